Source: an optimization exercise on an open RTL-to-GDS flow (aim: small area, a short achievable clock period and few clock cycles per item). Production flows keep margins and buffers that such runs may drop. At most, simulation tests tie the RTL to the original design; equivalence was not proved. The runs stand in the order in which they began. Some may have run side by side, so a run need not build on the results above it, and the first need not be the original design. The series may have gaps, and a smaller design here may also do less where the tests do not look. Only the layout flow was run in runs 2 and 3; the RTL was not checked for function there.

$ cat flow/run.sh
#!/bin/bash
# synth_recipe.tcl (not shown) runs the flow's synth.tcl, then flattens the netlist and writes it again
# the make line also repeats each setting of config.mk as NAME=value (left out here)
make -C /OpenROAD-flow-scripts/flow DESIGN_CONFIG=/design/flow/config.mk WORK_HOME=/design/flow/orfs CLKGATE_MAP_FILE= SYNTH_SCRIPT=/design/flow/synth_recipe.tcl finish
$ cat flow/config.mk
export PLATFORM = sky130hd
export DESIGN_NAME = shift_add_multiplier
export DESIGN_NICKNAME = shift_add_multiplier
export VERILOG_FILES = /design/flow/design.v
export SDC_FILE = /design/flow/constraint.sdc
export NUM_CORES = 4
export LEC_CHECK = 0
export CAP_MARGIN = 20
export CORE_MARGIN = 2
export CORE_UTILIZATION = 40
export SLEW_MARGIN = 20
$ cat flow/design.v
module shift_add_multiplier
#(
    parameter int OPERAND_WIDTH = 32
)
(
    input logic flush,
    input logic clk,
    input logic rst,
    input logic start,
    input logic [1:0] mul_type,
    input logic[OPERAND_WIDTH-1:0] a,
    input logic[OPERAND_WIDTH-1:0] b,
    output logic[2*OPERAND_WIDTH-1:0] p,
    output logic done,  
    output  logic   work
);
    enum int unsigned {IDLE, SHIFT, ADD, DONE} curr_state, next_state;
    localparam int OP_WIDTH_LOG = $clog2(OPERAND_WIDTH);
    logic [OP_WIDTH_LOG-1:0] counter;
    logic [OPERAND_WIDTH-1:0] b_reg;
    logic [2*OPERAND_WIDTH-1:0] accumulator, a_reg;  
    logic neg_result;
    always_comb
    begin : state_transition
        next_state = curr_state;
        unique case (curr_state)
            IDLE:    
            begin
                if (flush )next_state = IDLE;
                else next_state = start ? ADD : IDLE;
            end
            ADD:    
             begin
                if (flush )next_state = IDLE;
                else next_state = SHIFT;
            end
            SHIFT:   
            begin
                if (flush )next_state = IDLE;
                else next_state = (counter == unsigned'((OP_WIDTH_LOG)'(OPERAND_WIDTH-1))) ? DONE : ADD;
            end
            DONE:    
            begin
                if (flush )next_state = IDLE;
                else next_state = start ? DONE : IDLE;
            end
            default: next_state = curr_state;
        endcase
    end : state_transition
    always_comb
    begin : state_outputs
        done = '0;
        p = '0;
        unique case (curr_state)
            DONE:
            begin
                done = 1'b1;
                unique case (mul_type)
                    2'b00: p = accumulator[2*OPERAND_WIDTH-1:0];
                    2'b01,
                    2'b10: p = neg_result ? (~accumulator[2*OPERAND_WIDTH-1-1:0])+1'b1 : accumulator;
                    default: ;
                endcase
            end
            default: ;
        endcase
    end : state_outputs
    always_ff @ (posedge clk)
    begin
        if (rst || flush)
        begin
            curr_state <= IDLE;
            a_reg <= '0;
            b_reg <= '0;
            accumulator <= '0;
            counter <= '0;
            neg_result <= '0;
        end
        else
        begin
            curr_state <= next_state;
            unique case (curr_state)
                IDLE:
                begin
                    if (start)
                    begin
                        accumulator <= '0;
                        unique case (mul_type)
                            2'b00:
                            begin
                                neg_result <= '0;    
                                a_reg <= {{OPERAND_WIDTH{1'b0}}, a};
                                a_reg <= {{OPERAND_WIDTH{1'b0}}, a};
                                b_reg <= b;
                            end
                            2'b01:
                            begin
                                neg_result <= (a[OPERAND_WIDTH-1] ^ b[OPERAND_WIDTH-1]) && ((a != '0) && (b != '0));
                                a_reg <= (a[OPERAND_WIDTH-1]) ? {OPERAND_WIDTH*{1'b0}, (~a + 1'b1)} : a;
                                b_reg <= (b[OPERAND_WIDTH-1]) ? {(~b + 1'b1)} : b;
                                b_reg <= (b[OPERAND_WIDTH-1]) ? {(~b + 1'b1)} : b;
                            end
                            2'b10:
                            begin
                                neg_result <= a[OPERAND_WIDTH-1];
                                a_reg <= (a[OPERAND_WIDTH-1]) ? {OPERAND_WIDTH*{1'b0}, (~a + 1'b1)} : a;
                                b_reg <= b;
                            end
                            default:;
                        endcase
                    end
                end
                ADD: if (b_reg[0]) accumulator <= accumulator + a_reg;
                SHIFT:
                begin
                    a_reg <= a_reg<<1;
                    b_reg <= b_reg>>1;
                    counter <= counter + 1'b1;
                end
                DONE: counter <= '0;
                default: ;
            endcase
        end
    end
    always_ff @( posedge clk ) begin 
        if (rst || flush)       work <= 1'b0;
        else if(start) work <= 1'b1;
        else if (done) work <= 1'b0;
        else           work <= work;
    end
endmodule
$ cat flow/constraint.sdc
create_clock -name core_clock -period 5.5 [get_ports {clk}]
set_input_delay 1.1000 -clock core_clock [delete_from_list [all_inputs] [get_ports {clk}]]
set_output_delay 1.1000 -clock core_clock [all_outputs]
set_load 0.01 [all_outputs]
==> out/results.txt, run 1 <==
Slew @ Worst Pin -> 0.881 ns
Setup CP Type -> register to output pin
Clk slew on worst S/H paths -> 0.06 ns
DP Wirelength -> 33300 um
Most common cell in the netlist -> nor2_1
EDFF count, synth -> 0
Quantity of hold-fixing buffers added after cts -> 0
Syn_nets -> 1944
Final Skew -> 0.0123 ns
Final setup violation count -> 0
Drt wl/cell -> 18.9 um
Worst setup EP type -> output pin
Yosys top cell by area -> dfxtp_1
CTS H-tree lvls -> 4
Period minus WS final -> 5.24 ns
Reg2reg setup slack -> 1.60 ns
Setup Fix Bufs, Post-CTS -> 0
Post-synth top area share -> 0.251
TritonRoute pass-1 iters -> 8
Slew HR -> 0.409
First-pass GRT wire length -> 70000 um
Final Cycle Share -> 0.954
Final Max Tran Viols -> 0
Max Fclk -> 0.191 GHz
Critical path arrival -> 4.14 ns
Clock tree buffer depth -> 2
Hold Startpoint -> b_reg[31]$_SDFFE_PP0P_
Clock tree sinks -> 169
Seq cells post-synth -> 169
Area grow syn2layout -> 17.0%
Synth area leaders -> dfxtp_1 25%, ha_1 6.8%, a21oi_1 6.1%
Setup TNS -> 0 ns
Chip Height -> 187 um
Worst Slack Setup Final -> 0.256 ns
Die ar. -> 35100 um2
FP Rows -> 67
Vias in the first global route -> 12900
I/O Buffers -> 135
Synth unique cells -> 86
Die X -> 187 um
CTS buffer count -> 17
# IOs -> 136
Routability cong. -> 0.929
Critical R2R Capture -> accumulator[59]$_SDFFE_PP0P_
Maxcap violations -> 0
Critical path fanouts, max -> 6
Pre-CTS WS -> 0.625 ns
Total Routing Usage GR -> 0.244
Largest net degree at the start of global routing -> 62
Vias -> 14100
Hold Fails Final Rpt -> 0
Post-CTS resize count -> 0
Post-synth top cells -> 203 x nor2_1, 177 x nand2_1, 169 x dfxtp_1, 165 x a21oi_1, 112 x o21ai_0
Root Buffer -> clkbuf_16
CTS tree -> done
Antenna violations before repair -> 0
Syn Std Cell Area -> 13500 um2
Core area -> 33400 um2
Reg2reg path depth -> 11
FF-to-FF Start -> accumulator[32]$_SDFFE_PP0P_
Mapped Cells -> 1800
Number of antenna cells inserted -> 0
Hold worst-path end -> b_reg[31]$_SDFFE_PP0P_
RSZ-0062 raised after global routing -> no
Startpoint types -> register
Layout cells sized above 1 -> 0.0597
DR vias/cell -> 6.05
Sequential area share after synthesis -> 0.251
WL final -> 43800 um
DRC -> 0
Nets -> 2008
Post-Synthesis Mean Instance Area -> 7.48 um2
Synth Flop Type -> dfxtp_1
Status -> timing/DRC/antenna clean
GRT overflow -> 0
Clock Latency Late Sink -> 0.44 ns
Required @ worst endpoint -> 4.40 ns
Yosys warnings -> 1
Min-Delay Path Class -> register to register
Ys async rst share -> 0
Initial Util -> 0.403
Drt initial violations -> 1486
Worst hold stages -> 2
Antenna-violating nets left -> 0
==> final cells by class <==
class / instances / area (um2)
clock buffer: 22 / 464
clock inverter: 8 / 97.6
fill: 3452 / 17600
inverter: 38 / 143
multi-input combinational: 1470 / 9510
sequential: 169 / 3380
tap: 448 / 561
timing repair buffer: 168 / 1600
==> logic make-up after synthesis <==
kind of cell             synth area share
buffers and inverters              0.0457
XOR/XNOR                           0.0703
adder cells (fa/ha/maj)            0.0693
AO/OA/AOI/OAI                       0.323
multiplexers                      0.00158
AND/OR/NAND/NOR                     0.239
flip-flops                          0.251
==> how the worst max path moves through the flow <==
stage	startpoint	end	slack, ns	depth (start not counted)
floorplan	accumulator[1]$_SDFFE_PP0P_	p[62]	1.55	11
global placement	mul_type[0]	p[46]	0.61	8
detailed placement	mul_type[0]	p[46]	0.63	8
CTS	accumulator[1]$_SDFFE_PP0P_	p[60]	0.24	12
global route	accumulator[1]$_SDFFE_PP0P_	p[60]	0.01	12
finish	accumulator[1]$_SDFFE_PP0P_	p[62]	0.26	12
==> metal layers <==
metal / vias up / wire length [um] / global-route usage
met2: 546 / 18200 / 0.363
met5: - / 0 / 0
met3: 42 / 3320 / 0.0432
met1: 6582 / 21800 / 0.364
li1: 6884 / - / -
met4: 0 / 541 / 0.0524
==> cell usage in the layout (no fill, tap or decap), types with 55 or more instances in the layout <==
cell,n
ha_1,72
nor3_1,55
nor2_1,201
a222oi_1,61
a21oi_1,165
nand2_1,177
clkdlybuf4s50_1,135
xnor2_1,60
o21ai_0,112
dfxtp_1,168
==> per-stage QoR <==
step / cells / area, um2 / utilization / hold slack, ns
2_1_floorplan: 1800 / 13500 / - / 0.453
3_3_place_gp: 2293 / 15200 / 0.455 / 0.481
4_1_cts: 2323 / 15800 / 0.472 / 0.505
3_5_place_dp: 2293 / 15200 / 0.455 / 0.486
6_report: 2323 / 15800 / 0.472 / 0.502
5_1_grt: 2323 / 15800 / 0.472 / 0.525
==> worst max-delay path: stages, from the launching register on <==
cell             delay (ns)
dfxtp_1                0.37
inv_1                  0.13
ha_1                   0.22
or4b_4                 0.50
or3_4                  0.42
or3_4                  0.42
o41ai_4                0.46
and2_4                 0.24
nand2_2                0.06
nor2_2                 0.08
o21ai_1                0.07
a21oi_2                0.12
clkdlybuf4s50_1        0.61
Testbench counts, summed over its fixed seeds: cycles 51,456, items 768.
Power of run 1 is not shown: the default activity estimate is doubtful for this run.
==> run 2, diff against run 1 <==
==> flow/design.v (replaced) <==
module shift_add_multiplier
#(
    parameter int OPERAND_WIDTH = 32
)
(
    input  logic        flush,
    input  logic        clk,
    input  logic        rst,
    input  logic        start,
    input  logic [1:0]  mul_type,
    input  logic [31:0] a,
    input  logic [31:0] b,
    output logic [63:0] p,
    output logic        done,
    output logic        work
);
    logic [36:0] P_lo;
    logic [27:0] P_hi;
    logic [31:0] S;
    logic [31:0] C;
    logic [3:0] L_s, L_c;
    logic cy;
    logic [3:0] cnt;
    logic busy, last, fin, first;
    logic [1:0] e_one, e_two, e_neg;
    wire load   = start & ~busy & ~last & ~fin;
    wire nfirst = ~first;
    wire [32:0] A = {(mul_type[0] | mul_type[1]) & a[31], a};
    wire [36:0] bext = {{4{(mul_type == 2'b01) & b[31]}}, b, 1'b0};
    wire [31:0] sg = S & {32{nfirst}};
    wire [31:0] cg = C & {32{nfirst}};
    wire [33:0] pp0 = (({34{e_one[0]}} & {A[32], A}) | ({34{e_two[0]}} & {A, 1'b0})) ^ {34{e_neg[0]}};
    wire [33:0] pp1 = (({34{e_one[1]}} & {A[32], A}) | ({34{e_two[1]}} & {A, 1'b0})) ^ {34{e_neg[1]}};
    wire s1 = sg[0] ^ cg[0] ^ e_neg[0];
    wire c2 = (sg[0] & cg[0]) | (sg[0] & e_neg[0]) | (cg[0] & e_neg[0]);
    wire s3 = sg[1] ^ cg[1] ^ pp0[1];
    wire c4 = (sg[1] & cg[1]) | (sg[1] & pp0[1]) | (cg[1] & pp0[1]);
    wire s5 = sg[2] ^ cg[2] ^ e_neg[1];
    wire c6 = (sg[2] & cg[2]) | (sg[2] & e_neg[1]) | (cg[2] & e_neg[1]);
    wire s7 = pp0[2] ^ pp1[0] ^ s5;
    wire c8 = (pp0[2] & pp1[0]) | (pp0[2] & s5) | (pp1[0] & s5);
    wire s9 = sg[3] ^ cg[3] ^ pp0[3];
    wire c10 = (sg[3] & cg[3]) | (sg[3] & pp0[3]) | (cg[3] & pp0[3]);
    wire s11 = pp1[1] ^ c6 ^ s9;
    wire c12 = (pp1[1] & c6) | (pp1[1] & s9) | (c6 & s9);
    wire s13 = sg[4] ^ cg[4] ^ pp0[4];
    wire c14 = (sg[4] & cg[4]) | (sg[4] & pp0[4]) | (cg[4] & pp0[4]);
    wire s15 = pp1[2] ^ c10 ^ s13;
    wire c16 = (pp1[2] & c10) | (pp1[2] & s13) | (c10 & s13);
    wire s17 = sg[5] ^ cg[5] ^ pp0[5];
    wire c18 = (sg[5] & cg[5]) | (sg[5] & pp0[5]) | (cg[5] & pp0[5]);
    wire s19 = pp1[3] ^ c14 ^ s17;
    wire c20 = (pp1[3] & c14) | (pp1[3] & s17) | (c14 & s17);
    wire s21 = sg[6] ^ cg[6] ^ pp0[6];
    wire c22 = (sg[6] & cg[6]) | (sg[6] & pp0[6]) | (cg[6] & pp0[6]);
    wire s23 = pp1[4] ^ c18 ^ s21;
    wire c24 = (pp1[4] & c18) | (pp1[4] & s21) | (c18 & s21);
    wire s25 = sg[7] ^ cg[7] ^ pp0[7];
    wire c26 = (sg[7] & cg[7]) | (sg[7] & pp0[7]) | (cg[7] & pp0[7]);
    wire s27 = pp1[5] ^ c22 ^ s25;
    wire c28 = (pp1[5] & c22) | (pp1[5] & s25) | (c22 & s25);
    wire s29 = sg[8] ^ cg[8] ^ pp0[8];
    wire c30 = (sg[8] & cg[8]) | (sg[8] & pp0[8]) | (cg[8] & pp0[8]);
    wire s31 = pp1[6] ^ c26 ^ s29;
    wire c32 = (pp1[6] & c26) | (pp1[6] & s29) | (c26 & s29);
    wire s33 = sg[9] ^ cg[9] ^ pp0[9];
    wire c34 = (sg[9] & cg[9]) | (sg[9] & pp0[9]) | (cg[9] & pp0[9]);
    wire s35 = pp1[7] ^ c30 ^ s33;
    wire c36 = (pp1[7] & c30) | (pp1[7] & s33) | (c30 & s33);
    wire s37 = sg[10] ^ cg[10] ^ pp0[10];
    wire c38 = (sg[10] & cg[10]) | (sg[10] & pp0[10]) | (cg[10] & pp0[10]);
    wire s39 = pp1[8] ^ c34 ^ s37;
    wire c40 = (pp1[8] & c34) | (pp1[8] & s37) | (c34 & s37);
    wire s41 = sg[11] ^ cg[11] ^ pp0[11];
    wire c42 = (sg[11] & cg[11]) | (sg[11] & pp0[11]) | (cg[11] & pp0[11]);
    wire s43 = pp1[9] ^ c38 ^ s41;
    wire c44 = (pp1[9] & c38) | (pp1[9] & s41) | (c38 & s41);
    wire s45 = sg[12] ^ cg[12] ^ pp0[12];
    wire c46 = (sg[12] & cg[12]) | (sg[12] & pp0[12]) | (cg[12] & pp0[12]);
    wire s47 = pp1[10] ^ c42 ^ s45;
    wire c48 = (pp1[10] & c42) | (pp1[10] & s45) | (c42 & s45);
    wire s49 = sg[13] ^ cg[13] ^ pp0[13];
    wire c50 = (sg[13] & cg[13]) | (sg[13] & pp0[13]) | (cg[13] & pp0[13]);
    wire s51 = pp1[11] ^ c46 ^ s49;
    wire c52 = (pp1[11] & c46) | (pp1[11] & s49) | (c46 & s49);
    wire s53 = sg[14] ^ cg[14] ^ pp0[14];
    wire c54 = (sg[14] & cg[14]) | (sg[14] & pp0[14]) | (cg[14] & pp0[14]);
    wire s55 = pp1[12] ^ c50 ^ s53;
    wire c56 = (pp1[12] & c50) | (pp1[12] & s53) | (c50 & s53);
    wire s57 = sg[15] ^ cg[15] ^ pp0[15];
    wire c58 = (sg[15] & cg[15]) | (sg[15] & pp0[15]) | (cg[15] & pp0[15]);
    wire s59 = pp1[13] ^ c54 ^ s57;
    wire c60 = (pp1[13] & c54) | (pp1[13] & s57) | (c54 & s57);
    wire s61 = sg[16] ^ cg[16] ^ pp0[16];
    wire c62 = (sg[16] & cg[16]) | (sg[16] & pp0[16]) | (cg[16] & pp0[16]);
    wire s63 = pp1[14] ^ c58 ^ s61;
    wire c64 = (pp1[14] & c58) | (pp1[14] & s61) | (c58 & s61);
    wire s65 = sg[17] ^ cg[17] ^ pp0[17];
    wire c66 = (sg[17] & cg[17]) | (sg[17] & pp0[17]) | (cg[17] & pp0[17]);
    wire s67 = pp1[15] ^ c62 ^ s65;
    wire c68 = (pp1[15] & c62) | (pp1[15] & s65) | (c62 & s65);
    wire s69 = sg[18] ^ cg[18] ^ pp0[18];
    wire c70 = (sg[18] & cg[18]) | (sg[18] & pp0[18]) | (cg[18] & pp0[18]);
    wire s71 = pp1[16] ^ c66 ^ s69;
    wire c72 = (pp1[16] & c66) | (pp1[16] & s69) | (c66 & s69);
    wire s73 = sg[19] ^ cg[19] ^ pp0[19];
    wire c74 = (sg[19] & cg[19]) | (sg[19] & pp0[19]) | (cg[19] & pp0[19]);
    wire s75 = pp1[17] ^ c70 ^ s73;
    wire c76 = (pp1[17] & c70) | (pp1[17] & s73) | (c70 & s73);
    wire s77 = sg[20] ^ cg[20] ^ pp0[20];
    wire c78 = (sg[20] & cg[20]) | (sg[20] & pp0[20]) | (cg[20] & pp0[20]);
    wire s79 = pp1[18] ^ c74 ^ s77;
    wire c80 = (pp1[18] & c74) | (pp1[18] & s77) | (c74 & s77);
    wire s81 = sg[21] ^ cg[21] ^ pp0[21];
    wire c82 = (sg[21] & cg[21]) | (sg[21] & pp0[21]) | (cg[21] & pp0[21]);
    wire s83 = pp1[19] ^ c78 ^ s81;
    wire c84 = (pp1[19] & c78) | (pp1[19] & s81) | (c78 & s81);
    wire s85 = sg[22] ^ cg[22] ^ pp0[22];
    wire c86 = (sg[22] & cg[22]) | (sg[22] & pp0[22]) | (cg[22] & pp0[22]);
    wire s87 = pp1[20] ^ c82 ^ s85;
    wire c88 = (pp1[20] & c82) | (pp1[20] & s85) | (c82 & s85);
    wire s89 = sg[23] ^ cg[23] ^ pp0[23];
    wire c90 = (sg[23] & cg[23]) | (sg[23] & pp0[23]) | (cg[23] & pp0[23]);
    wire s91 = pp1[21] ^ c86 ^ s89;
    wire c92 = (pp1[21] & c86) | (pp1[21] & s89) | (c86 & s89);
    wire s93 = sg[24] ^ cg[24] ^ pp0[24];
    wire c94 = (sg[24] & cg[24]) | (sg[24] & pp0[24]) | (cg[24] & pp0[24]);
    wire s95 = pp1[22] ^ c90 ^ s93;
    wire c96 = (pp1[22] & c90) | (pp1[22] & s93) | (c90 & s93);
    wire s97 = sg[25] ^ cg[25] ^ pp0[25];
    wire c98 = (sg[25] & cg[25]) | (sg[25] & pp0[25]) | (cg[25] & pp0[25]);
    wire s99 = pp1[23] ^ c94 ^ s97;
    wire c100 = (pp1[23] & c94) | (pp1[23] & s97) | (c94 & s97);
    wire s101 = sg[26] ^ cg[26] ^ pp0[26];
    wire c102 = (sg[26] & cg[26]) | (sg[26] & pp0[26]) | (cg[26] & pp0[26]);
    wire s103 = pp1[24] ^ c98 ^ s101;
    wire c104 = (pp1[24] & c98) | (pp1[24] & s101) | (c98 & s101);
    wire s105 = sg[27] ^ cg[27] ^ pp0[27];
    wire c106 = (sg[27] & cg[27]) | (sg[27] & pp0[27]) | (cg[27] & pp0[27]);
    wire s107 = pp1[25] ^ c102 ^ s105;
    wire c108 = (pp1[25] & c102) | (pp1[25] & s105) | (c102 & s105);
    wire s109 = sg[28] ^ cg[28] ^ pp0[28];
    wire c110 = (sg[28] & cg[28]) | (sg[28] & pp0[28]) | (cg[28] & pp0[28]);
    wire s111 = pp1[26] ^ c106 ^ s109;
    wire c112 = (pp1[26] & c106) | (pp1[26] & s109) | (c106 & s109);
    wire s113 = sg[29] ^ cg[29] ^ pp0[29];
    wire c114 = (sg[29] & cg[29]) | (sg[29] & pp0[29]) | (cg[29] & pp0[29]);
    wire s115 = pp1[27] ^ c110 ^ s113;
    wire c116 = (pp1[27] & c110) | (pp1[27] & s113) | (c110 & s113);
    wire s117 = sg[30] ^ cg[30] ^ pp0[30];
    wire c118 = (sg[30] & cg[30]) | (sg[30] & pp0[30]) | (cg[30] & pp0[30]);
    wire s119 = pp1[28] ^ c114 ^ s117;
    wire c120 = (pp1[28] & c114) | (pp1[28] & s117) | (c114 & s117);
    wire s121 = sg[31] ^ cg[31] ^ pp0[31];
    wire c122 = (sg[31] & cg[31]) | (sg[31] & pp0[31]) | (cg[31] & pp0[31]);
    wire s123 = pp1[29] ^ c118 ^ s121;
    wire c124 = (pp1[29] & c118) | (pp1[29] & s121) | (c118 & s121);
    wire s125 = nfirst ^ pp0[32] ^ pp1[30];
    wire c126 = (nfirst & pp0[32]) | (nfirst & pp1[30]) | (pp0[32] & pp1[30]);
    wire s127 = c122 ^ s125;
    wire c128 = c122 & s125;
    wire s129 = first ^ ~pp0[33] ^ pp1[31];
    wire c130 = (first & ~pp0[33]) | (first & pp1[31]) | (~pp0[33] & pp1[31]);
    wire s131 = c126 ^ s129;
    wire c132 = c126 & s129;
    wire s133 = ~(pp1[32] ^ c130);
    wire c134 = pp1[32] | c130;
    wire [4:0] lsum = {L_s[3], L_s[2], L_s[1], L_s[0]} + {L_c[3], L_c[2], L_c[1], L_c[0]} + cy;
    wire [3:0] lo = lsum[3:0];
    wire [31:0] hsum = {{S[27], S[26], S[25], S[24], S[23], S[22], S[21], S[20], S[19], S[18], S[17], S[16], S[15], S[14], S[13], S[12], S[11], S[10], S[9], S[8], S[7], S[6], S[5], S[4], S[3], S[2], S[1], S[0]}, {L_s[3], L_s[2], L_s[1], L_s[0]}} + {{C[27], C[26], C[25], C[24], C[23], C[22], C[21], C[20], C[19], C[18], C[17], C[16], C[15], C[14], C[13], C[12], C[11], C[10], C[9], C[8], C[7], C[6], C[5], C[4], C[3], C[2], C[1], C[0]}, {L_c[3], L_c[2], L_c[1], L_c[0]}} + cy;
    wire [4:0] nwin = load ? bext[4:0] : P_lo[8:4];
    always_ff @(posedge clk) begin
        work  <= start & ~rst & ~flush;
        first <= load;
        e_one[0] <= nwin[1] ^ nwin[0];
        e_two[0] <= (nwin[2] & ~nwin[1] & ~nwin[0]) | (~nwin[2] & nwin[1] & nwin[0]);
        e_neg[0] <= nwin[2] & ~(nwin[1] & nwin[0]);
        e_one[1] <= nwin[3] ^ nwin[2];
        e_two[1] <= (nwin[4] & ~nwin[3] & ~nwin[2]) | (~nwin[4] & nwin[3] & nwin[2]);
        e_neg[1] <= nwin[4] & ~(nwin[3] & nwin[2]);
        L_s[0] <= pp0[0];
        L_c[0] <= s1;
        L_s[1] <= c2;
        L_c[1] <= s3;
        L_s[2] <= c4;
        L_c[2] <= s7;
        L_s[3] <= c8;
        L_c[3] <= s11;
        cy <= lsum[4] & nfirst;
        S[0] <= c12;
        S[1] <= c16;
        S[2] <= c20;
        S[3] <= c24;
        S[4] <= c28;
        S[5] <= c32;
        S[6] <= c36;
        S[7] <= c40;
        S[8] <= c44;
        S[9] <= c48;
        S[10] <= c52;
        S[11] <= c56;
        S[12] <= c60;
        S[13] <= c64;
        S[14] <= c68;
        S[15] <= c72;
        S[16] <= c76;
        S[17] <= c80;
        S[18] <= c84;
        S[19] <= c88;
        S[20] <= c92;
        S[21] <= c96;
        S[22] <= c100;
        S[23] <= c104;
        S[24] <= c108;
        S[25] <= c112;
        S[26] <= c116;
        S[27] <= c120;
        S[28] <= c124;
        S[29] <= c128;
        S[30] <= c132;
        S[31] <= ~pp1[33];
        C[0] <= s15;
        C[1] <= s19;
        C[2] <= s23;
        C[3] <= s27;
        C[4] <= s31;
        C[5] <= s35;
        C[6] <= s39;
        C[7] <= s43;
        C[8] <= s47;
        C[9] <= s51;
        C[10] <= s55;
        C[11] <= s59;
        C[12] <= s63;
        C[13] <= s67;
        C[14] <= s71;
        C[15] <= s75;
        C[16] <= s79;
        C[17] <= s83;
        C[18] <= s87;
        C[19] <= s91;
        C[20] <= s95;
        C[21] <= s99;
        C[22] <= s103;
        C[23] <= s107;
        C[24] <= s111;
        C[25] <= s115;
        C[26] <= s119;
        C[27] <= s123;
        C[28] <= s127;
        C[29] <= s131;
        C[30] <= s133;
        C[31] <= c134;
        if (rst || flush) begin
            busy <= 1'b0;
            last <= 1'b0;
            fin  <= 1'b0;
        end else begin
            busy <= load | (busy & (cnt != 4'(8)));
            last <= busy & (cnt == 4'(8));
            fin  <= last | (fin & start);
        end
        if (load) begin
            cnt  <= '0;
            P_lo <= bext;
        end else if (busy | last) begin
            cnt  <= cnt + 1'b1;
            P_lo <= {lo, P_lo[36:4]};
        end
        if (last)
            P_hi <= hsum[31:4];
    end
    assign done = fin;
    assign p    = {P_hi, P_lo[36:1]};
endmodule
==> out/results.txt, run 2 <==
Setup TNS -> 0 ns (unchanged)
Synth Area in XOR/XNOR -> 0.0912 (+0.0209)
Syn_nets -> 1034 (-47%)
Area share of fa/ha/maj cells after synthesis -> 0.191 (+0.122)
Seq cells post-synth -> 152 (-10%)
DRC -> 0 (unchanged)
First-pass GRT wire length -> 36100 um (-48%)
Critical Path Max Stage Delay -> 0.60 ns (about the same)
Post-synth top cells -> 88 x dfxtp_1, 79 x xnor2_1, 74 x inv_1, 66 x fa_1, 64 x edfxtp_1
Startpoint types -> input pin
Clk slew on worst S/H paths -> 0.07 ns (about the same)
Post-CTS resize count -> 0 (unchanged)
I/O Buffers -> 135 (unchanged)
Die X -> 157 um (-16%)
Met2 WL post-DR -> 10200 um (-44%)
# IOs -> 136 (unchanged)
Synth area leaders -> edfxtp_1 21%, dfxtp_1 19%, fa_1 14%
Clock tree buffer depth -> 2 (unchanged)
Critical-path cell list -> clkdlybuf4s50_1 -> nand2b_1 -> nor2_2 -> mux2i_1 -> inv_1 -> or3_1 -> o21ai_0
Chip Height -> 157 um (-16%)
M1 WL -> 10500 um (-52%)
Max Fclk -> 0.344 GHz (+81%)
Min Hold Slack -> 0.510 ns (+0.00761 ns)
Syn Std Cell Area -> 9320 um2 (-31%)
Critical path fanouts, max -> 18 (+12)
Critical path arrival -> 3.26 ns (-0.88 ns)
Antenna violations before repair -> 0 (unchanged)
Routability cong. -> 0.805 (-13%)
Final setup violation count -> 0 (unchanged)
Layout cells sized above 1 -> 0.0655 (+0.00579)
Commonest non-fill, non-tap cell in the layout -> clkdlybuf4s50_1
Drt wl/cell -> 16.8 um (-11%)
Mux share of post-synthesis cell area -> 0.00443 (+0.00285)
Post-Synthesis Mean Instance Area -> 10.8 um2 (+45%)
Nets -> 1152 (-43%)
WP buf/inv -> 2 (unchanged)
Hold Fails Final Rpt -> 0 (unchanged)
Final Cycle Share -> 0.528 (-0.426)
CP top delay family -> simple AND/OR/NAND/NOR gates
Synth Flop Type -> dfxtp_1
Most common cell in the netlist -> dfxtp_1
Most flop-heavy register -> P_lo
Clock Latency Late Sink -> 0.44 ns (about the same)
Min-Delay Path Class -> register to register
Drt initial violations -> 367 (-75%)
Sequential area share after synthesis -> 0.395 (+0.144)
Antenna-violating nets left -> 0 (unchanged)
Slew HR -> 0.331 (-0.0771)
CTS tree -> done
Die ar. -> 24500 um2 (-30%)
Worst setup EP type -> register
Vias -> 6608 (-53%)
TritonRoute pass-1 iters -> 5 (-3)
Number of flip-flops in the largest register -> 36
Final core utilization -> 0.506 (+0.0334)
Yosys top cell by area -> edfxtp_1
WL final -> 22000 um (-50%)
Setup Fix Bufs, Post-CTS -> 0 (unchanged)
Slowest-stage cell, CP -> nor2_2
Core area -> 22800 um2 (-32%)
Final Skew -> 0.0156 ns (+0.00335 ns)
Number of antenna cells inserted -> 0 (unchanged)
DR vias/cell -> 5.06 (-16%)
DP Wirelength -> 15900 um (-52%)
Yosys warnings -> 1 (unchanged)
Largest net degree at the start of global routing -> 68 (+9.7%)
Most frequent cells in the layout -> 135 x clkdlybuf4s50_1, 87 x dfxtp_1, 79 x xnor2_1, 74 x inv_1, 66 x fa_1
Quantity of hold-fixing buffers added after cts -> 0 (unchanged)
Simple-Gate Fraction of Synth Area -> 0.108 (-0.131)
Vias in the first global route -> 6810 (-47%)
Synth unique cells -> 69 (-20%)
Final Max Tran Viols -> 0 (unchanged)
Total Routing Usage GR -> 0.189 (-0.0542)
DR top layer -> met4
Area grow syn2layout -> 23.6%
GRT overflow -> 0 (unchanged)
Ys async rst share -> 0 (unchanged)
CTS H-tree lvls -> 4 (unchanged)
RSZ-0062 raised after global routing -> no
EDFF count, synth -> 64 (+64)
Complex-gate fraction of the synthesized area -> 0.158 (-0.165)
Mapped Cells -> 861 (-52%)
CTS buffer count -> 17 (unchanged)
Setup CP Type -> input pin to register
Status -> timing/DRC/antenna clean
Initial Util -> 0.409 (+0.00570)
Required @ worst endpoint -> 5.86 ns (+1.46 ns)
Largest family of logic cells by synthesized area -> adder cells
Slew @ Worst Pin -> 1.00 ns (+0.122 ns)
Maxcap violations -> 0 (unchanged)
Period minus WS final -> 2.90 ns (-2.34 ns)
Filler Cell Count -> 2062 (-40%)
Metal3 WL -> 915 um (-72%)
FP Rows -> 55 (-18%)
Clock tree sinks -> 152 (-10%)
Post-synth top area share -> 0.206 (-0.0451)
Root Buffer -> clkbuf_16
run 2: changes by cell type in the layout (fill, tap and decap cells not counted), sizes merged, moves of 64 or more:
cell | previous run | this run
fa | 1 | 66
nand2 | 179 | 40
edfxtp | 0 | 64
nor2 | 204 | 30
dfxtp | 169 | 88
o21ai | 116 | 26
a21oi | 166 | 36
run 2: layout make-up:
cell class,instances,area [um2],area share
clock buffer,17,425,0.0369
clock inverter,15,165,0.0143
inverter,75,282,0.0244
multi-input combinational,589,5150,0.447
sequential,152,3680,0.320
tap,313,392,0.0340
timing repair buffer,144,1420,0.123
run 2: path summary, 6_finish.rpt:
path	start	to	slack, ns	cells after the start
setup / recovery	start	e_two[1]$_DFF_P_	2.60	7
hold / removal	cnt[0]$_SDFFE_PP0N_	cnt[0]$_SDFFE_PP0N_	0.51	1
setup reg to reg	L_s[0]$_DFF_P_	P_hi[26]$_DFFE_PP_	2.60	9
hold reg to reg	cnt[0]$_SDFFE_PP0N_	cnt[0]$_SDFFE_PP0N_	0.51	1
run 2: metrics by stage:
step,instance area [um2],instances,setup slack (ns)
2_1_floorplan,9320,861,2.89
3_3_place_gp,10900,1273,2.23
3_5_place_dp,10900,1273,2.17
4_1_cts,11500,1305,2.59
5_1_grt,11500,1305,2.37
6_report,11500,1305,2.60
run 2: logic make-up (layout without fill, tap and decap cells):
family | Yosys count | after routing
adder cells (fa/ha/maj) | 103 | 103
multiplexers | 4 | 4
AND/OR/NAND/NOR | 186 | 186
flip-flops | 152 | 152
buffers and inverters | 120 | 251
XOR/XNOR | 97 | 97
AO/OA/AOI/OAI | 199 | 199
run 2: routing by layer:
metal | vias to the layer above | global-route usage
li1 | 3211 | -
met1 | 3217 | 0.259
met2 | 154 | 0.303
met3 | 26 | 0.0396
met4 | 0 | 0.0555
met5 | - | 0
Power of run 2 is not shown: the default activity estimate is doubtful for this run.
==> run 3, diff against run 2 <==
--- a/flow/config.mk
+++ b/flow/config.mk
@@ -6,6 +6,8 @@
 export NUM_CORES = 4
 export LEC_CHECK = 0
+export ABC_CLOCK_PERIOD_IN_PS = 2500
 export CAP_MARGIN = 20
 export CORE_MARGIN = 2
 export CORE_UTILIZATION = 40
+export SETUP_SLACK_MARGIN = 3.0
 export SLEW_MARGIN = 20
==> out/results.txt, run 3 <==
Clk slew on worst S/H paths -> 0.07 ns (about the same)
Slew HR -> 0.465 (+0.134)
Clock tree sinks -> 152 (unchanged)
Clock tree buffer depth -> 2 (unchanged)
WL final -> 22500 um (+2.3%)
RSZ-0062 raised after global routing -> yes
Most used cell, CP -> fa_2
Seq cells post-synth -> 152 (unchanged)
Drt initial violations -> 397 (+8.2%)
Critical path arrival -> 2.77 ns (-0.49 ns)
Number of antenna cells inserted -> 0 (unchanged)
Die ar. -> 24500 um2 (unchanged)
Drt wl/cell -> 17.2 um (+1.9%)
Routability cong. -> 0.804 (about the same)
DR vias/cell -> 5.11 (+0.93%)
# IOs -> 136 (unchanged)
Die X -> 157 um (unchanged)
Setup CP Type -> register to register
Required @ worst endpoint -> 5.67 ns (-0.19 ns)
Antenna-violating nets left -> 0 (unchanged)
Min Hold Slack -> 0.511 ns (+0.00163 ns)
CTS H-tree lvls -> 4 (unchanged)
Status -> timing/DRC/antenna clean
Worst setup EP type -> register
Root Buffer -> clkbuf_16
Final Cycle Share -> 0.473 (-0.0547)
Most frequent cells in the layout -> 91 x clkdlybuf4s50_1, 85 x dfxtp_1, 79 x xnor2_1, 74 x inv_1
Maxcap violations -> 0 (unchanged)
Clock Latency Late Sink -> 0.44 ns (about the same)
CTS buffer count -> 17 (unchanged)
Footprint of the multi-input gates -> 5280 um2 (+2.5%)
Min-Delay Path Class -> register to register
Hold Fails Final Rpt -> 0 (unchanged)
Period minus WS final -> 2.60 ns (-0.301 ns)
FP Rows -> 55 (unchanged)
TritonRoute pass-1 iters -> 5 (unchanged)
Syn Std Cell Area -> 9320 um2 (unchanged)
Antenna violations before repair -> 0 (unchanged)
Max Fclk -> 0.384 GHz (+12%)
DRC -> 0 (unchanged)
Setup TNS -> 0 ns (unchanged)
Final Max Tran Viols -> 0 (unchanged)
Slowest-stage cell, CP -> fa_2
DP Wirelength -> 16300 um (+2.7%)
Layout cells sized above 1 -> 0.0913 (+0.0257)
Reg2reg setup slack -> 2.90 ns (+0.30 ns)
Synth area leaders -> edfxtp_1 21%, dfxtp_1 19%, fa_1 14%
I/O Buffers -> 135 (unchanged)
Final setup violation count -> 0 (unchanged)
Commonest non-fill, non-tap cell in the layout -> clkdlybuf4s50_1
Synth Flop Type -> dfxtp_1
Number of flip-flops in the largest register -> 36 (unchanged)
CP top delay family -> compound AO/OA/AOI/OAI gates
Vias -> 6695 (+1.3%)
Critical path fanouts, max -> 3 (-15)
Syn_nets -> 1034 (unchanged)
Register Area -> 3690 um2 (+0.14%)
Startpoint types -> register
Yosys warnings -> 1 (unchanged)
Chip Height -> 157 um (unchanged)
Critical-path cell list -> fa_2 -> fa_2 -> a21oi_4 -> o211ai_4 -> and3_4 -> a221o_2 -> nor2_4 -> a211o_2 -> o311ai_2
Final Skew -> 0.0133 ns (-0.00229 ns)
Synth unique cells -> 69 (unchanged)
First-pass GRT wire length -> 36400 um (+0.72%)
Core area -> 22800 um2 (unchanged)
Largest net degree at the start of global routing -> 44 (-35%)
Yosys top cell by area -> edfxtp_1
Sequential area share after synthesis -> 0.395 (unchanged)
Initial Util -> 0.409 (unchanged)
Quantity of hold-fixing buffers added after cts -> 0 (unchanged)
Filler Cell Count -> 2069 (+0.34%)
Mapped Cells -> 861 (unchanged)
Post-Synthesis Mean Instance Area -> 10.8 um2 (unchanged)
Vias in the first global route -> 6815 (+0.073%)
Post-synth top area share -> 0.206 (unchanged)
WP buf/inv -> 0 (-2)
Most common cell in the netlist -> dfxtp_1
Slew @ Worst Pin -> 0.803 ns (-0.200 ns)
Most flop-heavy register -> P_lo
Area grow syn2layout -> 25.3%
Total Routing Usage GR -> 0.191 (+0.00162)
Critical Path Max Stage Delay -> 0.40 ns (-0.20 ns)
Post-synth top cells -> 88 x dfxtp_1, 79 x xnor2_1, 74 x inv_1, 66 x fa_1, 64 x edfxtp_1
CTS tree -> done
Nets -> 1157 (+0.43%)
Ys async rst share -> 0 (unchanged)
GRT overflow -> 0 (unchanged)
EDFF count, synth -> 64 (unchanged)
-- run 3: area by class of cell --
type                            count  share of cell area
Multi-Input combinational cell    589               0.452
Sequential cell                   152               0.316
Timing Repair Buffer              149               0.124
Clock buffer                       17              0.0364
Tap cell                          313              0.0335
Inverter                           75              0.0243
Clock inverter                     15              0.0141
-- run 3: kinds of logic after synthesis --
family                   after synthesis  share of synthesized area
AND/OR/NAND/NOR                      186                      0.108
XOR/XNOR                              97                     0.0912
multiplexers                           4                    0.00443
buffers and inverters                120                     0.0522
flip-flops                           152                      0.395
adder cells (fa/ha/maj)              103                      0.191
AO/OA/AOI/OAI                        199                      0.158
-- run 3: repair_timing --
| item | 4_1_cts | 5_1_grt |
|---|---|---|
| endpoints found under the hold margin | 0 | 0 |
| setup buffers | 2 | 3 |
| endpoints found under the setup margin | 79 | 22 |
| resized for setup | 53 | 22 |
| pin swaps | 7 | 6 |
-- run 3: through the flow --
step                 util  setup WS (ns)  instances  area [um2]
floorplan               -           3.01        861        9330
global placement    0.480           2.39       1273       10900
detailed placement  0.480           2.37       1273       10900
CTS                 0.508           2.92       1307       11600
global route        0.513           2.84       1310       11700
finish              0.513           2.90       1310       11700
-- run 3: path summary, 6_finish.rpt --
check	cells past startpoint	startpoint	to
worst max-delay path	9	cy$_DFF_P_	P_hi[26]$_DFFE_PP_
worst min-delay path	1	busy$_SDFF_PP0_	last$_SDFF_PP0_
worst max register to register	9	cy$_DFF_P_	P_hi[26]$_DFFE_PP_
worst min register to register	1	busy$_SDFF_PP0_	last$_SDFF_PP0_
-- run 3: routing by layer --
layer,GRT usage,routed length [um]
met4,0.0564,374
met5,0,0
met2,0.313,10800
met3,0.0332,811
met1,0.259,10500
Power of run 3 is not shown: the default activity estimate is doubtful for this run.
==> run 4, diff against run 3 <==
--- a/flow/design.v
+++ b/flow/design.v
@@ -166,7 +166,9 @@
     wire s133 = ~(pp1[32] ^ c130);
     wire c134 = pp1[32] | c130;
-    wire [4:0] lsum = {L_s[3], L_s[2], L_s[1], L_s[0]} + {L_c[3], L_c[2], L_c[1], L_c[0]} + cy;
+    wire [5:0] lsum1 = {1'b0, {L_s[3], L_s[2], L_s[1], L_s[0]}, 1'b1} + {1'b0, {L_c[3], L_c[2], L_c[1], L_c[0]}, cy};
+    wire [4:0] lsum = lsum1[5:1];
     wire [3:0] lo = lsum[3:0];
-    wire [31:0] hsum = {{S[27], S[26], S[25], S[24], S[23], S[22], S[21], S[20], S[19], S[18], S[17], S[16], S[15], S[14], S[13], S[12], S[11], S[10], S[9], S[8], S[7], S[6], S[5], S[4], S[3], S[2], S[1], S[0]}, {L_s[3], L_s[2], L_s[1], L_s[0]}} + {{C[27], C[26], C[25], C[24], C[23], C[22], C[21], C[20], C[19], C[18], C[17], C[16], C[15], C[14], C[13], C[12], C[11], C[10], C[9], C[8], C[7], C[6], C[5], C[4], C[3], C[2], C[1], C[0]}, {L_c[3], L_c[2], L_c[1], L_c[0]}} + cy;
+    wire [32:0] hsum1 = {{S[27], S[26], S[25], S[24], S[23], S[22], S[21], S[20], S[19], S[18], S[17], S[16], S[15], S[14], S[13], S[12], S[11], S[10], S[9], S[8], S[7], S[6], S[5], S[4], S[3], S[2], S[1], S[0]}, {L_s[3], L_s[2], L_s[1], L_s[0]}, 1'b1} + {{C[27], C[26], C[25], C[24], C[23], C[22], C[21], C[20], C[19], C[18], C[17], C[16], C[15], C[14], C[13], C[12], C[11], C[10], C[9], C[8], C[7], C[6], C[5], C[4], C[3], C[2], C[1], C[0]}, {L_c[3], L_c[2], L_c[1], L_c[0]}, cy};
+    wire [31:0] hsum = hsum1[32:1];
     wire [4:0] nwin = load ? bext[4:0] : P_lo[8:4];
     always_ff @(posedge clk) begin
--- a/flow/config.mk
+++ b/flow/config.mk
@@ -6,8 +6,8 @@
 export NUM_CORES = 4
 export LEC_CHECK = 0
-export ABC_CLOCK_PERIOD_IN_PS = 2500
+export ABC_CLOCK_PERIOD_IN_PS = 2200
 export CAP_MARGIN = 20
 export CORE_MARGIN = 2
 export CORE_UTILIZATION = 40
-export SETUP_SLACK_MARGIN = 3.0
+export SETUP_SLACK_MARGIN = 3.4
 export SLEW_MARGIN = 20
==> out/results.txt, run 4 <==
Status -> timing/DRC/antenna clean
Sequential area share after synthesis -> 0.388 (-0.00719)
Final Cycle Share -> 0.413 (-0.0598)
Min Hold Slack -> 0.507 ns (-0.00468 ns)
CP Depth -> 7 (-2)
Yosys warnings -> 1 (unchanged)
Reg2reg setup slack -> 3.29 ns (+0.39 ns)
Most common cell in the netlist -> dfxtp_1
CP top delay family -> adder cells
Worst setup EP type -> register
Area grow syn2layout -> 36.9%
GRT overflow -> 0 (unchanged)
FF-to-FF Start -> cy$_DFF_P_
Antenna-violating nets left -> 0 (unchanged)
Initial Util -> 0.406 (-0.00354)
Slowest-stage cell, CP -> fa_1
Number of flip-flops in the largest register -> 36 (unchanged)
DR vias/cell -> 5.16 (+0.88%)
CTS buffer count -> 17 (unchanged)
# IOs -> 136 (unchanged)
Drt initial violations -> 372 (-6.3%)
Die ar. -> 25000 um2 (+1.8%)
Min-Delay Path Class -> register to register
Largest net degree at the start of global routing -> 68 (+55%)
Vias -> 7223 (+7.9%)
Register Area -> 3720 um2 (+0.92%)
Final Skew -> 0.0147 ns (+0.00135 ns)
Setup TNS -> 0 ns (unchanged)
Total Routing Usage GR -> 0.204 (+0.0129)
Hold Fails Final Rpt -> 0 (unchanged)
Most flop-heavy register -> P_lo
First-pass GRT wire length -> 38700 um (+6.2%)
Quantity of hold-fixing buffers added after cts -> 0 (unchanged)
Footprint of the multi-input gates -> 6160 um2 (+17%)
Mapped Cells -> 900 (+4.5%)
Startpoint types -> input pin
Period minus WS final -> 2.27 ns (-0.329 ns)
WP buf/inv -> 3 (+3)
Clock tree sinks -> 152 (unchanged)
Most frequent cells in the layout -> 70 x inv_1, 69 x xnor2_1, 66 x dfxtp_1, 64 x edfxtp_1, 63 x nand2b_1
Critical path fanouts, max -> 2 (-1)
Yosys top cell by area -> edfxtp_1
Slew HR -> 0.572 (+0.107)
DRC -> 0 (unchanged)
Setup CP Type -> input pin to register
Required @ worst endpoint -> 5.87 ns (+0.20 ns)
Post-synth top cells -> 88 x dfxtp_1, 86 x inv_1, 85 x xnor2_1, 65 x fa_1, 65 x nand2b_1
Routability cong. -> 0.850 (+5.7%)
Chip Height -> 158 um (+0.90%)
Hold worst-path end -> cnt[0]$_SDFFE_PP0N_
TritonRoute pass-1 iters -> 5 (unchanged)
Clock Latency Late Sink -> 0.42 ns (-0.02 ns)
Hold Startpoint -> cnt[0]$_SDFFE_PP0N_
Maxcap violations -> 0 (unchanged)
I/O Buffers -> 135 (unchanged)
Slew @ Worst Pin -> 0.641 ns (-0.161 ns)
Synth area leaders -> edfxtp_1 20%, dfxtp_1 19%, fa_1 14%
Post-synth top area share -> 0.202 (-0.00375)
Seq cells post-synth -> 152 (unchanged)
Reg2reg path depth -> 9 (unchanged)
Commonest non-fill, non-tap cell in the layout -> inv_1
WL final -> 25200 um (+12%)
CTS H-tree lvls -> 4 (unchanged)
Number of antenna cells inserted -> 0 (unchanged)
Clk slew on worst S/H paths -> 0.07 ns (about the same)
Nets -> 1242 (+7.3%)
Antenna violations before repair -> 0 (unchanged)
Filler Cell Count -> 2036 (-1.6%)
Vias in the first global route -> 7123 (+4.5%)
EDFF count, synth -> 64 (unchanged)
Critical path arrival -> 2.64 ns (-0.13 ns)
Layout cells sized above 1 -> 0.357 (+0.265)
CTS tree -> done
Ys async rst share -> 0 (unchanged)
Critical Path Max Stage Delay -> 0.51 ns (+0.11 ns)
Synth unique cells -> 61 (-12%)
Critical R2R Capture -> P_hi[17]$_DFFE_PP_
Final Max Tran Viols -> 0 (unchanged)
Syn_nets -> 1073 (+3.8%)
DP Wirelength -> 17600 um (+7.9%)
Worst hold stages -> 1 (unchanged)
Final setup violation count -> 0 (unchanged)
Core area -> 23400 um2 (+2.7%)
Root Buffer -> clkbuf_16
Post-Synthesis Mean Instance Area -> 10.5 um2 (-2.6%)
Syn Std Cell Area -> 9490 um2 (+1.9%)
Critical-path cell list -> buf_8 -> buf_6 -> a22oi_2 -> xnor2_2 -> fa_1 -> inv_2 -> fa_2
Die X -> 158 um (+0.90%)
Drt wl/cell -> 18.0 um (+4.8%)
Synth Flop Type -> dfxtp_1
Clock tree buffer depth -> 2 (unchanged)
RSZ-0062 raised after global routing -> yes
Max Fclk -> 0.440 GHz (+14%)
FP Rows -> 56 (+1.8%)
[run 4: how the worst max path moves through the flow]
stage                from          endpoint  slack [ns]
floorplan            a[6]      C[3]$_DFF_P_        3.06
finish               a[9]      C[5]$_DFF_P_        3.23
global placement    start  e_two[1]$_DFF_P_        2.21
global route         a[7]      C[4]$_DFF_P_        3.20
CTS                  a[9]      C[6]$_DFF_P_        3.24
detailed placement  start  e_two[1]$_DFF_P_        2.20
[run 4: area by class of cell]
class | count | area share
tap | 319 | 0.0307
inverter | 87 | 0.0255
clock buffer | 17 | 0.0327
multi-input combinational | 608 | 0.474
clock inverter | 15 | 0.0134
sequential | 152 | 0.287
timing repair buffer | 203 | 0.137
[run 4: per-layer routing]
metal  routed length (um)  track usage  vias to the layer above
met4                  246       0.0433                        0
met2                11400        0.305                      194
met5                    0            0                        -
met1                11800        0.298                     3541
met3                 1710       0.0523                       14
li1                     -            -                     3474
[run 4: stage by stage]
step           setup WS (ns)  instances  utilization  area, um2
6_report                3.23       1401        0.555      13000
3_3_place_gp            2.21       1306        0.481      11300
4_1_cts                 3.24       1385        0.536      12500
3_5_place_dp            2.20       1306        0.481      11300
2_1_floorplan           3.06        900            -       9690
5_1_grt                 3.20       1401        0.555      13000
[run 4: kinds of logic after synthesis]
| group | synth area share |
|---|---|
| mux | 0.00540 |
| xor+xnor | 0.0923 |
| fa+ha+maj | 0.187 |
| buf+inv | 0.0571 |
| flops | 0.388 |
| compound gates | 0.168 |
| simple gates | 0.102 |
[run 4: timing repair]
item                       CTS  global route
setup endpoints to repair  223           150
cloned                       1             0
pin swaps                  115            70
buffers inserted            46            16
resized for setup          573            86
Testbench counts for the RTL of run 4, summed over its fixed seeds: cycles 9,984, items 768.
Power of run 4 is not shown: the default activity estimate is doubtful for this run.
==> run 5, diff against run 4 <==
--- a/flow/config.mk
+++ b/flow/config.mk
@@ -10,4 +10,4 @@
 export CORE_MARGIN = 2
 export CORE_UTILIZATION = 40
-export SETUP_SLACK_MARGIN = 3.4
+export SETUP_SLACK_MARGIN = 3.0
 export SLEW_MARGIN = 20
==> out/results.txt, run 5 <==
Filler Cell Count -> 2189 (+7.5%)
Drt wl/cell -> 17.3 um (-3.7%)
Critical Path Max Stage Delay -> 0.54 ns (+0.03 ns)
Status -> timing/DRC/antenna clean
EDFF count, synth -> 64 (unchanged)
WP buf/inv -> 2 (-1)
Period minus WS final -> 2.47 ns (+0.195 ns)
Slew @ Worst Pin -> 0.800 ns (+0.159 ns)
Antenna-violating nets left -> 0 (unchanged)
Sequential area share after synthesis -> 0.388 (unchanged)
Setup TNS -> 0 ns (unchanged)
CP top delay family -> adder cells
Final Cycle Share -> 0.449 (+0.0354)
Synth area leaders -> edfxtp_1 20%, dfxtp_1 19%, fa_1 14%
Number of flip-flops in the largest register -> 36 (unchanged)
Ys async rst share -> 0 (unchanged)
Final setup violation count -> 0 (unchanged)
Die X -> 158 um (unchanged)
Core area -> 23400 um2 (unchanged)
CTS tree -> done
Initial Util -> 0.406 (unchanged)
Synth Flop Type -> dfxtp_1
CTS buffer count -> 17 (unchanged)
GRT overflow -> 0 (unchanged)
Commonest non-fill, non-tap cell in the layout -> clkdlybuf4s50_1
Drt initial violations -> 395 (+6.2%)
Yosys top cell by area -> edfxtp_1
WL final -> 23500 um (-6.9%)
# IOs -> 136 (unchanged)
Post-synth top area share -> 0.202 (unchanged)
Clock tree buffer depth -> 2 (unchanged)
Worst setup EP type -> register
Grt met1 use -> 0.296 (-0.00229)
Mapped Cells -> 900 (unchanged)
Clock tree sinks -> 152 (unchanged)
Post-Synthesis Mean Instance Area -> 10.5 um2 (unchanged)
TritonRoute pass-1 iters -> 5 (unchanged)
Total Routing Usage GR -> 0.196 (-0.00760)
DR vias/cell -> 5.17 (+0.30%)
Post-synth top cells -> 88 x dfxtp_1, 86 x inv_1, 85 x xnor2_1, 65 x fa_1, 65 x nand2b_1
Most used cell, CP -> fa_1
Critical-path cell list -> dlygate4sd2_1 -> a22oi_2 -> xnor2_2 -> fa_1 -> inv_1 -> fa_1
Seq cells post-synth -> 152 (unchanged)
Synth unique cells -> 61 (unchanged)
Slowest-stage cell, CP -> fa_1
Final Skew -> 0.0129 ns (-0.00175 ns)
Vias in the first global route -> 6675 (-6.3%)
Clk slew on worst S/H paths -> 0.06 ns (about the same)
Most common cell in the netlist -> dfxtp_1
Final Max Tran Viols -> 0 (unchanged)
CTS H-tree lvls -> 4 (unchanged)
Clock Latency Late Sink -> 0.44 ns (+0.02 ns)
Vias -> 7007 (-3.0%)
RSZ-0062 raised after global routing -> no
Antenna violations before repair -> 0 (unchanged)
FP Rows -> 56 (unchanged)
Syn Std Cell Area -> 9490 um2 (unchanged)
Reg2reg setup slack -> 3.10 ns (-0.19 ns)
DRC -> 0 (unchanged)
Number of antenna cells inserted -> 0 (unchanged)
Min-Delay Path Class -> register to register
Critical path arrival -> 2.78 ns (+0.14 ns)
Root Buffer -> clkbuf_16
Largest net degree at the start of global routing -> 68 (unchanged)
Layout cells sized above 1 -> 0.0849 (-0.272)
Maxcap violations -> 0 (unchanged)
Critical path fanouts, max -> 4 (+2)
DP Wirelength -> 17500 um (-0.75%)
Nets -> 1196 (-3.7%)
Dpl cell area -> 11100 um2 (-1.4%)
Max Fclk -> 0.405 GHz (-7.9%)
Most flop-heavy register -> P_lo
Busiest grt layer -> met1
Met3 usage -> 0.0408 (-0.0115)
Final core utilization -> 0.508 (-0.0475)
Slew HR -> 0.466 (-0.106)
Area grow syn2layout -> 25.1%
Routability cong. -> 0.851 (+0.12%)
Required @ worst endpoint -> 5.81 ns (-0.06 ns)
Chip Height -> 158 um (unchanged)
First-pass GRT wire length -> 37100 um (-4.1%)
Syn_nets -> 1073 (unchanged)
Grt met2 use -> 0.283 (-0.0219)
I/O Buffers -> 135 (unchanged)
Final instance area -> 11900 um2 (-8.6%)
Hold Fails Final Rpt -> 0 (unchanged)
Yosys warnings -> 1 (unchanged)
Most frequent cells in the layout -> 98 x clkdlybuf4s50_1, 87 x dfxtp_1, 86 x inv_1, 84 x xnor2_1
Setup CP Type -> input pin to register
Die ar. -> 25000 um2 (unchanged)
Startpoint types -> input pin
run 5: routing by layer:
| metal | share of wire | up-vias |
|---|---|---|
| met2 | 0.43 | 177 |
| met3 | 0.050 | 25 |
| met1 | 0.51 | 3439 |
| li1 | - | 3366 |
| met5 | 0 | - |
| met4 | 0.015 | 0 |
run 5: worst paths after layout:
kind                  startpoint             endpoint  cells past startpoint
min          cnt[0]$_SDFFE_PP0N_  cnt[0]$_SDFFE_PP0N_                      1
max reg2reg       L_s[0]$_DFF_P_   P_hi[17]$_DFFE_PP_                      8
max                         a[3]         C[0]$_DFF_P_                      6
min reg2reg  cnt[0]$_SDFFE_PP0N_  cnt[0]$_SDFFE_PP0N_                      1
run 5: cell families (layout without fill, tap and decap cells):
family          after synthesis  in the layout  synth area share
simple gates                180            180             0.102
fa+ha+maj                   103            103             0.187
mux                           5              5           0.00540
xor+xnor                    100            100            0.0923
compound gates              220            220             0.168
buf+inv                     140            276            0.0571
flops                       152            152             0.388
run 5: cell type report:
cell class | instances | area (um2) | share of cell area
multi-input combinational | 608 | 5380 | 0.453
sequential | 152 | 3680 | 0.310
timing repair buffer | 157 | 1520 | 0.128
clock buffer | 22 | 475 | 0.0400
tap | 319 | 399 | 0.0336
inverter | 87 | 329 | 0.0277
clock inverter | 10 | 93.8 | 0.00790
run 5: stage by stage:
stage | std cells | worst slack, ns | hold slack, ns
2_1_floorplan | 900 | 3.04 | 0.462
4_1_cts | 1352 | 3.00 | 0.504
3_5_place_dp | 1311 | 2.29 | 0.489
3_3_place_gp | 1311 | 2.32 | 0.480
6_report | 1355 | 3.03 | 0.500
5_1_grt | 1355 | 2.99 | 0.534
run 5: timing repair:
| action | CTS | global route |
|---|---|---|
| pin swaps | 8 | 7 |
| gates resized for setup | 53 | 10 |
| hold buffers | 0 | 0 |
| setup endpoints to repair | 95 | 15 |
| gates cloned | 1 | 0 |
| setup buffers | 8 | 3 |
Power of run 5 is not shown: the default activity estimate is doubtful for this run.
==> run 6, diff against run 5 <==
--- a/flow/config.mk
+++ b/flow/config.mk
@@ -10,4 +10,5 @@
 export CORE_MARGIN = 2
 export CORE_UTILIZATION = 40
+export CTS_BUF_LIST = sky130_fd_sc_hd__clkbuf_4 sky130_fd_sc_hd__clkbuf_8
 export SETUP_SLACK_MARGIN = 3.0
 export SLEW_MARGIN = 20
==> out/results.txt, run 6 <==
Final setup violation count -> 0 (unchanged)
Register Area -> 3680 um2 (unchanged)
Required @ worst endpoint -> 5.85 ns (+0.04 ns)
Most used cell, CP -> fa_1
Number of flip-flops in the largest register -> 36 (unchanged)
Most frequent cells in the layout -> 87 x dfxtp_1, 86 x inv_1, 85 x xnor2_1, 65 x fa_1
Setup crit start -> a[2]
RSZ-0062 raised after global routing -> yes
Antenna-violating nets left -> 0 (unchanged)
Critical R2R Capture -> P_hi[17]$_DFFE_PP_
Startpoint types -> input pin
Core area -> 23400 um2 (unchanged)
Clock tree sinks -> 152 (unchanged)
Slew @ Worst Pin -> 0.780 ns (-0.0206 ns)
Most flop-heavy register -> P_lo
Die X -> 158 um (unchanged)
Drt initial violations -> 426 (+7.8%)
Synth area leaders -> edfxtp_1 20%, dfxtp_1 19%, fa_1 14%
TritonRoute pass-1 iters -> 5 (unchanged)
Nets -> 1197 (+0.084%)
Syn Std Cell Area -> 9490 um2 (unchanged)
Reg2reg path depth -> 8 (unchanged)
Ys async rst share -> 0 (unchanged)
Maxcap violations -> 0 (unchanged)
Setup TNS -> 0 ns (unchanged)
Final Max Tran Viols -> 0 (unchanged)
Critical Path Max Stage Delay -> 0.54 ns (about the same)
Footprint of the multi-input gates -> 5360 um2 (-0.49%)
WL final -> 23400 um (-0.25%)
I/O Buffers -> 135 (unchanged)
Syn_nets -> 1073 (unchanged)
Status -> timing/DRC/antenna clean
Vias -> 7054 (+0.67%)
Worst setup EP type -> register
CTS H-tree lvls -> 4 (unchanged)
Root Buffer -> clkbuf_8
Yosys warnings -> 1 (unchanged)
Sequential area share after synthesis -> 0.388 (unchanged)
Hold Fails Final Rpt -> 0 (unchanged)
Critical path fanouts, max -> 4 (unchanged)
Clock tree buffer depth -> 2 (unchanged)
Mapped Cells -> 900 (unchanged)
Final Skew -> 0.0124 ns (-0.000544 ns)
First-pass GRT wire length -> 36900 um (-0.43%)
FP Rows -> 56 (unchanged)
Setup CP Type -> input pin to register
Layout cells sized above 1 -> 0.0878 (+0.00281)
Vias in the first global route -> 6717 (+0.63%)
Die ar. -> 25000 um2 (unchanged)
Total Routing Usage GR -> 0.195 (-0.00148)
Post-synth top cells -> 88 x dfxtp_1, 86 x inv_1, 85 x xnor2_1, 65 x fa_1, 65 x nand2b_1
Antenna violations before repair -> 0 (unchanged)
Reg2reg setup slack -> 3.11 ns (about the same)
Drt wl/cell -> 17.3 um (-0.32%)
Area grow syn2layout -> 23.3%
Slowest-stage cell, CP -> fa_1
Routability cong. -> 0.851 (unchanged)
Initial Util -> 0.406 (unchanged)
FF-to-FF Start -> L_s[0]$_DFF_P_
Filler Cell Count -> 2213 (+1.1%)
Critical-path cell list -> dlygate4sd2_1 -> a22oi_1 -> xnor2_1 -> fa_1 -> inv_1 -> fa_1
Chip Height -> 158 um (unchanged)
Clock Latency Late Sink -> 0.47 ns (+0.03 ns)
DP Wirelength -> 17500 um (unchanged)
Critical path arrival -> 2.82 ns (+0.04 ns)
CTS tree -> done
# IOs -> 136 (unchanged)
Post-Synthesis Mean Instance Area -> 10.5 um2 (unchanged)
Max Fclk -> 0.405 GHz (-0.14%)
Min-Delay Path Class -> register to register
Yosys top cell by area -> edfxtp_1
Synth Flop Type -> dfxtp_1
Most common cell in the netlist -> dfxtp_1
Slew HR -> 0.480 (+0.0137)
DR vias/cell -> 5.20 (+0.60%)
GRT overflow -> 0 (unchanged)
Largest net degree at the start of global routing -> 68 (unchanged)
Seq cells post-synth -> 152 (unchanged)
CTS buffer count -> 17 (unchanged)
Synth unique cells -> 61 (unchanged)
Period minus WS final -> 2.47 ns (+0.00354 ns)
DRC -> 0 (unchanged)
Commonest non-fill, non-tap cell in the layout -> dfxtp_1
Final Cycle Share -> 0.449 (+0.000644)
Critical path endpoint -> L_c[3]$_DFF_P_
Clk slew on worst S/H paths -> 0.09 ns (+0.03 ns)
Post-synth top area share -> 0.202 (unchanged)
Number of antenna cells inserted -> 0 (unchanged)
EDFF count, synth -> 64 (unchanged)
run 6: cells by family (layout without fill, tap and decap cells):
| kind of cell | after synthesis | after routing | synth area share |
|---|---|---|---|
| AOI/OAI and AO/OA | 220 | 220 | 0.168 |
| and+or+nand+nor | 180 | 180 | 0.102 |
| DFF | 152 | 152 | 0.388 |
| buffers and inverters | 140 | 277 | 0.0571 |
| adders and majority gates | 103 | 103 | 0.187 |
| xor gates and xnor gates | 100 | 100 | 0.0923 |
| muxes | 5 | 5 | 0.00540 |
run 6: per-layer routing:
layer / global-route usage / share of wire / up-vias
met5: 0 / 0 / -
met4: 0.0519 / 0.014 / 0
met3: 0.0400 / 0.044 / 22
met2: 0.283 / 0.43 / 182
met1: 0.294 / 0.51 / 3495
li1: - / - / 3355
run 6: worst min-delay path by stage:
stage	slack (ns)	from	depth (start not counted)	endpoint
4_1_cts	0.51	cnt[0]$_SDFFE_PP0N_	1	cnt[0]$_SDFFE_PP0N_
3_5_place_dp	0.49	cnt[0]$_SDFFE_PP0N_	1	cnt[0]$_SDFFE_PP0N_
2_1_floorplan	0.46	cnt[0]$_SDFFE_PP0N_	1	cnt[0]$_SDFFE_PP0N_
6_report	0.51	cnt[0]$_SDFFE_PP0N_	1	cnt[0]$_SDFFE_PP0N_
5_1_grt	0.54	busy$_SDFF_PP0_	1	last$_SDFF_PP0_
3_3_place_gp	0.48	cnt[0]$_SDFFE_PP0N_	1	cnt[0]$_SDFFE_PP0N_
run 6: worst max-delay path, delay by kind of cell:
family,cells,cell delay (ns)
fa+ha+maj,2,0.98
xor+xnor,1,0.13
buf+inv,2,0.36
compound gates,1,0.25
run 6: repair_timing:
item                                    in CTS  in global routing
cloned                                       1                  0
pin swaps                                   12                  7
endpoints found under the setup margin     102                 37
resized for setup                           73                 23
buffers inserted                             9                  3
hold buffers                                 0                  0
run 6: metrics by stage:
stage | std cells | worst slack [ns] | hold slack (ns) | instance area (um2) | utilization
2_1_floorplan | 900 | 3.04 | 0.462 | 9490 | -
3_3_place_gp | 1311 | 2.32 | 0.480 | 11100 | 0.474
3_5_place_dp | 1311 | 2.29 | 0.489 | 11100 | 0.474
4_1_cts | 1353 | 3.00 | 0.511 | 11600 | 0.496
5_1_grt | 1356 | 3.00 | 0.537 | 11700 | 0.500
6_report | 1356 | 3.03 | 0.509 | 11700 | 0.500
run 6: area by class of cell:
type,count,share of cell area
Inverter,87,0.0281
Clock buffer,21,0.0231
Multi-Input combinational cell,608,0.457
Tap cell,319,0.0341
Sequential cell,152,0.315
Timing Repair Buffer,158,0.132
Clock inverter,11,0.0106
Power of run 6 is not shown: the default activity estimate is doubtful for this run.
==> run 7, diff against run 6 <==
==> flow/flow/run.sh (new file) <==
#!/bin/bash
# The standard layout, with the port buffers that buffer_ports inserts made
# from the smallest buffer instead of the delay cell it picks by default.
set -euo pipefail
export BUFFER_PORTS_ARGS="-buffer_cell sky130_fd_sc_hd__buf_1"
bash standard.sh > standard_flow.log 2>&1
==> flow/standard.sh (new file) <==
#!/bin/bash
# synth_recipe.tcl (not shown) runs the flow's synth.tcl, then flattens the netlist and writes it again
# the make line also repeats each setting of config.mk as NAME=value (left out here)
make -C /OpenROAD-flow-scripts/flow DESIGN_CONFIG=/design/flow/config.mk WORK_HOME=/design/flow/orfs CLKGATE_MAP_FILE= SYNTH_SCRIPT=/design/flow/synth_recipe.tcl "${@:-finish}"
--- a/flow/config.mk
+++ b/flow/config.mk
@@ -10,5 +10,4 @@
 export CORE_MARGIN = 2
 export CORE_UTILIZATION = 40
-export CTS_BUF_LIST = sky130_fd_sc_hd__clkbuf_4 sky130_fd_sc_hd__clkbuf_8
 export SETUP_SLACK_MARGIN = 3.0
 export SLEW_MARGIN = 20
removed: flow/run.sh
==> out/results.txt, run 7 <==
Period minus WS final -> 2.39 ns (-0.0776 ns)
Die ar. -> 25000 um2 (unchanged)
Startpoint types -> register
Nets -> 1187 (-0.84%)
Sequential area share after synthesis -> 0.388 (unchanged)
Clock tree sinks -> 152 (unchanged)
Final Cycle Share -> 0.435 (-0.0141)
Synth area leaders -> edfxtp_1 20%, dfxtp_1 19%, fa_1 14%
Required @ worst endpoint -> 5.67 ns (-0.18 ns)
Min-Delay Path Class -> register to register
DP Wirelength -> 16500 um (-5.4%)
Post-synth top area share -> 0.202 (unchanged)
Root Buffer -> clkbuf_16
Yosys warnings -> 1 (unchanged)
DR vias/cell -> 5.05 (-2.9%)
WL final -> 22100 um (-5.5%)
Filler Cell Count -> 2269 (+2.5%)
Most frequent cells in the layout -> 135 x buf_1, 86 x dfxtp_1, 86 x inv_1, 85 x xnor2_1, 65 x fa_1
Number of antenna cells inserted -> 0 (unchanged)
Vias -> 6802 (-3.6%)
# IOs -> 136 (unchanged)
Core area -> 23400 um2 (unchanged)
Initial Util -> 0.406 (unchanged)
Register Area -> 3690 um2 (about the same)
Syn Std Cell Area -> 9490 um2 (unchanged)
FP Rows -> 56 (unchanged)
CTS buffer count -> 17 (unchanged)
Synth Area in XOR/XNOR -> 0.0923 (unchanged)
Mapped Cells -> 900 (unchanged)
Area grow syn2layout -> 15.5%
Post-Synthesis Mean Instance Area -> 10.5 um2 (unchanged)
Footprint of the multi-input gates -> 5310 um2 (-0.93%)
Quantity of hold-fixing buffers added after cts -> 0 (unchanged)
Clock tree buffer depth -> 2 (unchanged)
Yosys top cell by area -> edfxtp_1
Max Fclk -> 0.418 GHz (+3.2%)
Vias in the first global route -> 6532 (-2.8%)
TritonRoute pass-1 iters -> 5 (unchanged)
Critical path fanouts, max -> 4 (unchanged)
Slew HR -> 0.572 (+0.0914)
Status -> timing/DRC/antenna clean
Clk slew on worst S/H paths -> 0.07 ns (-0.02 ns)
Die X -> 158 um (unchanged)
Synth unique cells -> 61 (unchanged)
Simple-Gate Fraction of Synth Area -> 0.102 (unchanged)
Critical path arrival -> 2.56 ns (-0.26 ns)
Setup TNS -> 0 ns (unchanged)
First-pass GRT wire length -> 35100 um (-4.9%)
Mux share of post-synthesis cell area -> 0.00540 (unchanged)
Ys async rst share -> 0 (unchanged)
Drt wl/cell -> 16.4 um (-4.8%)
EDFF count, synth -> 64 (unchanged)
Complex-gate fraction of the synthesized area -> 0.168 (unchanged)
Commonest non-fill, non-tap cell in the layout -> buf_1
Area share of fa/ha/maj cells after synthesis -> 0.187 (unchanged)
Final setup violation count -> 0 (unchanged)
Final Skew -> 0.0101 ns (-0.00227 ns)
I/O Buffers -> 135 (unchanged)
RSZ-0062 raised after global routing -> yes
Clock Latency Late Sink -> 0.43 ns (-0.04 ns)
Most flop-heavy register -> P_lo
DRC -> 0 (unchanged)
Setup CP Type -> register to register
Seq cells post-synth -> 152 (unchanged)
Syn_nets -> 1073 (unchanged)
Final Max Tran Viols -> 0 (unchanged)
Maxcap violations -> 0 (unchanged)
GRT overflow -> 0 (unchanged)
Hold Fails Final Rpt -> 0 (unchanged)
Antenna violations before repair -> 0 (unchanged)
Largest net degree at the start of global routing -> 68 (unchanged)
Chip Height -> 158 um (unchanged)
CTS H-tree lvls -> 4 (unchanged)
Post-synth top cells -> 88 x dfxtp_1, 86 x inv_1, 85 x xnor2_1, 65 x fa_1, 65 x nand2b_1
Routability cong. -> 0.888 (+4.3%)
Antenna-violating nets left -> 0 (unchanged)
Most common cell in the netlist -> dfxtp_1
Slew @ Worst Pin -> 0.643 ns (-0.137 ns)
Synth Flop Type -> dfxtp_1
Number of flip-flops in the largest register -> 36 (unchanged)
Layout cells sized above 1 -> 0.0711 (-0.0167)
Worst setup EP type -> register
Total Routing Usage GR -> 0.182 (-0.0124)
Largest family of logic cells by synthesized area -> adder cells
CTS tree -> done
Drt initial violations -> 471 (+11%)
## run 7: cell counts after synthesis
No cell type changed its count.
## run 7: routing by layer
| metal | track usage | vias up | wire [um] |
|---|---|---|---|
| met5 | 0 | - | 0 |
| met4 | 0.0549 | 0 | 333 |
| met3 | 0.0370 | 25 | 1020 |
| met2 | 0.257 | 138 | 9380 |
| met1 | 0.280 | 3299 | 11400 |
| li1 | - | 3340 | - |
## run 7: what timing repair did
| action | in CTS | in global routing |
|---|---|---|
| resized for setup | 2 | 9 |
| endpoints found under the hold margin | 0 | 0 |
| pin swaps | 1 | 4 |
| endpoints found under the setup margin | 7 | 37 |
| buffers inserted | 1 | 3 |
## run 7: kinds of logic (layout without fill, tap and decap cells)
kind of cell,count (synthesis),after routing
AOI/OAI and AO/OA,220,220
and+or+nand+nor,180,180
DFF,152,152
buffers and inverters,140,267
adders and majority gates,103,103
xor gates and xnor gates,100,100
muxes,5,5
## run 7: final cells by class
type / instances / area share
Multi-Input combinational cell: 608 / 0.484
Tap cell: 319 / 0.0364
Clock buffer: 17 / 0.0388
Timing Repair Buffer: 148 / 0.0551
Inverter: 87 / 0.0300
Clock inverter: 15 / 0.0193
Sequential cell: 152 / 0.336
## run 7: per-stage QoR
| step | hold WS (ns) | utilization | worst slack [ns] | std cells | cell area, um2 |
|---|---|---|---|---|---|
| CTS | 0.517 | 0.466 | 3.01 | 1343 | 10900 |
| finish | 0.512 | 0.468 | 3.11 | 1346 | 11000 |
| floorplan | 0.462 | - | 3.04 | 900 | 9490 |
| global placement | 0.480 | 0.438 | 2.44 | 1310 | 10300 |
| global route | 0.538 | 0.468 | 2.98 | 1346 | 11000 |
| detailed placement | 0.498 | 0.438 | 2.36 | 1310 | 10300 |
## run 7: critical path, cell delays in order (launching register included)
cell	delay, ns
dfxtp_2	0.35
inv_1	0.06
fa_1	0.44
nand2b_2	0.22
a21oi_4	0.18
o211ai_1	0.19
o31ai_4	0.39
a21oi_1	0.15
xnor2_1	0.15
## run 7: final timing paths
kind	start	end	slack, ns	cells past startpoint
max	L_s[0]$_DFF_P_	P_hi[13]$_DFFE_PP_	3.11	8
min	cnt[0]$_SDFFE_PP0N_	cnt[0]$_SDFFE_PP0N_	0.51	1
max reg2reg	L_s[0]$_DFF_P_	P_hi[13]$_DFFE_PP_	3.11	8
min reg2reg	cnt[0]$_SDFFE_PP0N_	cnt[0]$_SDFFE_PP0N_	0.51	1
Power of run 7 is not shown: the default activity estimate is doubtful for this run.
==> run 8, diff against run 7 <==
--- a/flow/config.mk
+++ b/flow/config.mk
@@ -6,8 +6,9 @@
 export NUM_CORES = 4
 export LEC_CHECK = 0
-export ABC_CLOCK_PERIOD_IN_PS = 2200
+export ABC_AREA = 1
 export CAP_MARGIN = 20
 export CORE_MARGIN = 2
 export CORE_UTILIZATION = 40
+export CTS_BUF_LIST = sky130_fd_sc_hd__clkbuf_4 sky130_fd_sc_hd__clkbuf_8
 export SETUP_SLACK_MARGIN = 3.0
 export SLEW_MARGIN = 20
==> out/results.txt, run 8 <==
Status -> timing/DRC/antenna clean
Sequential area share after synthesis -> 0.373 (-0.0153)
Commonest non-fill, non-tap cell in the layout -> nand2_1
Syn_nets -> 1363 (+27%)
Drt wl/cell -> 14.3 um (-13%)
First-pass GRT wire length -> 38800 um (+11%)
Mapped Cells -> 1190 (+32%)
Final Skew -> 0.0112 ns (+0.00105 ns)
Number of antenna cells inserted -> 0 (unchanged)
Hold Fails Final Rpt -> 0 (unchanged)
Required @ worst endpoint -> 5.84 ns (+0.17 ns)
Slew @ Worst Pin -> 0.658 ns (+0.0157 ns)
Max Fclk -> 0.424 GHz (+1.4%)
WP buf/inv -> 3 (+2)
# IOs -> 136 (unchanged)
Chip Height -> 161 um (+2.0%)
Vias in the first global route -> 7743 (+19%)
Core area -> 24300 um2 (+3.9%)
WL final -> 23700 um (+7.2%)
Final Max Tran Viols -> 0 (unchanged)
RSZ-0062 raised after global routing -> no
DP Wirelength -> 17700 um (+7.0%)
Most frequent cells in the layout -> 327 x nand2_1, 248 x inv_1, 135 x buf_1, 86 x dfxtp_1, 81 x xor2_1
Most used cell, CP -> fa_1
Critical path arrival -> 2.70 ns (+0.14 ns)
Worst setup EP type -> register
Period minus WS final -> 2.36 ns (-0.0335 ns)
TritonRoute pass-1 iters -> 5 (unchanged)
Slew HR -> 0.556 (-0.0151)
Synth Flop Type -> dfxtp_1
Vias -> 7833 (+15%)
Routability cong. -> 0.871 (-1.9%)
Area grow syn2layout -> 13.9%
Yosys warnings -> 1 (unchanged)
CP top delay family -> adder cells
I/O Buffers -> 135 (unchanged)
Setup CP Type -> register to register
DR vias/cell -> 4.71 (-6.8%)
Clock tree buffer depth -> 2 (unchanged)
Layout cells sized above 1 -> 0.0463 (-0.0248)
Post-synth top cells -> 328 x nand2_1, 251 x inv_1, 88 x dfxtp_1, 81 x xor2_1, 65 x fa_1
Most common cell in the netlist -> nand2_1
Startpoint types -> register
Post-synth top area share -> 0.194 (-0.00800)
Synth area leaders -> edfxtp_1 19%, dfxtp_1 18%, fa_1 13%
GRT overflow -> 0 (unchanged)
EDFF count, synth -> 64 (unchanged)
Critical-path cell list -> clkinvlp_4 -> buf_12 -> o22ai_1 -> xor2_1 -> fa_1 -> inv_1 -> fa_1
Seq cells post-synth -> 152 (unchanged)
Die ar. -> 26000 um2 (+4.0%)
Critical Path Max Stage Delay -> 0.51 ns (+0.07 ns)
Min-Delay Path Class -> register to register
Critical path fanouts, max -> 17 (+13)
Maxcap violations -> 0 (unchanged)
Largest net degree at the start of global routing -> 63 (-7.4%)
Nets -> 1499 (+26%)
Number of flip-flops in the largest register -> 36 (unchanged)
Die X -> 161 um (+2.0%)
Clock Latency Late Sink -> 0.46 ns (+0.03 ns)
Drt initial violations -> 467 (-0.85%)
Antenna-violating nets left -> 0 (unchanged)
Yosys top cell by area -> edfxtp_1
CTS H-tree lvls -> 4 (unchanged)
DRC -> 0 (unchanged)
Synth unique cells -> 34 (-44%)
Total Routing Usage GR -> 0.189 (+0.00625)
Final setup violation count -> 0 (unchanged)
Initial Util -> 0.406 (+0.000755)
Antenna violations before repair -> 0 (unchanged)
FP Rows -> 57 (+1.8%)
Slowest-stage cell, CP -> dfxtp_1
Clk slew on worst S/H paths -> 0.09 ns (+0.02 ns)
CTS buffer count -> 17 (unchanged)
CTS tree -> done
Post-Synthesis Mean Instance Area -> 8.31 um2 (-21%)
Clock tree sinks -> 152 (unchanged)
Most flop-heavy register -> P_lo
Final Cycle Share -> 0.429 (-0.00609)
Root Buffer -> clkbuf_8
Min Hold Slack -> 0.492 ns (-0.0202 ns)
Setup TNS -> 0 ns (unchanged)
Ys async rst share -> 0 (unchanged)
Syn Std Cell Area -> 9880 um2 (+4.1%)
-- run 8: cell types whose count changed after synthesis, sizes merged, moves of 64 or more --
cell and delta:
nand2b -65, xor2 +66, o22ai +64, xnor2 -84
nand2 +288, inv +168
-- run 8: stage by stage --
step	util	area [um2]	setup WS, ns	std cells
6_report	0.463	11300	3.14	1663
3_3_place_gp	0.439	10700	2.66	1621
5_1_grt	0.463	11300	3.05	1663
4_1_cts	0.462	11200	3.03	1663
2_1_floorplan	-	9890	3.00	1190
3_5_place_dp	0.439	10700	2.66	1621
-- run 8: worst paths after layout --
kind / start / slack, ns / endpoint / depth (start not counted)
setup / recovery: e_two[0]$_DFF_P_ / 3.14 / C[4]$_DFF_P_ / 7
hold / removal: busy$_SDFF_PP0_ / 0.49 / last$_SDFF_PP0_ / 2
setup reg to reg: e_two[0]$_DFF_P_ / 3.14 / C[4]$_DFF_P_ / 7
hold reg to reg: busy$_SDFF_PP0_ / 0.49 / last$_SDFF_PP0_ / 2
-- run 8: final cells by class --
cell class,count,area (um2)
Fill cell,2427,13100
Timing Repair Buffer,147,626
Inverter,255,978
Clock buffer,19,249
Sequential cell,152,3690
Tap cell,324,405
Multi-Input combinational cell,751,5100
Clock inverter,13,193
Timing Repair inverter,2,15.0
-- run 8: cell families after synthesis --
| logic type | count (synthesis) | share of synthesized area |
|---|---|---|
| XOR/XNOR | 82 | 0.0727 |
| AND/OR/NAND/NOR | 427 | 0.171 |
| AO/OA/AOI/OAI | 139 | 0.0912 |
| adder cells (fa/ha/maj) | 103 | 0.180 |
| buffers and inverters | 287 | 0.113 |
| flip-flops | 152 | 0.373 |
-- run 8: routing by layer --
metal,GRT usage,part of all wire,vias to the layer above
li1,-,-,3978
met1,0.279,0.51,3666
met2,0.283,0.43,166
met3,0.0357,0.049,23
met4,0.0511,0.013,0
met5,0,0,-
-- run 8: timing repair --
action | 4_1_cts | 5_1_grt
hold buffers | 0 | 0
gates resized for setup | 7 | 7
setup buffers | 8 | 0
gates cloned | 2 | 0
endpoints found under the setup margin | 95 | 75
-- run 8: worst register-to-register path, delay by kind of cell, from the launching register on --
kind,cells,cell delay [ns]
DFF,1,0.51
buffers and inverters,3,0.42
xor gates and xnor gates,1,0.29
AOI/OAI and AO/OA,1,0.17
adders and majority gates,2,0.86
Power of run 8 is not shown: the default activity estimate is doubtful for this run.
==> run 9, diff against run 8 <==
--- a/flow/config.mk
+++ b/flow/config.mk
@@ -6,9 +6,9 @@
 export NUM_CORES = 4
 export LEC_CHECK = 0
-export ABC_AREA = 1
+export ABC_CLOCK_PERIOD_IN_PS = 2500
 export CAP_MARGIN = 20
 export CORE_MARGIN = 2
 export CORE_UTILIZATION = 40
 export CTS_BUF_LIST = sky130_fd_sc_hd__clkbuf_4 sky130_fd_sc_hd__clkbuf_8
-export SETUP_SLACK_MARGIN = 3.0
+export SETUP_SLACK_MARGIN = 2.6
 export SLEW_MARGIN = 20
==> out/results.txt, run 9 <==
Critical R2R Capture -> P_hi[13]$_DFFE_PP_
Total Routing Usage GR -> 0.187 (-0.00113)
Min Hold Slack -> 0.505 ns (+0.0134 ns)
CTS H-tree lvls -> 4 (unchanged)
Startpoint types -> register
Largest net degree at the start of global routing -> 68 (+7.9%)
Period minus WS final -> 2.63 ns (+0.268 ns)
Clock tree sinks -> 152 (unchanged)
Most common cell in the netlist -> dfxtp_1
TritonRoute pass-1 iters -> 5 (unchanged)
Synth area leaders -> edfxtp_1 20%, dfxtp_1 19%, fa_1 14%
EDFF count, synth -> 64 (unchanged)
Sequential area share after synthesis -> 0.388 (+0.0153)
Die ar. -> 25000 um2 (-3.9%)
CTS buffer count -> 17 (unchanged)
Met3 usage -> 0.0457 (+0.0100)
Post-Synthesis Mean Instance Area -> 10.5 um2 (+27%)
DP Wirelength -> 16900 um (-4.7%)
Filler Cell Count -> 2310 (-4.8%)
Setup CP Type -> register to register
Min-Delay Path Class -> register to register
Post-synth top cells -> 88 x dfxtp_1, 86 x inv_1, 85 x xnor2_1, 65 x fa_1, 65 x nand2b_1
Antenna-violating nets left -> 0 (unchanged)
Post-CTS resize count -> 0 (-7)
Final Cycle Share -> 0.478 (+0.0487)
Hold Fails Final Rpt -> 0 (unchanged)
Synth Flop Type -> dfxtp_1
Final Skew -> 0.0144 ns (+0.00324 ns)
Grt met2 use -> 0.278 (-0.00582)
Chip Height -> 158 um (-1.9%)
RSZ-0062 raised after global routing -> no
Synth unique cells -> 61 (+79%)
Slew HR -> 0.325 (-0.231)
FF-to-FF Start -> L_s[0]$_DFF_P_
Grt met1 use -> 0.274 (-0.00434)
Clock tree buffer depth -> 2 (unchanged)
Clock Latency Late Sink -> 0.46 ns (about the same)
Maxcap violations -> 0 (unchanged)
Critical path fanouts, max -> 4 (-13)
DRC -> 0 (unchanged)
Post-synth top area share -> 0.202 (+0.00800)
Final core utilization -> 0.457 (-0.00534)
Drt initial violations -> 523 (+12%)
First-pass GRT wire length -> 36100 um (-7.0%)
Yosys top cell by area -> edfxtp_1
Setup TNS -> 0 ns (unchanged)
Most frequent cells in the layout -> 135 x buf_1, 87 x dfxtp_1, 86 x inv_1, 85 x xnor2_1
Syn_nets -> 1073 (-21%)
Reg2reg setup slack -> 2.87 ns (-0.27 ns)
Nets -> 1182 (-21%)
Ys async rst share -> 0 (unchanged)
GRT overflow -> 0 (unchanged)
Drt wl/cell -> 16.7 um (+17%)
Final Max Tran Viols -> 0 (unchanged)
Die X -> 158 um (-1.9%)
Mapped Cells -> 900 (-24%)
Status -> timing/DRC/antenna clean
Critical path endpoint -> P_hi[13]$_DFFE_PP_
Initial Util -> 0.406 (-0.000755)
Root Buffer -> clkbuf_8
# IOs -> 136 (unchanged)
WL final -> 22400 um (-5.4%)
Seq cells post-synth -> 152 (unchanged)
Clk slew on worst S/H paths -> 0.09 ns (about the same)
Quantity of hold-fixing buffers added after cts -> 0 (unchanged)
Max Fclk -> 0.380 GHz (-10%)
Number of flip-flops in the largest register -> 36 (unchanged)
Critical path arrival -> 2.83 ns (+0.13 ns)
Layout cells sized above 1 -> 0.0616 (+0.0153)
Vias in the first global route -> 6723 (-13%)
DR vias/cell -> 5.11 (+8.4%)
Routability cong. -> 0.858 (-1.5%)
FP Rows -> 56 (-1.8%)
Yosys warnings -> 1 (unchanged)
Syn Std Cell Area -> 9490 um2 (-3.9%)
Core area -> 23400 um2 (-3.8%)
Worst Slack Setup Final -> 2.87 ns (-0.268 ns)
Busiest grt layer -> met2
Area grow syn2layout -> 12.8%
Commonest non-fill, non-tap cell in the layout -> buf_1
CTS tree -> done
Vias -> 6850 (-13%)
Required @ worst endpoint -> 5.70 ns (-0.14 ns)
Worst setup EP type -> register
Setup Fix Bufs, Post-CTS -> 0 (-8)
Setup crit start -> L_s[0]$_DFF_P_
Reg2reg path depth -> 8 (+1)
Number of antenna cells inserted -> 0 (unchanged)
I/O Buffers -> 135 (unchanged)
Slew @ Worst Pin -> 1.01 ns (+0.352 ns)
Final setup violation count -> 0 (unchanged)
Most flop-heavy register -> P_lo
Pre-CTS WS -> 2.35 ns (-0.316 ns)
Antenna violations before repair -> 0 (unchanged)
-- run 9: cell types whose count changed after synthesis, moves of 61 or more --
cell / before / now
o22ai_1: 64 / 0
nand2_1: 328 / 41
xnor2_1: 1 / 85
nand2b_1: 0 / 65
a22oi_1: 1 / 62
xor2_1: 81 / 15
inv_1: 251 / 86
-- run 9: worst max-delay path: stages (launching register included) --
cell and delay, ns:
dfxtp_1 0.41, inv_1 0.08, fa_1 0.44, nand2b_1 0.19
a21oi_2 0.26, o211ai_1 0.22, o31ai_2 0.45, a21oi_1 0.15
xnor2_1 0.17
-- run 9: routing by layer --
metal | vias to the layer above | wire length, um
met5 | - | 0
met4 | 0 | 291
met3 | 22 | 1440
met2 | 174 | 9890
met1 | 3332 | 10800
li1 | 3322 | -
-- run 9: cell type report --
cell class                 count  area (um2)  area share
multi-input combinational    608        5270       0.493
sequential                   152        3690       0.344
timing repair buffer         143         567      0.0530
tap                          319         399      0.0373
inverter                      87         327      0.0305
clock buffer                  19         255      0.0238
clock inverter                13         196      0.0184
-- run 9: cells by family (layout without fill, tap and decap cells) --
group	after synthesis	after routing	share of synthesized area
XOR/XNOR	100	100	0.0923
AND/OR/NAND/NOR	180	180	0.102
multiplexers	5	5	0.00540
flip-flops	152	152	0.388
adder cells (fa/ha/maj)	103	103	0.187
AO/OA/AOI/OAI	220	220	0.168
buffers and inverters	140	262	0.0571
-- run 9: stage by stage --
stage	cells	instance area (um2)
final	1341	10700
after global routing	1341	10700
after CTS	1341	10700
after detailed placement	1309	10200
after global placement	1309	10200
after floorplan	900	9490
-- run 9: worst min path at each step --
stage | from | endpoint | cells past startpoint
finish | cnt[0]$_SDFFE_PP0N_ | cnt[0]$_SDFFE_PP0N_ | 1
global route | busy$_SDFF_PP0_ | last$_SDFF_PP0_ | 1
CTS | cnt[0]$_SDFFE_PP0N_ | cnt[0]$_SDFFE_PP0N_ | 1
detailed placement | cnt[0]$_SDFFE_PP0N_ | cnt[0]$_SDFFE_PP0N_ | 1
global placement | cnt[0]$_SDFFE_PP0N_ | cnt[0]$_SDFFE_PP0N_ | 1
floorplan | cnt[0]$_SDFFE_PP0N_ | cnt[0]$_SDFFE_PP0N_ | 1
Power of run 9 is not shown: the default activity estimate is doubtful for this run.
==> run 10, diff against run 9 <==
==> flow/design.v (replaced) <==
module shift_add_multiplier
#(
    parameter int OPERAND_WIDTH = 32
)
(
    input  logic        flush,
    input  logic        clk,
    input  logic        rst,
    input  logic        start,
    input  logic [1:0]  mul_type,
    input  logic [31:0] a,
    input  logic [31:0] b,
    output logic [63:0] p,
    output logic        done,
    output logic        work
);
    logic [36:0] P_lo;
    logic [27:0] P_hi;
    logic [31:0] S;
    logic [31:0] C;
    logic [5:0] L_s, L_c;
    logic cy;
    logic [2:0] cnt;
    logic busy, last, fin, first;
    logic [2:0] e_one, e_two, e_neg;
    wire load   = start & ~busy & ~last & ~fin;
    wire nfirst = ~first;
    wire [32:0] A = {(mul_type[0] | mul_type[1]) & a[31], a};
    wire [36:0] bext = {{4{(mul_type == 2'b01) & b[31]}}, b, 1'b0};
    wire [31:0] sg = S & {32{nfirst}};
    wire [31:0] cg = C & {32{nfirst}};
    wire [33:0] pp0 = (({34{e_one[0]}} & {A[32], A}) | ({34{e_two[0]}} & {A, 1'b0})) ^ {34{e_neg[0]}};
    wire [33:0] pp1 = (({34{e_one[1]}} & {A[32], A}) | ({34{e_two[1]}} & {A, 1'b0})) ^ {34{e_neg[1]}};
    wire [33:0] pp2 = (({34{e_one[2]}} & {A[32], A}) | ({34{e_two[2]}} & {A, 1'b0})) ^ {34{e_neg[2]}};
    wire s1 = sg[0] ^ cg[0] ^ e_neg[0];
    wire c2 = (sg[0] & cg[0]) | (sg[0] & e_neg[0]) | (cg[0] & e_neg[0]);
    wire s3 = sg[1] ^ cg[1] ^ pp0[1];
    wire c4 = (sg[1] & cg[1]) | (sg[1] & pp0[1]) | (cg[1] & pp0[1]);
    wire s5 = sg[2] ^ cg[2] ^ e_neg[1];
    wire c6 = (sg[2] & cg[2]) | (sg[2] & e_neg[1]) | (cg[2] & e_neg[1]);
    wire s7 = pp0[2] ^ pp1[0] ^ s5;
    wire c8 = (pp0[2] & pp1[0]) | (pp0[2] & s5) | (pp1[0] & s5);
    wire s9 = sg[3] ^ cg[3] ^ pp0[3];
    wire c10 = (sg[3] & cg[3]) | (sg[3] & pp0[3]) | (cg[3] & pp0[3]);
    wire s11 = pp1[1] ^ c6 ^ s9;
    wire c12 = (pp1[1] & c6) | (pp1[1] & s9) | (c6 & s9);
    wire s13 = sg[4] ^ cg[4] ^ e_neg[2];
    wire c14 = (sg[4] & cg[4]) | (sg[4] & e_neg[2]) | (cg[4] & e_neg[2]);
    wire s15 = pp0[4] ^ pp1[2] ^ pp2[0];
    wire c16 = (pp0[4] & pp1[2]) | (pp0[4] & pp2[0]) | (pp1[2] & pp2[0]);
    wire s17 = s13 ^ c10 ^ s15;
    wire c18 = (s13 & c10) | (s13 & s15) | (c10 & s15);
    wire s19 = sg[5] ^ cg[5] ^ pp0[5];
    wire c20 = (sg[5] & cg[5]) | (sg[5] & pp0[5]) | (cg[5] & pp0[5]);
    wire s21 = pp1[3] ^ pp2[1] ^ c14;
    wire c22 = (pp1[3] & pp2[1]) | (pp1[3] & c14) | (pp2[1] & c14);
    wire s23 = c16 ^ s19 ^ s21;
    wire c24 = (c16 & s19) | (c16 & s21) | (s19 & s21);
    wire s25 = sg[6] ^ cg[6] ^ pp0[6];
    wire c26 = (sg[6] & cg[6]) | (sg[6] & pp0[6]) | (cg[6] & pp0[6]);
    wire s27 = pp1[4] ^ pp2[2] ^ c20;
    wire c28 = (pp1[4] & pp2[2]) | (pp1[4] & c20) | (pp2[2] & c20);
    wire s29 = s25 ^ c22 ^ s27;
    wire c30 = (s25 & c22) | (s25 & s27) | (c22 & s27);
    wire s31 = sg[7] ^ cg[7] ^ pp0[7];
    wire c32 = (sg[7] & cg[7]) | (sg[7] & pp0[7]) | (cg[7] & pp0[7]);
    wire s33 = pp1[5] ^ pp2[3] ^ c26;
    wire c34 = (pp1[5] & pp2[3]) | (pp1[5] & c26) | (pp2[3] & c26);
    wire s35 = s31 ^ c28 ^ s33;
    wire c36 = (s31 & c28) | (s31 & s33) | (c28 & s33);
    wire s37 = sg[8] ^ cg[8] ^ pp0[8];
    wire c38 = (sg[8] & cg[8]) | (sg[8] & pp0[8]) | (cg[8] & pp0[8]);
    wire s39 = pp1[6] ^ pp2[4] ^ c32;
    wire c40 = (pp1[6] & pp2[4]) | (pp1[6] & c32) | (pp2[4] & c32);
    wire s41 = s37 ^ c34 ^ s39;
    wire c42 = (s37 & c34) | (s37 & s39) | (c34 & s39);
    wire s43 = sg[9] ^ cg[9] ^ pp0[9];
    wire c44 = (sg[9] & cg[9]) | (sg[9] & pp0[9]) | (cg[9] & pp0[9]);
    wire s45 = pp1[7] ^ pp2[5] ^ c38;
    wire c46 = (pp1[7] & pp2[5]) | (pp1[7] & c38) | (pp2[5] & c38);
    wire s47 = s43 ^ c40 ^ s45;
    wire c48 = (s43 & c40) | (s43 & s45) | (c40 & s45);
    wire s49 = sg[10] ^ cg[10] ^ pp0[10];
    wire c50 = (sg[10] & cg[10]) | (sg[10] & pp0[10]) | (cg[10] & pp0[10]);
    wire s51 = pp1[8] ^ pp2[6] ^ c44;
    wire c52 = (pp1[8] & pp2[6]) | (pp1[8] & c44) | (pp2[6] & c44);
    wire s53 = s49 ^ c46 ^ s51;
    wire c54 = (s49 & c46) | (s49 & s51) | (c46 & s51);
    wire s55 = sg[11] ^ cg[11] ^ pp0[11];
    wire c56 = (sg[11] & cg[11]) | (sg[11] & pp0[11]) | (cg[11] & pp0[11]);
    wire s57 = pp1[9] ^ pp2[7] ^ c50;
    wire c58 = (pp1[9] & pp2[7]) | (pp1[9] & c50) | (pp2[7] & c50);
    wire s59 = s55 ^ c52 ^ s57;
    wire c60 = (s55 & c52) | (s55 & s57) | (c52 & s57);
    wire s61 = sg[12] ^ cg[12] ^ pp0[12];
    wire c62 = (sg[12] & cg[12]) | (sg[12] & pp0[12]) | (cg[12] & pp0[12]);
    wire s63 = pp1[10] ^ pp2[8] ^ c56;
    wire c64 = (pp1[10] & pp2[8]) | (pp1[10] & c56) | (pp2[8] & c56);
    wire s65 = s61 ^ c58 ^ s63;
    wire c66 = (s61 & c58) | (s61 & s63) | (c58 & s63);
    wire s67 = sg[13] ^ cg[13] ^ pp0[13];
    wire c68 = (sg[13] & cg[13]) | (sg[13] & pp0[13]) | (cg[13] & pp0[13]);
    wire s69 = pp1[11] ^ pp2[9] ^ c62;
    wire c70 = (pp1[11] & pp2[9]) | (pp1[11] & c62) | (pp2[9] & c62);
    wire s71 = s67 ^ c64 ^ s69;
    wire c72 = (s67 & c64) | (s67 & s69) | (c64 & s69);
    wire s73 = sg[14] ^ cg[14] ^ pp0[14];
    wire c74 = (sg[14] & cg[14]) | (sg[14] & pp0[14]) | (cg[14] & pp0[14]);
    wire s75 = pp1[12] ^ pp2[10] ^ c68;
    wire c76 = (pp1[12] & pp2[10]) | (pp1[12] & c68) | (pp2[10] & c68);
    wire s77 = s73 ^ c70 ^ s75;
    wire c78 = (s73 & c70) | (s73 & s75) | (c70 & s75);
    wire s79 = sg[15] ^ cg[15] ^ pp0[15];
    wire c80 = (sg[15] & cg[15]) | (sg[15] & pp0[15]) | (cg[15] & pp0[15]);
    wire s81 = pp1[13] ^ pp2[11] ^ c74;
    wire c82 = (pp1[13] & pp2[11]) | (pp1[13] & c74) | (pp2[11] & c74);
    wire s83 = s79 ^ c76 ^ s81;
    wire c84 = (s79 & c76) | (s79 & s81) | (c76 & s81);
    wire s85 = sg[16] ^ cg[16] ^ pp0[16];
    wire c86 = (sg[16] & cg[16]) | (sg[16] & pp0[16]) | (cg[16] & pp0[16]);
    wire s87 = pp1[14] ^ pp2[12] ^ c80;
    wire c88 = (pp1[14] & pp2[12]) | (pp1[14] & c80) | (pp2[12] & c80);
    wire s89 = s85 ^ c82 ^ s87;
    wire c90 = (s85 & c82) | (s85 & s87) | (c82 & s87);
    wire s91 = sg[17] ^ cg[17] ^ pp0[17];
    wire c92 = (sg[17] & cg[17]) | (sg[17] & pp0[17]) | (cg[17] & pp0[17]);
    wire s93 = pp1[15] ^ pp2[13] ^ c86;
    wire c94 = (pp1[15] & pp2[13]) | (pp1[15] & c86) | (pp2[13] & c86);
    wire s95 = s91 ^ c88 ^ s93;
    wire c96 = (s91 & c88) | (s91 & s93) | (c88 & s93);
    wire s97 = sg[18] ^ cg[18] ^ pp0[18];
    wire c98 = (sg[18] & cg[18]) | (sg[18] & pp0[18]) | (cg[18] & pp0[18]);
    wire s99 = pp1[16] ^ pp2[14] ^ c92;
    wire c100 = (pp1[16] & pp2[14]) | (pp1[16] & c92) | (pp2[14] & c92);
    wire s101 = s97 ^ c94 ^ s99;
    wire c102 = (s97 & c94) | (s97 & s99) | (c94 & s99);
    wire s103 = sg[19] ^ cg[19] ^ pp0[19];
    wire c104 = (sg[19] & cg[19]) | (sg[19] & pp0[19]) | (cg[19] & pp0[19]);
    wire s105 = pp1[17] ^ pp2[15] ^ c98;
    wire c106 = (pp1[17] & pp2[15]) | (pp1[17] & c98) | (pp2[15] & c98);
    wire s107 = s103 ^ c100 ^ s105;
    wire c108 = (s103 & c100) | (s103 & s105) | (c100 & s105);
    wire s109 = sg[20] ^ cg[20] ^ pp0[20];
    wire c110 = (sg[20] & cg[20]) | (sg[20] & pp0[20]) | (cg[20] & pp0[20]);
    wire s111 = pp1[18] ^ pp2[16] ^ c104;
    wire c112 = (pp1[18] & pp2[16]) | (pp1[18] & c104) | (pp2[16] & c104);
    wire s113 = s109 ^ c106 ^ s111;
    wire c114 = (s109 & c106) | (s109 & s111) | (c106 & s111);
    wire s115 = sg[21] ^ cg[21] ^ pp0[21];
    wire c116 = (sg[21] & cg[21]) | (sg[21] & pp0[21]) | (cg[21] & pp0[21]);
    wire s117 = pp1[19] ^ pp2[17] ^ c110;
    wire c118 = (pp1[19] & pp2[17]) | (pp1[19] & c110) | (pp2[17] & c110);
    wire s119 = s115 ^ c112 ^ s117;
    wire c120 = (s115 & c112) | (s115 & s117) | (c112 & s117);
    wire s121 = sg[22] ^ cg[22] ^ pp0[22];
    wire c122 = (sg[22] & cg[22]) | (sg[22] & pp0[22]) | (cg[22] & pp0[22]);
    wire s123 = pp1[20] ^ pp2[18] ^ c116;
    wire c124 = (pp1[20] & pp2[18]) | (pp1[20] & c116) | (pp2[18] & c116);
    wire s125 = s121 ^ c118 ^ s123;
    wire c126 = (s121 & c118) | (s121 & s123) | (c118 & s123);
    wire s127 = sg[23] ^ cg[23] ^ pp0[23];
    wire c128 = (sg[23] & cg[23]) | (sg[23] & pp0[23]) | (cg[23] & pp0[23]);
    wire s129 = pp1[21] ^ pp2[19] ^ c122;
    wire c130 = (pp1[21] & pp2[19]) | (pp1[21] & c122) | (pp2[19] & c122);
    wire s131 = s127 ^ c124 ^ s129;
    wire c132 = (s127 & c124) | (s127 & s129) | (c124 & s129);
    wire s133 = sg[24] ^ cg[24] ^ pp0[24];
    wire c134 = (sg[24] & cg[24]) | (sg[24] & pp0[24]) | (cg[24] & pp0[24]);
    wire s135 = pp1[22] ^ pp2[20] ^ c128;
    wire c136 = (pp1[22] & pp2[20]) | (pp1[22] & c128) | (pp2[20] & c128);
    wire s137 = s133 ^ c130 ^ s135;
    wire c138 = (s133 & c130) | (s133 & s135) | (c130 & s135);
    wire s139 = sg[25] ^ cg[25] ^ pp0[25];
    wire c140 = (sg[25] & cg[25]) | (sg[25] & pp0[25]) | (cg[25] & pp0[25]);
    wire s141 = pp1[23] ^ pp2[21] ^ c134;
    wire c142 = (pp1[23] & pp2[21]) | (pp1[23] & c134) | (pp2[21] & c134);
    wire s143 = s139 ^ c136 ^ s141;
    wire c144 = (s139 & c136) | (s139 & s141) | (c136 & s141);
    wire s145 = sg[26] ^ cg[26] ^ pp0[26];
    wire c146 = (sg[26] & cg[26]) | (sg[26] & pp0[26]) | (cg[26] & pp0[26]);
    wire s147 = pp1[24] ^ pp2[22] ^ c140;
    wire c148 = (pp1[24] & pp2[22]) | (pp1[24] & c140) | (pp2[22] & c140);
    wire s149 = s145 ^ c142 ^ s147;
    wire c150 = (s145 & c142) | (s145 & s147) | (c142 & s147);
    wire s151 = sg[27] ^ cg[27] ^ pp0[27];
    wire c152 = (sg[27] & cg[27]) | (sg[27] & pp0[27]) | (cg[27] & pp0[27]);
    wire s153 = pp1[25] ^ pp2[23] ^ c146;
    wire c154 = (pp1[25] & pp2[23]) | (pp1[25] & c146) | (pp2[23] & c146);
    wire s155 = s151 ^ c148 ^ s153;
    wire c156 = (s151 & c148) | (s151 & s153) | (c148 & s153);
    wire s157 = sg[28] ^ cg[28] ^ pp0[28];
    wire c158 = (sg[28] & cg[28]) | (sg[28] & pp0[28]) | (cg[28] & pp0[28]);
    wire s159 = pp1[26] ^ pp2[24] ^ c152;
    wire c160 = (pp1[26] & pp2[24]) | (pp1[26] & c152) | (pp2[24] & c152);
    wire s161 = s157 ^ c154 ^ s159;
    wire c162 = (s157 & c154) | (s157 & s159) | (c154 & s159);
    wire s163 = sg[29] ^ cg[29] ^ pp0[29];
    wire c164 = (sg[29] & cg[29]) | (sg[29] & pp0[29]) | (cg[29] & pp0[29]);
    wire s165 = pp1[27] ^ pp2[25] ^ c158;
    wire c166 = (pp1[27] & pp2[25]) | (pp1[27] & c158) | (pp2[25] & c158);
    wire s167 = s163 ^ c160 ^ s165;
    wire c168 = (s163 & c160) | (s163 & s165) | (c160 & s165);
    wire s169 = sg[30] ^ cg[30] ^ pp0[30];
    wire c170 = (sg[30] & cg[30]) | (sg[30] & pp0[30]) | (cg[30] & pp0[30]);
    wire s171 = pp1[28] ^ pp2[26] ^ c164;
    wire c172 = (pp1[28] & pp2[26]) | (pp1[28] & c164) | (pp2[26] & c164);
    wire s173 = s169 ^ c166 ^ s171;
    wire c174 = (s169 & c166) | (s169 & s171) | (c166 & s171);
    wire s175 = sg[31] ^ cg[31] ^ pp0[31];
    wire c176 = (sg[31] & cg[31]) | (sg[31] & pp0[31]) | (cg[31] & pp0[31]);
    wire s177 = pp1[29] ^ pp2[27] ^ c170;
    wire c178 = (pp1[29] & pp2[27]) | (pp1[29] & c170) | (pp2[27] & c170);
    wire s179 = s175 ^ c172 ^ s177;
    wire c180 = (s175 & c172) | (s175 & s177) | (c172 & s177);
    wire s181 = nfirst ^ pp0[32] ^ pp1[30];
    wire c182 = (nfirst & pp0[32]) | (nfirst & pp1[30]) | (pp0[32] & pp1[30]);
    wire s183 = pp2[28] ^ c176 ^ s181;
    wire c184 = (pp2[28] & c176) | (pp2[28] & s181) | (c176 & s181);
    wire s185 = c178 ^ s183;
    wire c186 = c178 & s183;
    wire s187 = first ^ ~pp0[33] ^ pp1[31];
    wire c188 = (first & ~pp0[33]) | (first & pp1[31]) | (~pp0[33] & pp1[31]);
    wire s189 = pp2[29] ^ c182 ^ s187;
    wire c190 = (pp2[29] & c182) | (pp2[29] & s187) | (c182 & s187);
    wire s191 = c184 ^ s189;
    wire c192 = c184 & s189;
    wire s193 = ~(pp1[32] ^ pp2[30]);
    wire c194 = pp1[32] | pp2[30];
    wire s195 = c188 ^ s193 ^ c190;
    wire c196 = (c188 & s193) | (c188 & c190) | (s193 & c190);
    wire s197 = ~pp1[33] ^ pp2[31] ^ c194;
    wire c198 = (~pp1[33] & pp2[31]) | (~pp1[33] & c194) | (pp2[31] & c194);
    wire s199 = ~pp2[32];
    wire c200 = pp2[32];
    wire [7:0] lsum1 = {1'b0, {L_s[5], L_s[4], L_s[3], L_s[2], L_s[1], L_s[0]}, 1'b1} + {1'b0, {L_c[5], L_c[4], L_c[3], L_c[2], L_c[1], L_c[0]}, cy};
    wire [6:0] lsum = lsum1[7:1];
    wire [5:0] lo = lsum[5:0];
    wire [34:0] hsum1 = {{S[27], S[26], S[25], S[24], S[23], S[22], S[21], S[20], S[19], S[18], S[17], S[16], S[15], S[14], S[13], S[12], S[11], S[10], S[9], S[8], S[7], S[6], S[5], S[4], S[3], S[2], S[1], S[0]}, {L_s[5], L_s[4], L_s[3], L_s[2], L_s[1], L_s[0]}, 1'b1} + {{C[27], C[26], C[25], C[24], C[23], C[22], C[21], C[20], C[19], C[18], C[17], C[16], C[15], C[14], C[13], C[12], C[11], C[10], C[9], C[8], C[7], C[6], C[5], C[4], C[3], C[2], C[1], C[0]}, {L_c[5], L_c[4], L_c[3], L_c[2], L_c[1], L_c[0]}, cy};
    wire [33:0] hsum = hsum1[34:1];
    wire [6:0] nwin = load ? bext[6:0] : P_lo[12:6];
    always_ff @(posedge clk) begin
        work  <= start & ~rst & ~flush;
        first <= load;
        e_one[0] <= nwin[1] ^ nwin[0];
        e_two[0] <= (nwin[2] & ~nwin[1] & ~nwin[0]) | (~nwin[2] & nwin[1] & nwin[0]);
        e_neg[0] <= nwin[2] & ~(nwin[1] & nwin[0]);
        e_one[1] <= nwin[3] ^ nwin[2];
        e_two[1] <= (nwin[4] & ~nwin[3] & ~nwin[2]) | (~nwin[4] & nwin[3] & nwin[2]);
        e_neg[1] <= nwin[4] & ~(nwin[3] & nwin[2]);
        e_one[2] <= nwin[5] ^ nwin[4];
        e_two[2] <= (nwin[6] & ~nwin[5] & ~nwin[4]) | (~nwin[6] & nwin[5] & nwin[4]);
        e_neg[2] <= nwin[6] & ~(nwin[5] & nwin[4]);
        L_s[0] <= pp0[0];
        L_c[0] <= s1;
        L_s[1] <= c2;
        L_c[1] <= s3;
        L_s[2] <= c4;
        L_c[2] <= s7;
        L_s[3] <= c8;
        L_c[3] <= s11;
        L_s[4] <= c12;
        L_c[4] <= s17;
        L_s[5] <= c18;
        L_c[5] <= s23;
        cy <= lsum[6] & nfirst;
        S[0] <= c24;
        S[1] <= c30;
        S[2] <= c36;
        S[3] <= c42;
        S[4] <= c48;
        S[5] <= c54;
        S[6] <= c60;
        S[7] <= c66;
        S[8] <= c72;
        S[9] <= c78;
        S[10] <= c84;
        S[11] <= c90;
        S[12] <= c96;
        S[13] <= c102;
        S[14] <= c108;
        S[15] <= c114;
        S[16] <= c120;
        S[17] <= c126;
        S[18] <= c132;
        S[19] <= c138;
        S[20] <= c144;
        S[21] <= c150;
        S[22] <= c156;
        S[23] <= c162;
        S[24] <= c168;
        S[25] <= c174;
        S[26] <= c180;
        S[27] <= c186;
        S[28] <= c192;
        S[29] <= c196;
        S[30] <= c198;
        S[31] <= ~pp2[33];
        C[0] <= s29;
        C[1] <= s35;
        C[2] <= s41;
        C[3] <= s47;
        C[4] <= s53;
        C[5] <= s59;
        C[6] <= s65;
        C[7] <= s71;
        C[8] <= s77;
        C[9] <= s83;
        C[10] <= s89;
        C[11] <= s95;
        C[12] <= s101;
        C[13] <= s107;
        C[14] <= s113;
        C[15] <= s119;
        C[16] <= s125;
        C[17] <= s131;
        C[18] <= s137;
        C[19] <= s143;
        C[20] <= s149;
        C[21] <= s155;
        C[22] <= s161;
        C[23] <= s167;
        C[24] <= s173;
        C[25] <= s179;
        C[26] <= s185;
        C[27] <= s191;
        C[28] <= s195;
        C[29] <= s197;
        C[30] <= s199;
        C[31] <= c200;
        if (rst || flush) begin
            busy <= 1'b0;
            last <= 1'b0;
            fin  <= 1'b0;
        end else begin
            busy <= load | (busy & (cnt != 3'(5)));
            last <= busy & (cnt == 3'(5));
            fin  <= last | (fin & start);
        end
        if (load) begin
            cnt  <= '0;
            P_lo <= bext;
        end else if (busy | last) begin
            cnt  <= cnt + 1'b1;
            P_lo <= {lo, P_lo[36:6]};
        end
        if (last)
            P_hi <= hsum[33:6];
    end
    assign done = fin;
    assign p    = {P_hi, P_lo[36:1]};
endmodule
--- a/flow/config.mk
+++ b/flow/config.mk
@@ -6,9 +6,9 @@
 export NUM_CORES = 4
 export LEC_CHECK = 0
-export ABC_CLOCK_PERIOD_IN_PS = 2500
+export ABC_CLOCK_PERIOD_IN_PS = 2200
 export CAP_MARGIN = 20
 export CORE_MARGIN = 2
 export CORE_UTILIZATION = 40
 export CTS_BUF_LIST = sky130_fd_sc_hd__clkbuf_4 sky130_fd_sc_hd__clkbuf_8
-export SETUP_SLACK_MARGIN = 2.6
+export SETUP_SLACK_MARGIN = 3.0
 export SLEW_MARGIN = 20
==> out/results.txt, run 10 <==
Clock tree buffer depth -> 2 (unchanged)
CP top delay family -> adder cells
Seq cells post-synth -> 158 (+3.9%)
Post-synth top cells -> 112 x inv_1, 97 x fa_1, 94 x dfxtp_1, 93 x a22oi_1, 91 x xnor2_1
Slew HR -> 0.446 (+0.121)
I/O Buffers -> 135 (unchanged)
CTS tree -> done
Status -> timing/DRC/antenna clean
CTS buffer count -> 17 (unchanged)
Largest net degree at the start of global routing -> 39 (-43%)
FP Rows -> 60 (+7.1%)
DR vias/cell -> 5.31 (+3.9%)
Slowest-stage cell, CP -> fa_2
Clock tree sinks -> 158 (+3.9%)
DRC -> 0 (unchanged)
Number of flip-flops in the largest register -> 36 (unchanged)
Routability cong. -> 0.877 (+2.1%)
Largest family of logic cells by synthesized area -> adder cells
Clock Latency Late Sink -> 0.48 ns (+0.02 ns)
GRT overflow -> 0 (unchanged)
Post-synth top area share -> 0.180 (-0.0222)
# IOs -> 136 (unchanged)
Yosys warnings -> 1 (unchanged)
Hold Fails Final Rpt -> 0 (unchanged)
Root Buffer -> clkbuf_8
Final Skew -> 0.0209 ns (+0.00654 ns)
Post-Synthesis Mean Instance Area -> 10.5 um2 (-0.17%)
Critical path fanouts, max -> 3 (-1)
Sequential area share after synthesis -> 0.353 (-0.0349)
Complex-gate fraction of the synthesized area -> 0.171 (+0.00300)
Min-Delay Path Class -> register to register
Syn_nets -> 1231 (+15%)
Most frequent cells in the layout -> 105 x inv_1, 105 x buf_1, 89 x xnor2_1, 88 x dfxtp_1, 73 x nand2_1
Required @ worst endpoint -> 5.86 ns (+0.16 ns)
Area share of fa/ha/maj cells after synthesis -> 0.228 (+0.0407)
Worst setup EP type -> register
Synth unique cells -> 62 (+1.6%)
Min Hold Slack -> 0.504 ns (-0.00125 ns)
Antenna violations before repair -> 6 (+6)
Setup CP Type -> input pin to register
Antenna-violating nets left -> 0 (unchanged)
Critical-path cell list -> buf_8 -> nor2_4 -> nor2b_1 -> o21ai_1 -> xnor2_1 -> fa_2 -> fa_2 -> inv_2 -> ha_4
Drt wl/cell -> 18.3 um (+9.6%)
Total Routing Usage GR -> 0.198 (+0.0107)
Synth Flop Type -> dfxtp_1
Clk slew on worst S/H paths -> 0.11 ns (+0.02 ns)
Ys async rst share -> 0 (unchanged)
Vias in the first global route -> 8059 (+20%)
Mux share of post-synthesis cell area -> 0.00767 (+0.00226)
Max Fclk -> 0.372 GHz (-2.2%)
DP Wirelength -> 19500 um (+15%)
Yosys top cell by area -> fa_1
Nets -> 1353 (+14%)
Initial Util -> 0.403 (-0.00259)
Core area -> 26700 um2 (+14%)
RSZ-0062 raised after global routing -> yes
Most common cell in the netlist -> inv_1
Critical path arrival -> 3.05 ns (+0.22 ns)
Synth Area in XOR/XNOR -> 0.106 (+0.0134)
Vias -> 7990 (+17%)
Period minus WS final -> 2.69 ns (+0.0603 ns)
EDFF count, synth -> 64 (unchanged)
Quantity of hold-fixing buffers added after cts -> 0 (unchanged)
Chip Height -> 168 um (+6.4%)
Area grow syn2layout -> 18.4%
Final Cycle Share -> 0.489 (+0.0110)
Most flop-heavy register -> P_lo
Slew @ Worst Pin -> 0.830 ns (-0.181 ns)
Syn Std Cell Area -> 10800 um2 (+13%)
TritonRoute pass-1 iters -> 5 (unchanged)
Die X -> 168 um (+6.4%)
CTS H-tree lvls -> 4 (unchanged)
Synth area leaders -> fa_1 18%, edfxtp_1 18%, dfxtp_1 17%
WL final -> 27600 um (+23%)
First-pass GRT wire length -> 43800 um (+21%)
Final Max Tran Viols -> 0 (unchanged)
WP buf/inv -> 2 (+1)
Mapped Cells -> 1023 (+14%)
Startpoint types -> input pin
Layout cells sized above 1 -> 0.197 (+0.135)
Most used cell, CP -> fa_2
Drt initial violations -> 537 (+2.7%)
Simple-Gate Fraction of Synth Area -> 0.0732 (-0.0284)
Maxcap violations -> 0 (unchanged)
Final setup violation count -> 0 (unchanged)
Die ar. -> 28300 um2 (+13%)
Setup TNS -> 0 ns (unchanged)
Critical Path Max Stage Delay -> 0.58 ns (+0.13 ns)
==> run 10: cell count changes after synthesis, sizes merged, moves of 8 or more <==
cell    before  now
a21o         8   17
a22oi       62   93
clkbuf      35   43
fa          65   97
inv         87  115
nand2       41   75
nand2b      65    3
nor2b        6   22
xor2        15   39
==> run 10: final cells by class <==
class,instances,area (um2)
flip-flops and latches,158,3820
fillers,2489,14000
well taps,341,427
repair inverters,1,8.76
inverters,115,468
multi-input cells,696,6840
repair buffers,156,773
diodes,6,15.0
clock buffers,17,234
clock inverters,15,166
==> run 10: metal layers <==
metal | vias up | part of all wire | GRT usage | wire length, um
met4 | 0 | 0.016 | 0.0630 | 429
met3 | 34 | 0.047 | 0.0308 | 1290
li1 | 3777 | - | - | -
met2 | 214 | 0.49 | 0.324 | 13500
met5 | - | 0 | 0 | 0
met1 | 3965 | 0.45 | 0.272 | 12400
==> run 10: cells by family after synthesis <==
| group | Yosys count |
|---|---|
| buffers and inverters | 171 |
| muxes | 8 |
| AOI/OAI and AO/OA | 255 |
| and+or+nand+nor | 163 |
| DFF | 158 |
| adders and majority gates | 138 |
| xor gates and xnor gates | 130 |
==> run 10: repair_timing <==
| action | CTS | global route |
|---|---|---|
| endpoints found under the setup margin | 97 | 56 |
| buffers inserted | 8 | 4 |
| gates cloned | 2 | 1 |
| resized for setup | 89 | 49 |
| pin swaps | 32 | 21 |
==> run 10: stage by stage <==
step                       util  cell area, um2  setup slack, ns  std cells
after floorplan               -           11000             2.55       1023
after global placement    0.439           11700             2.23       1452
after detailed placement  0.439           11700             2.17       1452
after CTS                 0.468           12500             2.84       1494
after global routing      0.477           12700             2.73       1503
final                     0.477           12800             2.81       1505
==> run 10: path summary, 6_finish.rpt <==
path	slack, ns	start	end	depth (start not counted)
setup reg to reg	2.96	e_one[0]$_DFF_P_	C[26]$_DFF_P_	8
hold reg to reg	0.50	cnt[0]$_SDFFE_PP0N_	cnt[0]$_SDFFE_PP0N_	1
setup / recovery	2.81	mul_type[0]	C[26]$_DFF_P_	9
hold / removal	0.50	cnt[0]$_SDFFE_PP0N_	cnt[0]$_SDFFE_PP0N_	1
Testbench counts for the RTL of run 10, summed over its fixed seeds: cycles 7,680, items 768.
Power of run 10 is not shown: the default activity estimate is doubtful for this run.
==> run 11, diff against run 10 <==
--- a/flow/config.mk
+++ b/flow/config.mk
@@ -6,9 +6,9 @@
 export NUM_CORES = 4
 export LEC_CHECK = 0
-export ABC_CLOCK_PERIOD_IN_PS = 2200
+export ABC_CLOCK_PERIOD_IN_PS = 2000
 export CAP_MARGIN = 20
 export CORE_MARGIN = 2
 export CORE_UTILIZATION = 40
 export CTS_BUF_LIST = sky130_fd_sc_hd__clkbuf_4 sky130_fd_sc_hd__clkbuf_8
-export SETUP_SLACK_MARGIN = 3.0
+export SETUP_SLACK_MARGIN = 3.4
 export SLEW_MARGIN = 20
==> out/results.txt, run 11 <==
Status -> timing/DRC/antenna clean
WP buf/inv -> 7 (+5)
Setup crit start -> mul_type[0]
Die ar. -> 28300 um2 (unchanged)
Synth Flop Type -> dfxtp_1
# IOs -> 136 (unchanged)
Core area -> 26700 um2 (unchanged)
Drt wl/cell -> 19.3 um (+5.1%)
CTS buffer count -> 17 (unchanged)
Final Max Tran Viols -> 0 (unchanged)
Nets -> 1427 (+5.5%)
Largest net degree at the start of global routing -> 39 (unchanged)
Mapped Cells -> 1023 (unchanged)
WL final -> 30300 um (+9.9%)
Critical Path Max Stage Delay -> 0.43 ns (-0.15 ns)
CTS tree -> done
Area grow syn2layout -> 31.1%
Clock tree buffer depth -> 2 (unchanged)
Hold Fails Final Rpt -> 0 (unchanged)
Layout cells sized above 1 -> 0.351 (+0.155)
DR vias/cell -> 5.40 (+1.6%)
Critical R2R Capture -> C[26]$_DFF_P_
Critical path arrival -> 3.11 ns (+0.06 ns)
Clock tree sinks -> 158 (unchanged)
Cell count after placement -> 1451 (-0.069%)
Setup CP Type -> input pin to register
Number of antenna cells inserted -> 0 (-6)
Quantity of hold-fixing buffers added after cts -> 0 (unchanged)
FF-to-FF Start -> e_one[0]$_DFF_P_
Total Routing Usage GR -> 0.213 (+0.0152)
Filler Cell Count -> 2326 (-6.5%)
Critical path fanouts, max -> 3 (unchanged)
Required @ worst endpoint -> 5.84 ns (-0.02 ns)
Footprint of the multi-input gates -> 7190 um2 (+5.1%)
Drt initial violations -> 611 (+14%)
Maxcap violations -> 0 (unchanged)
Post-synth top cells -> 112 x inv_1, 97 x fa_1, 94 x dfxtp_1, 93 x a22oi_1, 91 x xnor2_1
FP Rows -> 60 (unchanged)
Most frequent cells in the layout -> 100 x inv_1, 86 x xnor2_1, 80 x buf_4, 78 x dfxtp_1, 71 x nand2_1
Die X -> 168 um (unchanged)
GRT overflow -> 0 (unchanged)
Slowest-stage cell, CP -> fa_1
First-pass GRT wire length -> 47000 um (+7.1%)
Initial Util -> 0.403 (unchanged)
Min-Delay Path Class -> register to register
EDFF count, synth -> 64 (unchanged)
Post-Synthesis Mean Instance Area -> 10.5 um2 (unchanged)
DP Wirelength -> 19900 um (+2.1%)
Syn_nets -> 1231 (unchanged)
Final setup violation count -> 0 (unchanged)
CP top delay family -> adder cells
Slew @ Worst Pin -> 0.644 ns (-0.185 ns)
Yosys warnings -> 1 (unchanged)
Most flop-heavy register -> P_lo
RSZ-0062 raised after global routing -> yes
Antenna violations before repair -> 0 (-6)
Final Skew -> 0.0192 ns (-0.00174 ns)
Slew HR -> 0.570 (+0.124)
Ys async rst share -> 0 (unchanged)
Final core utilization -> 0.529 (+0.0514)
Critical-path cell list -> buf_6 -> nor2_4 -> buf_4 -> buf_6 -> buf_6 -> buf_6 -> buf_6 -> nor2b_2 -> o21ai_2 -> xor2_1 -> ha_2 -> inv_1 -> fa_1
Period minus WS final -> 2.77 ns (+0.0805 ns)
CTS H-tree lvls -> 4 (unchanged)
Setup TNS -> 0 ns (unchanged)
Commonest non-fill, non-tap cell in the layout -> inv_1
Max Fclk -> 0.361 GHz (-2.9%)
CP Depth -> 13 (+4)
Register Area -> 3840 um2 (+0.46%)
Synth unique cells -> 62 (unchanged)
Sequential area share after synthesis -> 0.353 (unchanged)
Antenna-violating nets left -> 0 (unchanged)
Root Buffer -> clkbuf_8
Clock Latency Late Sink -> 0.48 ns (about the same)
Vias in the first global route -> 8627 (+7.0%)
Yosys top cell by area -> fa_1
Syn Std Cell Area -> 10800 um2 (unchanged)
TritonRoute pass-1 iters -> 5 (unchanged)
Startpoint types -> input pin
Critical path endpoint -> C[28]$_DFF_P_
Post-synth top area share -> 0.180 (unchanged)
Most common cell in the netlist -> inv_1
Vias -> 8487 (+6.2%)
Number of flip-flops in the largest register -> 36 (unchanged)
Clk slew on worst S/H paths -> 0.11 ns (about the same)
Reg2reg setup slack -> 2.96 ns (about the same)
Layout Cells excl Fill -> 1573 (+4.5%)
Chip Height -> 168 um (unchanged)
Synth area leaders -> fa_1 18%, edfxtp_1 18%, dfxtp_1 17%
Seq cells post-synth -> 158 (unchanged)
I/O Buffers -> 135 (unchanged)
Reg2reg path depth -> 8 (unchanged)
Worst setup EP type -> register
Final Cycle Share -> 0.504 (+0.0146)
Most used cell, CP -> buf_6
Routability cong. -> 0.866 (-1.3%)
DRC -> 0 (unchanged)
## run 11: metrics by stage
stage                     hold WS, ns  cell area, um2  setup WS (ns)
final                           0.488           14100           2.73
after global routing            0.520           14100           2.70
after CTS                       0.498           13600           2.83
after detailed placement        0.474           11900           2.16
after global placement          0.466           11900           2.23
after floorplan                 0.448           11100           2.55
## run 11: kinds of logic after synthesis
| group | after synthesis | share of synthesized area |
|---|---|---|
| adder cells (fa/ha/maj) | 138 | 0.228 |
| AND/OR/NAND/NOR | 163 | 0.0732 |
| buffers and inverters | 171 | 0.0610 |
| flip-flops | 158 | 0.353 |
| multiplexers | 8 | 0.00767 |
| AO/OA/AOI/OAI | 255 | 0.171 |
| XOR/XNOR | 130 | 0.106 |
## run 11: how the worst min path moves through the flow
stage | start | slack (ns) | to | depth (start not counted)
after detailed placement | cnt[2]$_SDFFE_PP0N_ | 0.47 | last$_SDFF_PP0_ | 2
after CTS | cnt[2]$_SDFFE_PP0N_ | 0.50 | last$_SDFF_PP0_ | 2
final | cnt[2]$_SDFFE_PP0N_ | 0.49 | last$_SDFF_PP0_ | 2
after floorplan | cnt[2]$_SDFFE_PP0N_ | 0.45 | last$_SDFF_PP0_ | 2
after global placement | cnt[1]$_SDFFE_PP0N_ | 0.47 | cnt[1]$_SDFFE_PP0N_ | 2
after global routing | cnt[2]$_SDFFE_PP0N_ | 0.52 | last$_SDFF_PP0_ | 2
## run 11: cell type report
type	instances	area share
Multi-Input combinational cell	696	0.509
Sequential cell	158	0.272
Timing Repair Buffer	230	0.125
Inverter	115	0.0326
Tap cell	341	0.0302
Clock buffer	18	0.0171
Clock inverter	14	0.0128
Timing Repair inverter	1	0.00213
## run 11: tightest hold or removal path, stage by stage, from the launching register on
cell,delay [ns]
dfxtp_1,0.33
nand2_1,0.08
nor4b_1,0.05
## run 11: routing by layer
metal | part of all wire | GRT usage | up-vias | wire [um]
li1 | - | - | 3909 | -
met1 | 0.43 | 0.282 | 4283 | 13100
met2 | 0.49 | 0.358 | 240 | 14900
met3 | 0.049 | 0.0360 | 55 | 1490
met4 | 0.026 | 0.0693 | 0 | 774
met5 | 0 | 0 | - | 0
## run 11: timing repair
item,4_1_cts,5_1_grt
setup endpoints to repair,225,190
setup buffers,62,25
cloned,3,0
pin swaps,84,21
gates resized for setup,248,110
Power of run 11 is not shown: the default activity estimate is doubtful for this run.
==> run 12, diff against run 11 <==
==> flow/design.v: back to that of run 4 <==
--- a/flow/config.mk
+++ b/flow/config.mk
@@ -6,9 +6,9 @@
 export NUM_CORES = 4
 export LEC_CHECK = 0
-export ABC_CLOCK_PERIOD_IN_PS = 2000
+export ABC_CLOCK_PERIOD_IN_PS = 2200
 export CAP_MARGIN = 20
 export CORE_MARGIN = 2
 export CORE_UTILIZATION = 40
 export CTS_BUF_LIST = sky130_fd_sc_hd__clkbuf_4 sky130_fd_sc_hd__clkbuf_8
-export SETUP_SLACK_MARGIN = 3.4
+export SETUP_SLACK_MARGIN = 3.0
 export SLEW_MARGIN = 20
==> out/results.txt, run 12 <==
Status -> timing/DRC/antenna clean
Setup TNS -> 0 ns (unchanged)
Slowest-stage cell, CP -> ha_1
Hold Fails Final Rpt -> 0 (unchanged)
Synth unique cells -> 61 (-1.6%)
Period minus WS final -> 2.38 ns (-0.385 ns)
EDFF count, synth -> 64 (unchanged)
Startpoint types -> register
WL final -> 22100 um (-27%)
Core area -> 23400 um2 (-12%)
Nets -> 1187 (-17%)
Mapped Cells -> 900 (-12%)
CTS tree -> done
Syn Std Cell Area -> 9490 um2 (-12%)
Required @ worst endpoint -> 5.72 ns (-0.12 ns)
Hold worst-path end -> cnt[0]$_SDFFE_PP0N_
Routability cong. -> 0.888 (+2.6%)
Root Buffer -> clkbuf_8
Clock tree sinks -> 152 (-3.8%)
Post-synth top cells -> 88 x dfxtp_1, 86 x inv_1, 85 x xnor2_1, 65 x fa_1, 65 x nand2b_1
GRT overflow -> 0 (unchanged)
Slew @ Worst Pin -> 0.649 ns (+0.00508 ns)
Final setup violation count -> 0 (unchanged)
Number of flip-flops in the largest register -> 36 (unchanged)
Worst setup EP type -> register
Vias in the first global route -> 6527 (-24%)
CTS buffer count -> 17 (unchanged)
Reg2reg path depth -> 7 (-1)
Setup crit start -> S[6]$_DFF_P_
Yosys warnings -> 1 (unchanged)
Clock Latency Late Sink -> 0.46 ns (-0.02 ns)
DRC -> 0 (unchanged)
TritonRoute pass-1 iters -> 5 (unchanged)
Critical-path cell list -> ha_1 -> nand4_1 -> o31ai_1 -> a31oi_1 -> o211ai_2 -> a31oi_1 -> xnor2_1
Initial Util -> 0.406 (+0.00259)
DP Wirelength -> 16500 um (-17%)
Syn_nets -> 1073 (-13%)
Final Max Tran Viols -> 0 (unchanged)
Clk slew on worst S/H paths -> 0.10 ns (about the same)
Most frequent cells in the layout -> 135 x buf_1, 86 x dfxtp_1, 86 x inv_1, 85 x xnor2_1, 65 x fa_1
Most used cell, CP -> a31oi_1
Antenna violations before repair -> 0 (unchanged)
DR vias/cell -> 5.07 (-6.1%)
Area grow syn2layout -> 13.4%
Slew HR -> 0.567 (-0.00292)
Commonest non-fill, non-tap cell in the layout -> buf_1
Most common cell in the netlist -> dfxtp_1
Critical path fanouts, max -> 7 (+4)
Hold Startpoint -> cnt[0]$_SDFFE_PP0N_
Antenna-violating nets left -> 0 (unchanged)
Maxcap violations -> 0 (unchanged)
CTS H-tree lvls -> 4 (unchanged)
Max Fclk -> 0.419 GHz (+16%)
FP Rows -> 56 (-6.7%)
Setup CP Type -> register to register
Yosys top cell by area -> edfxtp_1
Number of antenna cells inserted -> 0 (unchanged)
Seq cells post-synth -> 152 (-3.8%)
Min-Delay Path Class -> register to register
FF-to-FF Start -> S[6]$_DFF_P_
Synth area leaders -> edfxtp_1 20%, dfxtp_1 19%, fa_1 14%
Layout cells sized above 1 -> 0.0701 (-0.281)
Drt initial violations -> 480 (-21%)
Vias -> 6820 (-20%)
Die X -> 158 um (-6.0%)
Critical path arrival -> 2.60 ns (-0.51 ns)
Clock tree buffer depth -> 2 (unchanged)
Post-synth top area share -> 0.202 (+0.0222)
Worst hold stages -> 1 (-1)
# IOs -> 136 (unchanged)
Die ar. -> 25000 um2 (-12%)
Total Routing Usage GR -> 0.182 (-0.0315)
Drt wl/cell -> 16.4 um (-15%)
I/O Buffers -> 135 (unchanged)
Sequential area share after synthesis -> 0.388 (+0.0349)
Quantity of hold-fixing buffers added after cts -> 0 (unchanged)
Chip Height -> 158 um (-6.0%)
Post-Synthesis Mean Instance Area -> 10.5 um2 (+0.17%)
Final Skew -> 0.0145 ns (-0.00472 ns)
Most flop-heavy register -> P_lo
RSZ-0062 raised after global routing -> yes
Reg2reg setup slack -> 3.12 ns (+0.16 ns)
Final Cycle Share -> 0.434 (-0.0700)
Ys async rst share -> 0 (unchanged)
Synth Flop Type -> dfxtp_1
First-pass GRT wire length -> 35000 um (-26%)
Critical Path Max Stage Delay -> 0.45 ns (+0.02 ns)
Critical R2R Capture -> P_hi[23]$_DFFE_PP_
Largest net degree at the start of global routing -> 68 (+74%)
## run 12: cell types whose count changed after synthesis, moves of 24 or more
cell / before / now
nand2_1: 74 / 41
a22oi_1: 93 / 62
fa_1: 97 / 65
inv_1: 112 / 86
nand2b_1: 3 / 65
xor2_1: 39 / 15
## run 12: cell type report
class,count,area (um2)
clock buffers,17,234
clock inverters,15,211
fillers,2311,12600
inverters,87,329
multi-input cells,608,5300
flip-flops and latches,152,3690
well taps,319,399
repair buffers,148,604
## run 12: repair_timing
action | 4_1_cts | 5_1_grt
endpoints found under the hold margin | 0 | 0
gates cloned | 0 | 0
setup endpoints to repair | 7 | 37
buffers inserted | 1 | 3
pin swaps | 1 | 4
resized for setup | 2 | 8
## run 12: layer usage
metal | GRT usage | routed length (um)
met1 | 0.277 | 11300
met2 | 0.255 | 9380
met3 | 0.0405 | 1140
met4 | 0.0553 | 320
met5 | 0 | 0
## run 12: worst max-delay path by stage
stage,end,slack (ns),cells past startpoint
after detailed placement,e_two[1]$_DFF_P_,2.36,8
after floorplan,L_c[3]$_DFF_P_,3.04,5
after CTS,C[27]$_DFF_P_,3.01,5
final,P_hi[23]$_DFFE_PP_,3.12,7
after global routing,P_hi[17]$_DFFE_PP_,2.98,8
after global placement,e_two[1]$_DFF_P_,2.44,8
## run 12: per-stage QoR
step | setup slack (ns) | utilization | hold WS (ns) | area [um2] | instances
after CTS | 3.01 | 0.458 | 0.522 | 10700 | 1343
final | 3.12 | 0.460 | 0.515 | 10800 | 1346
after floorplan | 3.04 | - | 0.462 | 9490 | 900
after detailed placement | 2.36 | 0.438 | 0.498 | 10300 | 1310
after global placement | 2.44 | 0.438 | 0.480 | 10300 | 1310
after global routing | 2.98 | 0.460 | 0.545 | 10800 | 1346
## run 12: critical path: cells and delay by family, from the launching register on
kind                     cells  cell delay (ns)
adder cells (fa/ha/maj)      1             0.45
XOR/XNOR                     1             0.14
flip-flops                   1             0.36
AND/OR/NAND/NOR              1             0.27
AO/OA/AOI/OAI                4             0.91
## run 12: logic make-up (layout without fill, tap and decap cells)
family | count (synthesis) | in the layout | share of synthesized area
muxes | 5 | 5 | 0.00540
xor gates and xnor gates | 100 | 100 | 0.0923
and+or+nand+nor | 180 | 180 | 0.102
adders and majority gates | 103 | 103 | 0.187
DFF | 152 | 152 | 0.388
AOI/OAI and AO/OA | 220 | 220 | 0.168
buffers and inverters | 140 | 267 | 0.0571
Testbench counts for the RTL of run 12, summed over its fixed seeds: cycles 9,984, items 768.
Power of run 12 is not shown: the default activity estimate is doubtful for this run.
==> run 13, diff against run 12 <==
--- a/flow/config.mk
+++ b/flow/config.mk
@@ -9,5 +9,5 @@
 export CAP_MARGIN = 20
 export CORE_MARGIN = 2
-export CORE_UTILIZATION = 40
+export CORE_UTILIZATION = 55
 export CTS_BUF_LIST = sky130_fd_sc_hd__clkbuf_4 sky130_fd_sc_hd__clkbuf_8
 export SETUP_SLACK_MARGIN = 3.0
==> out/results.txt, run 13 <==
Status -> timing/DRC/antenna clean
Synth area leaders -> edfxtp_1 20%, dfxtp_1 19%, fa_1 14%
EDFF count, synth -> 64 (unchanged)
CTS buffer count -> 17 (unchanged)
Final Cycle Share -> 0.449 (+0.0150)
Post-synth top cells -> 88 x dfxtp_1, 86 x inv_1, 85 x xnor2_1, 65 x fa_1, 65 x nand2b_1
Slew @ Worst Pin -> 0.715 ns (+0.0651 ns)
Core area -> 17100 um2 (-27%)
Root Buffer -> clkbuf_8
GRT overflow -> 0 (unchanged)
Post-Synthesis Mean Instance Area -> 10.5 um2 (unchanged)
Synth unique cells -> 61 (unchanged)
Nets -> 1187 (unchanged)
Hold Startpoint -> cnt[0]$_SDFFE_PP0N_
Setup TNS -> 0 ns (unchanged)
Most common cell in the netlist -> dfxtp_1
Routability cong. -> 0.893 (+0.52%)
Slew HR -> 0.524 (-0.0434)
Min-Delay Path Class -> register to register
Total Routing Usage GR -> 0.246 (+0.0642)
Mapped Cells -> 900 (unchanged)
Syn_nets -> 1073 (unchanged)
RSZ-0062 raised after global routing -> yes
CTS H-tree lvls -> 4 (unchanged)
Layout cells sized above 1 -> 0.0672 (-0.00292)
Largest net degree at the start of global routing -> 68 (unchanged)
Final Skew -> 0.0135 ns (-0.00100 ns)
Number of flip-flops in the largest register -> 36 (unchanged)
I/O Buffers -> 135 (unchanged)
Vias in the first global route -> 6895 (+5.6%)
Worst hold stages -> 1 (unchanged)
Syn Std Cell Area -> 9490 um2 (unchanged)
Post-synth top area share -> 0.202 (unchanged)
Vias -> 7032 (+3.1%)
Number of antenna cells inserted -> 0 (unchanged)
Clk slew on worst S/H paths -> 0.09 ns (about the same)
Ys async rst share -> 0 (unchanged)
Hold Fails Final Rpt -> 0 (unchanged)
Worst setup EP type -> register
Max Fclk -> 0.405 GHz (-3.4%)
Critical path arrival -> 2.68 ns (+0.08 ns)
Period minus WS final -> 2.47 ns (+0.0827 ns)
DRC -> 0 (unchanged)
# IOs -> 136 (unchanged)
Maxcap violations -> 0 (unchanged)
Startpoint types -> register
Hold worst-path end -> cnt[0]$_SDFFE_PP0N_
Die ar. -> 18300 um2 (-27%)
DP Wirelength -> 16200 um (-2.1%)
Clock tree sinks -> 152 (unchanged)
Setup CP Type -> register to register
Area grow syn2layout -> 11.9%
Most frequent cells in the layout -> 135 x buf_1, 87 x dfxtp_1, 86 x inv_1, 85 x xnor2_1
Yosys warnings -> 1 (unchanged)
Final Max Tran Viols -> 0 (unchanged)
WL final -> 21800 um (-1.5%)
Critical R2R Capture -> P_hi[23]$_DFFE_PP_
Yosys top cell by area -> edfxtp_1
Clock Latency Late Sink -> 0.46 ns (about the same)
Drt wl/cell -> 17.4 um (+5.9%)
Commonest non-fill, non-tap cell in the layout -> buf_1
Clock tree buffer depth -> 2 (unchanged)
Seq cells post-synth -> 152 (unchanged)
Required @ worst endpoint -> 5.71 ns (about the same)
First-pass GRT wire length -> 35100 um (+0.51%)
Synth Flop Type -> dfxtp_1
CTS tree -> done
Reg2reg path depth -> 7 (unchanged)
Antenna violations before repair -> 0 (unchanged)
DR vias/cell -> 5.62 (+11%)
Chip Height -> 135 um (-14%)
FP Rows -> 48 (-14%)
Initial Util -> 0.557 (+0.151)
Most flop-heavy register -> P_lo
Reg2reg setup slack -> 3.03 ns (-0.08 ns)
FF-to-FF Start -> S[7]$_DFF_P_
Critical path fanouts, max -> 7 (unchanged)
TritonRoute pass-1 iters -> 5 (unchanged)
Final setup violation count -> 0 (unchanged)
Die X -> 135 um (-14%)
Antenna-violating nets left -> 0 (unchanged)
Sequential area share after synthesis -> 0.388 (unchanged)
Drt initial violations -> 407 (-15%)
## run 13: cell counts after synthesis
Identical to the previous run, type by type.
## run 13: final cells by class
| cell class | count | area [um2] |
|---|---|---|
| Clock buffer | 18 | 241 |
| Clock inverter | 14 | 173 |
| Fill cell | 1477 | 6430 |
| Inverter | 87 | 329 |
| Multi-Input combinational cell | 609 | 5310 |
| Sequential cell | 152 | 3680 |
| Tap cell | 225 | 282 |
| Timing Repair Buffer | 147 | 603 |
## run 13: worst max-delay path, cell delays in order, from the launching register on
cell      delay, ns
dfxtp_1        0.34
ha_1           0.48
nand4_1        0.31
o31ai_1        0.33
a31oi_1        0.12
o211ai_2       0.34
a31oi_1        0.15
xnor2_1        0.15
## run 13: cells by family (layout without fill, tap and decap cells)
kind of cell | Yosys count | in the layout | synth area share
AOI/OAI and AO/OA | 220 | 220 | 0.168
and+or+nand+nor | 180 | 181 | 0.102
DFF | 152 | 152 | 0.388
buffers and inverters | 140 | 266 | 0.0571
adders and majority gates | 103 | 103 | 0.187
xor gates and xnor gates | 100 | 100 | 0.0923
muxes | 5 | 5 | 0.00540
## run 13: how the worst max path moves through the flow
| stage | start | end | slack (ns) | depth (start not counted) |
|---|---|---|---|---|
| finish | S[7]$_DFF_P_ | P_hi[23]$_DFFE_PP_ | 3.03 | 7 |
| global placement | mul_type[1] | C[28]$_DFF_P_ | 2.55 | 8 |
| floorplan | a[2] | L_c[3]$_DFF_P_ | 3.04 | 5 |
| detailed placement | mul_type[1] | C[28]$_DFF_P_ | 2.49 | 8 |
| global route | S[7]$_DFF_P_ | P_hi[23]$_DFFE_PP_ | 2.94 | 7 |
| CTS | last$_SDFF_PP0_ | e_two[1]$_DFF_P_ | 2.98 | 8 |
## run 13: repair_timing
action,in CTS,in global routing
hold buffers,0,0
gates resized for setup,3,6
gates cloned,0,1
setup buffers,0,3
endpoints found under the setup margin,23,10
pin swaps,0,5
## run 13: per-layer routing
layer,track usage,up-vias,part of all wire
met5,0,-,0
met4,0.0723,0,0.018
met1,0.358,3411,0.47
li1,-,3340,-
met3,0.0572,29,0.069
met2,0.369,252,0.44
## run 13: stage by stage
stage	std cells	setup WS, ns	util	instance area (um2)	hold WS, ns
detailed placement	1216	2.49	0.594	10100	0.506
global placement	1216	2.55	0.594	10100	0.477
global route	1252	2.94	0.623	10600	0.559
floorplan	900	3.04	-	9490	0.462
finish	1252	3.03	0.623	10600	0.518
CTS	1248	2.98	0.619	10600	0.524
Power of run 13 is not shown: the default activity estimate is doubtful for this run.
==> run 14, diff against run 13 <==
--- a/flow/config.mk
+++ b/flow/config.mk
@@ -6,9 +6,9 @@
 export NUM_CORES = 4
 export LEC_CHECK = 0
-export ABC_CLOCK_PERIOD_IN_PS = 2200
+export ABC_CLOCK_PERIOD_IN_PS = 2000
 export CAP_MARGIN = 20
 export CORE_MARGIN = 2
 export CORE_UTILIZATION = 55
 export CTS_BUF_LIST = sky130_fd_sc_hd__clkbuf_4 sky130_fd_sc_hd__clkbuf_8
-export SETUP_SLACK_MARGIN = 3.0
+export SETUP_SLACK_MARGIN = 3.3
 export SLEW_MARGIN = 20
==> out/results.txt, run 14 <==
Drt wl/cell -> 18.9 um (+8.6%)
Critical path fanouts, max -> 6 (-1)
Critical path arrival -> 2.42 ns (-0.26 ns)
Hold Fails Final Rpt -> 0 (unchanged)
Required @ worst endpoint -> 5.70 ns (about the same)
Final Cycle Share -> 0.402 (-0.0461)
Period minus WS final -> 2.21 ns (-0.254 ns)
Setup TNS -> 0 ns (unchanged)
Drt initial violations -> 469 (+15%)
Quantity of hold-fixing buffers added after cts -> 0 (unchanged)
Clk slew on worst S/H paths -> 0.09 ns (about the same)
Final setup violation count -> 0 (unchanged)
WL final -> 24100 um (+10%)
Area grow syn2layout -> 22.4%
Min-Delay Path Class -> register to register
Min Hold Slack -> 0.538 ns (+0.0200 ns)
Mux share of post-synthesis cell area -> 0.00540 (unchanged)
Ys async rst share -> 0 (unchanged)
TritonRoute pass-1 iters -> 5 (unchanged)
Final Max Tran Viols -> 0 (unchanged)
Register Area -> 3710 um2 (+0.71%)
DR vias/cell -> 5.70 (+1.5%)
Total Routing Usage GR -> 0.265 (+0.0193)
Critical Path Max Stage Delay -> 0.45 ns (-0.03 ns)
Layout cells sized above 1 -> 0.233 (+0.165)
Most frequent cells in the layout -> 103 x buf_1, 79 x inv_1, 74 x dfxtp_1, 68 x xnor2_1
Core area -> 17100 um2 (unchanged)
Footprint of the multi-input gates -> 6020 um2 (+13%)
Synth Area in XOR/XNOR -> 0.0923 (unchanged)
Critical-path cell list -> ha_4 -> a21oi_4 -> o21ai_2 -> a221oi_4 -> or3b_4 -> a21oi_2 -> xnor2_1
Clock tree sinks -> 152 (unchanged)
Maxcap violations -> 0 (unchanged)
Status -> timing/DRC/antenna clean
Hold Startpoint -> cnt[1]$_SDFFE_PP0N_
Nets -> 1209 (+1.9%)
Slew HR -> 0.407 (-0.116)
Setup CP Type -> register to register
Simple-Gate Fraction of Synth Area -> 0.102 (unchanged)
Root Buffer -> clkbuf_8
Number of flip-flops in the largest register -> 36 (unchanged)
FP Rows -> 48 (unchanged)
Worst setup EP type -> register
Antenna violations before repair -> 0 (unchanged)
Final core utilization -> 0.681 (+0.0583)
Mapped Cells -> 900 (unchanged)
I/O Buffers -> 135 (unchanged)
Most flop-heavy register -> P_lo
Post-Synthesis Mean Instance Area -> 10.5 um2 (unchanged)
RSZ-0062 raised after global routing -> yes
Syn Std Cell Area -> 9490 um2 (unchanged)
Clock Latency Late Sink -> 0.47 ns (about the same)
Die X -> 135 um (unchanged)
Synth Flop Type -> dfxtp_1
Post-synth top cells -> 88 x dfxtp_1, 86 x inv_1, 85 x xnor2_1, 65 x fa_1, 65 x nand2b_1
Routability cong. -> 0.902 (+1.1%)
Vias in the first global route -> 7202 (+4.5%)
DRC -> 0 (unchanged)
Seq cells post-synth -> 152 (unchanged)
Syn_nets -> 1073 (unchanged)
Post-synth top area share -> 0.202 (unchanged)
Most common cell in the netlist -> dfxtp_1
Clock tree buffer depth -> 2 (unchanged)
Final Skew -> 0.0225 ns (+0.00906 ns)
Complex-gate fraction of the synthesized area -> 0.168 (unchanged)
GRT overflow -> 0 (unchanged)
Largest net degree at the start of global routing -> 68 (unchanged)
Initial Util -> 0.557 (unchanged)
Vias -> 7260 (+3.2%)
Area share of fa/ha/maj cells after synthesis -> 0.187 (unchanged)
CTS H-tree lvls -> 4 (unchanged)
FF-to-FF Start -> C[1]$_DFF_P_
CTS buffer count -> 17 (unchanged)
Setup crit start -> C[1]$_DFF_P_
Slowest-stage cell, CP -> or3b_4
EDFF count, synth -> 64 (unchanged)
Slew @ Worst Pin -> 0.888 ns (+0.174 ns)
# IOs -> 136 (unchanged)
Synth area leaders -> edfxtp_1 20%, dfxtp_1 19%, fa_1 14%
Antenna-violating nets left -> 0 (unchanged)
Max Fclk -> 0.452 GHz (+11%)
Sequential area share after synthesis -> 0.388 (unchanged)
Die ar. -> 18300 um2 (unchanged)
Number of antenna cells inserted -> 0 (unchanged)
DP Wirelength -> 16400 um (+1.4%)
Largest family of logic cells by synthesized area -> adder cells
Chip Height -> 135 um (unchanged)
Yosys top cell by area -> edfxtp_1
CTS tree -> done
Commonest non-fill, non-tap cell in the layout -> buf_1
Startpoint types -> register
Filler Cell Count -> 1369 (-7.3%)
Yosys warnings -> 1 (unchanged)
Synth unique cells -> 61 (unchanged)
First-pass GRT wire length -> 37400 um (+6.4%)
-- run 14: changes by cell type in the layout (fill, tap and decap cells not counted), sizes merged --
cell      previous run  this run
clkbuf              19        38
clkinvlp             4         1
inv                 90        93
bufinv               3         1
clkinv               4         6
nor2                25        27
or2                  3         4
-- run 14: what timing repair did --
| action | CTS | global route |
|---|---|---|
| endpoints found under the setup margin | 129 | 65 |
| resized for setup | 63 | 116 |
| gates cloned | 2 | 2 |
| pin swaps | 29 | 63 |
| setup buffers | 15 | 11 |
-- run 14: cell families (layout without fill, tap and decap cells) --
| group | after synthesis | count (layout) |
|---|---|---|
| buffers and inverters | 140 | 285 |
| multiplexers | 5 | 5 |
| adder cells (fa/ha/maj) | 103 | 103 |
| AND/OR/NAND/NOR | 180 | 184 |
| AO/OA/AOI/OAI | 220 | 220 |
| XOR/XNOR | 100 | 100 |
| flip-flops | 152 | 152 |
-- run 14: final cells by class --
| type | count | area share |
|---|---|---|
| clock buffers | 18 | 0.0208 |
| inverters | 87 | 0.0287 |
| repair buffers | 166 | 0.0771 |
| flip-flops and latches | 152 | 0.319 |
| clock inverters | 14 | 0.0122 |
| well taps | 225 | 0.0242 |
| multi-input cells | 612 | 0.518 |
-- run 14: worst paths after layout --
check / cells after the start / endpoint / slack, ns
worst max-delay path: 7 / P_hi[20]$_DFFE_PP_ / 3.29
worst min-delay path: 2 / cnt[1]$_SDFFE_PP0N_ / 0.54
worst max register to register: 7 / P_hi[20]$_DFFE_PP_ / 3.29
worst min register to register: 2 / cnt[1]$_SDFFE_PP0N_ / 0.54
-- run 14: critical path, delay by kind of cell (launching register included) --
kind	cells	cell delay (ns)
compound gates	4	0.79
simple gates	1	0.45
flops	1	0.34
fa+ha+maj	1	0.28
xor+xnor	1	0.09
-- run 14: routing by layer --
layer | track usage | part of all wire
met3 | 0.0531 | 0.060
met4 | 0.0764 | 0.017
met2 | 0.408 | 0.46
met5 | 0 | 0
met1 | 0.384 | 0.47
-- run 14: metrics by stage --
| step | area, um2 | setup slack (ns) | cells |
|---|---|---|---|
| after floorplan | 9660 | 3.06 | 900 |
| after CTS | 11100 | 3.28 | 1261 |
| after global placement | 10300 | 2.48 | 1212 |
| after detailed placement | 10300 | 2.37 | 1212 |
| after global routing | 11600 | 3.22 | 1274 |
| final | 11600 | 3.29 | 1274 |
Power of run 14 is not shown: the default activity estimate is doubtful for this run.
==> run 15, diff against run 14 <==
--- a/flow/config.mk
+++ b/flow/config.mk
@@ -7,8 +7,8 @@
 export LEC_CHECK = 0
 export ABC_CLOCK_PERIOD_IN_PS = 2000
-export CAP_MARGIN = 20
+export CAP_MARGIN = 0
 export CORE_MARGIN = 2
-export CORE_UTILIZATION = 55
+export CORE_UTILIZATION = 40
 export CTS_BUF_LIST = sky130_fd_sc_hd__clkbuf_4 sky130_fd_sc_hd__clkbuf_8
 export SETUP_SLACK_MARGIN = 3.3
-export SLEW_MARGIN = 20
+export SLEW_MARGIN = 0
==> out/results.txt, run 15 <==
Critical path arrival -> 2.41 ns (about the same)
Setup TNS -> 0 ns (unchanged)
CTS tree -> done
TritonRoute pass-1 iters -> 6 (+1)
WL final -> 23300 um (-3.4%)
EDFF count, synth -> 64 (unchanged)
Final Max Tran Viols -> 0 (unchanged)
DR vias/cell -> 5.11 (-10%)
Nets -> 1207 (-0.17%)
Sequential area share after synthesis -> 0.388 (unchanged)
Startpoint types -> register
Most frequent cells in the layout -> 105 x buf_1, 80 x inv_1, 70 x dfxtp_1, 68 x xnor2_1
Clock tree buffer depth -> 2 (unchanged)
CTS buffer count -> 17 (unchanged)
Worst setup EP type -> register
Total Routing Usage GR -> 0.191 (-0.0745)
Syn_nets -> 1073 (unchanged)
Syn Std Cell Area -> 9490 um2 (unchanged)
Post-synth top cells -> 88 x dfxtp_1, 86 x inv_1, 85 x xnor2_1, 65 x fa_1, 65 x nand2b_1
Setup CP Type -> register to register
Final Skew -> 0.0133 ns (-0.00925 ns)
Dpl cell area -> 10400 um2 (+1.1%)
Yosys top cell by area -> edfxtp_1
Slew @ Worst Pin -> 0.909 ns (+0.0208 ns)
Slowest-stage cell, CP -> o31ai_4
Required @ worst endpoint -> 5.70 ns (about the same)
Maxcap violations -> 0 (unchanged)
Clock Latency Late Sink -> 0.46 ns (about the same)
DRC -> 0 (unchanged)
Final setup violation count -> 0 (unchanged)
Drt initial violations -> 473 (+0.85%)
Root Buffer -> clkbuf_8
Chip Height -> 158 um (+17%)
Antenna violations before repair -> 1 (+1)
Vias -> 6977 (-3.9%)
Hold Fails Final Rpt -> 0 (unchanged)
Final core utilization -> 0.498 (-0.183)
Critical path fanouts, max -> 4 (-2)
Routability cong. -> 0.835 (-7.4%)
First-pass GRT wire length -> 36700 um (-1.8%)
Mapped Cells -> 900 (unchanged)
Min-Delay Path Class -> register to register
Antenna-violating nets left -> 0 (unchanged)
Area grow syn2layout -> 22.8%
Slew HR -> 0.393 (-0.0139)
Period minus WS final -> 2.21 ns (-0.00528 ns)
Vias in the first global route -> 6910 (-4.1%)
Number of flip-flops in the largest register -> 36 (unchanged)
Post-synth top area share -> 0.202 (unchanged)
CTS H-tree lvls -> 4 (unchanged)
Critical-path cell list -> inv_2 -> fa_2 -> nand2b_4 -> a21oi_4 -> o211ai_1 -> o31ai_4 -> buf_4 -> xor2_2
Seq cells post-synth -> 152 (unchanged)
Critical path endpoint -> P_hi[9]$_DFFE_PP_
Clock tree sinks -> 152 (unchanged)
Synth area leaders -> edfxtp_1 20%, dfxtp_1 19%, fa_1 14%
CP Depth -> 8 (+1)
Post-Synthesis Mean Instance Area -> 10.5 um2 (unchanged)
# IOs -> 136 (unchanged)
Synth Flop Type -> dfxtp_1
Drt wl/cell -> 17.0 um (-9.9%)
Critical Path Max Stage Delay -> 0.41 ns (-0.04 ns)
Yosys warnings -> 1 (unchanged)
Die ar. -> 25000 um2 (+36%)
Core area -> 23400 um2 (+37%)
Synth unique cells -> 61 (unchanged)
FF-to-FF Start -> L_s[0]$_DFF_P_
Ys async rst share -> 0 (unchanged)
GRT overflow -> 0 (unchanged)
Final Cycle Share -> 0.402 (-0.000960)
FP Rows -> 56 (+17%)
WP buf/inv -> 2 (+2)
Reg2reg setup slack -> 3.29 ns (about the same)
Clk slew on worst S/H paths -> 0.08 ns (about the same)
Critical R2R Capture -> P_hi[9]$_DFFE_PP_
Die X -> 158 um (+17%)
Status -> timing/DRC/antenna clean
Reg2reg path depth -> 8 (+1)
CP top delay family -> compound AO/OA/AOI/OAI gates
Largest net degree at the start of global routing -> 68 (unchanged)
Final instance area -> 11700 um2 (+0.30%)
Most flop-heavy register -> P_lo
Max Fclk -> 0.453 GHz (+0.24%)
DP Wirelength -> 16700 um (+1.8%)
Initial Util -> 0.406 (-0.151)
I/O Buffers -> 135 (unchanged)
Most common cell in the netlist -> dfxtp_1
Setup crit start -> L_s[0]$_DFF_P_
Commonest non-fill, non-tap cell in the layout -> buf_1
Layout cells sized above 1 -> 0.221 (-0.0120)
Number of antenna cells inserted -> 0 (unchanged)
RSZ-0062 raised after global routing -> yes
## run 15: changes by cell type in the layout (fill, tap and decap cells not counted), sizes merged
cell      previous run  this run
or2                  4         2
bufinv               1         2
clkbuf              38        31
clkinvlp             1         2
buf                146       154
inv                 93        94
clkinv               6         2
## run 15: cells by family (layout without fill, tap and decap cells)
family                   Yosys count  in the layout  synth area share
AND/OR/NAND/NOR                  180            182             0.102
adder cells (fa/ha/maj)          103            103             0.187
AO/OA/AOI/OAI                    220            220             0.168
flip-flops                       152            152             0.388
XOR/XNOR                         100            100            0.0923
multiplexers                       5              5           0.00540
buffers and inverters            140            285            0.0571
## run 15: how the worst min path moves through the flow
stage | from | to | slack [ns] | depth (start not counted)
after floorplan | cnt[0]$_SDFFE_PP0N_ | cnt[0]$_SDFFE_PP0N_ | 0.46 | 1
after global placement | cnt[0]$_SDFFE_PP0N_ | cnt[0]$_SDFFE_PP0N_ | 0.48 | 1
after detailed placement | cnt[0]$_SDFFE_PP0N_ | cnt[0]$_SDFFE_PP0N_ | 0.49 | 1
after CTS | cnt[0]$_SDFFE_PP0N_ | cnt[0]$_SDFFE_PP0N_ | 0.51 | 1
after global routing | cnt[0]$_SDFFE_PP0N_ | cnt[0]$_SDFFE_PP0N_ | 0.52 | 1
final | cnt[0]$_SDFFE_PP0N_ | cnt[0]$_SDFFE_PP0N_ | 0.50 | 1
## run 15: through the flow
stage	hold slack (ns)	std cells	setup WS (ns)
5_1_grt	0.524	1366	3.21
3_3_place_gp	0.483	1306	2.44
6_report	0.504	1366	3.29
4_1_cts	0.505	1361	3.29
2_1_floorplan	0.462	900	3.06
3_5_place_dp	0.491	1306	2.39
## run 15: what timing repair did
action / in CTS / in global routing
buffers inserted: 21 / 5
endpoints found under the setup margin: 94 / 73
pin swaps: 20 / 66
hold buffers: 0 / 0
resized for setup: 51 / 110
gates cloned: 2 / 0
## run 15: layout make-up
class	count	area, um2
fillers	2190	11700
multi-input cells	610	5910
flip-flops and latches	152	3710
repair buffers	166	902
well taps	319	399
inverters	87	334
clock buffers	19	255
clock inverters	13	141
## run 15: worst reg2reg max path, delay by kind of cell, from the launching register on
family          cells  cell delay [ns]
buf+inv             2             0.23
simple gates        1             0.16
xor+xnor            1             0.06
fa+ha+maj           1             0.38
compound gates      3             0.78
flops               1             0.35
## run 15: layer usage
metal,GRT usage,part of all wire
met2,0.280,0.44
met3,0.0526,0.066
met5,0,0.00056
met1,0.277,0.48
met4,0.0506,0.012
Power of run 15 is not shown: the default activity estimate is doubtful for this run.
==> run 16, diff against run 15 <==
--- a/flow/config.mk
+++ b/flow/config.mk
@@ -7,8 +7,9 @@
 export LEC_CHECK = 0
 export ABC_CLOCK_PERIOD_IN_PS = 2000
-export CAP_MARGIN = 0
+export CAP_MARGIN = 20
 export CORE_MARGIN = 2
 export CORE_UTILIZATION = 40
 export CTS_BUF_LIST = sky130_fd_sc_hd__clkbuf_4 sky130_fd_sc_hd__clkbuf_8
 export SETUP_SLACK_MARGIN = 3.3
-export SLEW_MARGIN = 0
+export SLEW_MARGIN = 20
+export TNS_END_PERCENT = 5
==> out/results.txt, run 16 <==
Final Cycle Share -> 0.419 (+0.0175)
Critical Path Max Stage Delay -> 0.46 ns (+0.05 ns)
Busiest grt layer -> met1
Final Max Tran Viols -> 0 (unchanged)
Final Skew -> 0.0198 ns (+0.00652 ns)
Routability cong. -> 0.909 (+8.8%)
Critical path fanouts, max -> 4 (unchanged)
Critical-path cell list -> buf_1 -> a22oi_2 -> xnor2_1 -> fa_1 -> inv_1 -> fa_1
Post-synth top area share -> 0.202 (unchanged)
Complex-gate fraction of the synthesized area -> 0.168 (unchanged)
Yosys warnings -> 1 (unchanged)
Status -> timing/DRC/antenna clean
Clock tree sinks -> 152 (unchanged)
Grt met2 use -> 0.259 (-0.0205)
Period minus WS final -> 2.30 ns (+0.0965 ns)
Simple-Gate Fraction of Synth Area -> 0.102 (unchanged)
Vias -> 6947 (-0.43%)
Quantity of hold-fixing buffers added after cts -> 0 (unchanged)
DP Wirelength -> 16600 um (-0.79%)
Most common cell in the netlist -> dfxtp_1
Antenna violations before repair -> 0 (-1)
Core area -> 23400 um2 (unchanged)
Synth Flop Type -> dfxtp_1
Most used cell, CP -> fa_1
GRT overflow -> 0 (unchanged)
Root Buffer -> clkbuf_8
Chip Height -> 158 um (unchanged)
CTS tree -> done
Setup TNS -> 0 ns (unchanged)
I/O Buffers -> 135 (unchanged)
Drt initial violations -> 504 (+6.6%)
TritonRoute pass-1 iters -> 8 (+2)
Synth unique cells -> 61 (unchanged)
Post-Synthesis Mean Instance Area -> 10.5 um2 (unchanged)
Slew HR -> 0.574 (+0.181)
Clock Latency Late Sink -> 0.47 ns (about the same)
Largest net degree at the start of global routing -> 68 (unchanged)
Syn Std Cell Area -> 9490 um2 (unchanged)
FP Rows -> 56 (unchanged)
Clock tree buffer depth -> 2 (unchanged)
Syn_nets -> 1073 (unchanged)
Met3 usage -> 0.0460 (-0.00657)
Number of flip-flops in the largest register -> 36 (unchanged)
Synth Area in XOR/XNOR -> 0.0923 (unchanged)
CTS buffer count -> 17 (unchanged)
Critical path arrival -> 2.65 ns (+0.24 ns)
WL final -> 22800 um (-2.0%)
CP top delay family -> adder cells
Required @ worst endpoint -> 5.84 ns (+0.14 ns)
DRC -> 0 (unchanged)
Slowest-stage cell, CP -> fa_1
First-pass GRT wire length -> 35600 um (-3.2%)
WP buf/inv -> 2 (unchanged)
Ys async rst share -> 0 (unchanged)
Worst setup EP type -> register
Mapped Cells -> 900 (unchanged)
Sequential area share after synthesis -> 0.388 (unchanged)
Most flop-heavy register -> P_lo
Area share of fa/ha/maj cells after synthesis -> 0.187 (unchanged)
Mux share of post-synthesis cell area -> 0.00540 (unchanged)
DR vias/cell -> 5.12 (+0.30%)
Vias in the first global route -> 6665 (-3.5%)
Die X -> 158 um (unchanged)
Startpoint types -> input pin
Drt wl/cell -> 16.8 um (-1.3%)
CTS H-tree lvls -> 4 (unchanged)
Final setup violation count -> 0 (unchanged)
Synth area leaders -> edfxtp_1 20%, dfxtp_1 19%, fa_1 14%
Post-synth top cells -> 88 x dfxtp_1, 86 x inv_1, 85 x xnor2_1, 65 x fa_1, 65 x nand2b_1
Slew @ Worst Pin -> 0.639 ns (-0.270 ns)
Nets -> 1197 (-0.83%)
Area grow syn2layout -> 18.6%
EDFF count, synth -> 64 (unchanged)
Seq cells post-synth -> 152 (unchanged)
Yosys top cell by area -> edfxtp_1
Grt met1 use -> 0.282 (+0.00429)
Die ar. -> 25000 um2 (unchanged)
Clk slew on worst S/H paths -> 0.09 ns (about the same)
Max Fclk -> 0.434 GHz (-4.2%)
Min-Delay Path Class -> register to register
Commonest non-fill, non-tap cell in the layout -> buf_1
Hold Fails Final Rpt -> 0 (unchanged)
# IOs -> 136 (unchanged)
Antenna-violating nets left -> 0 (unchanged)
Number of antenna cells inserted -> 0 (unchanged)
Setup CP Type -> input pin to register
Initial Util -> 0.406 (unchanged)
Layout cells sized above 1 -> 0.160 (-0.0606)
Most frequent cells in the layout -> 130 x buf_1, 86 x inv_1, 83 x xnor2_1, 79 x dfxtp_1
RSZ-0062 raised after global routing -> yes
Maxcap violations -> 0 (unchanged)
Largest family of logic cells by synthesized area -> adder cells
Total Routing Usage GR -> 0.185 (-0.00599)
[run 16: cell counts after synthesis]
Identical to the previous run, type by type.
[run 16: cell families after synthesis]
family | Yosys count
adder cells (fa/ha/maj) | 103
flip-flops | 152
AO/OA/AOI/OAI | 220
buffers and inverters | 140
XOR/XNOR | 100
multiplexers | 5
AND/OR/NAND/NOR | 180
[run 16: worst paths after layout]
check	startpoint	end	slack (ns)	cells after the start
worst max-delay path	a[2]	L_c[3]$_DFF_P_	3.20	6
worst min-delay path	cnt[0]$_SDFFE_PP0N_	cnt[0]$_SDFFE_PP0N_	0.52	1
worst max register to register	L_s[0]$_DFF_P_	P_hi[9]$_DFFE_PP_	3.23	9
worst min register to register	cnt[0]$_SDFFE_PP0N_	cnt[0]$_SDFFE_PP0N_	0.52	1
[run 16: cell type report]
cell class	count	area [um2]
Tap cell	319	399
Fill cell	2210	12100
Clock buffer	17	234
Inverter	87	329
Multi-Input combinational cell	609	5710
Clock inverter	15	174
Sequential cell	152	3700
Timing Repair Buffer	157	709
[run 16: worst reg2reg max path: cells and delay by family (launching register included)]
| family | cells | cell delay, ns |
|---|---|---|
| AO/OA/AOI/OAI | 3 | 0.61 |
| buffers and inverters | 3 | 0.41 |
| AND/OR/NAND/NOR | 1 | 0.17 |
| XOR/XNOR | 1 | 0.18 |
| flip-flops | 1 | 0.35 |
| adder cells (fa/ha/maj) | 1 | 0.39 |
[run 16: metrics by stage]
| step | util | hold slack, ns | area, um2 | setup WS [ns] | cells |
|---|---|---|---|---|---|
| 2_1_floorplan | - | 0.462 | 9640 | 3.06 | 900 |
| 3_3_place_gp | 0.444 | 0.486 | 10400 | 2.64 | 1308 |
| 3_5_place_dp | 0.444 | 0.503 | 10400 | 2.63 | 1308 |
| 4_1_cts | 0.469 | 0.520 | 11000 | 3.25 | 1350 |
| 5_1_grt | 0.481 | 0.539 | 11300 | 3.13 | 1356 |
| 6_report | 0.481 | 0.518 | 11300 | 3.20 | 1356 |
[run 16: timing repair]
action,4_1_cts,5_1_grt
resized for setup,23,54
setup buffers,9,6
gates cloned,1,0
pin swaps,10,18
endpoints found under the setup margin,144,95
[run 16: routing by layer]
| metal | part of all wire | routed length (um) |
|---|---|---|
| met1 | 0.51 | 11600 |
| met2 | 0.42 | 9610 |
| met3 | 0.059 | 1350 |
| met4 | 0.012 | 264 |
| met5 | 0 | 0 |
Power of run 16 is not shown: the default activity estimate is doubtful for this run.
==> run 17, diff against run 16 <==
--- a/flow/config.mk
+++ b/flow/config.mk
@@ -11,5 +11,6 @@
 export CORE_UTILIZATION = 40
 export CTS_BUF_LIST = sky130_fd_sc_hd__clkbuf_4 sky130_fd_sc_hd__clkbuf_8
+export CTS_CLUSTER_DIAMETER = 80
+export CTS_CLUSTER_SIZE = 40
 export SETUP_SLACK_MARGIN = 3.3
 export SLEW_MARGIN = 20
-export TNS_END_PERCENT = 5
==> out/results.txt, run 17 <==
Worst setup EP type -> register
Syn_nets -> 1073 (unchanged)
Die ar. -> 25000 um2 (unchanged)
Ys async rst share -> 0 (unchanged)
CP top delay family -> compound AO/OA/AOI/OAI gates
CTS buffer count -> 17 (unchanged)
GRT overflow -> 0 (unchanged)
Maxcap violations -> 0 (unchanged)
Pre-CTS WS -> 2.39 ns (-0.238 ns)
Root Buffer -> clkbuf_8
Hold Fails Final Rpt -> 0 (unchanged)
Vias -> 6977 (+0.43%)
DR vias/cell -> 5.11 (-0.30%)
Chip Height -> 158 um (unchanged)
Commonest non-fill, non-tap cell in the layout -> buf_1
WL final -> 23300 um (+2.1%)
Final setup violation count -> 0 (unchanged)
Clk slew on worst S/H paths -> 0.08 ns (about the same)
CTS H-tree lvls -> 4 (unchanged)
Die X -> 158 um (unchanged)
Vias in the first global route -> 6910 (+3.7%)
Critical path arrival -> 2.41 ns (-0.24 ns)
Clock tree sinks -> 152 (unchanged)
Area grow syn2layout -> 22.8%
Core area -> 23400 um2 (unchanged)
Largest family of logic cells by synthesized area -> adder cells
Yosys warnings -> 1 (unchanged)
Final Cycle Share -> 0.402 (-0.0175)
Period minus WS final -> 2.21 ns (-0.0965 ns)
Post-synth top area share -> 0.202 (unchanged)
Most common cell in the netlist -> dfxtp_1
I/O Buffers -> 135 (unchanged)
Setup TNS -> 0 ns (unchanged)
Min-Delay Path Class -> register to register
Layout cells sized above 1 -> 0.221 (+0.0606)
Number of antenna cells inserted -> 0 (unchanged)
FP Rows -> 56 (unchanged)
Post-Synthesis Mean Instance Area -> 10.5 um2 (unchanged)
Max Fclk -> 0.453 GHz (+4.4%)
Drt initial violations -> 473 (-6.2%)
Clock tree buffer depth -> 2 (unchanged)
Mux share of post-synthesis cell area -> 0.00540 (unchanged)
Required @ worst endpoint -> 5.70 ns (-0.14 ns)
Filler Cell Count -> 2190 (-0.90%)
Nets -> 1207 (+0.84%)
Largest net degree at the start of global routing -> 68 (unchanged)
Initial Util -> 0.406 (unchanged)
Most frequent cells in the layout -> 105 x buf_1, 80 x inv_1, 70 x dfxtp_1, 68 x xnor2_1
Setup CP Type -> register to register
Critical-path cell list -> inv_2 -> fa_2 -> nand2b_4 -> a21oi_4 -> o211ai_1 -> o31ai_4 -> buf_4 -> xor2_2
Startpoint types -> register
Syn Std Cell Area -> 9490 um2 (unchanged)
Register Area -> 3710 um2 (+0.37%)
Area share of fa/ha/maj cells after synthesis -> 0.187 (unchanged)
Mapped Cells -> 900 (unchanged)
Slew @ Worst Pin -> 0.909 ns (+0.270 ns)
# IOs -> 136 (unchanged)
Simple-Gate Fraction of Synth Area -> 0.102 (unchanged)
Yosys top cell by area -> edfxtp_1
WP buf/inv -> 2 (unchanged)
Quantity of hold-fixing buffers added after cts -> 0 (unchanged)
Slowest-stage cell, CP -> o31ai_4
First-pass GRT wire length -> 36700 um (+3.3%)
TritonRoute pass-1 iters -> 6 (-2)
Slew HR -> 0.393 (-0.181)
Most flop-heavy register -> P_lo
Final Skew -> 0.0133 ns (-0.00652 ns)
Worst Slack Setup Final -> 3.29 ns (+0.0965 ns)
Hold Startpoint -> cnt[0]$_SDFFE_PP0N_
Post-synth top cells -> 88 x dfxtp_1, 86 x inv_1, 85 x xnor2_1, 65 x fa_1, 65 x nand2b_1
Synth Flop Type -> dfxtp_1
Drt wl/cell -> 17.0 um (+1.3%)
Routability cong. -> 0.835 (-8.1%)
Synth area leaders -> edfxtp_1 20%, dfxtp_1 19%, fa_1 14%
FF-to-FF Start -> L_s[0]$_DFF_P_
Synth unique cells -> 61 (unchanged)
Final Max Tran Viols -> 0 (unchanged)
Status -> timing/DRC/antenna clean
Seq cells post-synth -> 152 (unchanged)
Critical path fanouts, max -> 4 (unchanged)
Sequential area share after synthesis -> 0.388 (unchanged)
DP Wirelength -> 16700 um (+0.79%)
Synth Area in XOR/XNOR -> 0.0923 (unchanged)
Complex-gate fraction of the synthesized area -> 0.168 (unchanged)
Clock Latency Late Sink -> 0.46 ns (about the same)
DRC -> 0 (unchanged)
Footprint of the multi-input gates -> 5910 um2 (+3.5%)
Antenna violations before repair -> 1 (+1)
RSZ-0062 raised after global routing -> yes
Setup crit start -> L_s[0]$_DFF_P_
Total Routing Usage GR -> 0.191 (+0.00599)
Antenna-violating nets left -> 0 (unchanged)
Number of flip-flops in the largest register -> 36 (unchanged)
Critical Path Max Stage Delay -> 0.41 ns (-0.05 ns)
CTS tree -> done
EDFF count, synth -> 64 (unchanged)
## run 17: kinds of logic after synthesis
logic type      count (synthesis)
compound gates                220
simple gates                  180
flops                         152
buf+inv                       140
fa+ha+maj                     103
xor+xnor                      100
mux                             5
## run 17: layout make-up
cell class / count / share of cell area
clock inverter: 13 / 0.0121
sequential: 152 / 0.319
inverter: 87 / 0.0287
timing repair buffer: 166 / 0.0774
tap: 319 / 0.0342
clock buffer: 19 / 0.0219
multi-input combinational: 610 / 0.507
## run 17: metrics by stage
stage               std cells  cell area (um2)  hold WS (ns)   util
finish                   1366            11700         0.504  0.498
global route             1366            11700         0.524  0.498
CTS                      1361            11200         0.505  0.477
detailed placement       1306            10400         0.491  0.444
global placement         1306            10400         0.483  0.444
floorplan                 900             9660         0.462      -
## run 17: worst reg2reg max path, stage by stage, from the launching register on
cell and delay [ns]:
dfxtp_2 0.35, inv_2 0.04, fa_2 0.38, nand2b_4 0.16
a21oi_4 0.14, o211ai_1 0.23, o31ai_4 0.41, buf_4 0.19
xor2_2 0.06
## run 17: final timing paths
kind	to	slack [ns]	cells after the start
worst max-delay path	P_hi[9]$_DFFE_PP_	3.29	8
worst min-delay path	cnt[0]$_SDFFE_PP0N_	0.50	1
worst max register to register	P_hi[9]$_DFFE_PP_	3.29	8
worst min register to register	cnt[0]$_SDFFE_PP0N_	0.50	1
## run 17: timing repair
item / in CTS / in global routing
setup endpoints to repair: 94 / 73
pin swaps: 20 / 66
setup buffers: 21 / 5
cloned: 2 / 0
gates resized for setup: 51 / 110
## run 17: routing by layer
metal	part of all wire	wire length [um]	GRT usage	vias to the layer above
met4	0.012	277	0.0506	2
met3	0.066	1540	0.0526	22
met5	0.00056	13	0	-
met1	0.48	11200	0.277	3384
li1	-	-	-	3382
met2	0.44	10300	0.280	187
Power of run 17 is not shown: the default activity estimate is doubtful for this run.
==> run 18, diff against run 17 <==
--- a/flow/config.mk
+++ b/flow/config.mk
@@ -11,6 +11,4 @@
 export CORE_UTILIZATION = 40
 export CTS_BUF_LIST = sky130_fd_sc_hd__clkbuf_4 sky130_fd_sc_hd__clkbuf_8
-export CTS_CLUSTER_DIAMETER = 80
-export CTS_CLUSTER_SIZE = 40
 export SETUP_SLACK_MARGIN = 3.3
 export SLEW_MARGIN = 20
==> out/results.txt, run 18 <==
Status -> timing/DRC/antenna clean
Die ar. -> 25000 um2 (unchanged)
GRT overflow -> 0 (unchanged)
DR vias/cell -> 5.11 (unchanged)
Vias in the first global route -> 6910 (unchanged)
# IOs -> 136 (unchanged)
Startpoint types -> register
Area grow syn2layout -> 22.8% (unchanged)
Antenna violations before repair -> 1 (unchanged)
Slowest-stage cell, CP -> o31ai_4
Slew HR -> 0.393 (unchanged)
Met3 usage -> 0.0526 (unchanged)
Post-synth top area share -> 0.202 (unchanged)
Final Skew -> 0.0133 ns (unchanged)
WL final -> 23300 um (unchanged)
Syn_nets -> 1073 (unchanged)
Vias -> 6977 (unchanged)
Ys async rst share -> 0 (unchanged)
Clk slew on worst S/H paths -> 0.08 ns (about the same)
CTS tree -> done
Slew @ Worst Pin -> 0.909 ns (unchanged)
Period minus WS final -> 2.21 ns (unchanged)
Setup CP Type -> register to register
Mapped Cells -> 900 (unchanged)
Antenna-violating nets left -> 0 (unchanged)
Final Cycle Share -> 0.402 (unchanged)
Grt met1 use -> 0.277 (unchanged)
Syn Std Cell Area -> 9490 um2 (unchanged)
Worst Slack Setup Final -> 3.29 ns (unchanged)
Hold Fails Final Rpt -> 0 (unchanged)
Min-Delay Path Class -> register to register
Drt wl/cell -> 17.0 um (unchanged)
Die X -> 158 um (unchanged)
Total Routing Usage GR -> 0.191 (unchanged)
Core area -> 23400 um2 (unchanged)
Post-synth top cells -> 88 x dfxtp_1, 86 x inv_1, 85 x xnor2_1, 65 x fa_1, 65 x nand2b_1
Busiest grt layer -> met2
Complex-gate fraction of the synthesized area -> 0.168 (unchanged)
Largest family of logic cells by synthesized area -> adder cells
I/O Buffers -> 135 (unchanged)
Root Buffer -> clkbuf_8
Critical-path cell list -> inv_2 -> fa_2 -> nand2b_4 -> a21oi_4 -> o211ai_1 -> o31ai_4 -> buf_4 -> xor2_2
Quantity of hold-fixing buffers added after cts -> 0 (unchanged)
Sequential area share after synthesis -> 0.388 (unchanged)
Commonest non-fill, non-tap cell in the layout -> buf_1
FP Rows -> 56 (unchanged)
Mux share of post-synthesis cell area -> 0.00540 (unchanged)
Clock Latency Late Sink -> 0.46 ns (about the same)
Routability cong. -> 0.835 (unchanged)
Seq cells post-synth -> 152 (unchanged)
Synth Area in XOR/XNOR -> 0.0923 (unchanged)
Nets -> 1207 (unchanged)
CTS H-tree lvls -> 4 (unchanged)
DRC -> 0 (unchanged)
Critical Path Max Stage Delay -> 0.41 ns (about the same)
Number of flip-flops in the largest register -> 36 (unchanged)
Required @ worst endpoint -> 5.70 ns (about the same)
Worst setup EP type -> register
RSZ-0062 raised after global routing -> yes
Area share of fa/ha/maj cells after synthesis -> 0.187 (unchanged)
Simple-Gate Fraction of Synth Area -> 0.102 (unchanged)
Yosys top cell by area -> edfxtp_1
DP Wirelength -> 16700 um (unchanged)
Synth area leaders -> edfxtp_1 20%, dfxtp_1 19%, fa_1 14%
Initial Util -> 0.406 (unchanged)
Drt initial violations -> 473 (unchanged)
Post-Synthesis Mean Instance Area -> 10.5 um2 (unchanged)
Final Max Tran Viols -> 0 (unchanged)
TritonRoute pass-1 iters -> 6 (unchanged)
Pre-CTS WS -> 2.39 ns (unchanged)
Critical path fanouts, max -> 4 (unchanged)
Most frequent cells in the layout -> 105 x buf_1, 80 x inv_1, 70 x dfxtp_1, 68 x xnor2_1
Clock tree buffer depth -> 2 (unchanged)
Clock tree sinks -> 152 (unchanged)
Filler Cell Count -> 2190 (unchanged)
Max Fclk -> 0.453 GHz (unchanged)
EDFF count, synth -> 64 (unchanged)
Critical path arrival -> 2.41 ns (about the same)
First-pass GRT wire length -> 36700 um (unchanged)
Yosys warnings -> 1 (unchanged)
Maxcap violations -> 0 (unchanged)
Layout cells sized above 1 -> 0.221 (unchanged)
Grt met2 use -> 0.280 (unchanged)
Final setup violation count -> 0 (unchanged)
Largest net degree at the start of global routing -> 68 (unchanged)
Chip Height -> 158 um (unchanged)
Most common cell in the netlist -> dfxtp_1
CTS buffer count -> 17 (unchanged)
Most flop-heavy register -> P_lo
Synth unique cells -> 61 (unchanged)
Number of antenna cells inserted -> 0 (unchanged)
Synth Flop Type -> dfxtp_1
Setup TNS -> 0 ns (unchanged)
-- run 18: cell counts in the layout (fill, tap and decap cells not counted) --
Identical to the previous run, type by type.
-- run 18: final timing paths --
check                      startpoint             endpoint  slack, ns  cells after the start
setup / recovery       L_s[0]$_DFF_P_    P_hi[9]$_DFFE_PP_       3.29                      8
hold / removal    cnt[0]$_SDFFE_PP0N_  cnt[0]$_SDFFE_PP0N_       0.50                      1
setup reg to reg       L_s[0]$_DFF_P_    P_hi[9]$_DFFE_PP_       3.29                      8
hold reg to reg   cnt[0]$_SDFFE_PP0N_  cnt[0]$_SDFFE_PP0N_       0.50                      1
-- run 18: what timing repair did --
item | CTS | global route
endpoints found under the setup margin | 94 | 73
hold endpoints to repair | 0 | 0
cloned | 2 | 0
pin swaps | 20 | 66
setup buffers | 21 | 5
resized for setup | 51 | 110
-- run 18: layout make-up --
cell class / count / area (um2) / share of cell area
tap: 319 / 399 / 0.0342
clock inverter: 13 / 141 / 0.0121
inverter: 87 / 334 / 0.0287
sequential: 152 / 3710 / 0.319
clock buffer: 19 / 255 / 0.0219
timing repair buffer: 166 / 902 / 0.0774
multi-input combinational: 610 / 5910 / 0.507
-- run 18: kinds of logic after synthesis --
logic type	Yosys count
adders and majority gates	103
and+or+nand+nor	180
xor gates and xnor gates	100
buffers and inverters	140
AOI/OAI and AO/OA	220
muxes	5
DFF	152
-- run 18: per-stage QoR --
stage               utilization  cell area (um2)  instances  hold slack [ns]
global placement          0.444            10400       1306            0.483
floorplan                     -             9660        900            0.462
detailed placement        0.444            10400       1306            0.491
global route              0.498            11700       1366            0.524
finish                    0.498            11700       1366            0.504
CTS                       0.477            11200       1361            0.505
-- run 18: critical path, delay by kind of cell (launching register included) --
kind	cells	cell delay [ns]
xor+xnor	1	0.06
flops	1	0.35
fa+ha+maj	1	0.38
buf+inv	2	0.23
compound gates	3	0.78
simple gates	1	0.16
-- run 18: layer usage --
metal,share of wire,wire length [um]
met5,0.00056,13
met4,0.012,277
met3,0.066,1540
met2,0.44,10300
met1,0.48,11200
Power of run 18 is not shown: the default activity estimate is doubtful for this run.
==> run 19, diff against run 18 <==
==> flow/design.v: back to that of run 10 <==
--- a/flow/config.mk
+++ b/flow/config.mk
@@ -6,9 +6,9 @@
 export NUM_CORES = 4
 export LEC_CHECK = 0
-export ABC_CLOCK_PERIOD_IN_PS = 2000
+export ABC_CLOCK_PERIOD_IN_PS = 3000
 export CAP_MARGIN = 20
 export CORE_MARGIN = 2
 export CORE_UTILIZATION = 40
 export CTS_BUF_LIST = sky130_fd_sc_hd__clkbuf_4 sky130_fd_sc_hd__clkbuf_8
-export SETUP_SLACK_MARGIN = 3.3
+export SETUP_SLACK_MARGIN = 2.5
 export SLEW_MARGIN = 20
==> out/results.txt, run 19 <==
Most frequent cells in the layout -> 135 x buf_1, 112 x inv_1, 94 x fa_1, 93 x a22oi_1, 91 x xnor2_1
Complex-gate fraction of the synthesized area -> 0.171 (+0.00300)
CTS buffer count -> 17 (unchanged)
Largest net degree at the start of global routing -> 54 (-21%)
Die ar. -> 28300 um2 (+13%)
Slew @ Worst Pin -> 1.02 ns (+0.106 ns)
GRT overflow -> 0 (unchanged)
FP Rows -> 60 (+7.1%)
Synth area leaders -> fa_1 18%, edfxtp_1 18%, dfxtp_1 17%
Grt met1 use -> 0.262 (-0.0150)
RSZ-0062 raised after global routing -> no
Clk slew on worst S/H paths -> 0.10 ns (+0.02 ns)
Area grow syn2layout -> 11.6%
Footprint of the multi-input gates -> 6330 um2 (+7.0%)
I/O Buffers -> 135 (unchanged)
Largest family of logic cells by synthesized area -> adder cells
Worst setup EP type -> register
TritonRoute pass-1 iters -> 8 (+2)
Worst Slack Setup Final -> 2.60 ns (-0.689 ns)
First-pass GRT wire length -> 42100 um (+15%)
Yosys top cell by area -> fa_1
Pre-CTS WS -> 2.11 ns (-0.276 ns)
Sequential area share after synthesis -> 0.353 (-0.0349)
Grt met2 use -> 0.308 (+0.0281)
Clock tree buffer depth -> 2 (unchanged)
Initial Util -> 0.403 (-0.00259)
Clock tree sinks -> 158 (+3.9%)
Synth Area in XOR/XNOR -> 0.106 (+0.0134)
Number of flip-flops in the largest register -> 36 (unchanged)
Critical R2R Capture -> C[28]$_DFF_P_
# IOs -> 136 (unchanged)
Min-Delay Path Class -> register to register
Seq cells post-synth -> 158 (+3.9%)
Post-Synthesis Mean Instance Area -> 10.5 um2 (-0.17%)
CTS H-tree lvls -> 4 (unchanged)
Reg2reg setup slack -> 2.69 ns (-0.60 ns)
CTS tree -> done
Core area -> 26700 um2 (+14%)
Vias -> 7854 (+13%)
Ys async rst share -> 0 (unchanged)
Slew HR -> 0.322 (-0.0713)
Most flop-heavy register -> P_lo
Nets -> 1344 (+11%)
DP Wirelength -> 19500 um (+16%)
Commonest non-fill, non-tap cell in the layout -> buf_1
Met3 usage -> 0.0383 (-0.0142)
Post-synth top area share -> 0.180 (-0.0222)
Busiest grt layer -> met2
Clock Latency Late Sink -> 0.47 ns (about the same)
Setup TNS -> 0 ns (unchanged)
Critical path arrival -> 3.24 ns (+0.83 ns)
DR vias/cell -> 5.27 (+3.1%)
Root Buffer -> clkbuf_8
Final Max Tran Viols -> 0 (unchanged)
Status -> timing/DRC/antenna clean
Period minus WS final -> 2.90 ns (+0.689 ns)
Antenna violations before repair -> 1 (unchanged)
DRC -> 0 (unchanged)
Synth unique cells -> 62 (+1.6%)
Mapped Cells -> 1023 (+14%)
Die X -> 168 um (+6.4%)
Hold worst-path end -> cnt[1]$_SDFFE_PP0N_
Final Skew -> 0.0182 ns (+0.00487 ns)
Final setup violation count -> 0 (unchanged)
Setup CP Type -> input pin to register
Required @ worst endpoint -> 5.85 ns (+0.15 ns)
Quantity of hold-fixing buffers added after cts -> 0 (unchanged)
Syn_nets -> 1231 (+15%)
Startpoint types -> input pin
Min Hold Slack -> 0.498 ns (-0.00608 ns)
Hold Fails Final Rpt -> 0 (unchanged)
Drt wl/cell -> 17.6 um (+3.0%)
Post-synth top cells -> 112 x inv_1, 97 x fa_1, 94 x dfxtp_1, 93 x a22oi_1, 91 x xnor2_1
Layout cells sized above 1 -> 0.0670 (-0.154)
Vias in the first global route -> 7794 (+13%)
FF-to-FF Start -> first$_DFF_P_
Register Area -> 3810 um2 (+2.6%)
Hold Startpoint -> cnt[1]$_SDFFE_PP0N_
Final core utilization -> 0.450 (-0.0483)
Final Cycle Share -> 0.527 (+0.125)
Syn Std Cell Area -> 10800 um2 (+13%)
Max Fclk -> 0.345 GHz (-24%)
Most common cell in the netlist -> inv_1
Reg2reg path depth -> 5 (-3)
Chip Height -> 168 um (+6.4%)
Simple-Gate Fraction of Synth Area -> 0.0732 (-0.0284)
Filler Cell Count -> 2600 (+19%)
Yosys warnings -> 1 (unchanged)
Maxcap violations -> 0 (unchanged)
Drt initial violations -> 492 (+4.0%)
EDFF count, synth -> 64 (unchanged)
Routability cong. -> 0.894 (+7.1%)
Area share of fa/ha/maj cells after synthesis -> 0.228 (+0.0407)
Total Routing Usage GR -> 0.190 (-0.000890)
Antenna-violating nets left -> 0 (unchanged)
Worst hold stages -> 2 (+1)
Synth Flop Type -> dfxtp_1
Mux share of post-synthesis cell area -> 0.00767 (+0.00226)
WL final -> 26200 um (+12%)
Critical path fanouts, max -> 7 (+3)
[run 19: cell types whose count changed after synthesis, sizes merged, moves of 8 or more]
cell,delta
nor2b,+16
clkbuf,+8
xor2,+24
nand2,+34
fa,+32
inv,+28
nand2b,-62
a21o,+9
a22oi,+31
[run 19: logic make-up (layout without fill, tap and decap cells)]
| kind of cell | after synthesis | in the layout |
|---|---|---|
| adder cells (fa/ha/maj) | 138 | 138 |
| other | 0 | 1 |
| AND/OR/NAND/NOR | 163 | 164 |
| flip-flops | 158 | 158 |
| XOR/XNOR | 130 | 130 |
| buffers and inverters | 171 | 296 |
| multiplexers | 8 | 8 |
| AO/OA/AOI/OAI | 255 | 255 |
[run 19: how the worst max path moves through the flow]
stage | start | endpoint | slack (ns) | cells after the start
after floorplan | mul_type[1] | C[28]$_DFF_P_ | 2.50 | 8
after global placement | a[31] | C[28]$_DFF_P_ | 2.16 | 8
after detailed placement | a[31] | C[28]$_DFF_P_ | 2.11 | 8
after CTS | first$_DFF_P_ | C[12]$_DFF_P_ | 2.59 | 6
after global routing | a[31] | C[28]$_DFF_P_ | 2.50 | 8
final | a[31] | C[28]$_DFF_P_ | 2.60 | 8
[run 19: through the flow]
step / cell area (um2) / std cells
after detailed placement: 11600 / 1453
after floorplan: 10800 / 1023
after global routing: 12000 / 1490
after CTS: 12000 / 1486
after global placement: 11600 / 1452
final: 12000 / 1491
[run 19: final cells by class]
cell class,instances,area share
flip-flops and latches,158,0.317
inverters,115,0.0365
clock buffers,18,0.0206
well taps,341,0.0355
multi-input cells,695,0.526
clock inverters,14,0.0121
diodes,1,0.000208
repair buffers,149,0.0519
[run 19: metal layers]
metal / wire length (um) / share of wire / up-vias
li1: - / - / 3744
met1: 11700 / 0.45 / 3870
met2: 12700 / 0.48 / 214
met3: 1450 / 0.055 / 26
met4: 320 / 0.012 / 0
met5: 0 / 0 / -
[run 19: critical path: stages]
cell,delay [ns]
buf_1,0.22
nor2b_1,0.22
o21ai_0,0.13
xnor2_1,0.21
fa_1,0.46
fa_1,0.43
inv_1,0.07
fa_1,0.40
[run 19: what timing repair did]
| action | CTS | global route |
|---|---|---|
| resized for setup | 5 | 1 |
| pin swaps | 1 | 1 |
| buffers inserted | 0 | 4 |
| setup endpoints to repair | 55 | 16 |
| gates cloned | 1 | 0 |
Testbench counts for the RTL of run 19, summed over its fixed seeds: cycles 7,680, items 768.
Power of run 19 is not shown: the default activity estimate is doubtful for this run.
==> run 20, diff against run 19 <==
==> flow/design.v: back to that of run 4 <==
==> flow/flow/run.sh (replaced) <==
#!/bin/bash
# The standard layout, with the port buffers that buffer_ports inserts made
# from the smallest buffer instead of the delay cell it picks by default, and
# clock-tree sinks clustered into larger groups.
set -euo pipefail
export BUFFER_PORTS_ARGS="-buffer_cell sky130_fd_sc_hd__buf_1"
export CTS_ARGS="-sink_clustering_enable -repair_clock_nets -sink_clustering_size 40 -sink_clustering_max_diameter 150 -buf_list sky130_fd_sc_hd__clkbuf_8"
bash standard.sh > standard_flow.log 2>&1
--- a/flow/config.mk
+++ b/flow/config.mk
@@ -6,9 +6,9 @@
 export NUM_CORES = 4
 export LEC_CHECK = 0
-export ABC_CLOCK_PERIOD_IN_PS = 3000
+export ABC_CLOCK_PERIOD_IN_PS = 2000
 export CAP_MARGIN = 20
 export CORE_MARGIN = 2
 export CORE_UTILIZATION = 40
 export CTS_BUF_LIST = sky130_fd_sc_hd__clkbuf_4 sky130_fd_sc_hd__clkbuf_8
-export SETUP_SLACK_MARGIN = 2.5
+export SETUP_SLACK_MARGIN = 3.3
 export SLEW_MARGIN = 20
==> out/results.txt, run 20 <==
Status -> timing/DRC/antenna clean
Routability cong. -> 0.835 (-6.6%)
Root Buffer -> clkbuf_8
Number of antenna cells inserted -> 0 (-1)
TritonRoute pass-1 iters -> 5 (-3)
Post-Synthesis Mean Instance Area -> 10.5 um2 (+0.17%)
DP Wirelength -> 16700 um (-14%)
Most frequent cells in the layout -> 105 x buf_1, 81 x inv_1, 70 x dfxtp_1, 68 x xnor2_1
First-pass GRT wire length -> 36700 um (-13%)
Synth area leaders -> edfxtp_1 20%, dfxtp_1 19%, fa_1 14%
Ys async rst share -> 0 (unchanged)
Hold Startpoint -> cnt[0]$_SDFFE_PP0N_
I/O Buffers -> 135 (unchanged)
Clock tree sinks -> 152 (-3.8%)
Required @ worst endpoint -> 5.70 ns (-0.15 ns)
Final Cycle Share -> 0.402 (-0.125)
Slew HR -> 0.383 (+0.0609)
Final Skew -> 0.0151 ns (-0.00309 ns)
DR vias/cell -> 5.10 (-3.2%)
Vias -> 6968 (-11%)
Drt wl/cell -> 17.0 um (-3.1%)
Chip Height -> 158 um (-6.0%)
Reg2reg path depth -> 8 (+3)
Layout cells sized above 1 -> 0.220 (+0.153)
Worst hold stages -> 1 (-1)
FP Rows -> 56 (-6.7%)
Setup crit start -> L_s[0]$_DFF_P_
EDFF count, synth -> 64 (unchanged)
CTS tree -> done
Maxcap violations -> 0 (unchanged)
Initial Util -> 0.406 (+0.00259)
Post-synth top cells -> 88 x dfxtp_1, 86 x inv_1, 85 x xnor2_1, 65 x fa_1, 65 x nand2b_1
Syn Std Cell Area -> 9490 um2 (-12%)
Critical Path Max Stage Delay -> 0.41 ns (-0.05 ns)
Met3 usage -> 0.0526 (+0.0142)
Largest net degree at the start of global routing -> 68 (+26%)
Slew @ Worst Pin -> 0.925 ns (-0.0908 ns)
CTS H-tree lvls -> 4 (unchanged)
FF-to-FF Start -> L_s[0]$_DFF_P_
Setup CP Type -> register to register
DRC -> 0 (unchanged)
Final core utilization -> 0.498 (+0.0481)
Critical-path cell list -> inv_2 -> fa_2 -> nand2b_4 -> a21oi_4 -> o211ai_1 -> o31ai_4 -> a21oi_2 -> xnor2_1
Hold worst-path end -> cnt[0]$_SDFFE_PP0N_
Period minus WS final -> 2.21 ns (-0.688 ns)
Critical R2R Capture -> P_hi[13]$_DFFE_PP_
Critical path arrival -> 2.41 ns (-0.83 ns)
Worst Slack Setup Final -> 3.29 ns (+0.688 ns)
Clock tree buffer depth -> 2 (unchanged)
Die X -> 158 um (-6.0%)
Most flop-heavy register -> P_lo
Slowest-stage cell, CP -> o31ai_4
Clk slew on worst S/H paths -> 0.08 ns (-0.02 ns)
# IOs -> 136 (unchanged)
Number of flip-flops in the largest register -> 36 (unchanged)
Post-synth top area share -> 0.202 (+0.0222)
RSZ-0062 raised after global routing -> yes
Antenna-violating nets left -> 0 (unchanged)
Core area -> 23400 um2 (-12%)
Synth Flop Type -> dfxtp_1
Synth unique cells -> 61 (-1.6%)
Syn_nets -> 1073 (-13%)
Antenna violations before repair -> 1 (unchanged)
CTS buffer count -> 17 (unchanged)
Nets -> 1207 (-10%)
Setup TNS -> 0 ns (unchanged)
Mapped Cells -> 900 (-12%)
WL final -> 23200 um (-11%)
Reg2reg setup slack -> 3.29 ns (+0.60 ns)
Quantity of hold-fixing buffers added after cts -> 0 (unchanged)
Commonest non-fill, non-tap cell in the layout -> buf_1
Max Fclk -> 0.453 GHz (+31%)
Critical path fanouts, max -> 4 (-3)
Worst setup EP type -> register
Grt met2 use -> 0.280 (-0.0281)
GRT overflow -> 0 (unchanged)
Yosys top cell by area -> edfxtp_1
Most common cell in the netlist -> dfxtp_1
Sequential area share after synthesis -> 0.388 (+0.0349)
Final setup violation count -> 0 (unchanged)
Startpoint types -> register
Pre-CTS WS -> 2.39 ns (+0.276 ns)
Final Max Tran Viols -> 0 (unchanged)
Die ar. -> 25000 um2 (-12%)
Min-Delay Path Class -> register to register
Area grow syn2layout -> 22.7%
Yosys warnings -> 1 (unchanged)
Total Routing Usage GR -> 0.191 (+0.000890)
Drt initial violations -> 476 (-3.3%)
Clock Latency Late Sink -> 0.46 ns (about the same)
Vias in the first global route -> 6915 (-11%)
Busiest grt layer -> met2
Grt met1 use -> 0.277 (+0.0150)
Seq cells post-synth -> 152 (-3.8%)
Hold Fails Final Rpt -> 0 (unchanged)
## run 20: cell types whose count changed in the layout (fill, tap and decap cells not counted), sizes merged, moves of 24 or more
cell    previous run  this run
inv              125        95
a22oi             93        62
nand2b             3        65
fa                97        65
xor2              39        15
nand2             75        41
## run 20: cell families (layout without fill, tap and decap cells)
family          Yosys count  in the layout  synth area share
compound gates          220            220             0.168
simple gates            180            182             0.102
flops                   152            152             0.388
buf+inv                 140            285            0.0571
fa+ha+maj               103            103             0.187
xor+xnor                100            100            0.0923
mux                       5              5           0.00540
## run 20: worst max-delay path by stage
stage               slack [ns]                  to
CTS                       3.29                p[7]
global route              3.21  P_hi[13]$_DFFE_PP_
detailed placement        2.39    e_two[1]$_DFF_P_
finish                    3.29  P_hi[13]$_DFFE_PP_
global placement          2.44    e_two[1]$_DFF_P_
floorplan                 3.06        C[3]$_DFF_P_
## run 20: critical path, delay by kind of cell, from the launching register on
| family | cells | cell delay, ns |
|---|---|---|
| DFF | 1 | 0.35 |
| AOI/OAI and AO/OA | 4 | 0.89 |
| xor gates and xnor gates | 1 | 0.14 |
| and+or+nand+nor | 1 | 0.16 |
| buffers and inverters | 1 | 0.04 |
| adders and majority gates | 1 | 0.38 |
## run 20: layer usage
| layer | part of all wire | vias to the layer above | wire (um) |
|---|---|---|---|
| li1 | - | 3380 | - |
| met4 | 0.011 | 2 | 258 |
| met1 | 0.48 | 3361 | 11000 |
| met5 | 0.00056 | - | 13 |
| met2 | 0.44 | 203 | 10300 |
| met3 | 0.069 | 22 | 1600 |
## run 20: final cells by class
cell class	count	area [um2]
clock inverters	14	145
clock buffers	18	248
flip-flops and latches	152	3710
well taps	319	399
repair buffers	166	902
multi-input cells	610	5910
inverters	87	334
fillers	2190	11800
## run 20: through the flow
stage | cells | hold slack [ns] | cell area (um2)
floorplan | 900 | 0.462 | 9660
global placement | 1306 | 0.483 | 10400
detailed placement | 1306 | 0.491 | 10400
CTS | 1361 | 0.505 | 11200
global route | 1366 | 0.524 | 11700
finish | 1366 | 0.503 | 11700
## run 20: what timing repair did
action	in CTS	in global routing
pin swaps	20	66
resized for setup	51	110
setup buffers	21	5
setup endpoints to repair	94	73
cloned	2	0
Testbench counts for the RTL of run 20, summed over its fixed seeds: cycles 9,984, items 768.
Power of run 20 is not shown: the default activity estimate is doubtful for this run.
==> run 21, diff against run 20 <==
==> flow/design.v: back to that of run 10 <==
--- a/flow/config.mk
+++ b/flow/config.mk
@@ -6,9 +6,9 @@
 export NUM_CORES = 4
 export LEC_CHECK = 0
-export ABC_CLOCK_PERIOD_IN_PS = 2000
+export ABC_CLOCK_PERIOD_IN_PS = 2700
 export CAP_MARGIN = 20
 export CORE_MARGIN = 2
 export CORE_UTILIZATION = 40
 export CTS_BUF_LIST = sky130_fd_sc_hd__clkbuf_4 sky130_fd_sc_hd__clkbuf_8
-export SETUP_SLACK_MARGIN = 3.3
+export SETUP_SLACK_MARGIN = 2.8
 export SLEW_MARGIN = 20
==> out/results.txt, run 21 <==
Hold Startpoint -> cnt[1]$_SDFFE_PP0N_
Clock tree buffer depth -> 2 (unchanged)
Nets -> 1344 (+11%)
Ys async rst share -> 0 (unchanged)
Seq cells post-synth -> 158 (+3.9%)
Slew @ Worst Pin -> 0.634 ns (-0.291 ns)
Setup TNS -> 0 ns (unchanged)
Slowest-stage cell, CP -> fa_1
CTS H-tree lvls -> 4 (unchanged)
Most used cell, CP -> fa_1
Mapped Cells -> 1023 (+14%)
Reg2reg setup slack -> 2.87 ns (-0.42 ns)
Die X -> 168 um (+6.4%)
Hold Fails Final Rpt -> 0 (unchanged)
Clock Latency Late Sink -> 0.47 ns (about the same)
Layout cells sized above 1 -> 0.117 (-0.102)
Max Fclk -> 0.371 GHz (-18%)
Syn Std Cell Area -> 10800 um2 (+13%)
TritonRoute pass-1 iters -> 4 (-1)
Slew HR -> 0.577 (+0.194)
RSZ-0062 raised after global routing -> yes
Maxcap violations -> 0 (unchanged)
CTS buffer count -> 17 (unchanged)
Reg2reg path depth -> 7 (-1)
Root Buffer -> clkbuf_8
Hold worst-path end -> cnt[1]$_SDFFE_PP0N_
Period minus WS final -> 2.69 ns (+0.485 ns)
Final setup violation count -> 0 (unchanged)
Synth area leaders -> fa_1 18%, edfxtp_1 18%, dfxtp_1 17%
Initial Util -> 0.403 (-0.00259)
Post-synth top area share -> 0.180 (-0.0222)
Area grow syn2layout -> 14.3%
Setup CP Type -> input pin to register
Startpoint types -> input pin
Clk slew on worst S/H paths -> 0.10 ns (+0.02 ns)
GRT overflow -> 0 (unchanged)
# IOs -> 136 (unchanged)
Antenna-violating nets left -> 0 (unchanged)
Quantity of hold-fixing buffers added after cts -> 0 (unchanged)
Number of flip-flops in the largest register -> 36 (unchanged)
Antenna violations before repair -> 1 (unchanged)
Final Max Tran Viols -> 0 (unchanged)
DP Wirelength -> 19500 um (+17%)
Final Skew -> 0.0189 ns (+0.00387 ns)
Required @ worst endpoint -> 5.85 ns (+0.15 ns)
Post-Synthesis Mean Instance Area -> 10.5 um2 (-0.17%)
Total Routing Usage GR -> 0.192 (+0.00145)
Worst hold stages -> 2 (+1)
Critical path fanouts, max -> 6 (+2)
First-pass GRT wire length -> 42500 um (+16%)
WL final -> 26600 um (+15%)
Routability cong. -> 0.864 (+3.5%)
Critical-path cell list -> buf_1 -> a22oi_2 -> xnor2_1 -> fa_2 -> fa_1 -> inv_1 -> fa_1
Filler Cell Count -> 2563 (+17%)
Drt initial violations -> 576 (+21%)
Most flop-heavy register -> P_lo
Vias -> 7832 (+12%)
Most frequent cells in the layout -> 116 x buf_1, 111 x inv_1, 91 x xnor2_1, 90 x dfxtp_1, 80 x a22oi_1
WP buf/inv -> 2 (+1)
DR vias/cell -> 5.25 (+3.0%)
Syn_nets -> 1231 (+15%)
Largest net degree at the start of global routing -> 54 (-21%)
Drt wl/cell -> 17.8 um (+4.9%)
I/O Buffers -> 135 (unchanged)
Sequential area share after synthesis -> 0.353 (-0.0349)
Worst setup EP type -> register
Die ar. -> 28300 um2 (+13%)
EDFF count, synth -> 64 (unchanged)
Min-Delay Path Class -> register to register
Clock tree sinks -> 158 (+3.9%)
Critical R2R Capture -> C[10]$_DFF_P_
Post-synth top cells -> 112 x inv_1, 97 x fa_1, 94 x dfxtp_1, 93 x a22oi_1, 91 x xnor2_1
FP Rows -> 60 (+7.1%)
Critical path arrival -> 3.04 ns (+0.63 ns)
DRC -> 0 (unchanged)
FF-to-FF Start -> e_two[0]$_DFF_P_
Vias in the first global route -> 7836 (+13%)
Core area -> 26700 um2 (+14%)
Chip Height -> 168 um (+6.4%)
Yosys top cell by area -> fa_1
Commonest non-fill, non-tap cell in the layout -> buf_1
Yosys warnings -> 1 (unchanged)
Critical Path Max Stage Delay -> 0.49 ns (+0.08 ns)
Final Cycle Share -> 0.490 (+0.0882)
Status -> timing/DRC/antenna clean
Synth unique cells -> 62 (+1.6%)
Synth Flop Type -> dfxtp_1
CP top delay family -> adder cells
CTS tree -> done
Most common cell in the netlist -> inv_1
run 21: cell types whose count changed in the layout (fill, tap and decap cells not counted), sizes merged, moves of 16 or more:
| cell | change |
|---|---|
| a22oi | +31 |
| buf | -21 |
| fa | +32 |
| inv | +27 |
| nand2 | +34 |
| nand2b | -62 |
| nor2b | +16 |
| xor2 | +24 |
run 21: layout make-up:
class	instances	area [um2]	share of cell area
Sequential cell	158	3810	0.310
Inverter	115	463	0.0376
Antenna cell	1	2.50	0.000203
Clock inverter	15	220	0.0179
Clock buffer	17	234	0.0190
Tap cell	341	427	0.0346
Multi-Input combinational cell	695	6500	0.528
Timing Repair Buffer	149	656	0.0532
run 21: repair_timing:
action | CTS | global route
setup buffers | 3 | 1
pin swaps | 8 | 10
cloned | 1 | 0
gates resized for setup | 14 | 34
setup endpoints to repair | 72 | 29
run 21: worst max path at each step:
stage | start | endpoint | slack, ns | cells past startpoint
detailed placement | a[31] | C[28]$_DFF_P_ | 2.15 | 8
global route | a[31] | C[27]$_DFF_P_ | 2.75 | 8
floorplan | mul_type[1] | C[28]$_DFF_P_ | 2.55 | 8
CTS | mul_type[0] | C[26]$_DFF_P_ | 2.80 | 9
finish | a[23] | C[19]$_DFF_P_ | 2.81 | 7
global placement | a[31] | C[28]$_DFF_P_ | 2.19 | 8
run 21: through the flow:
| stage | setup slack, ns | util | area [um2] | hold slack [ns] | cells |
|---|---|---|---|---|---|
| finish | 2.81 | 0.461 | 12300 | 0.498 | 1491 |
| global route | 2.75 | 0.461 | 12300 | 0.518 | 1491 |
| CTS | 2.80 | 0.458 | 12200 | 0.497 | 1489 |
| detailed placement | 2.15 | 0.437 | 11700 | 0.481 | 1453 |
| global placement | 2.19 | 0.437 | 11700 | 0.466 | 1453 |
| floorplan | 2.55 | - | 10900 | 0.454 | 1023 |
run 21: logic make-up (layout without fill, tap and decap cells):
group | count (synthesis) | in the layout | synth area share
other cells | 0 | 1 | 0
flops | 158 | 158 | 0.353
xor+xnor | 130 | 130 | 0.106
compound gates | 255 | 255 | 0.171
mux | 8 | 8 | 0.00767
fa+ha+maj | 138 | 138 | 0.228
buf+inv | 171 | 296 | 0.0610
simple gates | 163 | 164 | 0.0732
run 21: metal layers:
layer,up-vias,GRT usage,wire (um)
met4,0,0.0555,360
li1,3739,-,-
met1,3885,0.262,12000
met2,186,0.314,13000
met5,-,0,0
met3,22,0.0357,1270
run 21: worst reg2reg max path: cells and delay by family (launching register included):
| kind | cells | cell delay, ns |
|---|---|---|
| AOI/OAI and AO/OA | 1 | 0.18 |
| adders and majority gates | 3 | 1.36 |
| DFF | 1 | 0.45 |
| xor gates and xnor gates | 1 | 0.19 |
| buffers and inverters | 2 | 0.35 |
Testbench counts for the RTL of run 21, summed over its fixed seeds: cycles 7,680, items 768.
Power of run 21 is not shown: the default activity estimate is doubtful for this run.
==> run 22, diff against run 21 <==
==> flow/flow/run.sh (replaced) <==
#!/bin/bash
# The standard layout, with the port buffers that buffer_ports inserts made
# from the smallest buffer instead of the delay cell it picks by default.
set -euo pipefail
export BUFFER_PORTS_ARGS="-buffer_cell sky130_fd_sc_hd__buf_1"
bash standard.sh > standard_flow.log 2>&1
==> out/results.txt, run 22 <==
Status -> timing/DRC/antenna clean
Slew HR -> 0.577 (unchanged)
CTS buffer count -> 17 (unchanged)
Hold Fails Final Rpt -> 0 (unchanged)
Maxcap violations -> 0 (unchanged)
Most frequent cells in the layout -> 116 x buf_1, 111 x inv_1, 91 x xnor2_1, 90 x dfxtp_1, 80 x a22oi_1
# IOs -> 136 (unchanged)
TritonRoute pass-1 iters -> 4 (unchanged)
First-pass GRT wire length -> 42500 um (unchanged)
Clock tree sinks -> 158 (unchanged)
Post-synth top cells -> 112 x inv_1, 97 x fa_1, 94 x dfxtp_1, 93 x a22oi_1, 91 x xnor2_1
Reg2reg setup slack -> 2.87 ns (about the same)
WP buf/inv -> 2 (unchanged)
Syn_nets -> 1231 (unchanged)
FP Rows -> 60 (unchanged)
CTS tree -> done
Final Cycle Share -> 0.490 (unchanged)
Max Fclk -> 0.371 GHz (unchanged)
Seq cells post-synth -> 158 (unchanged)
Synth unique cells -> 62 (unchanged)
Footprint of the multi-input gates -> 6500 um2 (unchanged)
Sequential area share after synthesis -> 0.353 (unchanged)
Layout cells sized above 1 -> 0.117 (unchanged)
Number of flip-flops in the largest register -> 36 (unchanged)
Period minus WS final -> 2.69 ns (unchanged)
Hold Startpoint -> cnt[1]$_SDFFE_PP0N_
EDFF count, synth -> 64 (unchanged)
DR vias/cell -> 5.25 (unchanged)
Min-Delay Path Class -> register to register
Antenna violations before repair -> 1 (unchanged)
Die X -> 168 um (unchanged)
Yosys warnings -> 1 (unchanged)
Synth Flop Type -> dfxtp_1
Critical-path cell list -> buf_1 -> a22oi_2 -> xnor2_1 -> fa_2 -> fa_1 -> inv_1 -> fa_1
Setup crit start -> a[23]
WL final -> 26600 um (unchanged)
Slew @ Worst Pin -> 0.634 ns (unchanged)
Post-Synthesis Mean Instance Area -> 10.5 um2 (unchanged)
Die ar. -> 28300 um2 (unchanged)
Vias in the first global route -> 7836 (unchanged)
FF-to-FF Start -> e_two[0]$_DFF_P_
Nets -> 1344 (unchanged)
DP Wirelength -> 19500 um (unchanged)
Most flop-heavy register -> P_lo
Drt initial violations -> 576 (unchanged)
Vias -> 7832 (unchanged)
Initial Util -> 0.403 (unchanged)
Most common cell in the netlist -> inv_1
Critical Path Max Stage Delay -> 0.49 ns (about the same)
Area grow syn2layout -> 14.3% (unchanged)
Syn Std Cell Area -> 10800 um2 (unchanged)
DRC -> 0 (unchanged)
Startpoint types -> input pin
Synth area leaders -> fa_1 18%, edfxtp_1 18%, dfxtp_1 17%
RSZ-0062 raised after global routing -> yes
Register Area -> 3810 um2 (unchanged)
Slowest-stage cell, CP -> fa_1
Critical path arrival -> 3.04 ns (about the same)
GRT overflow -> 0 (unchanged)
CP top delay family -> adder cells
Final Max Tran Viols -> 0 (unchanged)
Final setup violation count -> 0 (unchanged)
Setup CP Type -> input pin to register
Core area -> 26700 um2 (unchanged)
Drt wl/cell -> 17.8 um (unchanged)
Antenna-violating nets left -> 0 (unchanged)
Critical path fanouts, max -> 6 (unchanged)
Largest net degree at the start of global routing -> 54 (unchanged)
Yosys top cell by area -> fa_1
Ys async rst share -> 0 (unchanged)
Setup TNS -> 0 ns (unchanged)
Clock Latency Late Sink -> 0.47 ns (about the same)
Chip Height -> 168 um (unchanged)
Final Skew -> 0.0189 ns (unchanged)
Clk slew on worst S/H paths -> 0.10 ns (about the same)
Commonest non-fill, non-tap cell in the layout -> buf_1
Routability cong. -> 0.864 (unchanged)
Total Routing Usage GR -> 0.192 (unchanged)
Clock tree buffer depth -> 2 (unchanged)
Post-synth top area share -> 0.180 (unchanged)
Required @ worst endpoint -> 5.85 ns (about the same)
Min Hold Slack -> 0.498 ns (unchanged)
Filler Cell Count -> 2563 (unchanged)
I/O Buffers -> 135 (unchanged)
Most used cell, CP -> fa_1
Mapped Cells -> 1023 (unchanged)
CTS H-tree lvls -> 4 (unchanged)
Worst setup EP type -> register
Root Buffer -> clkbuf_8
run 22: cell counts after synthesis:
Identical to the previous run, type by type.
run 22: path summary, 6_finish.rpt:
check | end | depth (start not counted)
hold / removal | cnt[1]$_SDFFE_PP0N_ | 2
setup / recovery | C[19]$_DFF_P_ | 7
setup reg to reg | C[10]$_DFF_P_ | 7
hold reg to reg | cnt[1]$_SDFFE_PP0N_ | 2
run 22: metrics by stage:
step	std cells	instance area (um2)	setup slack [ns]	utilization
detailed placement	1453	11700	2.15	0.437
global route	1491	12300	2.75	0.461
finish	1491	12300	2.81	0.461
CTS	1489	12200	2.80	0.458
floorplan	1023	10900	2.55	-
global placement	1453	11700	2.19	0.437
run 22: worst min-delay path, cell delays in order (launching register included):
cell and delay, ns:
dfxtp_1 0.33, inv_1 0.07, o22ai_1 0.06
run 22: cell families after synthesis:
logic type	count (synthesis)	synth area share
adder cells (fa/ha/maj)	138	0.228
flip-flops	158	0.353
AND/OR/NAND/NOR	163	0.0732
buffers and inverters	171	0.0610
XOR/XNOR	130	0.106
AO/OA/AOI/OAI	255	0.171
multiplexers	8	0.00767
run 22: per-layer routing:
layer  vias up  routed length [um]  GRT usage
li1       3739                   -          -
met1      3885               12000      0.262
met2       186               13000      0.314
met3        22                1270     0.0357
met4         0                 360     0.0555
met5         -                   0          0
run 22: area by class of cell:
type                    count  area share
diodes                      1    0.000203
clock buffers              17      0.0190
clock inverters            15      0.0179
inverters                 115      0.0376
multi-input cells         695       0.528
flip-flops and latches    158       0.310
well taps                 341      0.0346
repair buffers            149      0.0532
run 22: what timing repair did:
action / CTS / global route
buffers inserted: 3 / 1
resized for setup: 14 / 34
gates cloned: 1 / 0
hold endpoints to repair: 0 / 0
hold buffers: 0 / 0
pin swaps: 8 / 10
setup endpoints to repair: 72 / 29
Power of run 22 is not shown: the default activity estimate is doubtful for this run.
==> run 23, diff against run 22 <==
--- a/flow/config.mk
+++ b/flow/config.mk
@@ -6,9 +6,9 @@
 export NUM_CORES = 4
 export LEC_CHECK = 0
-export ABC_CLOCK_PERIOD_IN_PS = 2700
+export ABC_CLOCK_PERIOD_IN_PS = 2500
 export CAP_MARGIN = 20
 export CORE_MARGIN = 2
 export CORE_UTILIZATION = 40
 export CTS_BUF_LIST = sky130_fd_sc_hd__clkbuf_4 sky130_fd_sc_hd__clkbuf_8
-export SETUP_SLACK_MARGIN = 2.8
+export SETUP_SLACK_MARGIN = 2.9
 export SLEW_MARGIN = 20
==> out/results.txt, run 23 <==
DP Wirelength -> 19500 um (+0.14%)
Required @ worst endpoint -> 5.93 ns (+0.08 ns)
Final Cycle Share -> 0.488 (-0.00238)
Critical R2R Capture -> C[10]$_DFF_P_
Synth area leaders -> fa_1 18%, edfxtp_1 18%, dfxtp_1 17%
Chip Height -> 168 um (unchanged)
Most used cell, CP -> fa_1
Maxcap violations -> 0 (unchanged)
Post-synth top cells -> 112 x inv_1, 97 x fa_1, 94 x dfxtp_1, 93 x a22oi_1, 91 x xnor2_1
Die ar. -> 28300 um2 (unchanged)
Final Max Tran Viols -> 0 (unchanged)
Root Buffer -> clkbuf_8
Total Routing Usage GR -> 0.194 (+0.00163)
Footprint of the multi-input gates -> 6590 um2 (+1.4%)
Ys async rst share -> 0 (unchanged)
FP Rows -> 60 (unchanged)
Initial Util -> 0.403 (unchanged)
First-pass GRT wire length -> 43100 um (+1.4%)
# IOs -> 136 (unchanged)
Slew @ Worst Pin -> 0.694 ns (+0.0601 ns)
Setup CP Type -> input pin to register
Post-Synthesis Mean Instance Area -> 10.5 um2 (unchanged)
Vias -> 7891 (+0.75%)
RSZ-0062 raised after global routing -> yes
Post-synth top area share -> 0.180 (unchanged)
Critical path arrival -> 3.11 ns (+0.07 ns)
Die X -> 168 um (unchanged)
Worst hold stages -> 2 (unchanged)
Most flop-heavy register -> P_lo
Most frequent cells in the layout -> 110 x inv_1, 105 x buf_1, 90 x dfxtp_1, 90 x xnor2_1, 78 x a22oi_1
Antenna violations before repair -> 3 (+2)
Synth unique cells -> 62 (unchanged)
Slowest-stage cell, CP -> fa_1
Reg2reg setup slack -> 2.98 ns (+0.11 ns)
Synth Area in XOR/XNOR -> 0.106 (unchanged)
Routability cong. -> 0.888 (+2.8%)
Critical-path cell list -> buf_6 -> nor2_4 -> nor2b_1 -> o21ai_1 -> xnor2_1 -> fa_1 -> fa_1 -> inv_2 -> ha_4
TritonRoute pass-1 iters -> 5 (+1)
Status -> timing/DRC/antenna clean
Setup TNS -> 0 ns (unchanged)
EDFF count, synth -> 64 (unchanged)
Seq cells post-synth -> 158 (unchanged)
Largest family of logic cells by synthesized area -> adder cells
Synth Flop Type -> dfxtp_1
Simple-Gate Fraction of Synth Area -> 0.0732 (unchanged)
Register Area -> 3820 um2 (about the same)
Mapped Cells -> 1023 (unchanged)
Hold worst-path end -> cnt[1]$_SDFFE_PP0N_
Final setup violation count -> 0 (unchanged)
Syn_nets -> 1231 (unchanged)
DR vias/cell -> 5.29 (+0.75%)
Clock tree buffer depth -> 2 (unchanged)
Yosys top cell by area -> fa_1
CTS H-tree lvls -> 4 (unchanged)
Antenna-violating nets left -> 0 (unchanged)
Filler Cell Count -> 2526 (-1.4%)
Clock Latency Late Sink -> 0.47 ns (about the same)
Area grow syn2layout -> 15.1%
Area share of fa/ha/maj cells after synthesis -> 0.228 (unchanged)
Startpoint types -> input pin
Commonest non-fill, non-tap cell in the layout -> inv_1
WL final -> 26500 um (-0.21%)
Vias in the first global route -> 8005 (+2.2%)
Slew HR -> 0.537 (-0.0396)
Period minus WS final -> 2.68 ns (-0.0131 ns)
Largest net degree at the start of global routing -> 54 (unchanged)
Max Fclk -> 0.373 GHz (+0.49%)
I/O Buffers -> 135 (unchanged)
Critical Path Max Stage Delay -> 0.57 ns (+0.08 ns)
Syn Std Cell Area -> 10800 um2 (unchanged)
Clk slew on worst S/H paths -> 0.11 ns (about the same)
Drt initial violations -> 427 (-26%)
Drt wl/cell -> 17.8 um (-0.21%)
Yosys warnings -> 1 (unchanged)
GRT overflow -> 0 (unchanged)
Critical path fanouts, max -> 4 (-2)
FF-to-FF Start -> e_two[0]$_DFF_P_
Mux share of post-synthesis cell area -> 0.00767 (unchanged)
DRC -> 0 (unchanged)
Core area -> 26700 um2 (unchanged)
Layout cells sized above 1 -> 0.149 (+0.0316)
Hold Startpoint -> cnt[1]$_SDFFE_PP0N_
Worst setup EP type -> register
Number of flip-flops in the largest register -> 36 (unchanged)
Clock tree sinks -> 158 (unchanged)
Most common cell in the netlist -> inv_1
Final Skew -> 0.0235 ns (+0.00452 ns)
Sequential area share after synthesis -> 0.353 (unchanged)
Complex-gate fraction of the synthesized area -> 0.171 (unchanged)
Quantity of hold-fixing buffers added after cts -> 0 (unchanged)
Nets -> 1342 (-0.15%)
Min-Delay Path Class -> register to register
Reg2reg path depth -> 7 (unchanged)
CTS buffer count -> 17 (unchanged)
CTS tree -> done
Hold Fails Final Rpt -> 0 (unchanged)
==> run 23: cell count changes in the layout (fill, tap and decap cells not counted), moves of 4 or more <==
cell / change
fa_2: +15
buf_2: +22
inv_8: +4
bufinv_16: -5
inv_6: -4
buf_1: -11
fa_1: -15
clkbuf_2: -14
==> run 23: kinds of logic after synthesis <==
logic type               Yosys count
AO/OA/AOI/OAI                    255
XOR/XNOR                         130
adder cells (fa/ha/maj)          138
buffers and inverters            171
flip-flops                       158
multiplexers                       8
AND/OR/NAND/NOR                  163
==> run 23: timing repair <==
| action | 4_1_cts | 5_1_grt |
|---|---|---|
| resized for setup | 54 | 28 |
| cloned | 0 | 0 |
| setup endpoints to repair | 79 | 58 |
| setup buffers | 1 | 3 |
| pin swaps | 10 | 17 |
==> run 23: worst max-delay path by stage <==
stage	slack, ns	endpoint	start	cells after the start
floorplan	2.55	C[28]$_DFF_P_	mul_type[1]	8
global placement	2.24	C[28]$_DFF_P_	a[31]	8
detailed placement	2.19	C[28]$_DFF_P_	a[31]	8
CTS	2.82	C[10]$_DFF_P_	a[14]	7
global route	2.75	C[26]$_DFF_P_	mul_type[1]	9
finish	2.82	C[26]$_DFF_P_	mul_type[1]	9
==> run 23: metal layers <==
layer,up-vias,GRT usage,wire [um]
met4,0,0.0562,348
met5,-,0,0
met3,22,0.0266,1160
met2,185,0.325,13200
met1,3932,0.263,11900
li1,3752,-,-
==> run 23: final cells by class <==
cell class	instances	area share
Clock buffer	17	0.0189
Timing Repair Buffer	148	0.0561
Inverter	115	0.0367
Multi-Input combinational cell	694	0.532
Antenna cell	3	0.000606
Tap cell	341	0.0344
Sequential cell	158	0.308
Clock inverter	15	0.0137
==> run 23: per-stage QoR <==
step / instance area (um2) / hold slack [ns] / setup slack [ns] / std cells / utilization
final: 12400 / 0.491 / 2.82 / 1491 / 0.464
after detailed placement: 11700 / 0.477 / 2.19 / 1452 / 0.439
after CTS: 12300 / 0.494 / 2.82 / 1485 / 0.459
after global placement: 11700 / 0.469 / 2.24 / 1452 / 0.439
after global routing: 12400 / 0.514 / 2.75 / 1489 / 0.464
after floorplan: 10900 / 0.454 / 2.55 / 1023 / -
==> run 23: critical path: cells and delay by family <==
kind | cells | cell delay (ns)
simple gates | 2 | 0.26
buf+inv | 2 | 0.15
compound gates | 1 | 0.15
xor+xnor | 1 | 0.15
fa+ha+maj | 3 | 1.29
Power of run 23 is not shown: the default activity estimate is doubtful for this run.
==> run 24, diff against run 23 <==
--- a/flow/config.mk
+++ b/flow/config.mk
@@ -6,9 +6,9 @@
 export NUM_CORES = 4
 export LEC_CHECK = 0
-export ABC_CLOCK_PERIOD_IN_PS = 2500
+export ABC_CLOCK_PERIOD_IN_PS = 2700
 export CAP_MARGIN = 20
 export CORE_MARGIN = 2
-export CORE_UTILIZATION = 40
+export CORE_UTILIZATION = 50
 export CTS_BUF_LIST = sky130_fd_sc_hd__clkbuf_4 sky130_fd_sc_hd__clkbuf_8
-export SETUP_SLACK_MARGIN = 2.9
+export SETUP_SLACK_MARGIN = 2.8
 export SLEW_MARGIN = 20
==> out/results.txt, run 24 <==
Worst hold stages -> 2 (unchanged)
Quantity of hold-fixing buffers added after cts -> 0 (unchanged)
Hold worst-path end -> cnt[1]$_SDFFE_PP0N_
Mapped Cells -> 1023 (unchanged)
Syn Std Cell Area -> 10800 um2 (unchanged)
FF-to-FF Start -> e_neg[0]$_DFF_P_
Yosys top cell by area -> fa_1
Critical path arrival -> 3.06 ns (-0.05 ns)
CTS tree -> done
Filler Cell Count -> 1886 (-25%)
Slew HR -> 0.590 (+0.0524)
Vias -> 7908 (+0.22%)
DR vias/cell -> 5.55 (+4.9%)
Number of flip-flops in the largest register -> 36 (unchanged)
Footprint of the multi-input gates -> 6520 um2 (-1.1%)
Post-synth top area share -> 0.180 (unchanged)
Area grow syn2layout -> 13.1%
Worst Slack Setup Final -> 2.82 ns (-0.00231 ns)
WL final -> 26600 um (+0.28%)
Most flop-heavy register -> P_lo
CTS H-tree lvls -> 4 (unchanged)
I/O Buffers -> 135 (unchanged)
Die X -> 151 um (-10%)
DRC -> 0 (unchanged)
Ys async rst share -> 0 (unchanged)
Drt initial violations -> 503 (+18%)
Critical R2R Capture -> C[8]$_DFF_P_
First-pass GRT wire length -> 41900 um (-2.6%)
Most frequent cells in the layout -> 116 x buf_1, 110 x inv_1, 91 x xnor2_1, 89 x dfxtp_1, 76 x a22oi_1
Busiest grt layer -> met2
Final setup violation count -> 0 (unchanged)
RSZ-0062 raised after global routing -> yes
Vias in the first global route -> 7755 (-3.1%)
Antenna violations before repair -> 0 (-3)
Setup CP Type -> input pin to register
Syn_nets -> 1231 (unchanged)
Clock tree buffer depth -> 2 (unchanged)
Clock tree sinks -> 158 (unchanged)
Chip Height -> 151 um (-10%)
Post-Synthesis Mean Instance Area -> 10.5 um2 (unchanged)
Grt met2 use -> 0.370 (+0.0446)
Routability cong. -> 0.886 (-0.20%)
Reg2reg path depth -> 6 (-1)
Critical-path cell list -> clkbuf_2 -> a22oi_1 -> xor2_1 -> fa_2 -> fa_1 -> inv_2 -> ha_4
Slew @ Worst Pin -> 0.615 ns (-0.0786 ns)
WP buf/inv -> 2 (unchanged)
Total Routing Usage GR -> 0.244 (+0.0500)
Most common cell in the netlist -> inv_1
Seq cells post-synth -> 158 (unchanged)
Pre-CTS WS -> 2.14 ns (-0.0501 ns)
Synth unique cells -> 62 (unchanged)
Initial Util -> 0.511 (+0.108)
Period minus WS final -> 2.68 ns (+0.00231 ns)
Required @ worst endpoint -> 5.88 ns (-0.05 ns)
Critical path fanouts, max -> 6 (+2)
Core area -> 21100 um2 (-21%)
Clk slew on worst S/H paths -> 0.10 ns (about the same)
Drt wl/cell -> 18.7 um (+4.9%)
Register Area -> 3820 um2 (about the same)
Status -> timing/DRC/antenna clean
Hold Fails Final Rpt -> 0 (unchanged)
CTS buffer count -> 17 (unchanged)
Post-synth top cells -> 112 x inv_1, 97 x fa_1, 94 x dfxtp_1, 93 x a22oi_1, 91 x xnor2_1
Slowest-stage cell, CP -> fa_1
Synth Flop Type -> dfxtp_1
Die ar. -> 22700 um2 (-20%)
Reg2reg setup slack -> 2.88 ns (-0.10 ns)
Number of antenna cells inserted -> 0 (-3)
Commonest non-fill, non-tap cell in the layout -> buf_1
Grt met1 use -> 0.360 (+0.0964)
Final core utilization -> 0.578 (+0.114)
Worst setup EP type -> register
Final Max Tran Viols -> 0 (unchanged)
DP Wirelength -> 19500 um (about the same)
Antenna-violating nets left -> 0 (unchanged)
Max Fclk -> 0.373 GHz (about the same)
Layout cells sized above 1 -> 0.125 (-0.0239)
Min-Delay Path Class -> register to register
Yosys warnings -> 1 (unchanged)
Sequential area share after synthesis -> 0.353 (unchanged)
FP Rows -> 53 (-12%)
Final Cycle Share -> 0.488 (about the same)
Min Hold Slack -> 0.490 ns (-0.00114 ns)
GRT overflow -> 0 (unchanged)
Met3 usage -> 0.0395 (+0.0129)
# IOs -> 136 (unchanged)
Critical Path Max Stage Delay -> 0.56 ns (about the same)
Hold Startpoint -> cnt[1]$_SDFFE_PP0N_
TritonRoute pass-1 iters -> 5 (unchanged)
EDFF count, synth -> 64 (unchanged)
Clock Latency Late Sink -> 0.49 ns (+0.02 ns)
Nets -> 1345 (+0.22%)
CP top delay family -> adder cells
Startpoint types -> input pin
Setup TNS -> 0 ns (unchanged)
Synth area leaders -> fa_1 18%, edfxtp_1 18%, dfxtp_1 17%
Maxcap violations -> 0 (unchanged)
Largest net degree at the start of global routing -> 54 (unchanged)
Final Skew -> 0.0188 ns (-0.00468 ns)
Root Buffer -> clkbuf_8
[run 24: changes by cell type in the layout (fill, tap and decap cells not counted), sizes merged]
cell / previous run / this run
buf: 145 / 135
clkbuf: 20 / 32
inv: 122 / 123
clkinv: 7 / 6
diode: 3 / 0
nor2: 21 / 22
[run 24: cell families (layout without fill, tap and decap cells)]
family,after synthesis,in the layout,share of synthesized area
adder cells (fa/ha/maj),138,138,0.228
flip-flops,158,158,0.353
multiplexers,8,8,0.00767
XOR/XNOR,130,130,0.106
AO/OA/AOI/OAI,255,255,0.171
AND/OR/NAND/NOR,163,164,0.0732
buffers and inverters,171,297,0.0610
[run 24: worst min-delay path, stage by stage, from the launching register on]
cell and delay [ns]:
dfxtp_1 0.32, inv_1 0.07, o22ai_1 0.06
[run 24: routing by layer]
layer	up-vias	share of wire
met3	43	0.052
li1	3758	-
met5	-	0
met2	246	0.45
met4	0	0.021
met1	3861	0.47
[run 24: per-stage QoR]
| step | std cells | area (um2) |
|---|---|---|
| 2_1_floorplan | 1023 | 10900 |
| 3_3_place_gp | 1387 | 11600 |
| 3_5_place_dp | 1387 | 11600 |
| 4_1_cts | 1422 | 12100 |
| 5_1_grt | 1425 | 12200 |
| 6_report | 1425 | 12200 |
[run 24: how the worst max path moves through the flow]
stage / startpoint / end / slack [ns] / cells past startpoint
after global routing: a[13] / C[9]$_DFF_P_ / 2.75 / 7
final: a[29] / C[26]$_DFF_P_ / 2.82 / 7
after global placement: a[31] / C[28]$_DFF_P_ / 2.19 / 8
after detailed placement: a[31] / C[28]$_DFF_P_ / 2.14 / 8
after floorplan: mul_type[1] / C[28]$_DFF_P_ / 2.55 / 8
after CTS: a[29] / C[25]$_DFF_P_ / 2.81 / 8
[run 24: final cells by class]
cell class	count	area share
Clock buffer	17	0.0192
Multi-Input combinational cell	695	0.535
Sequential cell	158	0.313
Inverter	115	0.0369
Timing Repair Buffer	150	0.0545
Clock inverter	15	0.0131
Tap cell	275	0.0282
[run 24: repair_timing]
| item | 4_1_cts | 5_1_grt |
|---|---|---|
| gates resized for setup | 17 | 37 |
| setup endpoints to repair | 69 | 40 |
| buffers inserted | 2 | 3 |
| cloned | 1 | 0 |
| pin swaps | 2 | 11 |
Power of run 24 is not shown: the default activity estimate is doubtful for this run.

static timing again, ports no longer ideal:
No port has a modelled driver above. Below, the same layouts with a new extraction and two added sets of constraints.
Step 1 (the two cells are an assumption about what drives the block):
set clk [get_ports {clk}]
set_driving_cell -lib_cell sky130_fd_sc_hd__clkbuf_16 $clk
set_driving_cell -lib_cell sky130_fd_sc_hd__buf_2 [delete_from_list [all_inputs] $clk]
Step 2, shift: input delay + t, output delay - t, t = (earliest + latest rising clock arrival at the registers) / 2. This alone moves slack from input paths to output paths.
Three values: ideal ports, drivers, drivers and shift; two values: the first two.
run | t (ns) | setup slack, ns | latest minus earliest clock arrival (ns) | worst data-port slew with drivers (ns)
run 1 | 0.483 | 0.256 / 0.207 / 0.480 | 0.012 / 0.012 | 0.05
run 2 | 0.479 | 2.597 / 2.591 / 2.112 | 0.017 / 0.017 | 0.07
run 3 | 0.479 | 2.898 / 2.898 / 2.589 | 0.014 / 0.013 | 0.07
run 4 | 0.463 | 3.226 / 3.236 / 2.773 | 0.015 / 0.015 | 0.09
run 5 | 0.480 | 3.032 / 2.985 / 2.579 | 0.017 / 0.016 | 0.07
run 6 | 0.508 | 3.028 / 3.000 / 2.547 | 0.019 / 0.019 | 0.07
run 7 | 0.471 | 3.106 / 3.106 / 2.666 | 0.011 / 0.011 | 0.05
run 8 | 0.496 | 3.139 / 3.139 / 2.708 | 0.011 / 0.011 | 0.05
run 9 | 0.494 | 2.871 / 2.871 / 2.633 | 0.015 / 0.015 | 0.08
run 10 | 0.510 | 2.811 / 2.806 / 2.296 | 0.021 / 0.021 | 0.08
run 11 | 0.513 | 2.731 / 2.736 / 2.223 | 0.020 / 0.020 | 0.10
run 12 | 0.497 | 3.115 / 3.115 / 2.684 | 0.017 / 0.017 | 0.05
run 13 | 0.495 | 3.033 / 3.033 / 2.691 | 0.014 / 0.014 | 0.04
run 14 | 0.504 | 3.286 / 3.279 / 2.800 | 0.023 / 0.022 | 0.06
run 15 | 0.491 | 3.292 / 3.280 / 2.820 | 0.014 / 0.013 | 0.06
run 16 | 0.503 | 3.195 / 3.205 / 2.702 | 0.022 / 0.022 | 0.05
run 17 | 0.491 | 3.292 / 3.280 / 2.820 | 0.014 / 0.013 | 0.06
run 18 | 0.491 | 3.292 / 3.280 / 2.820 | 0.014 / 0.013 | 0.06
run 19 | 0.498 | 2.602 / 2.592 / 2.093 | 0.018 / 0.019 | 0.07
run 20 | 0.492 | 3.291 / 3.273 / 2.820 | 0.015 / 0.015 | 0.06
run 21 | 0.510 | 2.805 / 2.830 / 2.320 | 0.019 / 0.019 | 0.07
run 22 | 0.510 | 2.805 / 2.830 / 2.320 | 0.019 / 0.019 | 0.07
run 23 | 0.497 | 2.818 / 2.829 / 2.331 | 0.024 / 0.023 | 0.07
run 24 | 0.517 | 2.816 / 2.837 / 2.320 | 0.027 / 0.026 | 0.06
After both steps every run listed still meets setup and hold. The setup slack of run 10, which loses most, moves by -0.005 ns with the drivers and by -0.515 ns with both steps.
